This is an optimization exercise on Yosys and OpenROAD, whose aim is small area, not a production implementation. RTL that was checked went through simulation tests only; none was proved equivalent to the original. Runs are listed by start time; runs that overlapped did not see each other's results, and the first one shown may already differ from the original design. The series may have gaps, and a smaller design here may also do less where the tests do not look. Function not checked in run 4: the RTL went through the layout flow alone.

==> design/flow/design.v <==
module SYS_CTRL #(  parameter ALU_WIDTH = 16, ADDR_WIDTH = 4, DATA_BUS_WIDTH = 8, ALUFN_WIDTH = 4, NO_STATES = 12, STATE_WIDTH = $clog2(NO_STATES))
  ( input   wire                        CLK             ,      
    input   wire                        RST             ,      
    input   wire  [ALU_WIDTH-1:0]       ALU_OUT         ,      
    input   wire                        OUT_Valid       ,      
    input   wire  [DATA_BUS_WIDTH-1:0]  RX_P_Data       ,      
    input   wire                        RX_D_VLD        ,      
    input   wire  [DATA_BUS_WIDTH-1:0]  RdData          ,      
    input   wire                        RdData_Valid    ,      
		input		 wire  [DATA_BUS_WIDTH-3:0]	 Prescale_RX			  ,			   
		input		 wire												        FIFO_FULL				   ,			   
		output	 reg		[DATA_BUS_WIDTH-3:0]	  ClkDiv_RX				   ,			   
    output  reg                         ALU_EN          ,      
    output  reg   [ALUFN_WIDTH-1:0]     ALU_FUN         ,      
    output  reg                         CLK_EN          ,      
    output  reg   [ADDR_WIDTH-1:0]      Address					    ,      
    output  reg                         WrEn            ,      
    output  reg                         RdEn            ,      
    output  reg   [DATA_BUS_WIDTH-1:0]  WrData          ,      
    output  reg   [DATA_BUS_WIDTH-1:0]  TX_P_Data       ,      
    output  reg                         TX_D_VLD        ,      
    output  wire                        clk_div_en      );     
    reg [STATE_WIDTH-1:0] current_state, next_state;
    localparam S_IDLE         	 = 'b0000;			 
    localparam S_REG_WRT_ADRS  	= 'b0001;			 
    localparam S_REG_WRT_DATA  	= 'b0011;			 
    localparam S_REG_RD_ADRS	   = 'b0010;			 
    localparam S_REG_RD_OUT	 	 	= 'b0110;			 
		localparam S_ALU_IN_A				   =	'b0111;			 
		localparam S_ALU_IN_B				   =	'b0101;			 
		localparam S_ALU_FUN			 	   =	'b0100;			 
		localparam S_ALU_OUT_LSB		  =	'b1100;			 
		localparam S_ALU_OUT_MSB		  =	'b1101;			 
    localparam REG_WR_CMD  = 'hAA;
    localparam REG_RD_CMD  = 'hBB;
    localparam ALU_OP_CMD  = 'hCC;
    localparam ALU_NOP_CMD = 'hDD;
		reg	[ADDR_WIDTH-1:0]	addr_reg;
		reg	[ALUFN_WIDTH-1:0]	ALUFN_reg;
		wire CHANGE_ADDR,CHANGE_FUNC;
    always @(posedge CLK or negedge RST)
    begin
      if(!RST)
        current_state <= S_IDLE;
      else
        current_state <= next_state;
    end
    always @(*)
    begin
      case(current_state)
        S_IDLE: begin
       		ALU_EN 			  = 1'b0;
					ALU_FUN 		 =  'b1000;
					CLK_EN 			 = 1'b0;
					Address 		 = addr_reg;
					WrEn 				  = 1'b0;
					RdEn 				  = 1'b0;
					WrData 			 =  'b0;
					TX_P_Data 	=  'hFF;
					TX_D_VLD 		= 1'b0;
          if(RX_D_VLD)
            case(RX_P_Data)
              REG_WR_CMD:	begin
								ALU_EN = 1'b0;
								CLK_EN = 1'b0;
								next_state = S_REG_WRT_ADRS;
							end
							REG_RD_CMD:	begin
								ALU_EN = 1'b0;
								CLK_EN = 1'b0;
								next_state = S_REG_RD_ADRS;
							end 	
              ALU_OP_CMD:	begin
								ALU_EN = 1'b1;
								CLK_EN = 1'b1;
								next_state = S_ALU_IN_A;
							end 	
              ALU_NOP_CMD:	begin
								ALU_EN = 1'b1;
								CLK_EN = 1'b1;
								next_state = S_ALU_FUN;
							end 	
              default: next_state = S_IDLE;
            endcase
          else
            next_state = S_IDLE;
        end
        S_REG_WRT_ADRS:  begin
					ALU_EN 			 = 1'b0;
					ALU_FUN 		 =  'b1000;
					CLK_EN 			 = 1'b0;
					WrEn 			 	 = 1'b0;
					RdEn 				  = 1'b0;
					WrData 			 =  'b0;
					TX_P_Data 	=  'b0;
					TX_D_VLD 		= 1'b0;
          if(RX_D_VLD)
            begin
              Address = addr_reg;
							next_state = S_REG_WRT_DATA;
            end
          else
            begin
              Address = addr_reg;
							next_state = S_REG_WRT_ADRS;
            end
        end
        S_REG_WRT_DATA:  begin
					ALU_EN 			 = 1'b0;
					ALU_FUN 		 =  'b1000;
					CLK_EN 			 = 1'b0;
					Address 		 = addr_reg;
					WrData 			 =  'b0;
					TX_P_Data 	=  'b0;
					TX_D_VLD 		= 1'b0;
          if(RX_D_VLD)
            begin
							WrEn = 1'b1;
              RdEn = 1'b0;
              WrData = RX_P_Data;
							next_state = S_IDLE;
            end
          else
            begin
							WrEn = 1'b0;
              RdEn = 1'b0;
              WrData = 'b0;
							next_state = S_REG_WRT_DATA;
            end
        end
				S_REG_RD_ADRS:  begin
					ALU_EN 			= 1'b0;
					ALU_FUN 		= 'b1000;
					CLK_EN 			= 1'b0;
					WrEn 				= 1'b0;
					RdEn 				= 1'b0;
					WrData 			= 'b0;
					TX_P_Data 	= 'b0;
					TX_D_VLD 		= 1'b0;
          if(RX_D_VLD)
            begin
							Address = addr_reg;
							next_state = S_REG_RD_OUT;
            end
          else
						begin
							Address = addr_reg;
							next_state = S_REG_RD_ADRS;
						end    
        end
				S_REG_RD_OUT:	begin
					ALU_EN 	= 1'b0;
					ALU_FUN = 'b1000;
					CLK_EN 	= 1'b0;
					Address = addr_reg;
					WrData 	= 'b0;
					WrEn 		=	 1'b0;
          RdEn 		= 1'b1;
          if(RdData_Valid && !FIFO_FULL)
            begin
               TX_P_Data 	= RdData;
					     TX_D_VLD = 1'b1;
					     next_state = S_IDLE;
            end
          else
            begin
               TX_P_Data 	= 'b0;
					     TX_D_VLD = 1'b0;
					     next_state = S_REG_RD_OUT;
            end
				end
			S_ALU_IN_A:	begin
				Address 		= 'h0;
				ALU_EN 			= 1'b0;
				ALU_FUN 		= 'b1000;
				CLK_EN 			= 1'b0;
				TX_P_Data 	= 'b0;
				TX_D_VLD 		= 1'b0;
				if(RX_D_VLD)
            begin
							WrEn = 1'b1;
							RdEn = 1'b0;
              WrData = RX_P_Data;
							next_state = S_ALU_IN_B;
            end
          else
            begin
							WrEn = 1'b0;
							RdEn = 1'b0;
              WrData = 'b0;
							next_state = S_ALU_IN_A;
						end
				end
				S_ALU_IN_B:	begin
				Address 		= 'h1;
				ALU_EN 			= 1'b0;
				ALU_FUN 		= 'b1000;
				CLK_EN 			= 1'b0;
				TX_P_Data 	= 'b0;
				TX_D_VLD 		= 1'b0;
				if(RX_D_VLD)
            begin
							WrEn = 1'b1;
							RdEn = 1'b0;
              WrData = RX_P_Data;
							next_state = S_ALU_FUN;
            end
          else
						begin
							WrEn = 1'b0;
							RdEn = 1'b0;
              WrData = 'b0;
							next_state = S_ALU_IN_B;
						end
				end
			S_ALU_FUN:	begin
				ALU_EN 			= 1'b1;
				CLK_EN 			= 1'b1;
				Address 		= addr_reg;
				WrEn 				= 1'b0;
				RdEn 				= 1'b0;
				WrData 			= 'b0;
				TX_P_Data 	= 'b0;
				TX_D_VLD 		= 1'b0;
				WrEn 				= 1'b0;
        RdEn 				= 1'b0;
				if(RX_D_VLD)
            begin
              ALU_FUN = RX_P_Data;
							next_state = S_ALU_OUT_LSB;
            end
          else
						begin
						  ALU_FUN = 'b1000;
							next_state = S_ALU_FUN;
						end
				end
			S_ALU_OUT_LSB:	begin
				ALU_EN 			= 1'b1;
				CLK_EN 			= 1'b1;
				ALU_FUN  		= ALUFN_reg;
				Address 		= addr_reg;
				WrEn 				= 1'b0;
				RdEn 				= 1'b0;
				WrData 			= 'b0;
				WrEn 				= 1'b0;
        RdEn 				= 1'b0;
				if(OUT_Valid && !FIFO_FULL)
					begin
						 TX_P_Data = ALU_OUT[DATA_BUS_WIDTH-1:0];
						 TX_D_VLD = 1'b1;
						 next_state = S_ALU_OUT_MSB;
					end
				else
					begin
						TX_P_Data = 'b0;
						TX_D_VLD = 1'b0;
						next_state = S_ALU_OUT_LSB;
					end
			end
			S_ALU_OUT_MSB:	begin
				ALU_EN 			= 1'b1;
				CLK_EN 			= 1'b1;
				Address 		= addr_reg;
				WrEn 				= 1'b0;
				RdEn 				= 1'b0;
				WrData 			= 'b0;
				WrEn 				= 1'b0;
        RdEn 				= 1'b0;
				if(OUT_Valid && !FIFO_FULL)
					begin
						 TX_P_Data = ALU_OUT[2*DATA_BUS_WIDTH-1:DATA_BUS_WIDTH];
						 TX_D_VLD = 1'b1;
						 ALU_FUN  = 'b1000;
						 next_state = S_IDLE;
					end
				else
					begin
						TX_P_Data = 'b0;
						TX_D_VLD = 1'b0;
						ALU_FUN  = ALUFN_reg;
						next_state = S_ALU_OUT_MSB;
					end
			end
        default: begin
       		ALU_EN 			  = 1'b0;
					ALU_FUN 		 =  'b1000;
					CLK_EN 			 = 1'b0;
					Address 		 = addr_reg;
					WrEn 				  = 1'b0;
					RdEn 				  = 1'b0;
					WrData 			 =  'b0;
					TX_P_Data 	=  'b0;
					TX_D_VLD 		= 1'b0;
					next_state = S_IDLE;
				end
      endcase
    end
		always @(posedge CLK or negedge RST)
		begin
			if(!RST)
				addr_reg <= 'b0;
			else if(CHANGE_ADDR)
				addr_reg <= RX_P_Data; 
		end
		always @(posedge CLK or negedge RST)
		begin
			if(!RST)
				ALUFN_reg <= 'b1000;
			else if(CHANGE_FUNC)
				ALUFN_reg <= RX_P_Data; 
		end		
		always @(*)
		begin
			case(Prescale_RX)
				'd8:   	  ClkDiv_RX = 'd4;
				'd16:		   ClkDiv_RX =	'd2;
				'd32:		   ClkDiv_RX = 'd1;
				default:  ClkDiv_RX = 'd1;
			endcase
		end	
		assign CHANGE_ADDR = ( (current_state == S_REG_WRT_ADRS) ||
													 (current_state == S_REG_RD_ADRS)  );
		assign CHANGE_FUNC = ( (current_state == S_ALU_FUN) );
    assign clk_div_en = 1'b1;
endmodule
module ALU  #( parameter  OPRND_WIDTH = 8, OUT_WIDTH = 2 * OPRND_WIDTH, CTRL_WIDTH = 4)
  ( input   wire                     CLK          ,    
    input   wire                     RST          ,    
    input   wire                     Enable       ,    
    input   wire  [OPRND_WIDTH-1:0]  A            ,    
    input   wire  [OPRND_WIDTH-1:0]  B            ,    
    input   wire  [ CTRL_WIDTH-1:0]  ALU_FUN      ,    
    output  reg   [  OUT_WIDTH-1:0]  ALU_OUT      ,    
    output  reg                      OUT_VALID    );   
  reg [OUT_WIDTH-1:0] ALU_RESULT;
  always @(*)
  begin
    if(Enable)
      case(ALU_FUN)
        4'b0000:  ALU_RESULT = A + B;    
        4'b0001:  ALU_RESULT = A - B;    
        4'b0010:  ALU_RESULT = A * B;    
        4'b0011:  ALU_RESULT = (B == 8'd0) ? 16'd0 : A / B;    
        4'b0100:  ALU_RESULT = A & B;      
        4'b0101:  ALU_RESULT = A | B;      
        4'b0110:  ALU_RESULT = ~(A & B);   
        4'b0111:  ALU_RESULT = ~(A | B);   
        4'b1000:  ALU_RESULT = 'b0;
        4'b1001:  ALU_RESULT = (A==B)? 'd1:'d0;
        4'b1010:  ALU_RESULT =  (A>B)? 'd2:'d0;
        4'b1011:  ALU_RESULT =  (A<B)? 'd3:'d0;
        4'b1100:  ALU_RESULT = A>>1;     
        4'b1101:  ALU_RESULT = A<<1;     
        4'b1110:  ALU_RESULT = B>>1;     
        4'b1111:  ALU_RESULT = B<<1;     
        default:  ALU_RESULT = 'b0;
      endcase
    else
      ALU_RESULT = 'b0;
  end
  always @(posedge CLK or negedge RST)
  begin
    if(!RST)
      begin
        ALU_OUT   <= 'b0;
        OUT_VALID <= 1'b0;
      end
    else if(Enable)
      begin
        ALU_OUT   <= ALU_RESULT;
        OUT_VALID <= 1'b1;
      end
  end 
endmodule
module RegFile #(  parameter BUS_WIDTH = 8, DEPTH = 8, ADDR_WIDTH  = 4, PAR_EN = 1, PAR_TYPE = 0, PRESCALE = 32, DIV_RATIO = 32 )                            
  ( input   wire                    CLK           ,         
    input   wire                    RST           ,         
    input   wire                    WrEn          ,         
    input   wire                    RdEn          ,         
    input   wire  [ADDR_WIDTH-1:0]  Address       ,         
    input   wire  [BUS_WIDTH-1 :0]  WrData        ,         
    output  wire  [BUS_WIDTH-1 :0]  REG0          ,         
    output  wire  [BUS_WIDTH-1 :0]  REG1          ,         
    output  wire  [BUS_WIDTH-1 :0]  REG2          ,         
    output  wire  [BUS_WIDTH-1 :0]  REG3          ,         
    output  reg   [BUS_WIDTH-1 :0]  RdData        ,         
    output  reg                     RdData_Valid  );        
  reg [BUS_WIDTH-1:0] MEM [DEPTH-1:0];
  integer i;
  always @(posedge CLK or negedge RST)
  begin
      if(!RST)
        begin : MEMORY_CLEARING
          for(i = 0; i < DEPTH; i = i + 1)
          begin
            if(i == 2)
            begin
              MEM[i][0]   <= PAR_EN;
              MEM[i][1]   <= PAR_TYPE;
              MEM[i][7:2] <= PRESCALE;
            end
            else if(i == 3)
              MEM[i][7:0] <= DIV_RATIO;
            else
              MEM[i] <= 'b0;
          end     
          RdData <= 'b0;
          RdData_Valid <= 1'b0;
        end
      else if (WrEn && !RdEn)
        begin : WRITING
          if (Address < DEPTH)
            MEM[Address] <= WrData;
        end
      else if (!WrEn && RdEn)
        begin : READING
          RdData <= (Address < DEPTH) ? MEM[Address] : 'b0;
          RdData_Valid <= 1'b1;
        end
     else
       begin : NOT_READING
         RdData_Valid <= 1'b0;
       end
  end
  assign REG0 = MEM['h0];
  assign REG1 = MEM['h1];
  assign REG2 = MEM['h2];
  assign REG3 = MEM['h3]; 
endmodule
module SYS_CORE #( parameter MEM_DEPTH   = 8  ,      
                   parameter BUS_WIDTH   = 8  ,      
                   parameter ALU_WIDTH   = 16 ,      
                   parameter ADDR_WIDTH  = 4  ,      
                   parameter ALUFN_WIDTH = 4  ,      
                   parameter PAR_EN      = 1  ,      
                   parameter PAR_TYPE    = 0  ,      
                   parameter PRESCALE    = 32 ,      
                   parameter DIV_RATIO   = 32 )      
  ( input   wire                    i_clk        ,   
    input   wire                    i_rst_n      ,   
    input   wire  [BUS_WIDTH-1:0]   i_rx_data    ,   
    input   wire                    i_rx_valid   ,   
    input   wire                    i_fifo_full  ,   
    output  wire  [BUS_WIDTH-1:0]   o_tx_data    ,   
    output  wire                    o_tx_valid   ,   
    output  wire  [BUS_WIDTH-1:0]   o_uart_cfg   ,   
    output  wire  [BUS_WIDTH-1:0]   o_div_ratio  ,   
    output  wire  [BUS_WIDTH-3:0]   o_rx_div     );  
  wire  [ALUFN_WIDTH-1:0] x_ALU_fun    ;
  wire                    x_ALU_en     ;
  wire                    x_CG_en      ;
  wire  [ADDR_WIDTH-1:0]  x_Reg_addr   ;
  wire                    x_Reg_WrEn   ;
  wire                    x_Reg_RdEn   ;
  wire  [BUS_WIDTH-1:0]   x_Reg_WrData ;
  wire                    x_CD_en      ;
  wire  [ALU_WIDTH-1:0]   x_ALU_out    ;
  wire                    x_ALU_vld    ;
  wire  [BUS_WIDTH-1:0]   x_Reg_RdData ;
  wire  [BUS_WIDTH-1:0]   x_Reg_REG0   ;
  wire  [BUS_WIDTH-1:0]   x_Reg_REG1   ;
  wire                    x_Reg_RdVld  ;
  SYS_CTRL #(
    .ALU_WIDTH      ( ALU_WIDTH   ),
    .ADDR_WIDTH     ( ADDR_WIDTH  ),
    .ALUFN_WIDTH    ( ALUFN_WIDTH ),
    .DATA_BUS_WIDTH ( BUS_WIDTH   )
  )   U0_SYS_CTRL   (
    .CLK          ( i_clk )             ,
    .RST          ( i_rst_n )           ,
    .ALU_OUT      ( x_ALU_out )         ,
    .OUT_Valid    ( x_ALU_vld )         ,
    .RX_P_Data    ( i_rx_data )         ,
    .RX_D_VLD     ( i_rx_valid )        ,
    .RdData       ( x_Reg_RdData )      ,
    .RdData_Valid ( x_Reg_RdVld )       ,
    .Prescale_RX  ( o_uart_cfg[7:2] )   ,
    .ClkDiv_RX    ( o_rx_div )          ,
    .FIFO_FULL    ( i_fifo_full )       ,
    .ALU_EN       ( x_ALU_en )          ,
    .ALU_FUN      ( x_ALU_fun )         ,
    .CLK_EN       ( x_CG_en )           ,
    .Address      ( x_Reg_addr )        ,
    .WrEn         ( x_Reg_WrEn )        ,
    .RdEn         ( x_Reg_RdEn )        ,
    .WrData       ( x_Reg_WrData )      ,
    .TX_P_Data    ( o_tx_data )         ,
    .TX_D_VLD     ( o_tx_valid )        ,
    .clk_div_en   ( x_CD_en )           );
  ALU  #(
    .OUT_WIDTH   ( ALU_WIDTH   ),
    .OPRND_WIDTH ( BUS_WIDTH   ),
    .CTRL_WIDTH  ( ALUFN_WIDTH )
  )   U0_ALU    (
    .CLK          ( i_clk )       ,
    .RST          ( i_rst_n )     ,
    .Enable       ( x_ALU_en )    ,
    .A            ( x_Reg_REG0 )  ,
    .B            ( x_Reg_REG1 )  ,
    .ALU_FUN      ( x_ALU_fun )   ,
    .ALU_OUT      ( x_ALU_out )   ,
    .OUT_VALID    ( x_ALU_vld )   );
  RegFile #(
    .DEPTH      ( MEM_DEPTH  ),
    .PAR_EN     ( PAR_EN     ),
    .PAR_TYPE   ( PAR_TYPE   ),
    .PRESCALE   ( PRESCALE   ),
    .DIV_RATIO  ( DIV_RATIO  ),
    .BUS_WIDTH  ( BUS_WIDTH  ),
    .ADDR_WIDTH ( ADDR_WIDTH )
  )  U0_RegFile   (
    .CLK          ( i_clk )         ,
    .RST          ( i_rst_n )       ,
    .WrEn         ( x_Reg_WrEn )    ,
    .RdEn         ( x_Reg_RdEn )    ,
    .Address      ( x_Reg_addr )    ,
    .WrData       ( x_Reg_WrData )  ,
    .REG0         ( x_Reg_REG0 )    ,
    .REG1         ( x_Reg_REG1 )    ,
    .REG2         ( o_uart_cfg )    ,
    .REG3         ( o_div_ratio )   ,
    .RdData       ( x_Reg_RdData )  ,
    .RdData_Valid ( x_Reg_RdVld )   );
endmodule
==> design/flow/run.sh <==
#!/bin/bash
# synth_recipe.tcl (not shown) runs the flow's synth.tcl, then flattens the netlist and writes it again
# the make line also repeats each setting of config.mk as NAME=value (left out here)
make -C /OpenROAD-flow-scripts/flow DESIGN_CONFIG=/design/flow/config.mk WORK_HOME=/design/flow/orfs CLKGATE_MAP_FILE= SYNTH_SCRIPT=/design/flow/synth_recipe.tcl finish
==> design/flow/config.mk <==
export PLATFORM = sky130hd
export DESIGN_NAME = SYS_CORE
export DESIGN_NICKNAME = SYS_CORE
export VERILOG_FILES = /design/flow/design.v
export SDC_FILE = /design/flow/constraint.sdc
export NUM_CORES = 4
export LEC_CHECK = 0
export CAP_MARGIN = 20
export CORE_MARGIN = 2
export CORE_UTILIZATION = 40
export SLEW_MARGIN = 20
==> design/flow/constraint.sdc <==
create_clock -name core_clock -period 30.0 [get_ports {i_clk}]
set_input_delay 6.0000 -clock core_clock [delete_from_list [all_inputs] [get_ports {i_clk}]]
set_output_delay 6.0000 -clock core_clock [all_outputs]
set_load 0.01 [all_outputs]
==> results of run 1 <==
==> worst min-delay path by stage <==
stage                                       endpoint  slack (ns)                        startpoint  cells after the start
finish                  U0_ALU.OUT_VALID$_DFFE_PN0P_        0.47      U0_ALU.OUT_VALID$_DFFE_PN0P_                      1
CTS                     U0_ALU.OUT_VALID$_DFFE_PN0P_        0.47      U0_ALU.OUT_VALID$_DFFE_PN0P_                      1
floorplan               U0_ALU.OUT_VALID$_DFFE_PN0P_        0.43      U0_ALU.OUT_VALID$_DFFE_PN0P_                      1
global route        U0_RegFile.RdData[2]$_DFFE_PN0P_        0.50  U0_RegFile.RdData[2]$_DFFE_PN0P_                      2
global placement        U0_ALU.OUT_VALID$_DFFE_PN0P_        0.45      U0_ALU.OUT_VALID$_DFFE_PN0P_                      1
detailed placement      U0_ALU.OUT_VALID$_DFFE_PN0P_        0.45      U0_ALU.OUT_VALID$_DFFE_PN0P_                      1
==> logic make-up (layout without fill, tap and decap cells) <==
family / after synthesis / in the layout / share of synthesized area, %
and+or+nand+nor: 581 / 581 / 20.0
AOI/OAI and AO/OA: 526 / 526 / 26.5
adders and majority gates: 201 / 201 / 20.8
buffers and inverters: 181 / 211 / 5.37
DFF: 102 / 102 / 19.0
xor gates and xnor gates: 66 / 66 / 4.31
muxes: 47 / 47 / 3.90
other: 1 / 11 / 0.0279
==> per-stage QoR <==
step	util, %	area, µm²
after global placement	43.2	14400
after floorplan	-	13500
after detailed placement	43.2	14400
after CTS	44.2	14700
final	44.9	14900
after global routing	44.9	14900
==> metal layers <==
layer  vias to the layer above  part of all wire [%]
met4                         0                   2.8
li1                       6273                     -
met5                         -                     0
met3                        84                   4.9
met1                      6286                    45
met2                       406                    48
==> Yosys cell counts (14+ instances only) <==
cell type | instances | area [µm²]
nand2_1 | 230 | 863
ha_1 | 162 | 2030
o21ai_0 | 136 | 681
nor2_1 | 133 | 499
inv_1 | 105 | 394
dfrtp_1 | 98 | 2450
a21oi_1 | 91 | 455
nor3_1 | 61 | 305
clkbuf_1 | 57 | 214
xnor2_1 | 45 | 394
o21a_1 | 39 | 293
fa_1 | 38 | 761
nand3_1 | 33 | 165
mux2_2 | 31 | 349
o211ai_1 | 30 | 225
a21o_1 | 26 | 195
a22oi_1 | 23 | 173
o31ai_1 | 22 | 165
nand4_1 | 21 | 131
xor2_1 | 21 | 184
a221oi_1 | 16 | 140
o21bai_1 | 16 | 120
a22o_1 | 15 | 131
or3_1 | 15 | 93.8
a211oi_1 | 14 | 105
nand2b_1 | 14 | 87.6
==> timing repair <==
action,4_1_cts,5_1_grt
setup endpoints to repair,1,2
pin swaps,0,7
hold buffers,0,0
resized for setup,2,39
buffers inserted,0,13
==> critical path, delay by kind of cell, from the launching register on <==
kind | cells | cell delay, ns
mux | 8 | 2.74
simple gates | 29 | 5.84
fa+ha+maj | 13 | 4.17
flops | 1 | 0.37
buf+inv | 4 | 0.62
compound gates | 69 | 14.12
==> layout make-up <==
class | instances | area (µm²)
Clock buffer | 9 | 225
Tap cell | 448 | 561
Inverter | 106 | 398
Sequential cell | 102 | 2560
Timing Repair Buffer | 89 | 763
Clock inverter | 7 | 100
Multi-Input combinational cell | 1432 | 10300
Fill cell | 3369 | 18300
==> results.toml, run 1 <==
[yosys]
syn_avg_cell_area_um2 = 7.87
async_flop_share_pct = 100
netlist_area_um2 = 13400
synthCells = 1705
synth_cell_types = 92
synth_seq_area_share_pct = 19.0
ys.flop_type = "dfrtp_1"
synth_edf_count = 0
synth-warning-count = 4
ys_ff_latch = 102

[route]
drt_iter0_markers = 1069
wl_per_cell_um = 20.2
via_per_inst = 5.95
dr.pass1.iters = 7
wl_mm = 44.2
drc = 0
via_count = 13049
ant_nets = 0

[setup_path]
r2r-start = "U0_RegFile.MEM[1][6]$_DFFE_PN0P_"
reg2reg_depth = 123
crit_arrival_ns = 28.28
critPathSlowestCell = "or4_1"
crit_top_cell = "o21a_1"
crit_path_max_incr_delay_ns = 0.68
crit_required_ns = 30.25
critPathLaunch = "U0_RegFile.MEM[1][6]$_DFFE_PN0P_"
crit_path_end_kind = "flip-flop"
r2r_slack_ns = 1.97
start_kind = "flip-flop"
timing.rr.end = "U0_ALU.ALU_OUT[0]$_DFFE_PN0P_"
path_class = "reg -> reg"
crit_fanout = 12
cp-endpoint = "U0_ALU.ALU_OUT[0]$_DFFE_PN0P_"

[grt]
grt_pass1_vias = 12688
busiest_layer = "met2"
grt_util_met2_pct = 42.7
grt_pass1_wl_mm = 70.2
use_met1_pct = 32.7
use_met3_pct = 2.65
grt_max_degree = 56
antenna_found_initial = 1
grt_usage_pct = 24.9
grt-ovfl-total = 0

[die]
core-area_um2 = 33300
start_util_pct = 40.3
die_width_um = 187
std_cell_rows = 67
die-area_um2 = 35000
io_pins = 43
die_height_um = 187

[layout]
instances_no_fill = 2193
layout_commonest_cell = "nand2_1"
reg.largest.list = "U0_RegFile.MEM: 64 flops, U0_ALU.ALU_OUT: 16 flops, U0_RegFile.RdData: 8 flops"
nNetsFinal = 1952
antenna_cells = 0
regMostFlops = "U0_RegFile.MEM"
largest_reg_flops = 64
layout-drive-gt1-share_pct = 9.34
area_growth_pct = 11.3
layout.cells.most_common_list = "230 x nand2_1, 162 x ha_1, 132 x o21ai_0"

[sta]
hold_ws_ns = 0.472
tightest_slew_ns = 0.976
min_period_over_period_pct = 93.4
maxSlewHeadroom_pct = 34.7
period_minus_slack_ns = 28.03
setup_viol = 0
clock.fmax_mhz = 35.7
setup_tns_ns = 0
slew_viol_final = 0
hold_violations = 0
postLayoutSetupSlackWorst_ns = 1.97
fin_worst_skew_ns = 0.0102

[place]
gp_congestion = 0.912
dp_slack_ns = -0.0270
dpl.hpwl_mm = 33.2
dp.cells = 2164
port-buffer-count = 39

[run_status]
status = "finished clean"

[flow_run]
max_cap_viol_count = 0

[cts]
cts_buffers = 9
cts_tree = "built"
cts_buffer_depth = 2
clkTransAtPathRegs_ns = 0.08
cts-root-buf = "clkbuf_16"
htreeDepth = 3
cts.sinks = 102
clk_latency_ns = 0.37

[min_path]
hold_class = "reg -> reg"
Power of run 1 is left out: the tool's default activity adds up to more than one toggle a clock period on the data nets, which glitch-free logic cannot reach.
==> inputs of run 2 (changes only) <==
==> design/flow/design.v (replaced) <==
module SYS_CTRL (
    input  wire       CLK,
    input  wire       RST,
    input  wire [7:0] RX_P_Data,
    input  wire       RX_D_VLD,
    input  wire       FIFO_FULL,
    input  wire [7:0] RdData,
    input  wire [7:0] ALU_LO,
    input  wire [7:0] ALU_HI,
    output reg  [3:0] Addr,        
    output wire [7:0] WrEn,
    output wire       Clear,
    output wire       Step,
    output wire [2:0] Cnt,
    output wire [7:0] TX_P_Data,
    output wire       TX_D_VLD);
  localparam S_IDLE = 5'b00000,
             S_WA   = 5'b00001,    
             S_WD   = 5'b00010,    
             S_RA   = 5'b00011,    
             S_RO   = 5'b00100,    
             S_CA   = 5'b00101,    
             S_CB   = 5'b00110,    
             S_CF   = 5'b00111,    
             S_O1   = 5'b01000,    
             S_O2   = 5'b01001;    
  reg [4:0] st, nx;
  always @(*) begin
    nx = st;
    case (st)
      S_IDLE: if (RX_D_VLD)
                case (RX_P_Data)
                  8'hAA: nx = S_WA;
                  8'hBB: nx = S_RA;
                  8'hCC: nx = S_CA;
                  8'hDD: nx = S_CF;
                  default: nx = S_IDLE;
                endcase
      S_WA:   if (RX_D_VLD) nx = S_WD;
      S_WD:   if (RX_D_VLD) nx = S_IDLE;
      S_RA:   if (RX_D_VLD) nx = S_RO;
      S_RO:   if (!FIFO_FULL) nx = S_IDLE;
      S_CA:   if (RX_D_VLD) nx = S_CB;
      S_CB:   if (RX_D_VLD) nx = S_CF;
      S_CF:   if (RX_D_VLD) nx = 5'b11000;
      S_O1:   if (!FIFO_FULL) nx = S_O2;
      S_O2:   if (!FIFO_FULL) nx = S_IDLE;
      default:
        if (st[4:3] == 2'b11) nx = (st[2:0] == 3'd7) ? S_O1 : {2'b11, st[2:0] + 3'd1};
        else nx = S_IDLE;
    endcase
  end
  always @(posedge CLK or negedge RST)
    if (!RST) st <= S_IDLE;
    else      st <= nx;
  wire take_addr = RX_D_VLD & ((st == S_WA) | (st == S_RA) | (st == S_CF));
  always @(posedge CLK)
    if (take_addr) Addr <= RX_P_Data[3:0];
  wire wd = RX_D_VLD & (st == S_WD) & ~Addr[3];
  genvar k;
  generate for (k = 0; k < 8; k = k + 1) begin : g_we
    if (k == 0)      assign WrEn[k] = (wd & (Addr[2:0] == k)) | (RX_D_VLD & (st == S_CA));
    else if (k == 1) assign WrEn[k] = (wd & (Addr[2:0] == k)) | (RX_D_VLD & (st == S_CB));
    else             assign WrEn[k] =  wd & (Addr[2:0] == k);
  end endgenerate
  assign Clear = (st == S_CF);
  assign Step  = (st[4:3] == 2'b11);
  assign Cnt   = st[2:0];
  assign TX_D_VLD  = ~FIFO_FULL & ((st == S_RO) | (st == S_O1) | (st == S_O2));
  assign TX_P_Data = (st == S_RO) ? RdData : (st == S_O1) ? ALU_LO : ALU_HI;
endmodule
module ALU (
    input  wire       CLK,
    input  wire       Clear,      
    input  wire       Step,       
    input  wire [2:0] Cnt,        
    input  wire [3:0] FUN,
    input  wire [7:0] A,
    input  wire [7:0] B,
    output wire [7:0] LO,         
    output wire [7:0] HI);        
  reg [7:0] H, L;
  wire mul  = (FUN == 4'd2);
  wire div  = (FUN == 4'd3);
  wire last = (Cnt == 3'd7);
  wire subt = div | FUN[3] | (FUN[1:0] == 2'd1);      
  wire a    = A[mul ? Cnt : ~Cnt];
  wire [8:0] X = mul ? {1'b0, H} : {H, a};
  wire       useB = mul ? a : (div | last);
  wire [8:0] Yb = {1'b0, B & {8{useB}}};
  wire       sb = subt & (div | last);
  wire [8:0] s = X + (Yb ^ {9{sb}}) + {8'd0, sb};
  always @(posedge CLK) begin
    if (Clear)
      H <= 8'h00;
    else if (Step) begin
      if (mul) begin
        H <= s[8:1];
        L <= {s[0], L[7:1]};
      end else begin
        H <= (div & s[8]) ? X[7:0] : s[7:0];
        L <= {L[6:0], ~s[8]};
      end
    end
  end
  wire bz = (B == 8'd0);
  wire c  = ~L[0];           
  wire eq = (H == 8'd0);
  reg [7:0] lo, hi;
  always @(*) begin
    lo = 8'h00; hi = 8'h00;
    case (FUN)
      4'd0:  begin lo = H; hi = {7'd0, c}; end
      4'd1:  begin lo = H; hi = {8{c}}; end
      4'd2:  begin lo = L; hi = H; end
      4'd3:  begin lo = bz ? 8'h00 : L; end
      4'd4:  lo = A & B;
      4'd5:  lo = A | B;
      4'd6:  begin lo = ~(A & B); hi = 8'hFF; end
      4'd7:  begin lo = ~(A | B); hi = 8'hFF; end
      4'd8:  lo = 8'h00;
      4'd9:  lo = {7'd0, eq};
      4'd10: lo = {6'd0, ~c & ~eq, 1'b0};
      4'd11: lo = {6'd0, c, c};
      4'd12: lo = {1'b0, A[7:1]};
      4'd13: begin lo = {A[6:0], 1'b0}; hi = {7'd0, A[7]}; end
      4'd14: lo = {1'b0, B[7:1]};
      4'd15: begin lo = {B[6:0], 1'b0}; hi = {7'd0, B[7]}; end
    endcase
  end
  assign LO = lo;
  assign HI = hi;
endmodule
module RegFile (
    input  wire       CLK,
    input  wire       RST,
    input  wire [7:0] WrEn,       
    input  wire [7:0] WrData,
    input  wire [3:0] Address,    
    output wire [7:0] REG0,
    output wire [7:0] REG1,
    output wire [7:0] REG2,
    output wire [7:0] REG3,
    output wire [7:0] RdData);
  reg [7:0] MEM [0:7];
  integer i;
  always @(posedge CLK or negedge RST)
    if (!RST) begin
      for (i = 0; i < 8; i = i + 1) MEM[i] <= 8'h00;
      MEM[2] <= 8'h81;
      MEM[3] <= 8'h20;
    end else begin
      for (i = 0; i < 8; i = i + 1)
        if (WrEn[i]) MEM[i] <= WrData;
    end
  assign REG0 = MEM[0];
  assign REG1 = MEM[1];
  assign REG2 = MEM[2];
  assign REG3 = MEM[3];
  assign RdData = Address[3] ? 8'h00 : MEM[Address[2:0]];
endmodule
module SYS_CORE (
    input  wire       i_clk,
    input  wire       i_rst_n,
    input  wire [7:0] i_rx_data,
    input  wire       i_rx_valid,
    input  wire       i_fifo_full,
    output wire [7:0] o_tx_data,
    output wire       o_tx_valid,
    output wire [7:0] o_uart_cfg,
    output wire [7:0] o_div_ratio,
    output wire [5:0] o_rx_div);
  wire [3:0] addr;
  wire [7:0] wren, rd, reg0, reg1, lo, hi;
  wire       clear, step;
  wire [2:0] cnt;
  SYS_CTRL U0_SYS_CTRL (
    .CLK(i_clk), .RST(i_rst_n), .RX_P_Data(i_rx_data), .RX_D_VLD(i_rx_valid),
    .FIFO_FULL(i_fifo_full), .RdData(rd), .ALU_LO(lo), .ALU_HI(hi),
    .Addr(addr), .WrEn(wren), .Clear(clear), .Step(step), .Cnt(cnt),
    .TX_P_Data(o_tx_data), .TX_D_VLD(o_tx_valid));
  ALU U0_ALU (
    .CLK(i_clk), .Clear(clear), .Step(step), .Cnt(cnt), .FUN(addr),
    .A(reg0), .B(reg1), .LO(lo), .HI(hi));
  RegFile U0_RegFile (
    .CLK(i_clk), .RST(i_rst_n), .WrEn(wren), .WrData(i_rx_data), .Address(addr),
    .REG0(reg0), .REG1(reg1), .REG2(o_uart_cfg), .REG3(o_div_ratio), .RdData(rd));
  wire [5:0] pre = o_uart_cfg[7:2];
  assign o_rx_div = (pre == 6'd8) ? 6'd4 : (pre == 6'd16) ? 6'd2 : 6'd1;
endmodule
==> run 2 against run 1 <==
Against the previous run: count of clock-buffer cells in the layout grew 3; global-route usage shrank 1.6 points; highest routed layer unchanged; worst hold slack gained 0.032 ns; maximum frequency grew 110%; critical endpoint is now o_tx_valid; non-clock buffer count shrank 43; die area shrank 52%; first-iteration DRC count shrank 44%; critical path depth shrank 120; clock skew shrank 0.0034 ns; largest cell class unchanged; register-to-register slack gained 22 ns; final cell count shrank 58%; cell area shrank 53%.
==> results.toml, run 2 <==
[yosys]
synth_area_leaders = "dfrtp_1 26%, mux2_2 13%, nand2_1 6.0%"
synth-warning-count = 4
yosysTopAreaCell = "dfrtp_1"
synth_edf_count = 12
yosysMostFrequentCell = "nand2_1"
syn_avg_cell_area_um2 = 9.01
synth_fa_ha_area_share_pct = 3.03
muxShareOfSynthArea_pct = 18.1
synth_top_area_share_pct = 26.3
synth_top_family_by_area = "compound AO/OA/AOI/OAI gates"
synth_cell_types = 75
ys_ff_latch = 89
synthCells = 698
netlist_area_um2 = 6290
async_flop_share_pct = 77.5
synth-compound-area-share_pct = 20.2
synthTopCellsByCount = "101 x nand2_1, 71 x mux2_2, 66 x dfrtp_1"
synth_xor_area_share_pct = 2.65
ys.flop_type = "dfrtp_1"
yosys.area_share.simple_pct = 15.5
synth_seq_area_share_pct = 35.8

[setup_path]
start_kind = "input pin"
crit_fanout = 2
crit_arrival_ns = 7.13
crit_path_end_kind = "output pin"
path_class = "in -> out"
crit_required_ns = 24.00
reg2reg_depth = 15
r2r_slack_ns = 24.41

[cts]
cts_buffer_depth = 2
cts_tree = "built"
cts-root-buf = "clkbuf_16"
cts.sinks = 89
cts-resized-gates = 0
post-cts-setup-buffer-count = 0
htreeDepth = 3
clkTransAtPathRegs_ns = 0.06
cts_hold_buffers = 0
clk_latency_ns = 0.35
cts_buffers = 9

[die]
start_util_pct = 41.2
die_width_um = 129
die_height_um = 129
io_pins = 43
die-area_um2 = 16700
core-area_um2 = 15300
std_cell_rows = 45

[layout]
reg.largest.list = "U0_RegFile.MEM: 64 flops, U0_ALU.H: 8 flops, U0_ALU.L: 8 flops"
largest_reg_flops = 64
final-seq-area_um2 = 2250
layout-drive-gt1-share_pct = 16.7
layout.cells.most_common_list = "101 x nand2_1, 71 x mux2_2, 66 x dfrtp_1"
stdcell_area_um2 = 7050
nFillCells = 1491
multi_input_comb_area_um2 = 3760
layout_commonest_cell = "nand2_1"
area_growth_pct = 12.1
antenna_cells = 0
regMostFlops = "U0_RegFile.MEM"
nNetsFinal = 720

[grt]
grt_pass1_vias = 5209
grt-ovfl-total = 0
grt_usage_pct = 23.3
grt_pass1_wl_mm = 29.9
antenna_found_initial = 0
grt_max_degree = 70

[sta]
slew_viol_final = 0
period_minus_slack_ns = 13.13
hold_violations = 0
setup_viol = 0
maxSlewHeadroom_pct = 27.9
tightest_slew_ns = 1.07
setup_tns_ns = 0
fin_worst_skew_ns = 0.00679
rsz0062_at_grt = "false"
min_period_over_period_pct = 43.8
clock.fmax_mhz = 76.1

[min_path]
hold_path_depth = 1
hold_class = "reg -> reg"

[route]
wl_per_cell_um = 20.7
wl_mm = 18.8
via_count = 5548
via_per_inst = 6.09
drt_iter0_markers = 599
drc = 0
ant_nets = 0
dr.pass1.iters = 7

[place]
dpl.hpwl_mm = 13.0
gp_congestion = 0.918
placed_cell_area_um2 = 6740
port-buffer-count = 39

[flow_run]
max_cap_viol_count = 0

[run_status]
status = "finished clean"
==> run 2: cells by family (layout without fill, tap and decap cells) <==
| logic type | count (synthesis) | count (layout) |
|---|---|---|
| simple gates | 211 | 211 |
| compound gates | 196 | 196 |
| mux | 97 | 97 |
| flops | 89 | 89 |
| buf+inv | 70 | 70 |
| xor+xnor | 19 | 19 |
| fa+ha+maj | 15 | 15 |
| other cells | 1 | 3 |
==> run 2: critical path, stage by stage <==
cell	delay, ns
clkdlybuf4s50_1	0.41
nor3_1	0.16
clkdlybuf4s50_1	0.56
==> run 2: path summary, 6_finish.rpt <==
kind                                                       start                                to
worst max register to register     U0_SYS_CTRL.Addr[0]$_DFFE_PP_          U0_ALU.H[5]$_SDFFE_PP0P_
worst min register to register  U0_RegFile.MEM[7][4]$_DFFE_PN0P_  U0_RegFile.MEM[7][4]$_DFFE_PN0P_
min in group asynchronous                                i_rst_n  U0_RegFile.MEM[3][7]$_DFFE_PN0P_
max in group asynchronous                                i_rst_n  U0_RegFile.MEM[1][5]$_DFFE_PN0P_
worst min-delay path            U0_RegFile.MEM[7][4]$_DFFE_PN0P_  U0_RegFile.MEM[7][4]$_DFFE_PN0P_
worst max-delay path                                 i_fifo_full                        o_tx_valid
==> run 2: cell type report <==
type,count,share of cell area (%)
Multi-Input combinational cell,541,53.4
Sequential cell,89,31.9
Tap cell,211,3.75
Clock buffer,12,3.80
Inverter,8,0.426
Timing Repair Buffer,46,6.22
Clock inverter,4,0.462
==> run 2: per-stage QoR <==
step | hold slack [ns] | setup WS [ns] | utilization (%) | std cells
6_report | 0.504 | 16.87 | 46.2 | 911
5_1_grt | 0.513 | 16.81 | 46.2 | 911
4_1_cts | 0.505 | 16.86 | 46.1 | 911
3_5_place_dp | 0.490 | 16.86 | 44.2 | 895
3_3_place_gp | 0.482 | 16.85 | 44.2 | 895
2_1_floorplan | 0.474 | 17.71 | - | 700
==> run 2: routing by layer <==
layer | part of all wire [%] | wire length (µm) | track usage [%]
met3 | 6.2 | 1170 | 3.72
met5 | 0 | 0 | 0
met4 | 2.9 | 553 | 9.08
met2 | 46 | 8720 | 36.5
met1 | 45 | 8380 | 32.4
Power of run 2 is not shown: the default activity estimate is doubtful for this run.
==> inputs of run 3 (changes only) <==
--- a/design/flow/design.v
+++ b/design/flow/design.v
@@ -77,59 +77,64 @@
     input  wire [3:0] FUN,
     input  wire [7:0] A,
     input  wire [7:0] B,
-    output wire [7:0] LO,         
-    output wire [7:0] HI);        
+    output reg  [7:0] LO,         
+    output reg  [7:0] HI);        
   reg [7:0] H, L;
-  wire mul  = (FUN == 4'd2);
-  wire div  = (FUN == 4'd3);
-  wire last = (Cnt == 3'd7);
-  wire subt = div | FUN[3] | (FUN[1:0] == 2'd1);      
-  wire a    = A[mul ? Cnt : ~Cnt];
-  wire [8:0] X = mul ? {1'b0, H} : {H, a};
-  wire       useB = mul ? a : (div | last);
-  wire [8:0] Yb = {1'b0, B & {8{useB}}};
-  wire       sb = subt & (div | last);
-  wire [8:0] s = X + (Yb ^ {9{sb}}) + {8'd0, sb};
+  wire add   = (FUN == 4'd0);
+  wire mul   = (FUN == 4'd2);
+  wire div   = (FUN == 4'd3);
+  wire subt  = (FUN == 4'd1) | (FUN[3:2] == 2'b10);
+  wire lgc = (FUN[3:2] == 2'b01);
+  wire shift = (FUN[3:2] == 2'b11);
+  wire shl   = shift & FUN[0];
+  wire right = add | mul | subt;
+  wire first = (Cnt == 3'd0);
+  wire [2:0] cn  = shl ? Cnt + 3'd1 : Cnt;
+  wire [2:0] idx = right ? Cnt : ~cn;
+  wire       a   = A[idx];
+  wire       b   = B[idx];
+  wire       ae  = (shl & (Cnt == 3'd7)) ? 1'b0 : (shift & FUN[1]) ? b : a;
+  wire       useB = mul ? a : (add | subt) ? first : div;
+  wire [7:0] Yl   = (B ^ {8{div}}) & {8{useB}};
+  wire [8:0] X    = right ? {1'b0, H} : {H, ae};
+  wire       cin  = div | ((add | subt) & (a ^ subt));
+  wire [8:0] s    = X + {div, Yl} + {8'd0, cin};
+  wire       f = FUN[1] ^ (FUN[0] ? (a | b) : (a & b));
+  wire       r = div ? ~s[8] : lgc ? f : shl ? ae : H[0];
   always @(posedge CLK) begin
     if (Clear)
       H <= 8'h00;
     else if (Step) begin
-      if (mul) begin
+      if (right) begin
         H <= s[8:1];
-        L <= {s[0], L[7:1]};
+        L <= {s[0] ^ subt, L[7:1]};
       end else begin
         H <= (div & s[8]) ? X[7:0] : s[7:0];
-        L <= {L[6:0], ~s[8]};
+        L <= {L[6:0], r};
       end
     end
   end
   wire bz = (B == 8'd0);
-  wire c  = ~L[0];           
-  wire eq = (H == 8'd0);
-  reg [7:0] lo, hi;
+  wire eq = (L == 8'd0);
+  wire ge = ~H[0];
   always @(*) begin
-    lo = 8'h00; hi = 8'h00;
     case (FUN)
-      4'd0:  begin lo = H; hi = {7'd0, c}; end
-      4'd1:  begin lo = H; hi = {8{c}}; end
-      4'd2:  begin lo = L; hi = H; end
-      4'd3:  begin lo = bz ? 8'h00 : L; end
-      4'd4:  lo = A & B;
-      4'd5:  lo = A | B;
-      4'd6:  begin lo = ~(A & B); hi = 8'hFF; end
-      4'd7:  begin lo = ~(A | B); hi = 8'hFF; end
-      4'd8:  lo = 8'h00;
-      4'd9:  lo = {7'd0, eq};
-      4'd10: lo = {6'd0, ~c & ~eq, 1'b0};
-      4'd11: lo = {6'd0, c, c};
-      4'd12: lo = {1'b0, A[7:1]};
-      4'd13: begin lo = {A[6:0], 1'b0}; hi = {7'd0, A[7]}; end
-      4'd14: lo = {1'b0, B[7:1]};
-      4'd15: begin lo = {B[6:0], 1'b0}; hi = {7'd0, B[7]}; end
+      4'd3:    LO = bz ? 8'h00 : L;
+      4'd8:    LO = 8'h00;
+      4'd9:    LO = {7'd0, eq};
+      4'd10:   LO = {6'd0, ge & ~eq, 1'b0};
+      4'd11:   LO = {6'd0, ~ge, ~ge};
+      default: LO = L;
+    endcase
+    case (FUN)
+      4'd0, 4'd2:  HI = H;
+      4'd1:        HI = {8{H[0]}};
+      4'd6, 4'd7:  HI = 8'hFF;
+      4'd13:       HI = {7'd0, A[7]};
+      4'd15:       HI = {7'd0, B[7]};
+      default:     HI = 8'h00;
     endcase
   end
-  assign LO = lo;
-  assign HI = hi;
 endmodule
 module RegFile (
     input  wire       CLK,
--- a/design/flow/config.mk
+++ b/design/flow/config.mk
@@ -5,6 +5,7 @@
 export SDC_FILE = /design/flow/constraint.sdc
 export NUM_CORES = 4
 export LEC_CHECK = 0
+export ABC_AREA = 1
 export CAP_MARGIN = 20
 export CORE_MARGIN = 2
 export CORE_UTILIZATION = 40
==> run 3 against run 2 <==
Against the previous run: still clean on timing, DRC and antenna; maximum frequency is 0.36% higher; cell area is 10% lower; routed wire length is 12% lower; worst hold slack worse by 0.016 ns; critical path depth is 2 higher; largest cell class unchanged.
==> results.toml, run 3 <==
[run_status]
status = "finished clean"

[route]
wl_per_cell_um = 17.4
via_per_inst = 5.52
via_count = 5275
drt_iter0_markers = 519
dr.pass1.iters = 7
drc = 0
wl_mm = 16.6
ant_nets = 0

[cts]
clkTransAtPathRegs_ns = 0.06
htreeDepth = 3
cts-resized-gates = 0
post-cts-setup-buffer-count = 0
cts-root-buf = "clkbuf_16"
cts_tree = "built"
cts_buffer_depth = 2
clk_latency_ns = 0.36
cts_buffers = 9
cts_hold_buffers = 0
cts.sinks = 89

[die]
io_pins = 43
die_width_um = 122
die_height_um = 122
core-area_um2 = 13400
start_util_pct = 41.3
die-area_um2 = 14800
std_cell_rows = 42

[yosys]
synth_seq_area_share_pct = 40.6
syn_avg_cell_area_um2 = 7.44
synth_xor_area_share_pct = 1.27
netlist_area_um2 = 5540
synthTopCellsByCount = "205 x nand2_1, 95 x o21ai_0, 86 x inv_1"
synth_cell_types = 53
synth-compound-area-share_pct = 19.7
synth_top_area_share_pct = 29.8
synth_top_family_by_area = "simple AND/OR/NAND/NOR gates"
ys_ff_latch = 89
ys.flop_type = "dfrtp_1"
async_flop_share_pct = 77.5
muxShareOfSynthArea_pct = 0
yosysMostFrequentCell = "nand2_1"
synth_fa_ha_area_share_pct = 3.43
synth_area_leaders = "dfrtp_1 30%, nand2_1 14%, o21ai_0 8.6%"
synth-warning-count = 4
yosys.area_share.simple_pct = 26.6
synthCells = 744
synth_edf_count = 12
yosysTopAreaCell = "dfrtp_1"

[grt]
grt-ovfl-total = 0
grt_pass1_vias = 5144
antenna_found_initial = 0
grt_usage_pct = 23.6
grt_max_degree = 70
grt_pass1_wl_mm = 26.9

[setup_path]
path_delay_family = "buffers and inverters"
crit_fanout = 2
crit_required_ns = 24.00
r2r-start = "U0_SYS_CTRL.Addr[2]$_DFFE_PP_"
r2r_slack_ns = 24.87
path_class = "in -> out"
crit_buf_inv = 4
crit_arrival_ns = 7.09
crit_path_end_kind = "output pin"
crit_path_max_incr_delay_ns = 0.52
start_kind = "input pin"
reg2reg_depth = 25
critPathSlowestCell = "clkdlybuf4s50_1"
timing.rr.end = "U0_ALU.H[2]$_SDFFE_PP0P_"
path_cells = "clkdlybuf4s50_1, inv_1, nand2_1, inv_1, clkdlybuf4s50_1"

[place]
dpl.hpwl_mm = 12.5
gp_congestion = 0.873
port-buffer-count = 39

[min_path]
hold_path_depth = 2
hold_class = "reg -> reg"
hp-start = "U0_RegFile.MEM[6][5]$_DFFE_PN0P_"
min_to = "U0_RegFile.MEM[6][5]$_DFFE_PN0P_"

[sta]
clock.fmax_mhz = 76.4
slew_viol_final = 0
hold_ws_ns = 0.489
tightest_slew_ns = 0.966
rsz0062_at_grt = "false"
maxSlewHeadroom_pct = 35.3
hold_violations = 0
min_period_over_period_pct = 43.6
setup_viol = 0
fin_worst_skew_ns = 0.00836
period_minus_slack_ns = 13.09
setup_tns_ns = 0

[layout]
regMostFlops = "U0_RegFile.MEM"
nFillCells = 1381
layout-drive-gt1-share_pct = 6.68
layout_commonest_cell = "nand2_1"
nNetsFinal = 800
layout.cells.most_common_list = "205 x nand2_1, 95 x o21ai_0, 86 x inv_1"
reg.largest.list = "U0_RegFile.MEM: 64 flops, U0_ALU.H: 8 flops, U0_ALU.L: 8 flops"
area_growth_pct = 14.6
largest_reg_flops = 64
antenna_cells = 0

[flow_run]
max_cap_viol_count = 0
run 3: through the flow:
stage / setup WS (ns) / utilization [%] / instances / area, µm²
floorplan: 17.85 / - / 746 / 5550
global placement: 16.90 / 45.1 / 939 / 6050
detailed placement: 16.91 / 45.1 / 939 / 6050
CTS: 16.91 / 47.3 / 955 / 6340
global route: 16.87 / 47.3 / 955 / 6340
finish: 16.91 / 47.3 / 955 / 6340
run 3: how the worst max path moves through the flow:
| stage | start | to | slack, ns | depth (start not counted) |
|---|---|---|---|---|
| 2_1_floorplan | i_fifo_full | o_tx_valid | 17.85 | 3 |
| 3_3_place_gp | i_fifo_full | o_tx_valid | 16.90 | 5 |
| 4_1_cts | i_fifo_full | o_tx_valid | 16.91 | 5 |
| 6_report | i_fifo_full | o_tx_valid | 16.91 | 5 |
| 5_1_grt | i_fifo_full | o_tx_valid | 16.87 | 5 |
| 3_5_place_dp | i_fifo_full | o_tx_valid | 16.91 | 5 |
run 3: cell families after synthesis:
| family | count (synthesis) |
|---|---|
| and+or+nand+nor | 332 |
| other | 1 |
| xor gates and xnor gates | 8 |
| AOI/OAI and AO/OA | 184 |
| buffers and inverters | 116 |
| adders and majority gates | 14 |
| DFF | 89 |
run 3: worst reg2reg max path, delay by kind of cell, from the launching register on:
family	cells	cell delay [ns]
AO/OA/AOI/OAI	5	1.01
AND/OR/NAND/NOR	11	1.79
XOR/XNOR	1	0.22
flip-flops	1	0.66
adder cells (fa/ha/maj)	2	0.63
buffers and inverters	6	0.72
run 3: routing by layer:
metal  vias up  wire length [µm]  global-route usage (%)
met1      2499              7350                    30.2
met5         -                 0                       0
met4         0               461                    9.20
met3        31               863                    4.40
li1       2562                 -                       -
met2       183              7940                    39.5
run 3: final cells by class:
class                           count  area (µm²)  share of cell area (%)
Sequential cell                    89        2250                    35.5
Tap cell                          176         220                    3.47
Clock inverter                      7        70.1                    1.10
Inverter                           93         349                    5.50
Timing Repair Buffer               40         393                    6.19
Clock buffer                        9         225                    3.55
Multi-Input combinational cell    541        2840                    44.7
Power of run 3 is not shown: the default activity estimate is doubtful for this run.
==> inputs of run 4 (changes only) <==
--- a/design/flow/design.v
+++ b/design/flow/design.v
@@ -84,23 +84,21 @@
   wire mul   = (FUN == 4'd2);
   wire div   = (FUN == 4'd3);
   wire subt  = (FUN == 4'd1) | (FUN[3:2] == 2'b10);
-  wire lgc = (FUN[3:2] == 2'b01);
+  wire lgc   = (FUN[3:2] == 2'b01);
   wire shift = (FUN[3:2] == 2'b11);
   wire shl   = shift & FUN[0];
-  wire right = add | mul | subt;
+  wire shr   = shift & ~FUN[0];
+  wire right = ~(div | shr);
   wire first = (Cnt == 3'd0);
-  wire [2:0] cn  = shl ? Cnt + 3'd1 : Cnt;
-  wire [2:0] idx = right ? Cnt : ~cn;
-  wire       a   = A[idx];
+  wire [2:0] idx = right ? Cnt : ~Cnt;
   wire       b   = B[idx];
-  wire       ae  = (shl & (Cnt == 3'd7)) ? 1'b0 : (shift & FUN[1]) ? b : a;
+  wire       a   = (shift & FUN[1]) ? b : A[idx];
   wire       useB = mul ? a : (add | subt) ? first : div;
-  wire [7:0] Yl   = (B ^ {8{div}}) & {8{useB}};
-  wire [8:0] X    = right ? {1'b0, H} : {H, ae};
-  wire       cin  = div | ((add | subt) & (a ^ subt));
+  wire [7:0] Yl   = ((B ^ {8{div}}) & {8{useB}}) | {6'd0, shl & a, 1'b0};
+  wire [8:0] X    = right ? {1'b0, H} : {H, a};
+  wire       f    = FUN[1] ^ (FUN[0] ? (a | b) : (a & b));
+  wire       cin  = div | (add & a) | (subt & ~a) | (lgc & f);
   wire [8:0] s    = X + {div, Yl} + {8'd0, cin};
-  wire       f = FUN[1] ^ (FUN[0] ? (a | b) : (a & b));
-  wire       r = div ? ~s[8] : lgc ? f : shl ? ae : H[0];
   always @(posedge CLK) begin
     if (Clear)
       H <= 8'h00;
@@ -110,28 +108,26 @@
         L <= {s[0] ^ subt, L[7:1]};
       end else begin
         H <= (div & s[8]) ? X[7:0] : s[7:0];
-        L <= {L[6:0], r};
+        L <= {L[6:0], div ? ~s[8] : H[0]};
       end
     end
   end
   wire bz = (B == 8'd0);
   wire eq = (L == 8'd0);
-  wire ge = ~H[0];
+  wire lt = H[0];
   always @(*) begin
     case (FUN)
       4'd3:    LO = bz ? 8'h00 : L;
       4'd8:    LO = 8'h00;
       4'd9:    LO = {7'd0, eq};
-      4'd10:   LO = {6'd0, ge & ~eq, 1'b0};
-      4'd11:   LO = {6'd0, ~ge, ~ge};
+      4'd10:   LO = {6'd0, ~lt & ~eq, 1'b0};
+      4'd11:   LO = {6'd0, lt, lt};
       default: LO = L;
     endcase
     case (FUN)
-      4'd0, 4'd2:  HI = H;
-      4'd1:        HI = {8{H[0]}};
+      4'd0, 4'd2, 4'd13, 4'd15: HI = H;
+      4'd1:        HI = {8{lt}};
       4'd6, 4'd7:  HI = 8'hFF;
-      4'd13:       HI = {7'd0, A[7]};
-      4'd15:       HI = {7'd0, B[7]};
       default:     HI = 8'h00;
     endcase
   end
==> design/flow/flow/run.sh (new file) <==
#!/bin/bash
# Standard ORFS layout with smaller port buffers and clock-tree buffers:
# every input and output port still gets its own buffer (buf_1 instead of
# the flow's default choice), and CTS builds the tree from clkbuf_2 cells
# without dummy loads. The full make output goes to standard.log.
set -euo pipefail
export BUFFER_PORTS_ARGS="-buffer_cell sky130_fd_sc_hd__buf_1"
export CTS_ARGS="-sink_clustering_enable -repair_clock_nets -dont_use_dummy_load -buf_list sky130_fd_sc_hd__clkbuf_8"
bash standard.sh finish > standard.log 2>&1
==> design/flow/standard.sh (new file) <==
#!/bin/bash
# synth_recipe.tcl (not shown) runs the flow's synth.tcl, then flattens the netlist and writes it again
# the make line also repeats each setting of config.mk as NAME=value (left out here)
make -C /OpenROAD-flow-scripts/flow DESIGN_CONFIG=/design/flow/config.mk WORK_HOME=/design/flow/orfs CLKGATE_MAP_FILE= SYNTH_SCRIPT=/design/flow/synth_recipe.tcl "${@:-finish}"
removed: design/flow/run.sh
==> run 4 against run 3 <==
Against the previous run: routed wire length down 0.21%; count of clock-buffer cells in the layout unchanged; die area down 0.71%; still clean; worst hold slack about the same; register-to-register slack worse by 0.51 ns; critical path depth unchanged; sequential cell count unchanged; maximum frequency up 5.9%; critical endpoint unchanged.
==> results.toml, run 4 <==
[sta]
postLayoutSetupSlackWorst_ns = 17.65
tightest_slew_ns = 0.913
clock.fmax_mhz = 80.9
setup_viol = 0
hold_violations = 0
setup_tns_ns = 0
slew_viol_final = 0
min_period_over_period_pct = 41.2
maxSlewHeadroom_pct = 39.1
rsz0062_at_grt = "false"
period_minus_slack_ns = 12.35
fin_worst_skew_ns = 0.0387

[grt]
grt_pass1_vias = 4953
grt_usage_pct = 23.5
grt_pass1_wl_mm = 26.4
antenna_found_initial = 0
grt_max_degree = 70
grt-ovfl-total = 0

[route]
via_count = 5243
wl_per_cell_um = 17.7
wl_mm = 16.6
dr.pass1.iters = 5
ant_nets = 0
via_per_inst = 5.61
drc = 0
drt_iter0_markers = 339

[layout]
area_growth_pct = 7.13
post-route-util_pct = 44.1
layout.cells.most_common_list = "175 x nand2_1, 110 x o21ai_0, 85 x inv_1"
regMostFlops = "U0_RegFile.MEM"
layout-drive-gt1-share_pct = 5.01
largest_reg_flops = 64
layout_commonest_cell = "nand2_1"
antenna_cells = 0
multi_input_comb_area_um2 = 2790
reg.largest.list = "U0_RegFile.MEM: 64 flops, U0_ALU.H: 8 flops, U0_ALU.L: 8 flops"
nFillCells = 1422
nNetsFinal = 786
final-seq-area_um2 = 2250
stdcell_area_um2 = 5890

[setup_path]
crit_required_ns = 24.00
crit_fanout = 2
path_cells = "buf_1, inv_1, nand2_1, inv_1, buf_1"
path_class = "in -> out"
cp.depth = 5
reg2reg_depth = 25
crit_buf_inv = 4
crit_path_end_kind = "output pin"
crit_arrival_ns = 6.35
start_kind = "input pin"
critPathSlowestCell = "buf_1"
path_delay_family = "buffers and inverters"
crit_path_max_incr_delay_ns = 0.14

[yosys]
synth-compound-area-share_pct = 21.2
synth_fa_ha_area_share_pct = 3.46
yosysTopAreaCell = "dfrtp_1"
syn_avg_cell_area_um2 = 7.54
yosysMostFrequentCell = "nand2_1"
synth_top_area_share_pct = 30.0
ys_ff_latch = 89
synthCells = 729
synth_xor_area_share_pct = 2.09
ys.flop_type = "dfrtp_1"
synth_seq_area_share_pct = 41.0
synth_area_leaders = "dfrtp_1 30%, nand2_1 12%, o21ai_0 10%"
synth_top_family_by_area = "simple AND/OR/NAND/NOR gates"
muxShareOfSynthArea_pct = 0.182
yosys.area_share.simple_pct = 23.6
synthTopCellsByCount = "175 x nand2_1, 110 x o21ai_0, 85 x inv_1"
synth-warning-count = 4
netlist_area_um2 = 5500
async_flop_share_pct = 77.5
synth_cell_types = 46
synth_edf_count = 12

[die]
die_height_um = 121
start_util_pct = 41.2
core-area_um2 = 13300
io_pins = 43
die_width_um = 121
std_cell_rows = 42
die-area_um2 = 14700

[cts]
cts-resized-gates = 0
cts_buffers = 9
post-cts-setup-buffer-count = 0
clkTransAtPathRegs_ns = 0.06
cts-root-buf = "clkbuf_8"
clk_latency_ns = 0.39
cts_buffer_depth = 2
cts_tree = "built"
cts_hold_buffers = 0
cts.sinks = 89
htreeDepth = 3

[place]
placed_cell_area_um2 = 5760
dpl.hpwl_mm = 12.4
dp_slack_ns = 17.64
gp_congestion = 0.994
port-buffer-count = 39

[run_status]
status = "finished clean"

[min_path]
hold_class = "reg -> reg"
hold_path_depth = 2

[flow_run]
max_cap_viol_count = 0
[run 4: cell count changes in the layout (fill, tap and decap cells not counted), sizes merged, moves of 4 or more]
cell           delta
o31ai             -6
buf              +38
clkdlybuf4s50    -38
inv               -7
a221oi            -6
o2111ai           -4
nand3             +4
nor2             -14
o21ai            +15
nor4              -5
nand2            -26
a22oi            +17
[run 4: worst paths after layout]
| kind | startpoint | to | slack [ns] |
|---|---|---|---|
| worst max-delay path | i_fifo_full | o_tx_valid | 17.65 |
| worst min-delay path | U0_RegFile.MEM[6][0]$_DFFE_PN0P_ | U0_RegFile.MEM[6][0]$_DFFE_PN0P_ | 0.49 |
| worst max register to register | U0_SYS_CTRL.Addr[2]$_DFFE_PP_ | U0_ALU.H[7]$_SDFFE_PP0P_ | 24.36 |
| worst min register to register | U0_RegFile.MEM[6][0]$_DFFE_PN0P_ | U0_RegFile.MEM[6][0]$_DFFE_PN0P_ | 0.49 |
| max in group asynchronous | i_rst_n | U0_RegFile.MEM[7][1]$_DFFE_PN0P_ | 23.54 |
| min in group asynchronous | i_rst_n | U0_RegFile.MEM[0][4]$_DFFE_PN0P_ | 5.82 |
[run 4: cells by family after synthesis]
family	Yosys count
AO/OA/AOI/OAI	203
buffers and inverters	115
flip-flops	89
other	1
XOR/XNOR	11
adder cells (fa/ha/maj)	14
AND/OR/NAND/NOR	295
multiplexers	1
[run 4: cell type report]
type | instances | share of cell area (%)
flip-flops and latches | 89 | 38.2
well taps | 176 | 3.74
repair buffers | 40 | 2.63
multi-input cells | 527 | 47.4
clock buffers | 9 | 2.10
inverters | 93 | 5.93
[run 4: stage by stage]
stage	hold slack, ns	instances
6_report	0.489	934
5_1_grt	0.515	934
4_1_cts	0.491	934
3_5_place_dp	0.470	925
3_3_place_gp	0.464	925
2_1_floorplan	0.448	731
[run 4: routing by layer]
| layer | track usage, % | part of all wire [%] | up-vias |
|---|---|---|---|
| met5 | 0 | 0 | - |
| met4 | 10.7 | 3.9 | 0 |
| met3 | 3.62 | 4.3 | 45 |
| met2 | 38.9 | 48 | 151 |
| met1 | 30.1 | 44 | 2519 |
| li1 | - | - | 2528 |
[run 4: tightest hold or removal path: cells and delay by family, from the launching register on]
family             cells  cell delay [ns]
and+or+nand+nor        1             0.05
AOI/OAI and AO/OA      1             0.06
DFF                    1             0.34
Power of run 4 is not shown: the default activity estimate is doubtful for this run.
==> inputs of run 5 (changes only) <==
--- a/design/flow/design.v
+++ b/design/flow/design.v
@@ -13,8 +13,10 @@
     output wire       Step,
     output wire [2:0] Cnt,
     output wire [7:0] TX_P_Data,
-    output wire       TX_D_VLD);
-  localparam S_IDLE = 5'b00000,
+    output wire       TX_D_VLD,
+    output wire       Init);       
+  localparam S_INIT = 5'b01111,    
+             S_IDLE = 5'b00000,
              S_WA   = 5'b00001,    
              S_WD   = 5'b00010,    
              S_RA   = 5'b00011,    
@@ -45,13 +47,14 @@
       S_CF:   if (RX_D_VLD) nx = 5'b11000;
       S_O1:   if (!FIFO_FULL) nx = S_O2;
       S_O2:   if (!FIFO_FULL) nx = S_IDLE;
+      S_INIT: nx = S_IDLE;
       default:
         if (st[4:3] == 2'b11) nx = (st[2:0] == 3'd7) ? S_O1 : {2'b11, st[2:0] + 3'd1};
         else nx = S_IDLE;
     endcase
   end
   always @(posedge CLK or negedge RST)
-    if (!RST) st <= S_IDLE;
+    if (!RST) st <= S_INIT;
     else      st <= nx;
   wire take_addr = RX_D_VLD & ((st == S_WA) | (st == S_RA) | (st == S_CF));
   always @(posedge CLK)
@@ -64,6 +67,7 @@
     else             assign WrEn[k] =  wd & (Addr[2:0] == k);
   end endgenerate
   assign Clear = (st == S_CF);
+  assign Init  = (st == S_INIT);
   assign Step  = (st[4:3] == 2'b11);
   assign Cnt   = st[2:0];
   assign TX_D_VLD  = ~FIFO_FULL & ((st == S_RO) | (st == S_O1) | (st == S_O2));
@@ -135,6 +139,7 @@
 module RegFile (
     input  wire       CLK,
     input  wire       RST,
+    input  wire       Init,       
     input  wire [7:0] WrEn,       
     input  wire [7:0] WrData,
     input  wire [3:0] Address,    
@@ -143,22 +148,42 @@
     output wire [7:0] REG2,
     output wire [7:0] REG3,
     output wire [7:0] RdData);
-  reg [7:0] MEM [0:7];
-  integer i;
+  reg [7:0] r0, r1, r2, r3, r4, r5, r6, r7;
+  wire [7:0] wd = WrData & {8{~Init}};
   always @(posedge CLK or negedge RST)
     if (!RST) begin
-      for (i = 0; i < 8; i = i + 1) MEM[i] <= 8'h00;
-      MEM[2] <= 8'h81;
-      MEM[3] <= 8'h20;
+      r2 <= 8'h81;
+      r3 <= 8'h20;
     end else begin
-      for (i = 0; i < 8; i = i + 1)
-        if (WrEn[i]) MEM[i] <= WrData;
+      if (WrEn[2]) r2 <= WrData;
+      if (WrEn[3]) r3 <= WrData;
     end
-  assign REG0 = MEM[0];
-  assign REG1 = MEM[1];
-  assign REG2 = MEM[2];
-  assign REG3 = MEM[3];
-  assign RdData = Address[3] ? 8'h00 : MEM[Address[2:0]];
+  always @(posedge CLK) begin
+    if (WrEn[0] | Init) r0 <= wd;
+    if (WrEn[1] | Init) r1 <= wd;
+    if (WrEn[4] | Init) r4 <= wd;
+    if (WrEn[5] | Init) r5 <= wd;
+    if (WrEn[6] | Init) r6 <= wd;
+    if (WrEn[7] | Init) r7 <= wd;
+  end
+  reg [7:0] rd;
+  always @(*)
+    case (Address)
+      4'd0: rd = r0;
+      4'd1: rd = r1;
+      4'd2: rd = r2;
+      4'd3: rd = r3;
+      4'd4: rd = r4;
+      4'd5: rd = r5;
+      4'd6: rd = r6;
+      4'd7: rd = r7;
+      default: rd = 8'h00;
+    endcase
+  assign REG0 = r0;
+  assign REG1 = r1;
+  assign REG2 = r2;
+  assign REG3 = r3;
+  assign RdData = rd;
 endmodule
 module SYS_CORE (
     input  wire       i_clk,
@@ -173,18 +198,18 @@
     output wire [5:0] o_rx_div);
   wire [3:0] addr;
   wire [7:0] wren, rd, reg0, reg1, lo, hi;
-  wire       clear, step;
+  wire       clear, step, init;
   wire [2:0] cnt;
   SYS_CTRL U0_SYS_CTRL (
     .CLK(i_clk), .RST(i_rst_n), .RX_P_Data(i_rx_data), .RX_D_VLD(i_rx_valid),
     .FIFO_FULL(i_fifo_full), .RdData(rd), .ALU_LO(lo), .ALU_HI(hi),
     .Addr(addr), .WrEn(wren), .Clear(clear), .Step(step), .Cnt(cnt),
-    .TX_P_Data(o_tx_data), .TX_D_VLD(o_tx_valid));
+    .TX_P_Data(o_tx_data), .TX_D_VLD(o_tx_valid), .Init(init));
   ALU U0_ALU (
     .CLK(i_clk), .Clear(clear), .Step(step), .Cnt(cnt), .FUN(addr),
     .A(reg0), .B(reg1), .LO(lo), .HI(hi));
   RegFile U0_RegFile (
-    .CLK(i_clk), .RST(i_rst_n), .WrEn(wren), .WrData(i_rx_data), .Address(addr),
+    .CLK(i_clk), .RST(i_rst_n), .Init(init), .WrEn(wren), .WrData(i_rx_data), .Address(addr),
     .REG0(reg0), .REG1(reg1), .REG2(o_uart_cfg), .REG3(o_div_ratio), .RdData(rd));
   wire [5:0] pre = o_uart_cfg[7:2];
   assign o_rx_div = (pre == 6'd8) ? 6'd4 : (pre == 6'd16) ? 6'd2 : 6'd1;
==> design/flow/flow/run.sh (replaced) <==
#!/bin/bash
# Standard ORFS layout (standard.sh, unchanged synthesis) with three changes
# that only affect cell sizes:
#  - every input and output port still gets its own buffer, but a buf_1;
#  - after floorplan, combinational cells are swapped for the smallest cell
#    of the same function (flow/downsize.tcl); later repair steps fix slew/cap;
#  - CTS builds the clock tree from clkbuf_8 cells, without dummy loads.
# The full make output goes to standard.log in the work folder.
set -euo pipefail
here=$(pwd)
export BUFFER_PORTS_ARGS="-buffer_cell sky130_fd_sc_hd__buf_1"
export POST_FLOORPLAN_TCL="$here/flow/downsize.tcl"
export CTS_ARGS="-sink_clustering_enable -repair_clock_nets -dont_use_dummy_load -buf_list sky130_fd_sc_hd__clkbuf_8"
bash standard.sh finish > standard.log 2>&1
==> design/flow/flow/downsize.tcl (new file) <==
# Swap every combinational cell for the smallest-area cell of the same
# function family (same name up to the drive-strength suffix). Timing has
# tens of ns of slack; later repair_design fixes any slew/cap issue.
set n 0
set saved 0.0
foreach inst [get_cells *] {
  set m [get_property $inst ref_name]
  if {![regexp {^(sky130_fd_sc_hd__[a-z0-9]+)_(\d+)$} $m -> base sz]} { continue }
  if {[regexp {__(df|edf|sdf|dl|conb|tap|fill|decap|clkbuf|clkdly|dlygate)} $base]} { continue }
  set best $m
  set barea [get_property [get_lib_cells */$m] area]
  foreach cand [get_lib_cells */${base}_*] {
    set cn [get_property $cand name]
    if {![regexp "^${base}_\\d+\$" $cn]} { continue }
    if {[get_property $cand dont_use]} { continue }
    set a [get_property $cand area]
    if {$a < $barea} { set best $cn; set barea $a }
  }
  if {$best ne $m} {
    set saved [expr {$saved + [get_property [get_lib_cells */$m] area] - $barea}]
    replace_cell $inst $best
    incr n
  }
}
puts "downsize: replaced $n cells, saved $saved um2"
==> run 5 against run 4 <==
Against the previous run: via count is 11% lower; die area down 1.3%; sequential cell count unchanged; critical path type unchanged; largest cell class is now registers.
==> results.toml, run 5 <==
[place]
port-buffer-count = 39
dpl.hpwl_mm = 11.3
placed_cell_area_um2 = 5590
gp_congestion = 0.936

[route]
via_count = 4680
wl_mm = 14.9
dr.pass1.iters = 5
via_per_inst = 5.38
drc = 0
wl_per_cell_um = 17.1
drt_iter0_markers = 438
ant_nets = 0

[die]
io_pins = 43
core-area_um2 = 13200
die_height_um = 120
std_cell_rows = 42
die-area_um2 = 14500
die_width_um = 120
start_util_pct = 40.9

[layout]
final-seq-area_um2 = 2500
post-route-util_pct = 43.1
multi_input_comb_area_um2 = 2290
antenna_cells = 0
layout-drive-gt1-share_pct = 4.03
area_growth_pct = 5.35
nNetsFinal = 722
layout.cells.most_common_list = "138 x nand2_1, 99 x inv_1, 60 x edfxtp_1, 60 x o21ai_0, 52 x nand3_1"
nFillCells = 1379
stdcell_area_um2 = 5710
layout_commonest_cell = "nand2_1"

[sta]
clock.fmax_mhz = 80.9
setup_viol = 0
rsz0062_at_grt = "false"
slew_viol_final = 0
fin_worst_skew_ns = 0.0161
hold_violations = 0
setup_tns_ns = 0
maxSlewHeadroom_pct = 29.1
tightest_slew_ns = 1.06
hold_ws_ns = 0.525
period_minus_slack_ns = 12.35
min_period_over_period_pct = 41.2

[setup_path]
path_class = "in -> out"
start_kind = "input pin"
crit_required_ns = 24.00
reg2reg_depth = 29
crit_fanout = 2
crit_arrival_ns = 6.35
r2r_slack_ns = 24.03
crit_path_end_kind = "output pin"
critPathLaunch = "i_fifo_full"
r2r-start = "U0_SYS_CTRL.Addr[0]$_DFFE_PP_"
cp-endpoint = "o_tx_valid"
timing.rr.end = "U0_ALU.H[3]$_SDFFE_PP0P_"

[min_path]
hold_class = "reg -> reg"

[yosys]
syn_avg_cell_area_um2 = 8.26
async_flop_share_pct = 23.6
synth_cell_types = 47
synth_seq_area_share_pct = 46.0
synth_area_leaders = "edfxtp_1 33%, nand2_1 8.7%, inv_1 6.9%"
ys.flop_type = "edfxtp_1"
synth-warning-count = 3
yosysTopAreaCell = "edfxtp_1"
yosysMostFrequentCell = "nand2_1"
synth_edf_count = 60
netlist_area_um2 = 5420
synth_top_area_share_pct = 33.2
synthTopCellsByCount = "126 x nand2_1, 99 x inv_1, 60 x edfxtp_1"
synthCells = 656
ys_ff_latch = 89

[grt]
antenna_found_initial = 0
grt_util_met2_pct = 34.9
grt_pass1_vias = 4415
use_met1_pct = 29.7
use_met3_pct = 3.44
busiest_layer = "met2"
grt_max_degree = 38
grt_pass1_wl_mm = 23.9
grt_usage_pct = 21.6
grt-ovfl-total = 0

[cts]
post-cts-setup-buffer-count = 0
clkTransAtPathRegs_ns = 0.08
cts_buffers = 9
cts.sinks = 89
cts_hold_buffers = 0
cts_tree = "built"
cts-root-buf = "clkbuf_8"
htreeDepth = 3
cts-resized-gates = 0
cts_buffer_depth = 2
clk_latency_ns = 0.37

[run_status]
status = "finished clean"

[flow_run]
max_cap_viol_count = 0
-- run 5: per-layer routing --
layer	part of all wire, %	routed length, µm
met3	4.7	697
met5	0	0
met2	47	7040
met1	46	6860
met4	2.1	319
-- run 5: cell families after synthesis --
| kind of cell | count (synthesis) | synth area share (%) |
|---|---|---|
| other | 1 | 0.0692 |
| muxes | 1 | 0.185 |
| adders and majority gates | 14 | 3.51 |
| DFF | 89 | 46.0 |
| AOI/OAI and AO/OA | 157 | 17.3 |
| and+or+nand+nor | 260 | 21.9 |
| xor gates and xnor gates | 10 | 1.75 |
| buffers and inverters | 124 | 9.25 |
-- run 5: area by class of cell --
class                   count  area share [%]
multi-input cells         445            40.1
clock buffers               9            2.17
repair buffers             43            3.09
well taps                 176            3.86
inverters                 108            7.10
flip-flops and latches     89            43.7
-- run 5: worst max-delay path, stage by stage --
cell and delay (ns):
buf_1 0.08, inv_1 0.05, nand2_1 0.04, inv_1 0.04, buf_1 0.14
-- run 5: stage by stage --
stage / setup WS, ns / std cells
2_1_floorplan: 17.85 / 658
3_3_place_gp: 17.64 / 861
3_5_place_dp: 17.64 / 861
4_1_cts: 17.64 / 870
5_1_grt: 17.62 / 870
6_report: 17.65 / 870
-- run 5: worst min path at each step --
stage | startpoint | to | slack (ns) | cells after the start
3_3_place_gp | U0_RegFile.r3[5]$_DFFE_PN1P_ | U0_RegFile.r3[5]$_DFFE_PN1P_ | 0.51 | 2
2_1_floorplan | U0_RegFile.r3[5]$_DFFE_PN1P_ | U0_RegFile.r3[5]$_DFFE_PN1P_ | 0.50 | 2
5_1_grt | U0_RegFile.r3[5]$_DFFE_PN1P_ | U0_RegFile.r3[5]$_DFFE_PN1P_ | 0.56 | 2
3_5_place_dp | U0_RegFile.r3[5]$_DFFE_PN1P_ | U0_RegFile.r3[5]$_DFFE_PN1P_ | 0.52 | 2
4_1_cts | U0_RegFile.r3[5]$_DFFE_PN1P_ | U0_RegFile.r3[5]$_DFFE_PN1P_ | 0.53 | 2
6_report | U0_RegFile.r3[5]$_DFFE_PN1P_ | U0_RegFile.r3[5]$_DFFE_PN1P_ | 0.52 | 2
Power of run 5 is not shown: the default activity estimate is doubtful for this run.
==> inputs of run 6 (changes only) <==
--- a/design/flow/design.v
+++ b/design/flow/design.v
@@ -49,7 +49,7 @@
       S_O2:   if (!FIFO_FULL) nx = S_IDLE;
       S_INIT: nx = S_IDLE;
       default:
-        if (st[4:3] == 2'b11) nx = (st[2:0] == 3'd7) ? S_O1 : {2'b11, st[2:0] + 3'd1};
+        if (st[4:3] == 2'b11) nx = (st[2:0] == 3'd7) ? S_O1 : {2'b11, st[2] ^ (st[1] & st[0]), st[1] ^ st[0], ~st[0]};
         else nx = S_IDLE;
     endcase
   end
@@ -102,7 +102,15 @@
   wire [8:0] X    = right ? {1'b0, H} : {H, a};
   wire       f    = FUN[1] ^ (FUN[0] ? (a | b) : (a & b));
   wire       cin  = div | (add & a) | (subt & ~a) | (lgc & f);
-  wire [8:0] s    = X + {div, Yl} + {8'd0, cin};
+  wire [8:0] Y = {div, Yl};
+  wire [9:0] c;
+  wire [8:0] s;
+  assign c[0] = cin;
+  genvar i;
+  generate for (i = 0; i < 9; i = i + 1) begin : g_add
+    assign s[i]   = X[i] ^ Y[i] ^ c[i];
+    assign c[i+1] = (X[i] & Y[i]) | (c[i] & (X[i] ^ Y[i]));
+  end endgenerate
   always @(posedge CLK) begin
     if (Clear)
       H <= 8'h00;
==> run 6 against run 5 <==
Against the previous run: synthesized cell count shrank 5.3%; register-to-register slack worse by 1.6 ns; non-clock buffer count unchanged; via count decreased by 4.1%; worst hold slack worse by 0.0064 ns; clock skew rose by 0.0049 ns; area after synthesis decreased by 3.6%; critical path depth did not move; die area down 3.4%; sequential cell count stayed put; critical path type unchanged; critical endpoint unchanged; largest cell class unchanged.
==> results.toml, run 6 <==
[route]
drt_iter0_markers = 351
ant_nets = 0
via_count = 4490
drc = 0
dr.pass1.iters = 6
wl_per_cell_um = 17.6
via_per_inst = 5.43
wl_mm = 14.6

[layout]
antenna_cells = 0
layout_commonest_cell = "nand2_1"
area_growth_pct = 5.93
nNetsFinal = 682
layout-drive-gt1-share_pct = 4.58
layout.cells.most_common_list = "133 x nand2_1, 78 x inv_1, 63 x o21ai_0"

[cts]
post-cts-setup-buffer-count = 0
cts.sinks = 89
htreeDepth = 3
cts-root-buf = "clkbuf_8"
cts_buffers = 9
cts-resized-gates = 0
cts_buffer_depth = 2
cts_tree = "built"
cts_hold_buffers = 0
clkTransAtPathRegs_ns = 0.07
clk_latency_ns = 0.38

[setup_path]
critPathSlowestCell = "buf_1"
crit_path_max_incr_delay_ns = 0.14
start_kind = "input pin"
path_cells = "buf_1, inv_1, nand2_1, inv_1, buf_1"
crit_fanout = 2
path_delay_family = "buffers and inverters"
path_class = "in -> out"
crit_path_end_kind = "output pin"
crit_required_ns = 24.00
crit_arrival_ns = 6.35
crit_buf_inv = 4

[die]
io_pins = 43
die_width_um = 118
std_cell_rows = 41
core-area_um2 = 12700
start_util_pct = 41.3
die-area_um2 = 14000
die_height_um = 118

[sta]
maxSlewHeadroom_pct = 30.6
slew_viol_final = 0
tightest_slew_ns = 1.04
clock.fmax_mhz = 81.0
period_minus_slack_ns = 12.35
setup_viol = 0
fin_worst_skew_ns = 0.0210
min_period_over_period_pct = 41.2
rsz0062_at_grt = "false"
hold_violations = 0
setup_tns_ns = 0

[place]
gp_congestion = 0.937
dpl.hpwl_mm = 11.1
port-buffer-count = 39

[yosys]
synth_seq_area_share_pct = 47.7
synthCells = 621
ys.flop_type = "edfxtp_1"
yosysMostFrequentCell = "nand2_1"
yosysTopAreaCell = "edfxtp_1"
netlist_area_um2 = 5230
synth_cell_types = 46
synth_top_area_share_pct = 34.5
syn_avg_cell_area_um2 = 8.42
ys_ff_latch = 89
synthTopCellsByCount = "124 x nand2_1, 77 x inv_1, 63 x o21ai_0"
synth_edf_count = 60
async_flop_share_pct = 23.6
synth-warning-count = 3
synth_area_leaders = "edfxtp_1 34%, nand2_1 8.9%, dfrtp_1 6.7%"

[grt]
grt_max_degree = 40
use_met1_pct = 27.6
grt_pass1_wl_mm = 23.5
grt_usage_pct = 21.6
grt_util_met2_pct = 35.4
grt-ovfl-total = 0
use_met3_pct = 3.91
grt_pass1_vias = 4314
antenna_found_initial = 0
busiest_layer = "met2"

[run_status]
status = "finished clean"

[min_path]
hold_class = "reg -> reg"

[flow_run]
max_cap_viol_count = 0
## run 6: changes by cell type in the layout (fill, tap and decap cells not counted), moves of 6 or more
cell / change
nor2_1: +12
ha_1: -7
o22ai_1: -8
nor3_1: +8
inv_1: -21
fa_1: +6
a21oi_1: -21
## run 6: path summary, 6_finish.rpt
kind / depth (start not counted) / endpoint / startpoint / slack, ns
max in group asynchronous: 2 / U0_SYS_CTRL.st[0]$_DFFE_PN1P_ / i_rst_n / 24.11
worst max register to register: 36 / U0_ALU.H[3]$_SDFFE_PP0P_ / U0_SYS_CTRL.Addr[0]$_DFFE_PP_ / 22.41
worst min register to register: 2 / U0_RegFile.r3[5]$_DFFE_PN1P_ / U0_RegFile.r3[5]$_DFFE_PN1P_ / 0.52
worst max-delay path: 5 / o_tx_valid / i_fifo_full / 17.65
min in group asynchronous: 2 / U0_RegFile.r3[4]$_DFFE_PN0P_ / i_rst_n / 5.58
worst min-delay path: 2 / U0_RegFile.r3[5]$_DFFE_PN1P_ / U0_RegFile.r3[5]$_DFFE_PN1P_ / 0.52
## run 6: cell type report
class / count / area [µm²]
Inverter: 86 / 323
Multi-Input combinational cell: 428 / 2200
Sequential cell: 89 / 2500
Fill cell: 1305 / 7130
Clock buffer: 9 / 124
Tap cell: 172 / 215
Timing Repair Buffer: 43 / 176
## run 6: metal layers
metal | vias up | wire [µm]
li1 | 2177 | -
met1 | 2154 | 6380
met2 | 132 | 7010
met3 | 27 | 671
met4 | 0 | 524
met5 | - | 0
## run 6: stage by stage
| stage | std cells | instance area [µm²] | setup slack [ns] | hold slack [ns] | util (%) |
|---|---|---|---|---|---|
| 6_report | 827 | 5540 | 17.65 | 0.519 | 43.7 |
| 5_1_grt | 827 | 5540 | 17.59 | 0.554 | 43.7 |
| 4_1_cts | 827 | 5530 | 17.65 | 0.521 | 43.7 |
| 3_5_place_dp | 818 | 5410 | 17.65 | 0.509 | 42.7 |
| 3_3_place_gp | 818 | 5410 | 17.64 | 0.501 | 42.7 |
| 2_1_floorplan | 623 | 5240 | 17.85 | 0.472 | - |
## run 6: worst reg2reg max path: cells and delay by family, from the launching register on
| family | cells | cell delay (ns) |
|---|---|---|
| adder cells (fa/ha/maj) | 8 | 2.61 |
| flip-flops | 1 | 0.50 |
| buffers and inverters | 9 | 1.38 |
| AND/OR/NAND/NOR | 14 | 2.30 |
| AO/OA/AOI/OAI | 4 | 0.59 |
| XOR/XNOR | 1 | 0.07 |
## run 6: logic make-up after synthesis
kind of cell / synth area share, %
other: 0.0717
DFF: 47.7
adders and majority gates: 4.26
buffers and inverters: 8.30
and+or+nand+nor: 23.8
AOI/OAI and AO/OA: 15.0
xor gates and xnor gates: 0.814
Power of run 6 is not shown: the default activity estimate is doubtful for this run.
==> inputs of run 7 (changes only) <==
==> design/flow/flow/run.sh (replaced) <==
#!/bin/bash
# The standard layout (standard.sh) with changes that only affect how the
# combinational logic is mapped and how large the cells are:
#  - synthesis runs flow/synth.tcl: synth_recipe.tcl with an area-oriented ABC
#    script (flow/abc_area.script); registers are mapped as in the standard
#    synthesis;
#  - every input and output port still gets its own buffer, but a buf_1;
#  - after floorplan, combinational cells are swapped for the smallest cell
#    of the same function (flow/downsize.tcl); later repair steps fix slew/cap;
#  - CTS builds the clock tree from clkbuf_8 cells, without dummy loads.
# The full make output goes to standard.log in the work folder.
set -euo pipefail
here=$(pwd)
export FLOW_ABC_SCRIPT="$here/flow/abc_area.script"
export BUFFER_PORTS_ARGS="-buffer_cell sky130_fd_sc_hd__buf_1"
export POST_FLOORPLAN_TCL="$here/flow/downsize.tcl"
export CTS_ARGS="-sink_clustering_enable -repair_clock_nets -dont_use_dummy_load -buf_list sky130_fd_sc_hd__clkbuf_8"
bash standard.sh finish SYNTH_SCRIPT="$here/flow/synth.tcl" > standard.log 2>&1
==> design/flow/flow/abc_area.script (new file) <==
strash
dch -f
amap
mfs -a
strash
dch -f
amap
topo
dnsize -c
==> design/flow/flow/synth.tcl (new file) <==
# The standard flow's synthesis script (synth_recipe.tcl) with one change: Yosys's abc
# call for the combinational logic runs flow/abc_area.script (area-oriented
# mapping with amap and don't-care optimisation) instead of ORFS's script.
# Flip-flops are mapped before abc, so registers, their names and cell types
# are those of the standard synthesis.
proc synth {args} { yosys synth -nofsm -noshare {*}$args }
proc abc {args} {
  set i [lsearch $args -script]
  if {$i >= 0} { lset args [expr {$i + 1}] $::env(FLOW_ABC_SCRIPT) }
  yosys abc {*}$args
}
source $::env(SCRIPTS_DIR)/synth.tcl
# left out here: clear keep_hierarchy, flatten, clean up, hide names made inside functions, write 1_2_yosys.v
==> run 7 against run 6 <==
Against the previous run: first-iteration DRC count shrank 1.1%; routed wire length is 10% lower; sequential cell count stayed put; highest routed layer unchanged; register-to-register slack got worse by 2.6 ns; clock skew increased by 0.00073 ns.
==> results.toml, run 7 <==
[run_status]
status = "finished clean"

[sta]
hold_violations = 0
clock.fmax_mhz = 81.1
tightest_slew_ns = 1.08
setup_tns_ns = 0
rsz0062_at_grt = "false"
min_period_over_period_pct = 41.1
setup_viol = 0
fin_worst_skew_ns = 0.0217
slew_viol_final = 0
maxSlewHeadroom_pct = 28.3
period_minus_slack_ns = 12.32

[layout]
layout_commonest_cell = "clkinv_1"
antenna_cells = 0
layout.cells.most_common_list = "70 x clkinv_1, 65 x nor2_1, 60 x edfxtp_1"
area_growth_pct = 10.5
nNetsFinal = 533
instances_no_fill = 649
nFillCells = 1096
layout-drive-gt1-share_pct = 4.74

[place]
dp.cells = 640
dpl.hpwl_mm = 9.78
gp_congestion = 0.951
port-buffer-count = 39

[die]
die_width_um = 112
std_cell_rows = 39
die_height_um = 112
die-area_um2 = 12500
io_pins = 43
start_util_pct = 40.7
core-area_um2 = 11400

[grt]
grt_pass1_wl_mm = 21.1
use_met3_pct = 4.90
antenna_found_initial = 0
grt_usage_pct = 21.9
grt_pass1_vias = 3937
busiest_layer = "met2"
grt_max_degree = 26
grt-ovfl-total = 0
grt_util_met2_pct = 35.8
use_met1_pct = 29.2

[cts]
cts-resized-gates = 0
cts_hold_buffers = 0
cts_buffers = 9
cts_buffer_depth = 2
clkTransAtPathRegs_ns = 0.06
cts-root-buf = "clkbuf_8"
cts_tree = "built"
htreeDepth = 3
cts.sinks = 89
clk_latency_ns = 0.36
post-cts-setup-buffer-count = 0

[setup_path]
crit_path_end_kind = "output pin"
crit_required_ns = 24.00
crit_fanout = 2
path_class = "in -> out"
crit_arrival_ns = 6.32
start_kind = "input pin"

[flow_run]
max_cap_viol_count = 0

[yosys]
synthCells = 455
async_flop_share_pct = 23.6
synth_cell_types = 40
syn_avg_cell_area_um2 = 10.2
yosysTopAreaCell = "edfxtp_1"
synth_top_area_share_pct = 38.9
synth_area_leaders = "edfxtp_1 39%, dfrtp_1 7.6%, clkinv_1 5.7%"
yosysMostFrequentCell = "clkinv_1"
synth_edf_count = 60
synthTopCellsByCount = "70 x clkinv_1, 65 x nor2_1, 60 x edfxtp_1"
netlist_area_um2 = 4630
synth_seq_area_share_pct = 53.9
synth-warning-count = 3
ys_ff_latch = 89
ys.flop_type = "edfxtp_1"

[route]
drc = 0
ant_nets = 0
via_count = 3920
drt_iter0_markers = 347
wl_mm = 13.1
dr.pass1.iters = 5
wl_per_cell_um = 20.2
via_per_inst = 6.04

[min_path]
hold_class = "reg -> reg"
## run 7: changes by cell type after synthesis, sizes merged, moves of 6 or more
cell / change
nand3: -41
buf: -11
nand2: -107
clkinv: +68
o22ai: +19
a22oi: +10
clkbuf: -6
a222oi: +18
inv: -84
o21ai: -44
o221ai: +12
## run 7: stage by stage
| stage | area, µm² | utilization, % | worst slack [ns] | hold WS, ns |
|---|---|---|---|---|
| 4_1_cts | 5110 | 44.9 | 17.67 | 0.515 |
| 6_report | 5110 | 45.0 | 17.68 | 0.515 |
| 3_5_place_dp | 4990 | 43.9 | 17.67 | 0.505 |
| 5_1_grt | 5110 | 45.0 | 17.65 | 0.550 |
| 3_3_place_gp | 4990 | 43.9 | 17.67 | 0.501 |
| 2_1_floorplan | 4640 | - | 17.83 | 0.463 |
## run 7: final timing paths
path / startpoint / endpoint / slack (ns) / cells after the start
setup / recovery: i_fifo_full / o_tx_valid / 17.68 / 3
min in group asynchronous: i_rst_n / U0_RegFile.r2[5]$_DFFE_PN0P_ / 5.59 / 2
hold / removal: U0_ALU.H[2]$_SDFFE_PP0P_ / U0_ALU.H[2]$_SDFFE_PP0P_ / 0.52 / 2
setup reg to reg: U0_SYS_CTRL.Addr[0]$_DFFE_PP_ / U0_ALU.H[7]$_SDFFE_PP0P_ / 19.82 / 36
max in group asynchronous: i_rst_n / U0_SYS_CTRL.st[2]$_DFFE_PN1P_ / 24.10 / 2
hold reg to reg: U0_ALU.H[2]$_SDFFE_PP0P_ / U0_ALU.H[2]$_SDFFE_PP0P_ / 0.52 / 2
## run 7: area by class of cell
| cell class | instances | area, µm² | area share [%] |
|---|---|---|---|
| Sequential cell | 89 | 2500 | 48.8 |
| Tap cell | 143 | 179 | 3.50 |
| Clock buffer | 9 | 124 | 2.42 |
| Timing Repair Buffer | 43 | 176 | 3.45 |
| Inverter | 70 | 263 | 5.14 |
| Multi-Input combinational cell | 295 | 1880 | 36.7 |
## run 7: per-layer routing
metal  part of all wire, %  up-vias
li1                      -     1841
met1                    43     1903
met2                    47      157
met3                   7.6       19
met4                   1.8        0
met5                     0        -
## run 7: kinds of logic after synthesis
family,after synthesis,synth area share [%]
AOI/OAI and AO/OA,152,23.4
and+or+nand+nor,127,11.6
DFF,89,53.9
buffers and inverters,73,6.16
adders and majority gates,13,4.81
other,1,0.0810
## run 7: critical path, cell delays in order
cell and delay (ns):
buf_1 0.08, nor2_1 0.09, buf_1 0.15
Power of run 7 is not shown: the default activity estimate is doubtful for this run.
==> inputs of run 8 (changes only) <==
--- a/design/flow/flow/run.sh
+++ b/design/flow/flow/run.sh
@@ -14,5 +14,5 @@
 export FLOW_ABC_SCRIPT="$here/flow/abc_area.script"
 export BUFFER_PORTS_ARGS="-buffer_cell sky130_fd_sc_hd__buf_1"
 export POST_FLOORPLAN_TCL="$here/flow/downsize.tcl"
-export CTS_ARGS="-sink_clustering_enable -repair_clock_nets -dont_use_dummy_load -buf_list sky130_fd_sc_hd__clkbuf_8"
+export CTS_ARGS="-sink_clustering_enable -repair_clock_nets -dont_use_dummy_load -sink_clustering_size 30 -sink_clustering_max_diameter 200 -buf_list sky130_fd_sc_hd__clkbuf_16"
 bash standard.sh finish SYNTH_SCRIPT="$here/flow/synth.tcl" > standard.log 2>&1
==> run 8 against run 7 <==
Against the previous run: still clean; routed wire length rose by 0.23%; synthesized cell count did not move; via count rose by 0.87%; critical path type unchanged; largest cell class unchanged; highest routed layer unchanged.
==> results.toml, run 8 <==
[yosys]
ys.flop_type = "edfxtp_1"
synth_cell_types = 40
synthTopCellsByCount = "70 x clkinv_1, 65 x nor2_1, 60 x edfxtp_1"
muxShareOfSynthArea_pct = 0
yosysMostFrequentCell = "clkinv_1"
synth_seq_area_share_pct = 53.9
synth_edf_count = 60
yosys.area_share.simple_pct = 11.6
synth_xor_area_share_pct = 0
netlist_area_um2 = 4630
synth_area_leaders = "edfxtp_1 39%, dfrtp_1 7.6%, clkinv_1 5.7%"
syn_avg_cell_area_um2 = 10.2
ys_ff_latch = 89
synth-compound-area-share_pct = 23.4
yosysTopAreaCell = "edfxtp_1"
synth-warning-count = 3
synth_top_family_by_area = "compound AO/OA/AOI/OAI gates"
async_flop_share_pct = 23.6
synth_top_area_share_pct = 38.9
synth_fa_ha_area_share_pct = 4.81
synthCells = 455

[grt]
grt_max_degree = 26
grt-ovfl-total = 0
antenna_found_initial = 0
grt_pass1_wl_mm = 21.2
grt_pass1_vias = 3918
grt_usage_pct = 22.0

[layout]
layout.cells.most_common_list = "70 x clkinv_1, 65 x nor2_1, 60 x edfxtp_1"
antenna_cells = 0
area_growth_pct = 12.6
instances_no_fill = 649
nNetsFinal = 533
layout-drive-gt1-share_pct = 4.74
layout_commonest_cell = "clkinv_1"

[route]
via_count = 3954
met1_length_mm = 5.52
wl_per_cell_um = 20.3
wl_mm = 13.2
dr_wl_met2_mm = 6.26
ant_nets = 0
via_per_inst = 6.09
drc = 0
drt_iter0_markers = 403
route.met3.wl_mm = 1.11
routed.top_layer = "met4"
dr.pass1.iters = 6

[cts]
clkTransAtPathRegs_ns = 0.05
htreeDepth = 3
cts.sinks = 89
post-cts-setup-buffer-count = 0
clk_latency_ns = 0.34
cts_buffer_depth = 2
cts_tree = "built"
cts-root-buf = "clkbuf_16"
cts_hold_buffers = 0
cts-resized-gates = 0
cts_buffers = 9

[sta]
maxSlewHeadroom_pct = 27.1
setup_tns_ns = 0
rsz0062_at_grt = "false"
fin_worst_skew_ns = 0.0138
setup_viol = 0
tightest_slew_ns = 1.09
period_minus_slack_ns = 12.32
slew_viol_final = 0
clock.fmax_mhz = 81.1
hold_violations = 0
min_period_over_period_pct = 41.1
hold_ws_ns = 0.512

[min_path]
hold_path_depth = 2
hp-start = "U0_ALU.H[2]$_SDFFE_PP0P_"
hold_class = "reg -> reg"
min_to = "U0_ALU.H[2]$_SDFFE_PP0P_"

[place]
port-buffer-count = 39
dpl.hpwl_mm = 9.78
gp_congestion = 0.951
dp.cells = 640

[setup_path]
crit_top_cell = "buf_1"
critPathLaunch = "i_fifo_full"
r2r-start = "U0_SYS_CTRL.Addr[0]$_DFFE_PP_"
reg2reg_depth = 36
path_delay_family = "buffers and inverters"
crit_arrival_ns = 6.32
crit_required_ns = 24.00
path_cells = "buf_1, nor2_1, buf_1"
start_kind = "input pin"
crit_buf_inv = 2
critPathSlowestCell = "buf_1"
path_class = "in -> out"
crit_fanout = 2
crit_path_end_kind = "output pin"
timing.rr.end = "U0_ALU.H[7]$_SDFFE_PP0P_"
crit_path_max_incr_delay_ns = 0.15
r2r_slack_ns = 19.84

[die]
die_height_um = 112
die-area_um2 = 12500
io_pins = 43
start_util_pct = 40.7
core-area_um2 = 11400
std_cell_rows = 39
die_width_um = 112

[flow_run]
max_cap_viol_count = 0

[run_status]
status = "finished clean"
[run 8: logic make-up after synthesis]
kind of cell    after synthesis
other cells                   1
compound gates              152
simple gates                127
flops                        89
fa+ha+maj                    13
buf+inv                      73
[run 8: how the worst max path moves through the flow]
stage | to | slack, ns | cells past startpoint
2_1_floorplan | o_tx_valid | 17.83 | 1
4_1_cts | o_tx_valid | 17.67 | 3
3_3_place_gp | o_tx_valid | 17.67 | 3
5_1_grt | o_tx_valid | 17.65 | 3
3_5_place_dp | o_tx_valid | 17.67 | 3
6_report | o_tx_valid | 17.68 | 3
[run 8: final cells by class]
class / instances / area, µm²
fill: 1082 / 6150
sequential: 89 / 2500
multi-input combinational: 295 / 1880
inverter: 70 / 263
clock buffer: 9 / 225
tap: 143 / 179
timing repair buffer: 43 / 176
[run 8: worst register-to-register path, delay by kind of cell (launching register included)]
family	cells	cell delay (ns)
AOI/OAI and AO/OA	14	3.89
adders and majority gates	8	2.64
buffers and inverters	10	2.32
and+or+nand+nor	4	0.62
DFF	1	0.57
[run 8: metrics by stage]
stage / cell area, µm² / worst slack (ns) / utilization, %
after floorplan: 4640 / 17.83 / -
after global placement: 4990 / 17.67 / 43.9
after detailed placement: 4990 / 17.67 / 43.9
after CTS: 5210 / 17.67 / 45.8
after global routing: 5220 / 17.65 / 45.9
final: 5220 / 17.68 / 45.9
[run 8: per-layer routing]
layer	GRT usage, %	vias to the layer above
li1	-	1841
met1	29.3	1891
met2	36.0	195
met3	4.79	27
met4	7.00	0
met5	0	-
Power of run 8 is not shown: the default activity estimate is doubtful for this run.
==> inputs of run 9 (changes only) <==
--- a/design/flow/flow/run.sh
+++ b/design/flow/flow/run.sh
@@ -14,5 +14,5 @@
 export FLOW_ABC_SCRIPT="$here/flow/abc_area.script"
 export BUFFER_PORTS_ARGS="-buffer_cell sky130_fd_sc_hd__buf_1"
 export POST_FLOORPLAN_TCL="$here/flow/downsize.tcl"
-export CTS_ARGS="-sink_clustering_enable -repair_clock_nets -dont_use_dummy_load -sink_clustering_size 30 -sink_clustering_max_diameter 200 -buf_list sky130_fd_sc_hd__clkbuf_16"
+export CTS_ARGS="-sink_clustering_enable -repair_clock_nets -dont_use_dummy_load -sink_clustering_size 24 -sink_clustering_max_diameter 150 -buf_list sky130_fd_sc_hd__clkbuf_8"
 bash standard.sh finish SYNTH_SCRIPT="$here/flow/synth.tcl" > standard.log 2>&1
==> run 9 against run 8 <==
Against the previous run: maximum frequency about the same; critical path type unchanged; cell area decreased by 1.9%; sequential cell count unchanged; still clean; utilization decreased by 0.89 points; clock skew increased by 0.0079 ns; first-iteration DRC count decreased by 14%; global-route usage decreased by 0.081 points; non-clock buffer count unchanged; synthesized cell count unchanged; via count decreased by 0.86%; count of clock-buffer cells in the layout unchanged.
==> results.toml, run 9 <==
[die]
core-area_um2 = 11400
die_height_um = 112
io_pins = 43
die_width_um = 112
start_util_pct = 40.7
std_cell_rows = 39
die-area_um2 = 12500

[route]
drc = 0
wl_mm = 13.1
route.met3.wl_um = 995
drt_iter0_markers = 347
dr_wl_met2_mm = 6.21
dr.pass1.iters = 5
via_per_inst = 6.04
via_count = 3920
ant_nets = 0
routed.top_layer = "met4"
met1_length_mm = 5.69
wl_per_cell_um = 20.2

[sta]
period_minus_slack_ns = 12.32
postLayoutSetupSlackWorst_ns = 17.68
min_period_over_period_pct = 41.1
rsz0062_at_grt = "false"
clock.fmax_mhz = 81.1
tightest_slew_ns = 1.08
setup_viol = 0
fin_worst_skew_ns = 0.0217
setup_tns_ns = 0
maxSlewHeadroom_pct = 28.3
slew_viol_final = 0
hold_violations = 0

[yosys]
synth-warning-count = 3
ys.flop_type = "edfxtp_1"
synth_area_leaders = "edfxtp_1 39%, dfrtp_1 7.6%, clkinv_1 5.7%"
synth_seq_area_share_pct = 53.9
yosysTopAreaCell = "edfxtp_1"
synth_edf_count = 60
async_flop_share_pct = 23.6
ys_ff_latch = 89
syn_avg_cell_area_um2 = 10.2
synthCells = 455
synthTopCellsByCount = "70 x clkinv_1, 65 x nor2_1, 60 x edfxtp_1"
yosysMostFrequentCell = "clkinv_1"
synth_top_area_share_pct = 38.9
netlist_area_um2 = 4630
synth_cell_types = 40

[cts]
post-cts-setup-buffer-count = 0
cts-root-buf = "clkbuf_8"
clkTransAtPathRegs_ns = 0.06
htreeDepth = 3
cts_hold_buffers = 0
cts-resized-gates = 0
cts_buffers = 9
clk_latency_ns = 0.36
cts.sinks = 89
cts_buffer_depth = 2
cts_tree = "built"

[setup_path]
crit_arrival_ns = 6.32
path_class = "in -> out"
crit_path_end_kind = "output pin"
crit_fanout = 2
start_kind = "input pin"
crit_required_ns = 24.00

[place]
port-buffer-count = 39
dpl.hpwl_mm = 9.78
dp_slack_ns = 17.67
dp.cells = 640
gp_congestion = 0.951

[grt]
grt_pass1_vias = 3937
grt_max_degree = 26
grt_pass1_wl_mm = 21.1
grt-ovfl-total = 0
grt_usage_pct = 21.9
antenna_found_initial = 0

[layout]
layout-drive-gt1-share_pct = 4.74
area_growth_pct = 10.5
antenna_cells = 0
nFillCells = 1096
post-route-util_pct = 45.0
nNetsFinal = 533
layout_commonest_cell = "clkinv_1"
layout.cells.most_common_list = "70 x clkinv_1, 65 x nor2_1, 60 x edfxtp_1"
instances_no_fill = 649

[flow_run]
max_cap_viol_count = 0

[min_path]
hold_class = "reg -> reg"

[run_status]
status = "finished clean"
==> run 9: area by class of cell <==
type | count | area [µm²] | area share (%)
clock buffer | 9 | 124 | 2.42
inverter | 70 | 263 | 5.14
multi-input combinational | 295 | 1880 | 36.7
sequential | 89 | 2500 | 48.8
tap | 143 | 179 | 3.50
timing repair buffer | 43 | 176 | 3.45
==> run 9: per-layer routing <==
metal  track usage (%)  up-vias
li1                  -     1841
met1              29.2     1903
met2              35.8      157
met3              4.90       19
met4              6.91        0
met5                 0        -
==> run 9: path summary, 6_finish.rpt <==
check,start,to,slack [ns],cells after the start
hold reg to reg,U0_ALU.H[2]$_SDFFE_PP0P_,U0_ALU.H[2]$_SDFFE_PP0P_,0.52,2
hold / removal,U0_ALU.H[2]$_SDFFE_PP0P_,U0_ALU.H[2]$_SDFFE_PP0P_,0.52,2
min in group asynchronous,i_rst_n,U0_RegFile.r2[5]$_DFFE_PN0P_,5.59,2
setup reg to reg,U0_SYS_CTRL.Addr[0]$_DFFE_PP_,U0_ALU.H[7]$_SDFFE_PP0P_,19.82,36
setup / recovery,i_fifo_full,o_tx_valid,17.68,3
max in group asynchronous,i_rst_n,U0_SYS_CTRL.st[2]$_DFFE_PN1P_,24.10,2
==> run 9: worst max-delay path: stages <==
cell,delay [ns]
buf_1,0.08
nor2_1,0.09
buf_1,0.15
==> run 9: logic make-up after synthesis <==
family | synth area share (%)
compound gates | 23.4
simple gates | 11.6
flops | 53.9
buf+inv | 6.16
fa+ha+maj | 4.81
other cells | 0.0810
==> run 9: through the flow <==
step	hold slack (ns)	instance area (µm²)
3_5_place_dp	0.505	4990
3_3_place_gp	0.501	4990
2_1_floorplan	0.463	4640
4_1_cts	0.515	5110
6_report	0.515	5110
5_1_grt	0.550	5110
Power of run 9 is not shown: the default activity estimate is doubtful for this run.
==> inputs of run 10 (changes only) <==
--- a/design/flow/design.v
+++ b/design/flow/design.v
@@ -30,7 +30,9 @@
   always @(*) begin
     nx = st;
     case (st)
-      S_IDLE: if (RX_D_VLD)
+      S_IDLE, S_INIT: begin       
+              nx = S_IDLE;
+              if (RX_D_VLD)
                 case (RX_P_Data)
                   8'hAA: nx = S_WA;
                   8'hBB: nx = S_RA;
@@ -38,6 +40,7 @@
                   8'hDD: nx = S_CF;
                   default: nx = S_IDLE;
                 endcase
+            end
       S_WA:   if (RX_D_VLD) nx = S_WD;
       S_WD:   if (RX_D_VLD) nx = S_IDLE;
       S_RA:   if (RX_D_VLD) nx = S_RO;
@@ -47,7 +50,6 @@
       S_CF:   if (RX_D_VLD) nx = 5'b11000;
       S_O1:   if (!FIFO_FULL) nx = S_O2;
       S_O2:   if (!FIFO_FULL) nx = S_IDLE;
-      S_INIT: nx = S_IDLE;
       default:
         if (st[4:3] == 2'b11) nx = (st[2:0] == 3'd7) ? S_O1 : {2'b11, st[2] ^ (st[1] & st[0]), st[1] ^ st[0], ~st[0]};
         else nx = S_IDLE;
--- a/design/flow/flow/run.sh
+++ b/design/flow/flow/run.sh
@@ -14,5 +14,5 @@
 export FLOW_ABC_SCRIPT="$here/flow/abc_area.script"
 export BUFFER_PORTS_ARGS="-buffer_cell sky130_fd_sc_hd__buf_1"
 export POST_FLOORPLAN_TCL="$here/flow/downsize.tcl"
-export CTS_ARGS="-sink_clustering_enable -repair_clock_nets -dont_use_dummy_load -sink_clustering_size 24 -sink_clustering_max_diameter 150 -buf_list sky130_fd_sc_hd__clkbuf_8"
+export CTS_ARGS="-sink_clustering_enable -repair_clock_nets -dont_use_dummy_load -buf_list sky130_fd_sc_hd__clkbuf_8"
 bash standard.sh finish SYNTH_SCRIPT="$here/flow/synth.tcl" > standard.log 2>&1
==> run 10 against run 9 <==
Against the previous run: largest cell class unchanged; non-clock buffer count unchanged; die area is essentially flat; utilization grew 0.13 points; global-route usage grew 0.33 points; sequential share of layout area fell by 0.14 points; clock skew increased by 0.00090 ns; critical path type unchanged; still clean; critical endpoint unchanged; highest routed layer unchanged; cell area increased by 0.29%.
==> results.toml, run 10 <==
[run_status]
status = "finished clean"

[setup_path]
start_kind = "input pin"
crit_arrival_ns = 6.43
path_cells = "buf_1, nor2_1, buf_1"
crit_path_end_kind = "output pin"
timing.rr.end = "U0_ALU.H[4]$_SDFFE_PP0P_"
crit_required_ns = 24.00
crit_top_cell = "buf_1"
critPathSlowestCell = "buf_1"
crit_fanout = 2
crit_path_max_incr_delay_ns = 0.17
r2r-start = "U0_SYS_CTRL.Addr[0]$_DFFE_PP_"
reg2reg_depth = 36
r2r_slack_ns = 20.33
path_class = "in -> out"

[yosys]
ys_ff_latch = 89
yosysTopAreaCell = "edfxtp_1"
synthCells = 455
synth_top_area_share_pct = 38.9
synthTopCellsByCount = "66 x clkinv_1, 65 x nor2_1, 60 x edfxtp_1"
synth_edf_count = 60
synth_seq_area_share_pct = 53.9
netlist_area_um2 = 4630
syn_avg_cell_area_um2 = 10.2
ys.flop_type = "edfxtp_1"
yosysMostFrequentCell = "clkinv_1"
synth_cell_types = 35
synth_area_leaders = "edfxtp_1 39%, dfrtp_1 7.6%, clkinv_1 5.3%"
synth-warning-count = 3
async_flop_share_pct = 23.6

[place]
dpl.hpwl_mm = 9.90
dp.cells = 640
port-buffer-count = 39
dp_slack_ns = 17.58
gp_congestion = 0.938

[grt]
grt_pass1_wl_mm = 21.5
grt_pass1_vias = 3776
grt_max_degree = 26
antenna_found_initial = 0
grt_usage_pct = 22.2
grt-ovfl-total = 0

[sta]
tightest_slew_ns = 1.06
min_period_over_period_pct = 41.4
postLayoutSetupSlackWorst_ns = 17.57
hold_violations = 0
slew_viol_final = 0
clock.fmax_mhz = 80.5
maxSlewHeadroom_pct = 29.1
setup_tns_ns = 0
rsz0062_at_grt = "false"
setup_viol = 0
period_minus_slack_ns = 12.43
fin_worst_skew_ns = 0.0226

[min_path]
hp-start = "U0_ALU.H[1]$_SDFFE_PP0P_"
hold_path_depth = 2
min_to = "U0_ALU.H[1]$_SDFFE_PP0P_"
hold_class = "reg -> reg"

[layout]
area_growth_pct = 10.8
nNetsFinal = 533
antenna_cells = 0
layout-drive-gt1-share_pct = 5.34
post-route-util_pct = 45.1
layout.cells.most_common_list = "66 x clkinv_1, 64 x nor2_1, 60 x edfxtp_1"
layout_commonest_cell = "clkinv_1"
instances_no_fill = 649

[die]
die_width_um = 112
die-area_um2 = 12500
std_cell_rows = 39
die_height_um = 112
core-area_um2 = 11400
start_util_pct = 40.7
io_pins = 43

[cts]
cts_buffer_depth = 2
cts_tree = "built"
cts_hold_buffers = 0
post-cts-setup-buffer-count = 0
cts.sinks = 89
clk_latency_ns = 0.37
cts_buffers = 9
htreeDepth = 3
cts-resized-gates = 0
cts-root-buf = "clkbuf_8"
clkTransAtPathRegs_ns = 0.07

[route]
drc = 0
wl_mm = 13.5
drt_iter0_markers = 406
ant_nets = 0
via_per_inst = 6.09
dr.pass1.iters = 6
via_count = 3953
wl_per_cell_um = 20.8

[flow_run]
max_cap_viol_count = 0
==> run 10: changes by cell type in the layout (fill, tap and decap cells not counted), sizes merged, moves of 2 or more <==
cell,before,now
a21oi,27,31
o221ai,14,11
o22ai,27,29
o2111ai,1,3
o21ai,22,16
a211oi,1,3
clkinv,70,66
nand2,26,29
a222oi,18,20
nor3,10,8
or2,3,5
==> run 10: worst max-delay path: cells and delay by family <==
family | cells | cell delay [ns]
buffers and inverters | 2 | 0.27
and+or+nand+nor | 1 | 0.15
==> run 10: logic make-up (layout without fill, tap and decap cells) <==
group / Yosys count / after routing / share of synthesized area [%]
AOI/OAI and AO/OA: 151 / 151 / 23.2
and+or+nand+nor: 132 / 132 / 12.2
DFF: 89 / 89 / 53.9
buffers and inverters: 69 / 118 / 5.83
adders and majority gates: 13 / 13 / 4.81
other: 1 / 3 / 0.0810
==> run 10: final cells by class <==
type | count | area (µm²)
multi-input cells | 299 | 1910
inverters | 66 | 248
fillers | 1098 | 6240
repair buffers | 43 | 176
flip-flops and latches | 89 | 2500
clock buffers | 9 | 124
well taps | 143 | 179
==> run 10: worst max path at each step <==
stage / from / endpoint / slack [ns] / cells past startpoint
after floorplan: i_fifo_full / o_tx_valid / 17.83 / 1
after global placement: i_fifo_full / o_tx_valid / 17.59 / 3
after detailed placement: i_fifo_full / o_tx_valid / 17.58 / 3
after CTS: i_fifo_full / o_tx_valid / 17.58 / 3
after global routing: i_fifo_full / o_tx_valid / 17.54 / 3
final: i_fifo_full / o_tx_valid / 17.57 / 3
==> run 10: layer usage <==
| metal | GRT usage [%] | vias to the layer above | wire (µm) |
|---|---|---|---|
| met3 | 4.46 | 30 | 906 |
| met1 | 30.1 | 1892 | 5960 |
| met5 | 0 | - | 0 |
| li1 | - | 1856 | - |
| met4 | 7.08 | 0 | 349 |
| met2 | 36.1 | 175 | 6250 |
==> run 10: metrics by stage <==
stage | hold WS (ns) | cell area (µm²)
finish | 0.515 | 5130
floorplan | 0.463 | 4640
global placement | 0.495 | 5000
detailed placement | 0.506 | 5000
CTS | 0.515 | 5120
global route | 0.530 | 5130
Power of run 10 is not shown: the default activity estimate is doubtful for this run.
==> inputs of run 11 (changes only) <==
--- a/design/flow/design.v
+++ b/design/flow/design.v
@@ -13,10 +13,8 @@
     output wire       Step,
     output wire [2:0] Cnt,
     output wire [7:0] TX_P_Data,
-    output wire       TX_D_VLD,
-    output wire       Init);       
-  localparam S_INIT = 5'b01111,    
-             S_IDLE = 5'b00000,
+    output wire       TX_D_VLD);
+  localparam S_IDLE = 5'b00000,
              S_WA   = 5'b00001,    
              S_WD   = 5'b00010,    
              S_RA   = 5'b00011,    
@@ -30,7 +28,7 @@
   always @(*) begin
     nx = st;
     case (st)
-      S_IDLE, S_INIT: begin       
+      S_IDLE: begin
               nx = S_IDLE;
               if (RX_D_VLD)
                 case (RX_P_Data)
@@ -56,7 +54,7 @@
     endcase
   end
   always @(posedge CLK or negedge RST)
-    if (!RST) st <= S_INIT;
+    if (!RST) st <= S_IDLE;
     else      st <= nx;
   wire take_addr = RX_D_VLD & ((st == S_WA) | (st == S_RA) | (st == S_CF));
   always @(posedge CLK)
@@ -69,7 +67,6 @@
     else             assign WrEn[k] =  wd & (Addr[2:0] == k);
   end endgenerate
   assign Clear = (st == S_CF);
-  assign Init  = (st == S_INIT);
   assign Step  = (st[4:3] == 2'b11);
   assign Cnt   = st[2:0];
   assign TX_D_VLD  = ~FIFO_FULL & ((st == S_RO) | (st == S_O1) | (st == S_O2));
@@ -149,7 +146,6 @@
 module RegFile (
     input  wire       CLK,
     input  wire       RST,
-    input  wire       Init,       
     input  wire [7:0] WrEn,       
     input  wire [7:0] WrData,
     input  wire [3:0] Address,    
@@ -159,23 +155,26 @@
     output wire [7:0] REG3,
     output wire [7:0] RdData);
   reg [7:0] r0, r1, r2, r3, r4, r5, r6, r7;
-  wire [7:0] wd = WrData & {8{~Init}};
   always @(posedge CLK or negedge RST)
     if (!RST) begin
+      r0 <= 8'h00;
+      r1 <= 8'h00;
       r2 <= 8'h81;
       r3 <= 8'h20;
+      r4 <= 8'h00;
+      r5 <= 8'h00;
+      r6 <= 8'h00;
+      r7 <= 8'h00;
     end else begin
+      if (WrEn[0]) r0 <= WrData;
+      if (WrEn[1]) r1 <= WrData;
       if (WrEn[2]) r2 <= WrData;
       if (WrEn[3]) r3 <= WrData;
+      if (WrEn[4]) r4 <= WrData;
+      if (WrEn[5]) r5 <= WrData;
+      if (WrEn[6]) r6 <= WrData;
+      if (WrEn[7]) r7 <= WrData;
     end
-  always @(posedge CLK) begin
-    if (WrEn[0] | Init) r0 <= wd;
-    if (WrEn[1] | Init) r1 <= wd;
-    if (WrEn[4] | Init) r4 <= wd;
-    if (WrEn[5] | Init) r5 <= wd;
-    if (WrEn[6] | Init) r6 <= wd;
-    if (WrEn[7] | Init) r7 <= wd;
-  end
   reg [7:0] rd;
   always @(*)
     case (Address)
@@ -208,18 +207,18 @@
     output wire [5:0] o_rx_div);
   wire [3:0] addr;
   wire [7:0] wren, rd, reg0, reg1, lo, hi;
-  wire       clear, step, init;
+  wire       clear, step;
   wire [2:0] cnt;
   SYS_CTRL U0_SYS_CTRL (
     .CLK(i_clk), .RST(i_rst_n), .RX_P_Data(i_rx_data), .RX_D_VLD(i_rx_valid),
     .FIFO_FULL(i_fifo_full), .RdData(rd), .ALU_LO(lo), .ALU_HI(hi),
     .Addr(addr), .WrEn(wren), .Clear(clear), .Step(step), .Cnt(cnt),
-    .TX_P_Data(o_tx_data), .TX_D_VLD(o_tx_valid), .Init(init));
+    .TX_P_Data(o_tx_data), .TX_D_VLD(o_tx_valid));
   ALU U0_ALU (
     .CLK(i_clk), .Clear(clear), .Step(step), .Cnt(cnt), .FUN(addr),
     .A(reg0), .B(reg1), .LO(lo), .HI(hi));
   RegFile U0_RegFile (
-    .CLK(i_clk), .RST(i_rst_n), .Init(init), .WrEn(wren), .WrData(i_rx_data), .Address(addr),
+    .CLK(i_clk), .RST(i_rst_n), .WrEn(wren), .WrData(i_rx_data), .Address(addr),
     .REG0(reg0), .REG1(reg1), .REG2(o_uart_cfg), .REG3(o_div_ratio), .RdData(rd));
   wire [5:0] pre = o_uart_cfg[7:2];
   assign o_rx_div = (pre == 6'd8) ? 6'd4 : (pre == 6'd16) ? 6'd2 : 6'd1;
==> run 11 against run 10 <==
Against the previous run: via count grew 15%; final cell count rose by 12%; still clean on timing, DRC and antenna; critical path type unchanged; die area rose by 3.0%; routed wire length increased by 8.6%.
==> results.toml, run 11 <==
[cts]
clkTransAtPathRegs_ns = 0.07
cts_buffer_depth = 2
htreeDepth = 3
cts_hold_buffers = 0
cts.sinks = 89
cts_tree = "built"
cts-resized-gates = 0
clk_latency_ns = 0.37
cts-root-buf = "clkbuf_8"
cts_buffers = 9
post-cts-setup-buffer-count = 0

[route]
via_count = 4538
via_per_inst = 6.22
wl_mm = 14.6
drc = 0
dr.pass1.iters = 5
wl_per_cell_um = 20.0
drt_iter0_markers = 484
ant_nets = 0

[sta]
period_minus_slack_ns = 12.35
rsz0062_at_grt = "false"
fin_worst_skew_ns = 0.0221
maxSlewHeadroom_pct = 33.7
slew_viol_final = 0
hold_violations = 0
setup_tns_ns = 0
setup_viol = 0
tightest_slew_ns = 0.991
clock.fmax_mhz = 80.9
min_period_over_period_pct = 41.2

[yosys]
syn_avg_cell_area_um2 = 8.96
synth_area_leaders = "dfrtp_1 35%, edfxtp_1 7.5%, o22ai_1 7.5%"
yosysTopAreaCell = "dfrtp_1"
async_flop_share_pct = 77.5
yosysMostFrequentCell = "clkinv_1"
ys_ff_latch = 89
netlist_area_um2 = 4780
ys.flop_type = "dfrtp_1"
synthTopCellsByCount = "83 x clkinv_1, 81 x nor2_1, 66 x dfrtp_1"
synth-warning-count = 3
synth_top_area_share_pct = 34.6
synthCells = 533
synth_edf_count = 12
synth_seq_area_share_pct = 47.1
synth_cell_types = 40

[die]
die_height_um = 113
io_pins = 43
start_util_pct = 41.5
core-area_um2 = 11500
die-area_um2 = 12800
die_width_um = 113
std_cell_rows = 39

[run_status]
status = "finished clean"

[min_path]
hold_class = "reg -> reg"
min_to = "U0_ALU.H[5]$_SDFFE_PP0P_"
hold_path_depth = 2
hp-start = "U0_ALU.H[5]$_SDFFE_PP0P_"

[setup_path]
crit_path_end_kind = "output pin"
reg2reg_depth = 35
crit_arrival_ns = 6.35
path_class = "in -> out"
timing.rr.end = "U0_ALU.H[1]$_SDFFE_PP0P_"
r2r-start = "U0_SYS_CTRL.Addr[2]$_DFFE_PP_"
crit_fanout = 2
start_kind = "input pin"
r2r_slack_ns = 20.04
crit_required_ns = 24.00

[layout]
antenna_cells = 0
area_growth_pct = 10.2
instances_no_fill = 730
layout-drive-gt1-share_pct = 3.41
layout_commonest_cell = "clkinv_1"
layout.cells.most_common_list = "83 x clkinv_1, 81 x nor2_1, 66 x dfrtp_1"
nNetsFinal = 614
nFillCells = 1149

[place]
dpl.hpwl_mm = 10.7
dp.cells = 720
port-buffer-count = 39
gp_congestion = 0.905

[grt]
grt_max_degree = 70
grt_pass1_wl_mm = 23.2
antenna_found_initial = 0
grt_usage_pct = 23.3
grt-ovfl-total = 0
grt_pass1_vias = 4351

[flow_run]
max_cap_viol_count = 0
## run 11: cell types whose count changed in the layout (fill, tap and decap cells not counted), sizes merged, moves of 5 or more
cell / previous run / this run
nor2: 65 / 81
clkinv: 66 / 83
nand2: 29 / 24
nand3: 12 / 7
edfxtp: 60 / 12
a22oi: 10 / 5
o21ai: 16 / 23
a21oi: 31 / 53
o22ai: 29 / 57
dfrtp: 14 / 66
a222oi: 20 / 10
## run 11: final cells by class
cell class / instances / area, µm² / share of cell area (%)
Clock buffer: 9 / 124 / 2.35
Inverter: 83 / 312 / 5.92
Multi-Input combinational cell: 360 / 2200 / 41.8
Sequential cell: 89 / 2250 / 42.7
Tap cell: 143 / 179 / 3.40
Timing Repair Buffer: 46 / 200 / 3.80
## run 11: routing by layer
metal | part of all wire [%] | GRT usage (%) | up-vias
met5 | 0 | 0 | -
met4 | 2.7 | 7.97 | 0
met3 | 7.5 | 4.23 | 35
met2 | 47 | 38.0 | 205
met1 | 43 | 31.5 | 2197
li1 | - | - | 2101
## run 11: kinds of logic (layout without fill, tap and decap cells)
kind of cell	Yosys count	after routing	share of synthesized area [%]
flops	89	89	47.1
compound gates	208	208	29.3
other cells	1	3	0.0785
buf+inv	86	138	6.99
simple gates	136	136	11.9
fa+ha+maj	13	13	4.66
## run 11: worst max-delay path: stages
cell,delay (ns)
buf_1,0.09
nor2_1,0.11
buf_1,0.16
## run 11: metrics by stage
| stage | cell area, µm² | hold WS, ns | setup WS [ns] | utilization [%] |
|---|---|---|---|---|
| CTS | 5260 | 0.518 | 17.65 | 45.7 |
| detailed placement | 5130 | 0.499 | 17.66 | 44.6 |
| global route | 5270 | 0.539 | 17.58 | 45.7 |
| global placement | 5130 | 0.495 | 17.67 | 44.6 |
| finish | 5270 | 0.516 | 17.65 | 45.7 |
| floorplan | 4790 | 0.446 | 17.83 | - |
## run 11: worst max path at each step
stage,from,end,slack (ns),depth (start not counted)
after floorplan,i_fifo_full,o_tx_valid,17.83,1
after global placement,i_fifo_full,o_tx_valid,17.67,3
after detailed placement,i_fifo_full,o_tx_valid,17.66,3
after CTS,i_fifo_full,o_tx_valid,17.65,3
after global routing,i_fifo_full,o_tx_valid,17.58,3
final,i_fifo_full,o_tx_valid,17.65,3
Power of run 11 is not shown: the default activity estimate is doubtful for this run.
==> inputs of run 12 (changes only) <==
==> design/flow/design.v (replaced) <==
module SYS_CTRL (
    input  wire       CLK,
    input  wire       RST,
    input  wire [7:0] RX_P_Data,
    input  wire       RX_D_VLD,
    input  wire       FIFO_FULL,
    input  wire [7:0] ALU_LO,
    input  wire [7:0] ALU_HI,
    output reg  [3:0] Addr,        
    input  wire [1:0] Ph,          
    output wire [3:0] WrEn,        
    output wire       LoadH,       
    output wire       Ins,         
    output wire       LoadL,       
    output wire       Fmt,
    output wire       Clear,
    output wire       Step,
    output wire [2:0] Cnt,
    output wire [7:0] TX_P_Data,
    output wire       TX_D_VLD,
    output wire       Init);       
  localparam S_INIT = 5'b01111,    
             S_IDLE = 5'b00000,
             S_WA   = 5'b00001,    
             S_WD   = 5'b00010,    
             S_RA   = 5'b00011,    
             S_RO   = 5'b00100,    
             S_RS   = 5'b01010,    
             S_WP   = 5'b01011,    
             S_CA   = 5'b00101,    
             S_CB   = 5'b00110,    
             S_CF   = 5'b00111,    
             S_O1   = 5'b01000,    
             S_O2   = 5'b01001;    
  reg [4:0] st, nx;
  always @(*) begin
    nx = st;
    case (st)
      S_IDLE, S_INIT: begin       
              nx = S_IDLE;
              if (RX_D_VLD)
                case (RX_P_Data)
                  8'hAA: nx = S_WA;
                  8'hBB: nx = S_RA;
                  8'hCC: nx = S_CA;
                  8'hDD: nx = S_CF;
                  default: nx = S_IDLE;
                endcase
            end
      S_WA:   if (RX_D_VLD) nx = S_WD;
      S_WD:   if (RX_D_VLD) nx = LoadH ? S_WP : S_IDLE;
      S_WP:   if (slot_wr) nx = S_IDLE;
      S_RA:   if (RX_D_VLD) nx = S_RO;
      S_RO:   if (LoadL) nx = S_RS;
      S_RS:   if (!FIFO_FULL) nx = S_IDLE;
      S_CA:   if (RX_D_VLD) nx = S_CB;
      S_CB:   if (RX_D_VLD) nx = S_CF;
      S_CF:   if (RX_D_VLD) nx = 5'b11000;
      S_O1:   if (!FIFO_FULL) nx = S_O2;
      S_O2:   if (!FIFO_FULL) nx = S_IDLE;
      default:
        if (st[4:3] == 2'b11) nx = (st[2:0] == 3'd7) ? S_O1 : {2'b11, st[2] ^ (st[1] & st[0]), st[1] ^ st[0], ~st[0]};
        else nx = S_IDLE;
    endcase
  end
  always @(posedge CLK or negedge RST)
    if (!RST) st <= S_INIT;
    else      st <= nx;
  wire take_addr = RX_D_VLD & ((st == S_WA) | (st == S_RA) | (st == S_CF));
  always @(posedge CLK)
    if (take_addr) Addr <= RX_P_Data[3:0];
  wire [1:0] jr = Addr[1:0] + Ph;
  wire slot_rd = (jr == 2'd0);
  wire slot_wr = (jr == 2'd3);
  wire wd = RX_D_VLD & (st == S_WD) & ~Addr[3];
  assign WrEn[0] = (wd & (Addr[2:0] == 3'd0)) | (RX_D_VLD & (st == S_CA));
  assign WrEn[1] = (wd & (Addr[2:0] == 3'd1)) | (RX_D_VLD & (st == S_CB));
  assign WrEn[2] =  wd & (Addr[2:0] == 3'd2);
  assign WrEn[3] =  wd & (Addr[2:0] == 3'd3);
  assign LoadH = wd & Addr[2];
  assign Ins   = (st == S_WP) & slot_wr;
  assign LoadL = (st == S_RO) & (Addr[3] | ~Addr[2] | slot_rd);
  assign Fmt   = (st == S_O1);
  assign Clear = (st == S_CF) | (st == S_INIT);    
  assign Init  = (st == S_INIT);
  assign Step  = (st[4:3] == 2'b11);
  assign Cnt   = st[2:0];
  assign TX_D_VLD  = ~FIFO_FULL & ((st == S_RS) | (st == S_O1) | (st == S_O2));
  assign TX_P_Data = (st == S_O2) ? ALU_HI : ALU_LO;
endmodule
module ALU (
    input  wire       CLK,
    input  wire       Clear,      
    input  wire       LoadH,      
    input  wire       LoadL,      
    input  wire [7:0] DH,
    input  wire [7:0] DL,
    input  wire       Fmt,        
    input  wire       Step,       
    input  wire [2:0] Cnt,        
    input  wire [3:0] FUN,
    input  wire [7:0] A,
    input  wire [7:0] B,
    output reg  [7:0] LO,         
    output reg  [7:0] HI,         
    output wire [7:0] HQ);        
  reg [7:0] H, L;
  wire add   = (FUN == 4'd0);
  wire mul   = (FUN == 4'd2);
  wire div   = (FUN == 4'd3);
  wire subt  = (FUN == 4'd1) | (FUN[3:2] == 2'b10);
  wire lgc   = (FUN[3:2] == 2'b01);
  wire shift = (FUN[3:2] == 2'b11);
  wire shl   = shift & FUN[0];
  wire shr   = shift & ~FUN[0];
  wire right = ~(div | shr);
  wire first = (Cnt == 3'd0);
  wire [2:0] idx = right ? Cnt : ~Cnt;
  wire       b   = B[idx];
  wire       a   = (shift & FUN[1]) ? b : A[idx];
  wire       useB = mul ? a : (add | subt) ? first : div;
  wire [7:0] Yl   = ((B ^ {8{div}}) & {8{useB}}) | {6'd0, shl & a, 1'b0};
  wire [8:0] X    = right ? {1'b0, H} : {H, a};
  wire       f    = FUN[1] ^ (FUN[0] ? (a | b) : (a & b));
  wire       cin  = div | (add & a) | (subt & ~a) | (lgc & f);
  wire [8:0] Y = {div, Yl};
  wire [9:0] c;
  wire [8:0] s;
  assign c[0] = cin;
  genvar i;
  generate for (i = 0; i < 9; i = i + 1) begin : g_add
    assign s[i]   = X[i] ^ Y[i] ^ c[i];
    assign c[i+1] = (X[i] & Y[i]) | (c[i] & (X[i] ^ Y[i]));
  end endgenerate
  always @(posedge CLK)
    if (Clear)
      H <= 8'h00;
    else if (LoadH)
      H <= DH;
    else if (Step)
      H <= right ? s[8:1] : ((div & s[8]) ? X[7:0] : s[7:0]);
  always @(posedge CLK)
    if (LoadL)
      L <= DL;
    else if (Step)
      L <= right ? {s[0] ^ subt, L[7:1]} : {L[6:0], div ? ~s[8] : H[0]};
  assign HQ = H;
  wire bz = (B == 8'd0);
  wire eq = (L == 8'd0);
  wire lt = H[0];
  always @(*) begin
    if (!Fmt) LO = L;
    else case (FUN)
      4'd3:    LO = bz ? 8'h00 : L;
      4'd8:    LO = 8'h00;
      4'd9:    LO = {7'd0, eq};
      4'd10:   LO = {6'd0, ~lt & ~eq, 1'b0};
      4'd11:   LO = {6'd0, lt, lt};
      default: LO = L;
    endcase
    case (FUN)
      4'd0, 4'd2, 4'd13, 4'd15: HI = H;
      4'd1:        HI = {8{lt}};
      4'd6, 4'd7:  HI = 8'hFF;
      default:     HI = 8'h00;
    endcase
  end
endmodule
module RegFile (
    input  wire       CLK,
    input  wire       RST,
    input  wire       Init,       
    input  wire [3:0] WrEn,       
    input  wire [7:0] WrData,
    input  wire       Ins,        
    input  wire [7:0] InsData,
    input  wire [3:0] Address,    
    output wire [7:0] REG0,
    output wire [7:0] REG1,
    output wire [7:0] REG2,
    output wire [7:0] REG3,
    output wire [1:0] Ph,         
    output wire [7:0] RdData);    
  reg [7:0] r0, r1, r2, r3, p0, p1, p2, p3;
  reg [1:0] ph;
  reg       fill;                 
  wire [7:0] wd = WrData & {8{~Init}};
  always @(posedge CLK or negedge RST)
    if (!RST) begin
      r2 <= 8'h81;
      r3 <= 8'h20;
      ph <= 2'd3;
      fill <= 1'b1;
    end else begin
      if (WrEn[2]) r2 <= WrData;
      if (WrEn[3]) r3 <= WrData;
      ph <= ph + 2'd1;
      if (ph == 2'd3 && !Init) fill <= 1'b0;
    end
  always @(posedge CLK) begin
    if (WrEn[0] | Init) r0 <= wd;
    if (WrEn[1] | Init) r1 <= wd;
    p0 <= (Ins | fill) ? InsData : p3;
    p1 <= p0;
    p2 <= p1;
    p3 <= p2;
  end
  reg [7:0] rd;
  always @(*)
    case (Address)
      4'd0: rd = r0;
      4'd1: rd = r1;
      4'd2: rd = r2;
      4'd3: rd = r3;
      4'd4, 4'd5, 4'd6, 4'd7: rd = p0;
      default: rd = 8'h00;
    endcase
  assign REG0 = r0;
  assign REG1 = r1;
  assign REG2 = r2;
  assign REG3 = r3;
  assign Ph = ph;
  assign RdData = rd;
endmodule
module SYS_CORE (
    input  wire       i_clk,
    input  wire       i_rst_n,
    input  wire [7:0] i_rx_data,
    input  wire       i_rx_valid,
    input  wire       i_fifo_full,
    output wire [7:0] o_tx_data,
    output wire       o_tx_valid,
    output wire [7:0] o_uart_cfg,
    output wire [7:0] o_div_ratio,
    output wire [5:0] o_rx_div);
  wire [3:0] addr, wren;
  wire [7:0] rd, reg0, reg1, lo, hi, hbuf;
  wire [1:0] ph;
  wire       clear, step, init, loadh, ins, loadl, fmt;
  wire [2:0] cnt;
  SYS_CTRL U0_SYS_CTRL (
    .CLK(i_clk), .RST(i_rst_n), .RX_P_Data(i_rx_data), .RX_D_VLD(i_rx_valid),
    .FIFO_FULL(i_fifo_full), .ALU_LO(lo), .ALU_HI(hi), .Ph(ph),
    .Addr(addr), .WrEn(wren), .LoadH(loadh), .Ins(ins), .LoadL(loadl), .Fmt(fmt),
    .Clear(clear), .Step(step), .Cnt(cnt),
    .TX_P_Data(o_tx_data), .TX_D_VLD(o_tx_valid), .Init(init));
  ALU U0_ALU (
    .CLK(i_clk), .Clear(clear), .LoadH(loadh), .LoadL(loadl),
    .DH(i_rx_data), .DL(rd), .Fmt(fmt), .Step(step), .Cnt(cnt), .FUN(addr),
    .A(reg0), .B(reg1), .LO(lo), .HI(hi), .HQ(hbuf));
  RegFile U0_RegFile (
    .CLK(i_clk), .RST(i_rst_n), .Init(init), .WrEn(wren), .WrData(i_rx_data),
    .Ins(ins), .InsData(hbuf), .Address(addr),
    .REG0(reg0), .REG1(reg1), .REG2(o_uart_cfg), .REG3(o_div_ratio), .Ph(ph), .RdData(rd));
  wire [5:0] pre = o_uart_cfg[7:2];
  assign o_rx_div = (pre == 6'd8) ? 6'd4 : (pre == 6'd16) ? 6'd2 : 6'd1;
endmodule
==> run 12 against run 11 <==
Against the previous run: worst hold slack worse by 0.20 ns; utilization down 0.055 points; synthesized cell count down 8.6%; highest routed layer unchanged.
==> results.toml, run 12 <==
[run_status]
status = "finished clean"

[place]
dpl.hpwl_mm = 10.3
gp_congestion = 0.949
port-buffer-count = 39
dp_slack_ns = 17.67

[cts]
cts_tree = "built"
clkTransAtPathRegs_ns = 0.09
cts_buffers = 9
cts-root-buf = "clkbuf_8"
post-cts-setup-buffer-count = 0
cts_hold_buffers = 0
htreeDepth = 3
cts-resized-gates = 0
cts.sinks = 92
cts_buffer_depth = 2
clk_latency_ns = 0.39

[die]
start_util_pct = 41.3
std_cell_rows = 38
core-area_um2 = 10900
die_height_um = 110
die_width_um = 110
die-area_um2 = 12200
io_pins = 43

[sta]
hold_violations = 0
min_period_over_period_pct = 41.1
maxSlewHeadroom_pct = 25.1
rsz0062_at_grt = "false"
postLayoutSetupSlackWorst_ns = 17.68
period_minus_slack_ns = 12.32
fin_worst_skew_ns = 0.0279
clock.fmax_mhz = 81.1
setup_viol = 0
slew_viol_final = 0
setup_tns_ns = 0
tightest_slew_ns = 1.12

[setup_path]
r2r-start = "U0_SYS_CTRL.Addr[0]$_DFFE_PP_"
reg2reg_depth = 34
crit_top_cell = "buf_1"
timing.rr.end = "U0_ALU.H[6]$_SDFFE_PP0P_"
crit_path_max_incr_delay_ns = 0.15
crit_path_end_kind = "output pin"
path_class = "in -> out"
start_kind = "input pin"
path_cells = "buf_1, nor2_1, buf_1"
critPathSlowestCell = "buf_1"
r2r_slack_ns = 19.01
crit_arrival_ns = 6.32
crit_required_ns = 24.00
crit_fanout = 2

[min_path]
hold_path_depth = 0
hold_class = "reg -> reg"
hp-start = "U0_RegFile.p1[0]$_DFF_P_"
min_to = "U0_RegFile.p2[0]$_DFF_P_"

[grt]
grt_usage_pct = 24.1
grt-ovfl-total = 0
grt_pass1_vias = 3731
grt_pass1_wl_mm = 21.2
antenna_found_initial = 0
grt_max_degree = 29

[yosys]
synth_seq_area_share_pct = 49.9
yosysMostFrequentCell = "nor2_1"
synthCells = 487
async_flop_share_pct = 26.1
netlist_area_um2 = 4520
syn_avg_cell_area_um2 = 9.28
synth_area_leaders = "edfxtp_1 19%, dfxtp_1 18%, nor2_1 8.3%"
ys_ff_latch = 92
synthTopCellsByCount = "100 x nor2_1, 64 x clkinv_1, 44 x o22ai_1"
synth_cell_types = 46
synth_edf_count = 28
synth_top_area_share_pct = 18.6
synth-warning-count = 3
ys.flop_type = "dfxtp_1"
yosysTopAreaCell = "edfxtp_1"

[layout]
layout-drive-gt1-share_pct = 4.63
layout.cells.most_common_list = "100 x nor2_1, 64 x clkinv_1, 44 x o22ai_1"
antenna_cells = 0
layout_commonest_cell = "nor2_1"
area_growth_pct = 10.5
nFillCells = 1097
nNetsFinal = 569

[route]
via_per_inst = 6.09
route.met3.wl_mm = 1.18
dr.pass1.iters = 7
ant_nets = 0
routed.top_layer = "met4"
wl_per_cell_um = 20.8
dr_wl_met2_mm = 6.05
wl_mm = 14.1
drt_iter0_markers = 473
drc = 0
met1_length_mm = 6.64
via_count = 4138

[flow_run]
max_cap_viol_count = 0
-- run 12: changes by cell type after synthesis, sizes merged, moves of 8 or more --
cell     delta
dfrtp      -52
dfxtp      +32
a21oi      -21
clkinv     -19
nor2       +19
edfxtp     +16
o21ai      -13
o22ai      -13
o221ai     -10
a2111oi     +8
o22a        -8
-- run 12: kinds of logic (layout without fill, tap and decap cells) --
group / Yosys count / in the layout / synth area share (%)
other: 1 / 3 / 0.0830
buffers and inverters: 67 / 118 / 5.81
AOI/OAI and AO/OA: 161 / 161 / 24.8
and+or+nand+nor: 151 / 151 / 13.9
adders and majority gates: 15 / 15 / 5.48
DFF: 92 / 92 / 49.9
-- run 12: stage by stage --
stage	area (µm²)	instances	hold WS, ns	util, %
floorplan	4530	489	0.310	-
global placement	4870	671	0.311	44.5
detailed placement	4870	671	0.312	44.5
CTS	4990	680	0.321	45.7
global route	4990	680	0.319	45.7
finish	4990	680	0.317	45.7
-- run 12: worst max-delay path: cells and delay by family --
kind	cells	cell delay (ns)
buf+inv	2	0.23
simple gates	1	0.09
-- run 12: final cells by class --
| class | count | area [µm²] | area share [%] |
|---|---|---|---|
| inverter | 64 | 240 | 4.81 |
| sequential | 92 | 2250 | 45.1 |
| timing repair buffer | 45 | 191 | 3.83 |
| multi-input combinational | 330 | 2010 | 40.2 |
| clock buffer | 9 | 124 | 2.48 |
| tap | 140 | 175 | 3.51 |
-- run 12: how the worst max path moves through the flow --
stage,end,cells past startpoint,startpoint,slack (ns)
global route,o_tx_valid,3,i_fifo_full,17.65
finish,o_tx_valid,3,i_fifo_full,17.68
floorplan,o_tx_valid,1,i_fifo_full,17.83
CTS,o_tx_valid,3,i_fifo_full,17.67
detailed placement,o_tx_valid,3,i_fifo_full,17.67
global placement,o_tx_valid,3,i_fifo_full,17.67
-- run 12: layer usage --
metal / vias up / GRT usage [%]
li1: 1918 / -
met1: 1998 / 34.9
met2: 198 / 35.1
met3: 24 / 6.64
met4: 0 / 6.96
met5: - / 0
Power of run 12 is not shown: the default activity estimate is doubtful for this run.
==> inputs of run 13 (changes only) <==
==> design/flow/flow/abc_area.script (replaced) <==
strash
dch -f
amap
mfs2
strash
dch -f
amap
topo
dnsize -c
==> run 13 against run 12 <==
Against the previous run: synthesized cell count decreased by 1.4%; non-clock buffer count decreased by 1; via count is 2.1% lower; critical path depth unchanged; die area shrank 0.56%; area after synthesis shrank 0.58%; routed wire length fell by 5.5%; maximum frequency shrank 0.17%; utilization is 0.11 points lower; register-to-register slack improved by 0.57 ns.
==> results.toml, run 13 <==
[yosys]
async_flop_share_pct = 26.1
netlist_area_um2 = 4490
yosysTopAreaCell = "edfxtp_1"
syn_avg_cell_area_um2 = 9.36
synth_edf_count = 28
yosysMostFrequentCell = "nor2_1"
ys_ff_latch = 92
synth_seq_area_share_pct = 50.2
synth_area_leaders = "edfxtp_1 19%, dfxtp_1 18%, dfrtp_1 7.8%"
ys.flop_type = "dfxtp_1"
synthCells = 480
synth-warning-count = 3
synth_top_area_share_pct = 18.7
synthTopCellsByCount = "84 x nor2_1, 64 x clkinv_1, 46 x o22ai_1"
synth_cell_types = 41

[layout]
area_growth_pct = 10.4
nNetsFinal = 561
antenna_cells = 0
stdcell_area_um2 = 4960
layout-drive-gt1-share_pct = 4.51
layout.cells.most_common_list = "84 x nor2_1, 64 x clkinv_1, 46 x o22ai_1"
multi_input_comb_area_um2 = 1980
final-seq-area_um2 = 2250
layout_commonest_cell = "nor2_1"
post-route-util_pct = 45.6
instances_no_fill = 672
nFillCells = 1056

[min_path]
hp-start = "U0_RegFile.p1[4]$_DFF_P_"
hold_class = "reg -> reg"
hold_path_depth = 0
min_to = "U0_RegFile.p2[4]$_DFF_P_"

[setup_path]
path_cells = "buf_1, nor2b_1, buf_1"
start_kind = "input pin"
r2r-start = "U0_SYS_CTRL.Addr[0]$_DFFE_PP_"
crit_fanout = 2
cp.depth = 3
reg2reg_depth = 33
r2r_slack_ns = 19.58
crit_required_ns = 24.00
path_delay_family = "buffers and inverters"
crit_top_cell = "buf_1"
critPathSlowestCell = "buf_1"
path_class = "in -> out"
crit_path_end_kind = "output pin"
timing.rr.end = "U0_ALU.H[1]$_SDFFE_PP0P_"
crit_arrival_ns = 6.34
crit_path_max_incr_delay_ns = 0.15
crit_buf_inv = 2

[place]
placed_cell_area_um2 = 4830
dpl.hpwl_mm = 10.0
gp_congestion = 0.929
port-buffer-count = 39
dp.cells = 662

[die]
die_width_um = 110
die_height_um = 110
std_cell_rows = 38
die-area_um2 = 12100
io_pins = 43
core-area_um2 = 10900
start_util_pct = 41.3

[route]
via_count = 4053
via_per_inst = 6.03
ant_nets = 0
drc = 0
wl_per_cell_um = 19.9
dr.pass1.iters = 7
wl_mm = 13.4
drt_iter0_markers = 368

[cts]
clkTransAtPathRegs_ns = 0.08
cts_tree = "built"
post-cts-setup-buffer-count = 0
cts_buffer_depth = 2
cts_buffers = 9
clk_latency_ns = 0.38
cts-root-buf = "clkbuf_8"
htreeDepth = 3
cts.sinks = 92
cts-resized-gates = 0
cts_hold_buffers = 0

[sta]
fin_worst_skew_ns = 0.0253
tightest_slew_ns = 1.04
rsz0062_at_grt = "false"
period_minus_slack_ns = 12.34
slew_viol_final = 0
setup_viol = 0
hold_violations = 0
maxSlewHeadroom_pct = 30.5
setup_tns_ns = 0
clock.fmax_mhz = 81.0
min_period_over_period_pct = 41.1

[grt]
grt_pass1_vias = 3734
grt_pass1_wl_mm = 20.6
grt_max_degree = 29
grt_usage_pct = 23.3
grt-ovfl-total = 0
antenna_found_initial = 0

[flow_run]
max_cap_viol_count = 0

[run_status]
status = "finished clean"
## run 13: cell count changes in the layout (fill, tap and decap cells not counted), sizes merged, moves of 4 or more
cell   previous run  this run
o21a              1         5
nor2            100        84
o22a              0         8
a22oi            12         6
o21ai            10        17
nor3             10         5
## run 13: metal layers
metal | global-route usage [%] | vias up | part of all wire [%]
li1 | - | 1892 | -
met5 | 0 | - | 0
met4 | 9.22 | 0 | 3.0
met3 | 6.11 | 39 | 9.4
met1 | 33.6 | 1907 | 45
met2 | 33.2 | 215 | 42
## run 13: worst register-to-register path, delay by kind of cell, from the launching register on
family	cells	cell delay [ns]
adder cells (fa/ha/maj)	8	2.69
AND/OR/NAND/NOR	3	0.49
flip-flops	1	0.52
buffers and inverters	10	2.73
AO/OA/AOI/OAI	12	3.86
## run 13: metrics by stage
step | setup WS (ns) | hold WS [ns]
5_1_grt | 17.62 | 0.339
2_1_floorplan | 17.82 | 0.310
6_report | 17.66 | 0.331
3_5_place_dp | 17.66 | 0.313
3_3_place_gp | 17.66 | 0.311
4_1_cts | 17.65 | 0.331
## run 13: final cells by class
class / instances / area share [%]
clock buffers: 9 / 2.50
inverters: 64 / 4.84
multi-input cells: 323 / 40.0
flip-flops and latches: 92 / 45.4
well taps: 140 / 3.53
repair buffers: 44 / 3.71
## run 13: cell families after synthesis
family / count (synthesis) / synth area share (%)
AOI/OAI and AO/OA: 167 / 25.4
adders and majority gates: 15 / 5.51
buffers and inverters: 67 / 5.85
DFF: 92 / 50.2
other: 1 / 0.0835
and+or+nand+nor: 138 / 13.0
## run 13: how the worst max path moves through the flow
stage | from | to | slack, ns
5_1_grt | i_fifo_full | o_tx_valid | 17.62
3_5_place_dp | i_fifo_full | o_tx_valid | 17.66
2_1_floorplan | i_fifo_full | o_tx_valid | 17.82
3_3_place_gp | i_fifo_full | o_tx_valid | 17.66
6_report | i_fifo_full | o_tx_valid | 17.66
4_1_cts | i_fifo_full | o_tx_valid | 17.65
Power of run 13 is not shown: the default activity estimate is doubtful for this run.

[what the ideal ports hide]
In the flow no input, the clock included, has a driving cell. The finished layouts below were timed again as built, in two steps.
Step 1 (the two cells are an assumption about what drives the block):
set clk [get_ports {i_clk}]
set_driving_cell -lib_cell sky130_fd_sc_hd__clkbuf_16 $clk
set_driving_cell -lib_cell sky130_fd_sc_hd__buf_2 [delete_from_list [all_inputs] $clk]
Step 2, shift: input delay + t, output delay - t, t = (earliest + latest rising clock arrival at the registers) / 2. This alone moves slack from input paths to output paths.
a / b / c = no drivers / after step 1 / after step 2; a / b = the first two.
run	t (ns)	slack for setup (ns)	worst setup path after step 2
run 1	0.409	1.971 / 1.971 / 1.971	register to register
run 2	0.392	16.866 / 16.841 / 16.841	input to output
run 3	0.396	16.912 / 16.891 / 16.891	input to output
run 4	0.409	17.645 / 17.626 / 17.626	input to output
run 5	0.402	17.647 / 17.624 / 17.624	input to output
run 6	0.401	17.652 / 17.631 / 17.631	input to output
run 7	0.379	17.676 / 17.657 / 17.657	input to output
run 8	0.366	17.676 / 17.657 / 17.657	input to output
run 9	0.379	17.676 / 17.657 / 17.657	input to output
run 10	0.391	17.575 / 17.553 / 17.553	input to output
run 11	0.392	17.646 / 17.624 / 17.624	input to output
run 12	0.413	17.677 / 17.657 / 17.657	input to output
run 13	0.398	17.656 / 17.637 / 17.637	input to output
After both steps setup and hold are still met in every run listed. The setup slack of run 2, which loses most, moves by -0.025 ns with the drivers and by -0.025 ns with both steps.
